From an optimization exercise on the open Yosys and OpenROAD flow, aimed at small area; shortcuts taken in it are not production practice. Function was checked by simulation only, so behaviour that the tests miss may differ from the original. The runs stand in the order in which they began. Some may have run side by side, so a run need not build on the results above it, and the first need not be the original design. Not every run is shown, and edits may drop behaviour that the tests do not exercise.

## design/flow/design.v

```verilog
module top (
    input clk,                   
    input mode,                  
    input song,                  
    input plus,                  
    input minus,                 
    input rst,                   
    input set,                   
    input refer,                 
    input player1,               
    input player2,               
    output reg [8:0] rope,       
    output reg [1:0] sel,        
    output reg [1:0] ledr,       
    output reg [1:0] ledg,       
    output reg [1:0] ledb,       
    output reg [3:0] ledop,      
    output reg [7:0] segdata1,   
    output reg [7:0] segdata0,   
    output reg [7:0] seg,        
    output reg [7:0] sel8,       
    output reg ledplayer1,       
    output reg ledplayer2,       
    output reg buzzer,           
    output reg round_indicator_1, 
    output reg round_indicator_2 
);
wire playsong;                   
wire song_pulse;                 
wire mode_pulse;                 
wire plus_pulse;                 
wire minus_pulse;                
wire set_pulse;                  
wire refer_pulse;                
wire player1_pulse;              
wire player2_pulse;              
wire [1:0] led_slowgreen;        
wire [3:0] led_midyellow;        
wire [1:0] led_fastred;          
wire [8:0] led_rope_afk1;        
wire [1:0] led_win_afk1;         
wire [1:0] led_test_afk1;        
wire [8:0] led_rope_afk2;        
wire [1:0] led_win_afk2;         
wire [1:0] led_test_afk2;        
reg gameoverflag;                    
reg win1;                        
reg win2;                        
reg draw;                        
reg winflag_1;                   
reg winflag_2;                   
reg buzzerflag;                  
reg [1:0] modereg;               
reg [3:0] cycle;                 
reg [2:0] scan;                  
reg [3:0] score1;                
reg [3:0] score2;                
reg [3:0] win;                   
reg [3:0] now_round_reg1;        
reg [3:0] now_round_reg0;        
reg [7:0] secreg;                
reg [3:0] secreg1;               
reg [3:0] secreg0;               
reg [7:0] sec;                   
reg [3:0] sec1;                  
reg [3:0] sec0;                  
reg [4:0] now_round;             
reg [1:0] cntdownsec;            
reg [1:0] buzzer_gameover_1;     
reg [3:0] buzzer_gameover_8;     
reg [3:0] next_state;            
reg [3:0] current_state;         
reg [63:0] dispseg;              
reg [23:0] flick_cnt_1Hz;        
reg [23:0] flick_cnt_2Hz;        
reg [22:0] flick_cnt_4Hz_1;      
reg [22:0] flick_cnt_4Hz_2;      
reg [22:0] flick_cnt_4_33Hz;     
reg [23:0] buzzer_cnt_1Hz;       
reg [22:0] buzzer_cnt_4Hz;       
reg [25:0] buzzer_cnt_0_5Hz;     
reg [23:0] countdown_1Hz;        
reg [23:0] win_cnt_2Hz;          
parameter init              = 4'd0;
parameter time_set          = 4'd1;
parameter round_set         = 4'd2;
parameter finish_setting    = 4'd3;
parameter counting_down     = 4'd4;
parameter gaming            = 4'd5;
parameter check             = 4'd6;
parameter gameover          = 4'd7;
debounce mode_debounce (                               
    .clk (clk),
    .rst (rst),
    .key (mode),
    .key_pulse (mode_pulse)
);
debounce song_debounce (                               
    .clk (clk),
    .rst (rst),
    .key (song),
    .key_pulse (song_pulse)
);
debounce sec_plus_debounce (                               
    .clk (clk),
    .rst (rst),
    .key (plus),
    .key_pulse (plus_pulse)
);
debounce sec_minus_debounce (                               
    .clk (clk),
    .rst (rst),
    .key (minus),
    .key_pulse (minus_pulse)
);
debounce set_debounce (                               
    .clk (clk),
    .rst (rst),
    .key (set),
    .key_pulse (set_pulse)
);
debounce refer_debounce (                               
    .clk (clk),
    .rst (rst),
    .key (refer),
    .key_pulse (refer_pulse)
);
debounce player1_debounce (                               
    .clk (clk),
    .rst (rst),
    .key (player1),
    .key_pulse (player1_pulse)
);
debounce player2_debounce (                               
    .clk (clk),
    .rst (rst),
    .key (player2),
    .key_pulse (player2_pulse)
);
breath_led_slow greenslow (
    .clk(clk),
    .rst(rst),
    .ledslow1(led_slowgreen[0]),
    .ledslow2(led_slowgreen[1])
);
breath_led_mid yellowmid (
    .clk(clk),
    .rst(rst),
    .ledmid11(led_midyellow[0]),
    .ledmid12(led_midyellow[1]),
    .ledmid21(led_midyellow[2]),
    .ledmid22(led_midyellow[3])
);
breath_led_fast redfast (
    .clk(clk),
    .rst(rst),
    .ledfast1(led_fastred[0]),
    .ledfast2(led_fastred[1])
);
breath_led_afk1 afk1(
    .clk(clk),
    .rst(rst),
    .ledafkrope(led_rope_afk1),
    .ledafk1(led_win_afk1[0]),
    .ledafk2(led_win_afk1[1]),
    .ledafk3(led_test_afk1[0]),
    .ledafk4(led_test_afk1[1])
);
breath_led_afk2 afk2(
    .clk(clk),
    .rst(rst),
    .ledafkrope(led_rope_afk2),
    .ledafk1(led_win_afk2[0]),
    .ledafk2(led_win_afk2[1]),
    .ledafk3(led_test_afk2[0]),
    .ledafk4(led_test_afk2[1])
);
playsongs bgm(
    .clk(clk),
    .rst(gameoverflag),
    .song(song_pulse),
    .buzzer(playsong)
);
always @(posedge clk or negedge rst)
begin
    if(!rst)
    begin
        ledop[1] <= 0;
        current_state <= init;
    end
    else
    begin
        current_state <= next_state;
        ledop[1] <= 1;
    end
end
always @(posedge clk)
begin
    case(current_state)
    init:   next_state <= time_set;
    time_set:
    begin
        if(set_pulse)
        next_state <= round_set;
    end
    round_set:
    begin
        if(set_pulse)
        next_state <= finish_setting;
    end
    finish_setting:
    begin
        if(refer_pulse)
        next_state <= counting_down;
    end
    counting_down:
    begin
        if(cntdownsec == 0)
        next_state <= gaming;
    end
    gaming:
    begin
        if(secreg > 0)
        begin
            if(rope[0] || rope[8])
            next_state <= check;
        end
        else
        next_state<= check;
    end
    check:
    begin
        if((score1 == win)|| (score2 == win))
        next_state <= gameover;
        else
        begin
            if(refer_pulse)
            next_state <= counting_down;
        end
    end
    gameover:
    begin
        next_state <= gameover;
    end
    endcase
end
always @(posedge clk)
begin
    case(current_state)
    init:
    begin
        score1  <= 0;
        score2  <= 0;
        win1    <= 0;
        win2    <= 0;
        now_round<=1;
        draw    <= 0;
    end
    gaming:
    begin
        if      (rope[0])   begin win1 <= 1; win2 <= 0; end
        else if (rope[8])   begin win1 <= 0; win2 <= 1; end
        else if ((rope[0]||rope[1]||rope[2]||rope[3])&&(secreg == 0)) begin win1 <= 1; win2 <= 0; end
        else if ((rope[5]||rope[6]||rope[7]||rope[8])&&(secreg == 0)) begin win1 <= 0; win2 <= 1; end
        else if (rope[4]&&(secreg == 0)) begin draw <= 1; end
    end
    check:
    begin
        if      (win1)  begin score1 <= score1 + 1; now_round <= now_round + 1; win1 <= 0; end
        else if (win2)  begin score2 <= score2 + 1; now_round <= now_round + 1; win2 <= 0; end
        else if (draw)  begin now_round <= now_round + 1; draw <= 0; end
    end
    default:
    begin
        win1 <= 0;
        win2 <= 0;
    end
    endcase
end
always @(posedge clk)
begin
    case(current_state)
    init:
    begin
        ledr    <= 2'b00;
        ledg    <= 2'b11;
        ledb    <= 2'b11;
    end
    time_set:
    begin
    if(set_pulse)  
    begin
        ledr[1] <= 1;
        ledg[1] <= 0;
    end
    end
    round_set:
    begin
    if(set_pulse)  
    begin
        ledr[0] <= 1;
        ledg[0] <= 0;
    end  
    end
    finish_setting:
    begin
        if(refer_pulse)
        begin
            ledr <= 2'b11;
            ledg <= 2'b11;
            ledb <= 2'b11;
            flick_cnt_4Hz_1 <= 0;
        end
    end
    counting_down:
    begin
        if(flick_cnt_4Hz_1 >= 3_000)
        begin
            ledr <= ~ledr;
            ledg <= ~ledg;
            ledb <= ~ledb;
            flick_cnt_4Hz_1 <= 0;
        end
        else flick_cnt_4Hz_1 <= flick_cnt_4Hz_1 + 1;
        if(cntdownsec == 0)
        begin
            ledr <= 2'b11;
            ledg <= 2'b11;
            ledb <= 2'b11;
        end
    end
    gaming:
    begin
        if(rope[4])
        begin
            ledg[0] <= led_slowgreen[0];
            ledg[1] <= led_slowgreen[1];
            ledr[1] <= 1;
            ledr[0] <= 1;
        end
        else if(rope[2]||rope[3]||rope[5]||rope[6])
        begin
            ledg[0] <= led_midyellow[0];
            ledr[0] <= led_midyellow[1];
            ledg[1] <= led_midyellow[2];
            ledr[1] <= led_midyellow[3];
        end
        else if(rope[0]||rope[1]||rope[7]||rope[8])
        begin
            ledg[0] <= 1;
            ledg[1] <= 1;
            ledr[0] <= led_fastred[0];
            ledr[1] <= led_fastred[1];
        end
    end
    default:
    begin
        ledr    <= 2'b11;
        ledg    <= 2'b11;
        ledb    <= 2'b11;
        flick_cnt_4Hz_1 <= 0;
    end
    endcase
end
always @(posedge clk)
begin
    case(current_state)
    init:
    begin
        sec     <= 5;
        win     <= 1;
    end
    time_set:
    begin
        if(plus_pulse)  
        begin
            if (sec >= 95)
            sec <= 5;
            else
            sec <= sec + 5;
        end
        if(minus_pulse)  
        begin
            if (sec <= 5)
            sec <= 95;
            else
            sec <= sec - 5;
        end
    end
    round_set:
    begin
        if(plus_pulse)  
        begin
            if(win == 9) win <= 1;
            else win <= win + 1;
        end
        if(minus_pulse)  
        begin
            if(win == 1) win <= 9;
            else win <= win - 1;
        end
    end
    default: begin win <= win; end
    endcase
end
always @(posedge clk)
begin
    case(current_state)
    init:
    begin
        ledop[3] <= 1;
        ledop[2] <= 1;
        ledop[0] <= 1;
    end
    time_set:
    begin
        if(set) ledop[0] <= 1;
        else    ledop[0] <= 0;
        if(plus)ledop[2] <= 1;
        else    ledop[2] <= 0;
        if(minus)ledop[3] <= 1;
        else    ledop[3] <= 0;
    end
    round_set:
    begin
        if(set) ledop[0] <= 1;
        else    ledop[0] <= 0;
        if(plus)ledop[2] <= 1;
        else    ledop[2] <= 0;
        if(minus)ledop[3] <= 1;
        else    ledop[3] <= 0;
    end
    default:
    begin
        ledop[3] <= 1;
        ledop[2] <= 1;
        ledop[0] <= 1;
    end
    endcase
end
always @(posedge clk)
begin
    case(current_state)
    counting_down:
    begin
        if(flick_cnt_1Hz >= 12_000)
        begin
            cntdownsec <= cntdownsec - 1;
            flick_cnt_1Hz <= 0;
        end
        else flick_cnt_1Hz <= flick_cnt_1Hz + 1;
    end
    default:
    begin
        flick_cnt_1Hz <= 0;
        cntdownsec <= 3;
    end
    endcase
end
always @(posedge clk)
begin
    case(current_state)
    init: countdown_1Hz <= 0;
    counting_down:
    begin
        secreg <= sec;
    end
    gaming:
    begin
        if(countdown_1Hz >= 12_000)
        begin
            countdown_1Hz <= 0;
            secreg <= secreg - 1;
        end
        else countdown_1Hz <= countdown_1Hz + 1;
    end
    check:
    begin
        if(rope[0]||rope[8])    secreg <= secreg;
        if(secreg == 0)         secreg <= secreg;
    end
    endcase
end
always @(posedge clk)
begin
    if(current_state == init)
    begin
        sec1    <= 0;
        sec0    <= 0;
        secreg1 <= 0;
        secreg0 <= 0;
        now_round_reg1 <= 0;
        now_round_reg0 <= 0;
    end
    sec0 <= sec % 10;
    sec1 <= sec / 10;
    secreg0 <= secreg % 10;
    secreg1 <= secreg / 10;
    now_round_reg0 <= now_round % 10;
    now_round_reg1 <= now_round / 10;
end
always @(posedge clk)
begin
    case(current_state)
    init:
    begin
        sel <= 2'b11;
        flick_cnt_2Hz <= 0;
    end
    time_set:
    begin
        if(flick_cnt_2Hz>=6_000)
        begin
            sel <= ~sel;
            flick_cnt_2Hz <= 0;
        end
        else flick_cnt_2Hz <= flick_cnt_2Hz + 1;
    end
    round_set:
    begin
    sel[0] <= 1;
    if(flick_cnt_2Hz>=6_000)
        begin
            sel[1] <= ~sel[1];
            flick_cnt_2Hz <= 0;
        end
    else flick_cnt_2Hz <= flick_cnt_2Hz + 1;
    end
    finish_setting: sel <= 2'b00;
    counting_down: sel <= 2'b10;
    gaming: sel <= 2'b00;
    endcase
end
always @(posedge clk)
begin
    case(current_state)
    init: dispseg <= 64'h0;
    time_set:
    begin
    case(sec0)
        0: segdata0 <= 8'h3f;
        5: segdata0 <= 8'h6d;
    endcase
    case(sec1)
        0: segdata1 <= 8'h3f;
        1: segdata1 <= 8'h06;
        2: segdata1 <= 8'h5b;
        3: segdata1 <= 8'h4f;
        4: segdata1 <= 8'h66;
        5: segdata1 <= 8'h6d;
        6: segdata1 <= 8'h7d;
        7: segdata1 <= 8'h07;
        8: segdata1 <= 8'h7f;
        9: segdata1 <= 8'h6f;
    endcase
    end
    round_set:
    begin
    case(win)
        1: segdata1 <= 8'h06;
        2: segdata1 <= 8'h5b;
        3: segdata1 <= 8'h4f;
        4: segdata1 <= 8'h66;
        5: segdata1 <= 8'h6d;
        6: segdata1 <= 8'h7d;
        7: segdata1 <= 8'h07;
        8: segdata1 <= 8'h7f;
        9: segdata1 <= 8'h6f;
    endcase
    end
    finish_setting:
    begin
    case(sec0)
        0: segdata0 <= 8'h3f;
        5: segdata0 <= 8'h6d;
    endcase
    case(sec1)
        0: segdata1 <= 8'h3f;
        1: segdata1 <= 8'h06;
        2: segdata1 <= 8'h5b;
        3: segdata1 <= 8'h4f;
        4: segdata1 <= 8'h66;
        5: segdata1 <= 8'h6d;
        6: segdata1 <= 8'h7d;
        7: segdata1 <= 8'h07;
        8: segdata1 <= 8'h7f;
        9: segdata1 <= 8'h6f;
    endcase
    case(win)
    1:
    begin
        dispseg[63:56] <= 8'h06;     
        dispseg[55:48] <= 8'h40;     
        dispseg[47:40] <= 8'h3f;     
        dispseg[39:32] <= 8'h3f;     
        dispseg[31:24] <= 8'h3f;     
        dispseg[23:16] <= 8'h40;     
        dispseg[15:8]  <= 8'h40;     
        dispseg[7:0]   <= 8'h3f;     
    end
    2:
    begin
        dispseg[63:56] <= 8'h5b;     
        dispseg[55:48] <= 8'h40;     
        dispseg[47:40] <= 8'h3f;     
        dispseg[39:32] <= 8'h3f;     
        dispseg[31:24] <= 8'h3f;     
        dispseg[23:16] <= 8'h40;     
        dispseg[15:8]  <= 8'h40;     
        dispseg[7:0]   <= 8'h3f;     
    end
    3:
    begin
        dispseg[63:56] <= 8'h4f;     
        dispseg[55:48] <= 8'h40;     
        dispseg[47:40] <= 8'h3f;     
        dispseg[39:32] <= 8'h3f;     
        dispseg[31:24] <= 8'h3f;     
        dispseg[23:16] <= 8'h40;     
        dispseg[15:8]  <= 8'h40;     
        dispseg[7:0]   <= 8'h3f;     
    end
    4:
    begin
        dispseg[63:56] <= 8'h66;     
        dispseg[55:48] <= 8'h40;     
        dispseg[47:40] <= 8'h3f;     
        dispseg[39:32] <= 8'h3f;     
        dispseg[31:24] <= 8'h3f;     
        dispseg[23:16] <= 8'h40;     
        dispseg[15:8]  <= 8'h40;     
        dispseg[7:0]   <= 8'h3f;     
    end
    5:
    begin
        dispseg[63:56] <= 8'h6d;     
        dispseg[55:48] <= 8'h40;     
        dispseg[47:40] <= 8'h3f;     
        dispseg[39:32] <= 8'h3f;     
        dispseg[31:24] <= 8'h3f;     
        dispseg[23:16] <= 8'h40;     
        dispseg[15:8]  <= 8'h40;     
        dispseg[7:0]   <= 8'h3f;     
    end
    6:
    begin
        dispseg[63:56] <= 8'h7d;     
        dispseg[55:48] <= 8'h40;     
        dispseg[47:40] <= 8'h3f;     
        dispseg[39:32] <= 8'h3f;     
        dispseg[31:24] <= 8'h3f;     
        dispseg[23:16] <= 8'h40;     
        dispseg[15:8]  <= 8'h40;     
        dispseg[7:0]   <= 8'h3f;     
    end
    7:
    begin
        dispseg[63:56] <= 8'h07;     
        dispseg[55:48] <= 8'h40;     
        dispseg[47:40] <= 8'h3f;     
        dispseg[39:32] <= 8'h3f;     
        dispseg[31:24] <= 8'h3f;     
        dispseg[23:16] <= 8'h40;     
        dispseg[15:8]  <= 8'h40;     
        dispseg[7:0]   <= 8'h3f;     
    end
    8:
    begin
        dispseg[63:56] <= 8'h7f;     
        dispseg[55:48] <= 8'h40;     
        dispseg[47:40] <= 8'h3f;     
        dispseg[39:32] <= 8'h3f;     
        dispseg[31:24] <= 8'h3f;     
        dispseg[23:16] <= 8'h40;     
        dispseg[15:8]  <= 8'h40;     
        dispseg[7:0]   <= 8'h3f;     
    end
    9:
    begin
        dispseg[63:56] <= 8'h6f;     
        dispseg[55:48] <= 8'h40;     
        dispseg[47:40] <= 8'h3f;     
        dispseg[39:32] <= 8'h3f;     
        dispseg[31:24] <= 8'h3f;     
        dispseg[23:16] <= 8'h40;     
        dispseg[15:8]  <= 8'h40;     
        dispseg[7:0]   <= 8'h3f;     
    end
    endcase
    end
    counting_down:
    begin
    case(now_round_reg1)
        0: dispseg[47:40] <=8'h3f;
        1: dispseg[47:40] <=8'h06;
        2: dispseg[47:40] <=8'h5b;
        3: dispseg[47:40] <=8'h4f;
        4: dispseg[47:40] <=8'h66;
        5: dispseg[47:40] <=8'h6d;
        6: dispseg[47:40] <=8'h7d;
        7: dispseg[47:40] <=8'h07;
        8: dispseg[47:40] <=8'h7f;
        9: dispseg[47:40] <=8'h6f;
    endcase
    case(now_round_reg0)
        0: dispseg[39:32] <=8'h3f;
        1: dispseg[39:32] <=8'h06;
        2: dispseg[39:32] <=8'h5b;
        3: dispseg[39:32] <=8'h4f;
        4: dispseg[39:32] <=8'h66;
        5: dispseg[39:32] <=8'h6d;
        6: dispseg[39:32] <=8'h7d;
        7: dispseg[39:32] <=8'h07;
        8: dispseg[39:32] <=8'h7f;
        9: dispseg[39:32] <=8'h6f;
    endcase
    case(cntdownsec)   
        3: segdata0 <= 8'h4f;
        2: segdata0 <= 8'h5b;
        1: segdata0 <= 8'h06;
        0: segdata0 <= 8'h3f;
    endcase
    end
    gaming:
    begin
    case(secreg0)
        0: segdata0 <= 8'h3f;
        1: segdata0 <= 8'h06;
        2: segdata0 <= 8'h5b;
        3: segdata0 <= 8'h4f;
        4: segdata0 <= 8'h66;
        5: segdata0 <= 8'h6d;
        6: segdata0 <= 8'h7d;
        7: segdata0 <= 8'h07;
        8: segdata0 <= 8'h7f;
        9: segdata0 <= 8'h6f;
    endcase
    case(secreg1)
        0: segdata1 <= 8'h3f;
        1: segdata1 <= 8'h06;
        2: segdata1 <= 8'h5b;
        3: segdata1 <= 8'h4f;
        4: segdata1 <= 8'h66;
        5: segdata1 <= 8'h6d;
        6: segdata1 <= 8'h7d;
        7: segdata1 <= 8'h07;
        8: segdata1 <= 8'h7f;
        9: segdata1 <= 8'h6f;
    endcase
    end
    check:
    begin
    case(score1)
        0: dispseg[31:24] <= 8'h3f;
        1: dispseg[31:24] <= 8'h06;
        2: dispseg[31:24] <= 8'h5b;
        3: dispseg[31:24] <= 8'h4f;
        4: dispseg[31:24] <= 8'h66;
        5: dispseg[31:24] <= 8'h6d;
        6: dispseg[31:24] <= 8'h7d;
        7: dispseg[31:24] <= 8'h07;
        8: dispseg[31:24] <= 8'h7f;
        9: dispseg[31:24] <= 8'h6f;
    endcase
    case(score2)
        0: dispseg[7 : 0] <= 8'h3f;
        1: dispseg[7 : 0] <= 8'h06;
        2: dispseg[7 : 0] <= 8'h5b;
        3: dispseg[7 : 0] <= 8'h4f;
        4: dispseg[7 : 0] <= 8'h66;
        5: dispseg[7 : 0] <= 8'h6d;
        6: dispseg[7 : 0] <= 8'h7d;
        7: dispseg[7 : 0] <= 8'h07;
        8: dispseg[7 : 0] <= 8'h7f;
        9: dispseg[7 : 0] <= 8'h6f;
    endcase
    end
    gameover:
    begin
    if(score1 == win)
    begin
        dispseg[63:56] <= 8'h7d;
        dispseg[55:48] <= 8'h7d;
        dispseg[47:40] <= 8'h7d;
        dispseg[39:32] <= 8'h7d;
        dispseg[31:24] <= 8'h38;
        dispseg[23:16] <= 8'h3f;
        dispseg[15:8]  <= 8'h6d;
        dispseg[7:0]   <= 8'h79;
    end
    if(score2 == win)
    begin
        dispseg[63:56] <= 8'h38;
        dispseg[55:48] <= 8'h3f;
        dispseg[47:40] <= 8'h6d;
        dispseg[39:32] <= 8'h79;
        dispseg[31:24] <= 8'h7d;
        dispseg[23:16] <= 8'h7d;
        dispseg[15:8]  <= 8'h7d;
        dispseg[7:0]   <= 8'h7d;
    end
    end
    endcase
end
always @(posedge clk)
begin
    if(current_state >= finish_setting)
    begin
        scan <= scan + 1;
        case(scan)
        3'd0: begin sel8 <= 8'b1111_1110; seg <= dispseg[7:0]; end
        3'd1: begin sel8 <= 8'b1111_1101; seg <= dispseg[15:8]; end
        3'd2: begin sel8 <= 8'b1111_1011; seg <= dispseg[23:16]; end
        3'd3: begin sel8 <= 8'b1111_0111; seg <= dispseg[31:24]; end
        3'd4: begin sel8 <= 8'b1110_1111; seg <= dispseg[39:32]; end
        3'd5: begin sel8 <= 8'b1101_1111; seg <= dispseg[47:40]; end
        3'd6: begin sel8 <= 8'b1011_1111; seg <= dispseg[55:48]; end
        3'd7: begin sel8 <= 8'b0111_1111; seg <= dispseg[63:56]; end
        endcase
    end
    else sel8 <= 8'b1111_1111;
    if(current_state == init)
    begin
        scan <= 0;
        seg  <= 8'h00;
    end
end
always @(posedge clk)
begin
    case(current_state)
    init:
    begin
        flick_cnt_4_33Hz <= 0;
        cycle <= 1;
        winflag_2 <= 0;
        flick_cnt_4Hz_2 <= 0;
        rope <= 9'b0000_0_0000;
    end
    time_set:
    begin
        if      (modereg == 2'b00) rope <= led_rope_afk1;
        else if (modereg == 2'b01)
        begin
            rope[8:5] <= led_rope_afk2[8:5];
            rope[3:0] <= led_rope_afk2[3:0];
            rope[4] <= led_rope_afk2[4];
        end
        else if (modereg == 2'b10) rope <= 9'b1111_1_1111;
        else if (modereg == 2'b11) rope <= 9'b0000_0_0000;
    end
    round_set:
    begin
        if      (modereg == 2'b00) rope <= led_rope_afk1;
        else if (modereg == 2'b01)
        begin
            rope[8:5] <= led_rope_afk2[8:5];
            rope[3:0] <= led_rope_afk2[3:0];
            rope[4] <= led_rope_afk2[4];
        end
        else if (modereg == 2'b10) rope <= 9'b1111_1_1111;
        else if (modereg == 2'b11) rope <= 9'b0000_0_0000;
    end
    finish_setting: rope <= 9'b0000_0_0000;
    counting_down:
    begin
        if (flick_cnt_4_33Hz >= 2_769)
        begin
            cycle <= cycle + 1;
            flick_cnt_4_33Hz <= 0;
        end
        else flick_cnt_4_33Hz <= flick_cnt_4_33Hz + 1;
        case(cycle)
            1: rope <= 9'b1000_0_0001;
            2: rope <= 9'b0100_0_0010;
            3: rope <= 9'b0010_0_0100;
            4: rope <= 9'b0001_0_1000;
            5: rope <= 9'b0000_1_0000;
            6: rope <= 9'b0001_0_1000;
            7: rope <= 9'b0010_0_0100;
            8: rope <= 9'b0100_0_0010;
            9: rope <= 9'b1000_0_0001;
            10:rope <= 9'b0100_0_0010;
            11:rope <= 9'b0010_0_0100;
            12:rope <= 9'b0001_0_1000;
            13:rope <= 9'b0000_1_0000;
        endcase
    end
    gaming:
    begin
        if(player1_pulse) rope <= {rope[7:0],rope[8]};
        if(player2_pulse) rope <= {rope[0],rope[8:1]};
    end
    check:
    begin
        if((score1==win || score2==win )) winflag_2 <= 1;
        rope <= rope;
        flick_cnt_4_33Hz <= 0;
        cycle <= 1;
    end
    gameover:
    begin
        if((score1==win || score2==win ) && (winflag_2 == 1))
        begin
            rope <= 9'b0101_0_1010;
            winflag_2 <= 0;
        end
        if(flick_cnt_4Hz_2 >= 3_000)
        begin
            rope <= ~rope;
            flick_cnt_4Hz_2 <= 0;
        end
        else flick_cnt_4Hz_2 <= flick_cnt_4Hz_2 + 1;
    end
    default:
    begin
        flick_cnt_4_33Hz <= 0;
        cycle <= 1;
    end
    endcase
end
always @(posedge clk)
begin
    case(current_state)
    time_set:
    begin
        if(set_pulse||plus_pulse||minus_pulse||buzzerflag)
        begin
            if(buzzer_cnt_4Hz <= 1_500)
            begin
                buzzerflag <= 1;
                buzzer <= 1;
                buzzer_cnt_4Hz <= buzzer_cnt_4Hz + 1;
            end
            else
            begin
                buzzerflag <= 0;
                buzzer <= 0;
                buzzer_cnt_4Hz <= 0;
            end
        end
    end
    round_set:
    begin
        if(plus_pulse||minus_pulse||buzzerflag)
        begin
            if(buzzer_cnt_4Hz <= 1_500)
            begin
                buzzerflag <= 1;
                buzzer <= 1;
                buzzer_cnt_4Hz <= buzzer_cnt_4Hz + 1;
            end
            else
            begin
                buzzerflag <= 0;
                buzzer <= 0;
                buzzer_cnt_4Hz <= 0;
            end
        end
        if(set_pulse) buzzerflag <= 1;
    end
    finish_setting:
    begin
        if(buzzer_cnt_4Hz <= 1_500 && buzzerflag == 1)
        begin
            buzzerflag <= 1;
            buzzer <= 1;
            buzzer_cnt_4Hz <= buzzer_cnt_4Hz + 1;
        end
        else
        begin
            buzzerflag <= 0;
            buzzer <= 0;
            buzzer_cnt_4Hz <= 0;
        end
    end
    counting_down:
    begin
        if(buzzer_cnt_1Hz >= 6_000)
        begin
            buzzer <= ~buzzer;
            buzzer_cnt_1Hz <= 0;
        end
        else buzzer_cnt_1Hz <= buzzer_cnt_1Hz + 1;
    end
    check:
    begin
        if((score1==win || score2==win )) winflag_1 <= 1;
        if(buzzer_cnt_4Hz >= 1_500 && buzzer_gameover_8 < 8)
        begin
            buzzer <= ~buzzer;
            buzzer_cnt_4Hz <= 0;
            buzzer_gameover_8 <= buzzer_gameover_8 + 1;
        end
        else buzzer_cnt_4Hz <= buzzer_cnt_4Hz + 1;
    end
    gameover:
    begin
        if((score1==win || score2==win ) && (winflag_1 == 1))
        begin
            buzzer <= ~buzzer;
            winflag_1 <= 0;
        end
        if(buzzer_cnt_0_5Hz >= 24_000 && buzzer_gameover_1 < 1)
        begin
            buzzer <= ~buzzer;
            buzzer_cnt_0_5Hz <= 0;
            gameoverflag <= 1;
            buzzer_gameover_1 <= buzzer_gameover_1 + 1;
        end
        else buzzer_cnt_0_5Hz <= buzzer_cnt_0_5Hz + 1;
        if(buzzer_gameover_1 == 1)  buzzer <= playsong;
    end
    default:
    begin
        buzzer <= 0;
        buzzer_gameover_8 <= 0;
        buzzer_gameover_1 <= 0;
        buzzer_cnt_4Hz <= 0;
        buzzer_cnt_0_5Hz <= 0;
        winflag_1 <= 0;
        buzzerflag <= 0;
        gameoverflag <= 0;
    end 
    endcase
    if(current_state == init) buzzer_cnt_1Hz <= 0;
end
always @(posedge clk) 
begin
    case(current_state)
    time_set:
    begin
        if(modereg == 2'b00)
        begin
            ledplayer1 <= led_win_afk1[0];  
            ledplayer2 <= led_win_afk1[1];
        end
        else if(modereg == 2'b01)
        begin
            ledplayer1 <= led_win_afk2[0];  
            ledplayer2 <= led_win_afk2[1];
        end
        else if(modereg == 2'b10)
        begin
            ledplayer1 <= 1;  
            ledplayer2 <= 1;
        end
        else if(modereg == 2'b11)
        begin
            ledplayer1 <= 0;  
            ledplayer2 <= 0;
        end
    end
    round_set:
    begin
        if(modereg == 2'b00)
        begin
            ledplayer1 <= led_win_afk1[0];  
            ledplayer2 <= led_win_afk1[1];
        end
        else if(modereg == 2'b01)
        begin
            ledplayer1 <= led_win_afk2[0];  
            ledplayer2 <= led_win_afk2[1];
        end
        else if(modereg == 2'b10)
        begin
            ledplayer1 <= 1;  
            ledplayer2 <= 1;
        end
        else if(modereg == 2'b11)
        begin
            ledplayer1 <= 0;  
            ledplayer2 <= 0;
        end
    end
    check:
    begin
        if(win_cnt_2Hz >= 3_000)
        begin
            win_cnt_2Hz <= 0;
            if(rope[0]||rope[1]||rope[2]||rope[3])
            ledplayer1 <= ~ledplayer1;
            if(rope[5]||rope[6]||rope[7]||rope[8])
            ledplayer2 <= ~ledplayer2;
        end
        else win_cnt_2Hz <= win_cnt_2Hz + 1;
    end
    gameover:
    begin
        if(win_cnt_2Hz >= 3_000)
        begin
            win_cnt_2Hz <= 0;
            if(score1 == win)
            ledplayer1 <= ~ledplayer1;
            if(score2 == win)
            ledplayer2 <= ~ledplayer2;
        end
        else win_cnt_2Hz <= win_cnt_2Hz + 1;
    end
    default:
    begin
        ledplayer1 <= 0;
        ledplayer2 <= 0;
        win_cnt_2Hz <= 0;
    end
    endcase
end
always @(posedge clk)
begin
    case(current_state)
    time_set:
    begin
        if(modereg == 2'b00)
        begin
            round_indicator_1 <= led_test_afk1[0];
            round_indicator_2 <= led_test_afk1[1];
        end
        else if(modereg == 2'b01)
        begin
            round_indicator_1 <= led_test_afk2[0];
            round_indicator_2 <= led_test_afk2[1];
        end
        else if(modereg == 2'b10)
        begin
            round_indicator_1 <= 1;
            round_indicator_2 <= 1;
        end
        else if(modereg == 2'b11)
        begin
            round_indicator_1 <= 0;
            round_indicator_2 <= 0;
        end
    end
    round_set:
    begin
        if(modereg == 2'b00)
        begin
            round_indicator_1 <= led_test_afk1[0];
            round_indicator_2 <= led_test_afk1[1];
        end
        else if(modereg == 2'b01)
        begin
            round_indicator_1 <= led_test_afk2[0];
            round_indicator_2 <= led_test_afk2[1];
        end
        else if(modereg == 2'b10)
        begin
            round_indicator_1 <= 1;
            round_indicator_2 <= 1;
        end
        else if(modereg == 2'b11)
        begin
            round_indicator_1 <= 0;
            round_indicator_2 <= 0;
        end
    end
    default:
    begin
        round_indicator_1 <= 0;
        round_indicator_2 <= 0;
    end
    endcase
end
always @(posedge clk or negedge rst)
begin
    if(!rst) modereg <= 2'b00;
    else if(mode_pulse) modereg <= modereg + 1;
end
endmodule
module debounce (clk,rst,key,key_pulse);
parameter       N  =  1;                       
input             clk;
input             rst;
input 	[N-1:0]   key;                         
output  [N-1:0]   key_pulse;                   
reg     [N-1:0]   key_rst_pre;                 
reg     [N-1:0]   key_rst;                     
wire    [N-1:0]   key_edge;                    
always @(posedge clk or negedge rst)
begin
    if (!rst) begin
        key_rst <= {N{1'b1}};                 
        key_rst_pre <= {N{1'b1}};
    end
    else begin
        key_rst <= key;                      
        key_rst_pre <= key_rst;              
    end    
end
assign key_edge = key_rst_pre & (~key_rst); 
reg	[7:0]	  cnt;                        
always @(posedge clk or negedge rst)
begin
    if(!rst)
        cnt <= 8'h0;
    else if(key_edge)
        cnt <= 8'h0;
    else
        cnt <= cnt + 1'h1;
end  
reg     [N-1:0]   key_sec_pre;                 
reg     [N-1:0]   key_sec;                    
always @(posedge clk or negedge rst)
begin
    if (!rst) 
        key_sec <= {N{1'b1}};                
    else if (cnt==8'hff)
        key_sec <= key;  
end
always @(posedge clk or negedge rst)
begin
    if (!rst)
        key_sec_pre <= {N{1'b1}};
    else                   
        key_sec_pre <= key_sec;             
end      
assign key_pulse = key_sec_pre & (~key_sec);     
endmodule
module breath_led_slow(clk,rst,ledslow1,ledslow2);
input clk;             	 
input rst;             	 
output reg ledslow1;     
output reg ledslow2;
reg [24:0] cnt1;       	 
reg [24:0] cnt2;       	 
reg flag;              	 
parameter   CNT_NUM = 40;	 
always@(posedge clk or negedge rst) begin 
	if(!rst) begin
		cnt1<=13'd0;
		end 
	else begin
		if(cnt1>=CNT_NUM-1) 
			cnt1<=1'b0;
		else 
			cnt1<=cnt1+1'b1; 
		end
	end
always@(posedge clk or negedge rst) begin 
	if(!rst) begin
		cnt2<=13'd0;
		flag<=1'b0;
	end 
	else begin
		if(cnt1==CNT_NUM-1) begin	 
			if(!flag) begin       	 
				if(cnt2>=CNT_NUM-1)	 
					flag<=1'b1;
				else
					cnt2<=cnt2+1'b1;
			end 
			else begin           	 
				if(cnt2<=0)          
					flag<=1'b0;
				else 
					cnt2<=cnt2-1'b1;
			end
		end
	else cnt2<=cnt2;   	 
	ledslow1 <= (cnt1<cnt2)?1'b0:1'b1;
	ledslow2 <= (cnt2<cnt1)?1'b0:1'b1;
	end
end
endmodule
module breath_led_mid(clk,rst,ledmid11,ledmid12,ledmid21,ledmid22);
input clk;             	 
input rst;             	 
output reg ledmid11;     
output reg ledmid12;
output reg ledmid21;
output reg ledmid22;
reg [24:0] cnt1;       	 
reg [24:0] cnt2;       	 
reg flag;              	 
parameter   CNT_NUM = 24;	 
always@(posedge clk or negedge rst) begin 
	if(!rst) begin
		cnt1<=13'd0;
		end 
	else begin
		if(cnt1>=CNT_NUM-1) 
			cnt1<=1'b0;
		else 
			cnt1<=cnt1+1'b1; 
		end
	end
always@(posedge clk or negedge rst) begin 
	if(!rst) begin
		cnt2<=13'd0;
		flag<=1'b0;
	end 
	else begin
		if(cnt1==CNT_NUM-1) begin	 
			if(!flag) begin       	 
				if(cnt2>=CNT_NUM-1)	 
					flag<=1'b1;
				else
					cnt2<=cnt2+1'b1;
			end 
			else begin           	 
				if(cnt2<=0)          
					flag<=1'b0;
				else 
					cnt2<=cnt2-1'b1;
			end
		end
	else cnt2<=cnt2;   	 
	ledmid11 <= (cnt1<cnt2)?1'b0:1'b1;
	ledmid12 <= ledmid11;
	ledmid21 <= (cnt2<cnt1)?1'b0:1'b1;
	ledmid22 <= ledmid21;
	end
end
endmodule
module breath_led_fast(clk,rst,ledfast1,ledfast2);
input clk;             	 
input rst;             	 
output reg ledfast1;     
output reg ledfast2;
reg [24:0] cnt1;       	 
reg [24:0] cnt2;       	 
reg flag;              	 
parameter   CNT_NUM = 15;	 
always@(posedge clk or negedge rst) begin 
	if(!rst) begin
		cnt1<=13'd0;
		end 
	else begin
		if(cnt1>=CNT_NUM-1) 
			cnt1<=1'b0;
		else 
			cnt1<=cnt1+1'b1; 
		end
	end
always@(posedge clk or negedge rst) begin 
	if(!rst) begin
		cnt2<=13'd0;
		flag<=1'b0;
	end 
	else begin
		if(cnt1==CNT_NUM-1) begin	 
			if(!flag) begin       	 
				if(cnt2>=CNT_NUM-1)	 
					flag<=1'b1;
				else
					cnt2<=cnt2+1'b1;
			end 
			else begin           	 
				if(cnt2<=0)          
					flag<=1'b0;
				else 
					cnt2<=cnt2-1'b1;
			end
		end
	else cnt2<=cnt2;   	 
	ledfast1 <= (cnt1<cnt2)?1'b0:1'b1;
	ledfast2 <= (cnt2<cnt1)?1'b0:1'b1;
	end
end
endmodule
module breath_led_afk1(clk,rst,ledafkrope,ledafk1,ledafk2,ledafk3,ledafk4);
input clk;             	 
input rst;             	 
output reg [8:0] ledafkrope;     
output reg ledafk1;
output reg ledafk2;
output reg ledafk3;
output reg ledafk4;
reg [24:0] cnt1;       	 
reg [24:0] cnt2;       	 
reg flag;              	 
parameter   CNT_NUM = 40;	 
always@(posedge clk or negedge rst) begin 
	if(!rst) begin
		cnt1<=13'd0;
		end 
	else begin
		if(cnt1>=CNT_NUM-1) 
			cnt1<=1'b0;
		else 
			cnt1<=cnt1+1'b1; 
		end
	end
always@(posedge clk or negedge rst) begin 
	if(!rst) begin
		cnt2<=13'd0;
		flag<=1'b0;
	end 
	else begin
		if(cnt1==CNT_NUM-1) begin	 
			if(!flag) begin       	 
				if(cnt2>=CNT_NUM-1)	 
					flag<=1'b1;
				else
					cnt2<=cnt2+1'b1;
			end 
			else begin           	 
				if(cnt2<=0)          
					flag<=1'b0;
				else 
					cnt2<=cnt2-1'b1;
			end
		end
	else cnt2<=cnt2;   	 
	ledafkrope[8] <= (cnt1<cnt2)?1'b0:1'b1;
	ledafkrope[7] <= (cnt1<cnt2)?1'b0:1'b1;
	ledafkrope[6] <= (cnt1<cnt2)?1'b0:1'b1;
	ledafkrope[5] <= (cnt1<cnt2)?1'b0:1'b1;
	ledafkrope[4] <= (cnt1<cnt2)?1'b0:1'b1;
	ledafkrope[3] <= (cnt1<cnt2)?1'b0:1'b1;
	ledafkrope[2] <= (cnt1<cnt2)?1'b0:1'b1;
	ledafkrope[1] <= (cnt1<cnt2)?1'b0:1'b1;
	ledafkrope[0] <= (cnt1<cnt2)?1'b0:1'b1;
	ledafk1 <= (cnt1<cnt2)?1'b0:1'b1;
	ledafk2 <= (cnt1<cnt2)?1'b0:1'b1;
	ledafk3 <= (cnt1<cnt2)?1'b0:1'b1;
	ledafk4 <= (cnt1<cnt2)?1'b0:1'b1;
	end
end
endmodule
module breath_led_afk2(clk,rst,ledafkrope,ledafk1,ledafk2,ledafk3,ledafk4);
input clk;             	 
input rst;             	 
output reg [8:0] ledafkrope;     
output reg ledafk1;
output reg ledafk2;
output reg ledafk3;
output reg ledafk4;
reg [24:0] cnt1;       	 
reg [24:0] cnt2;       	 
reg flag;              	 
parameter   CNT_NUM = 40;	 
always@(posedge clk or negedge rst) begin 
	if(!rst) begin
		cnt1<=13'd0;
		end 
	else begin
		if(cnt1>=CNT_NUM-1) 
			cnt1<=1'b0;
		else 
			cnt1<=cnt1+1'b1; 
		end
	end
always@(posedge clk or negedge rst) begin 
	if(!rst) begin
		cnt2<=13'd0;
		flag<=1'b0;
	end 
	else begin
		if(cnt1==CNT_NUM-1) begin	 
			if(!flag) begin       	 
				if(cnt2>=CNT_NUM-1)	 
					flag<=1'b1;
				else
					cnt2<=cnt2+1'b1;
			end 
			else begin           	 
				if(cnt2<=0)          
					flag<=1'b0;
				else 
					cnt2<=cnt2-1'b1;
			end
		end
	else cnt2<=cnt2;   	 
	ledafkrope[8] <= (cnt1<cnt2)?1'b0:1'b1;
	ledafkrope[7] <= (cnt1<cnt2)?1'b0:1'b1;
	ledafkrope[6] <= (cnt1<cnt2)?1'b0:1'b1;
	ledafkrope[5] <= (cnt1<cnt2)?1'b0:1'b1;
	ledafkrope[4] <= (cnt1>cnt2)?1'b0:1'b1;
	ledafkrope[3] <= (cnt1<cnt2)?1'b0:1'b1;
	ledafkrope[2] <= (cnt1<cnt2)?1'b0:1'b1;
	ledafkrope[1] <= (cnt1<cnt2)?1'b0:1'b1;
	ledafkrope[0] <= (cnt1<cnt2)?1'b0:1'b1;
	ledafk1 <= (cnt1>cnt2)?1'b0:1'b1;
	ledafk2 <= (cnt1>cnt2)?1'b0:1'b1;
	ledafk3 <= (cnt1>cnt2)?1'b0:1'b1;
	ledafk4 <= (cnt1>cnt2)?1'b0:1'b1;
	end
end
endmodule
module playsongs(
    input clk,
    input rst,
    input song,
    output reg buzzer
);
parameter   N_sil= 440,  
            N_do = 458,  
            N_re = 408,  
            N_mi = 364,  
            N_fa = 343,  
            N_so = 306,  
            N_la = 272,  
            N_si = 243,  
            stoptime= 11,
            dotime  = 13,
            retime  = 14,
            mitime  = 16,
            fatime  = 17,
            sotime  = 19,
            latime  = 22,
            sitime  = 24;
reg [16:0]	cnt0;	     
reg [10:0]	cnt1;	     
reg	[6 :0]	cnt2;	     
reg	[16:0]	pre_set;	 
wire[16:0]	pre_div;	 
reg	[10:0]	cishu;	     
wire[10:0]	cishu_div;	 
reg [1: 0]  flag;	     
reg	[6 :0]	YINFU;	     
always @(posedge clk or negedge rst)
begin
    if(!rst)        flag <= 2'b00;
    else if(song)   flag <= flag + 1;
end
always @(posedge clk or negedge rst)
begin
    if(!rst)                YINFU <= 66;
    else if(flag == 2'b00)  YINFU <= 66;
    else if(flag == 2'b01)  YINFU <= 48;
    else if(flag == 2'b10)  YINFU <= 36;
    else                    YINFU <= 1;
end
always @(posedge clk or negedge rst)
begin
    if(!rst)                    cnt0 <= 0;
    else if(flag == 2'b11)      cnt0 <= 0;
    else if(song)               cnt0 <= 0;
    else
    begin
        if(cnt0 == pre_set - 1) cnt0 <= 0;
        else                    cnt0 <= cnt0 + 1;
    end
end
always @(posedge clk or negedge rst)
begin
    if(!rst)                    cnt1 <= 0;
    else if(flag == 2'b11)      cnt1 <= 0;
    else if(song)               cnt1 <= 0;
    else
    begin
        if(cnt0 == pre_set - 1)
        begin
            if(cnt1 == cishu)   cnt1 <= 0;
            else                cnt1 <= cnt1 + 1;
        end
    end
end
always @(posedge clk or negedge rst)
begin
    if(!rst)                        cnt2 <= 0;
    else if(flag == 2'b11)          cnt2 <= 0;
    else if(song)                   cnt2 <= 0;
    else
    begin
        if(cnt1 == cishu && cnt0 == pre_set - 1)
        begin
            if(cnt2 == YINFU - 1)   cnt2 <= 0;
            else                    cnt2 <= cnt2 + 1;
        end
    end
end
always @(*)
begin
    case(pre_set)
        N_sil:cishu<= stoptime;
        N_do:cishu <= dotime;
        N_re:cishu <= retime;
        N_mi:cishu <= mitime;
        N_fa:cishu <= fatime;
        N_so:cishu <= sotime;
        N_la:cishu <= latime;
        N_si:cishu <= sitime;
        default:cishu <= stoptime;
    endcase
end
always @(*)
begin
    if(flag == 2'b00)
    begin
        case(cnt2)	 
            0 : pre_set <= N_mi;
            1 : pre_set <= N_mi;
            2 : pre_set <= N_fa;
            3 : pre_set <= N_so;
            4 : pre_set <= N_so;
            5 : pre_set <= N_fa;
            6 : pre_set <= N_mi;
            7 : pre_set <= N_re;
            8 : pre_set <= N_do;
            9 : pre_set <= N_do;
            10: pre_set <= N_re;
            11: pre_set <= N_mi;            
            12: pre_set <= N_mi;
            13: pre_set <= N_re;
            14: pre_set <= N_re;
            15: pre_set <= N_sil;
            16: pre_set <= N_mi;
            17: pre_set <= N_mi;
            18: pre_set <= N_fa;
            19: pre_set <= N_so;
            20: pre_set <= N_so;
            21: pre_set <= N_fa;
            22: pre_set <= N_mi;
            23: pre_set <= N_re;
            24: pre_set <= N_do;
            25: pre_set <= N_do;
            26: pre_set <= N_re;
            27: pre_set <= N_mi;
            28: pre_set <= N_re;
            29: pre_set <= N_do;
            30: pre_set <= N_do;
            31: pre_set <= N_sil;
            32: pre_set <= N_re;
            33: pre_set <= N_re;
            34: pre_set <= N_mi;
            35: pre_set <= N_do;
            36: pre_set <= N_re;
            37: pre_set <= N_mi;
            38: pre_set <= N_fa;
            39: pre_set <= N_mi;
            40: pre_set <= N_do;
            41: pre_set <= N_re;
            42: pre_set <= N_mi;
            43: pre_set <= N_fa;
            44: pre_set <= N_mi;
            45: pre_set <= N_re;
            46: pre_set <= N_do;
            47: pre_set <= N_re;
            48: pre_set <= N_so;
            49: pre_set <= N_sil;
            50: pre_set <= N_mi;
            51: pre_set <= N_mi;
            52: pre_set <= N_fa;
            53: pre_set <= N_so;
            54: pre_set <= N_so;
            55: pre_set <= N_fa;
            56: pre_set <= N_mi;
            57: pre_set <= N_re;
            58: pre_set <= N_do;
            59: pre_set <= N_do;
            60: pre_set <= N_re;
            61: pre_set <= N_mi;
            62: pre_set <= N_re;
            63: pre_set <= N_do;
            64: pre_set <= N_do;
            65: pre_set <= N_sil;
            default: pre_set <= N_sil;
        endcase
    end
    else if (flag == 2'b01)
    begin
        case(cnt2)	 
            0 : pre_set <= N_do;
            1 : pre_set <= N_do;
            2 : pre_set <= N_so;
            3 : pre_set <= N_so;
            4 : pre_set <= N_la;
            5 : pre_set <= N_la;
            6 : pre_set <= N_so;
            7 : pre_set <= N_sil;
            8 : pre_set <= N_fa;
            9 : pre_set <= N_fa;
            10: pre_set <= N_mi;
            11: pre_set <= N_mi;
            12: pre_set <= N_re;
            13: pre_set <= N_re;
            14: pre_set <= N_do;
            15: pre_set <= N_sil;
            16: pre_set <= N_so;
            17: pre_set <= N_so;
            18: pre_set <= N_fa;
            19: pre_set <= N_fa;
            20: pre_set <= N_mi;
            21: pre_set <= N_mi;
            22: pre_set <= N_re;
            23: pre_set <= N_sil;
            24: pre_set <= N_so;
            25: pre_set <= N_so;
            26: pre_set <= N_fa;
            27: pre_set <= N_fa;
            28: pre_set <= N_mi;
            29: pre_set <= N_mi;
            30: pre_set <= N_re;
            31: pre_set <= N_sil;
            32: pre_set <= N_do;
            33: pre_set <= N_do;
            34: pre_set <= N_so;
            35: pre_set <= N_so;
            36: pre_set <= N_la;
            37: pre_set <= N_la;
            38: pre_set <= N_so;
            39: pre_set <= N_sil;
            40: pre_set <= N_fa;
            41: pre_set <= N_fa;
            42: pre_set <= N_mi;
            43: pre_set <= N_mi;
            44: pre_set <= N_re;
            45: pre_set <= N_re;
            46: pre_set <= N_do;
            47: pre_set <= N_sil;
            default: pre_set <= N_sil;
        endcase
    end
    else if (flag == 2'b10)
    begin
        case(cnt2)	 
            0 : pre_set <= N_do;
            1 : pre_set <= N_re;
            2 : pre_set <= N_mi;
            3 : pre_set <= N_do;
            4 : pre_set <= N_do;
            5 : pre_set <= N_re;
            6 : pre_set <= N_mi;
            7 : pre_set <= N_do;
            8 : pre_set <= N_mi;
            9 : pre_set <= N_fa;
            10: pre_set <= N_so;
            11: pre_set <= N_sil;
            12: pre_set <= N_mi;
            13: pre_set <= N_fa;
            14: pre_set <= N_so;
            15: pre_set <= N_sil;
            16: pre_set <= N_so;
            17: pre_set <= N_la;
            18: pre_set <= N_so;
            19: pre_set <= N_fa;
            20: pre_set <= N_mi;
            21: pre_set <= N_do;
            22: pre_set <= N_so;
            23: pre_set <= N_la;
            24: pre_set <= N_so;
            25: pre_set <= N_fa;
            26: pre_set <= N_mi;
            27: pre_set <= N_do;
            28: pre_set <= N_re;
            29: pre_set <= N_so;
            30: pre_set <= N_do;
            31: pre_set <= N_sil;
            32: pre_set <= N_re;
            33: pre_set <= N_so;
            34: pre_set <= N_do;
            35: pre_set <= N_sil;
            default: pre_set <= N_sil;
        endcase
    end
    else    pre_set <= N_sil;
end
assign pre_div = pre_set / 2;
assign cishu_div = cishu * 4 / 5;
always @(posedge clk or negedge rst)
begin
    if(!rst)                    buzzer <= 0;
    else if(pre_set != N_sil)
    begin
        if(cnt1 < cishu_div)
        begin
            if(cnt0 < pre_div)  buzzer <= 0;
            else                buzzer <= 1;
        end
        else                    buzzer <= 0;
    end
    else                        buzzer <= 0;
end
endmodule
```

## design/flow/run.sh

```bash
#!/bin/bash
# synth_recipe.tcl (not shown) runs the flow's synth.tcl, then flattens the netlist and writes it again
# the make line also repeats each setting of config.mk as NAME=value (left out here)
make -C /OpenROAD-flow-scripts/flow DESIGN_CONFIG=/design/flow/config.mk WORK_HOME=/design/flow/orfs CLKGATE_MAP_FILE= SYNTH_SCRIPT=/design/flow/synth_recipe.tcl finish
```

## design/flow/config.mk

```make
export PLATFORM = sky130hd
export DESIGN_NAME = top
export DESIGN_NICKNAME = top
export VERILOG_FILES = /design/flow/design.v
export SDC_FILE = /design/flow/constraint.sdc
export NUM_CORES = 4
export LEC_CHECK = 0
export CAP_MARGIN = 20
export CORE_MARGIN = 2
export CORE_UTILIZATION = 40
export PLACE_DENSITY = 0.6
export SLEW_MARGIN = 20
```

## design/flow/constraint.sdc

```tcl
create_clock -name core_clock -period 10.0 [get_ports {clk}]
set_input_delay 2.0000 -clock core_clock [delete_from_list [all_inputs] [get_ports {clk}]]
set_output_delay 2.0000 -clock core_clock [all_outputs]
set_load 0.01 [all_outputs]
```

==> run notes, run 1 <==
- Slew Viols, Final: 0
- Required @ worst endpoint: 10600 ps
- Row count: 127
- Initial core utilization: 40.15%
- Crit path capture type: register
- Sink Count: 824
- Clock slew at reported path FFs: 60 ps
- Gr usage total: 17.99%
- First-pass GRT wire length: 182200 um
- Setup ws final: 1598 ps
- Routed len/inst: 16.08 um
- I/O pin count: 68
- Register area share after synthesis: 45.49%
- H-tree depth: 3
- Slew margin rel.: 28.88%
- Clock buffer depth: 3
- Layout Nets: 5535
- Drc violations: 0
- Max-cap violation count: 0
- Largest net degree at the start of global routing: 91
- Final hold vios: 0
- Storage cell area: 0.02183 mm2
- Placed inst area: 0.05091 mm2
- Fin crit period: 8402 ps
- CP most frequent cell: ha_1
- Synth async-reset ratio: 48.67%
- Num CTS Buffers: 93
- Fillcell total: 11.38k
- Root Driver: clkbuf_16
- Register bit total from synthesis: 824
- Crit path max fanout: 25
- Clk_skew: 34.84 ps
- Synth top area cells: edfxtp_1 21%, dfrtp_1 19%, ha_1 9.5%
- Core ar.: 0.1195 mm2
- Synth Flop Type: dfrtp_1
- Clock insertion delay at the later pin of the skew report: 690 ps
- Vias per Instance: 5.279
- Initial DRC count: 2459
- Post-route cell area: 0.05412 mm2
- P&R area growth vs syn: 12.80%
- HPWL Detailed: 78530 um
- Via Count: 36.15k
- Die Width: 350.3 um
- Initial antenna violation count: 1
- DIE AREA: 0.1227 mm2
- Cells after synthesis: 4954
- Placer congestion estimate: 0.8995
- Footprint of the multi-input gates: 0.02505 mm2
- Fmax: 119.0 MHz
- Vias in the first global route: 34.84k
- Die height: 350.3 um
- Startpoint Class: register
- Worst hold path class: register to register
- Quantity of gates resized following cts: 0
- Total gr overflow: 0
- CTS tree: yes
- Slew @ Worst Pin: 1040 ps
- Netlist Area Pre-Place: 0.04798 mm2
- Layout cells sized above 1: 6.114%
- Yosys cell types: 102
- RSZ-0062 raised after global routing: false
- Count leader, synth: nor2_1
- Post-CTS Hold Fix Bufs: 0
- Synth warnings: 8
- Post-CTS Setup Inserts: 0
- Period utilization: 84.02%
- Final setup fails: 0
- IO Port Bufs: 64
- Slowest cell on the critical path: dfrtp_1
- Arr. time, crit path: 9000 ps
- TritonRoute pass-1 iters: 6
- Area leader, netlist: edfxtp_1
- Crit Path Category: register to register
- Number of routed nets with antenna violations: 0
- Status: no timing/DRC/antenna violations
- Mean Syn Cell Area: 9.685 um2
- Post-Route WL: 110100 um
- Largest stage delay, worst path: 970 ps
- Number of synthesized flops with an enable pin: 328
- Most common library cells after synthesis: 534 x nor2_1, 368 x dfrtp_1, 366 x ha_1
- Yosys top cell area share: 20.53%
- DP Worst Slack: 1735 ps
- Final setup TNS: 0 ps
[critical path, delay by kind of cell, from the launching register on]
| family | cells | cell delay, ps |
|---|---|---|
| AO/OA/AOI/OAI | 14 | 3110 |
| adder cells (fa/ha/maj) | 5 | 1670 |
| buffers and inverters | 3 | 650 |
| flip-flops | 1 | 970 |
| AND/OR/NAND/NOR | 8 | 1920 |
[area by class of cell]
| cell class | count | share of cell area [%] |
|---|---|---|
| Inverter | 283 | 1.963 |
| Tap cell | 1612 | 3.727 |
| Sequential cell | 824 | 40.33 |
| Clock buffer | 135 | 5.137 |
| Timing Repair Buffer | 106 | 1.782 |
| Antenna cell | 1 | 0.004624 |
| Multi-Input combinational cell | 3846 | 46.29 |
| Clock inverter | 40 | 0.7698 |
[layout by cell type (no fill, tap or decap), types with 33 or more instances in the layout]
cell type | synthesis | routed
nor2_1 | 534 | 532
dfrtp_1 | 368 | 368
ha_1 | 366 | 366
nand2_1 | 343 | 343
o21ai_0 | 331 | 329
edfxtp_1 | 328 | 328
inv_1 | 277 | 277
a21oi_1 | 253 | 253
xnor2_1 | 199 | 199
nand3_1 | 177 | 177
conb_1 | 2 | 177
xor2_1 | 156 | 156
nor4_1 | 101 | 101
nor2b_1 | 97 | 97
clkbuf_16 | 0 | 97
nor3_1 | 98 | 95
dfxtp_1 | 95 | 95
a21o_1 | 94 | 94
and3_1 | 85 | 85
nand4_1 | 83 | 83
nand2b_1 | 66 | 65
clkdlybuf4s50_1 | 0 | 63
a31oi_1 | 55 | 55
o21a_1 | 48 | 48
mux2i_1 | 41 | 41
buf_4 | 6 | 41
o211ai_1 | 36 | 36
dfstp_2 | 33 | 33
[cells by family (layout without fill, tap and decap cells)]
| group | Yosys count | after routing | synth area share [%] |
|---|---|---|---|
| adder cells (fa/ha/maj) | 375 | 375 | 9.837 |
| multiplexers | 66 | 66 | 1.497 |
| other | 2 | 178 | 0.01565 |
| AO/OA/AOI/OAI | 1105 | 1105 | 14.79 |
| XOR/XNOR | 355 | 355 | 6.480 |
| flip-flops | 824 | 824 | 45.49 |
| AND/OR/NAND/NOR | 1768 | 1768 | 18.11 |
| buffers and inverters | 459 | 564 | 3.776 |
[state kept, by name (all words and copies together), names as in the netlist, 11 cells and up]
signal and cells:
afk2.cnt1 25, afk1.cnt1 25, buzzer_cnt_4Hz 23, flick_cnt_4Hz_2 23, bgm.cnt1 11, yellowmid.cnt2 25, redfast.cnt1 25, win_cnt_2Hz 24
flick_cnt_4_33Hz 23, greenslow.cnt1 25, bgm.cnt0 17, countdown_1Hz 24, afk2.cnt2 25, flick_cnt_2Hz 24, afk1.cnt2 25, buzzer_cnt_1Hz 24
greenslow.cnt2 25, buzzer_cnt_0_5Hz 26, flick_cnt_4Hz_1 23, dispseg 40, redfast.cnt2 25, flick_cnt_1Hz 24, yellowmid.cnt1 25
[per-layer routing]
metal,wire (um),track usage (%),part of all wire (%),up-vias
met5,13,0,0.012,-
met4,2290,4.984,2.1,2
met3,5780,3.261,5.3,170
met2,49030,28.28,45,641
met1,52970,25.39,48,17210
li1,-,-,-,18124
[per-stage QoR]
stage / hold slack (ps) / std cells / utilization [%]
finish: 363.1 / 6847 / 45.29
global route: 371.4 / 6846 / 45.29
CTS: 364.9 / 6846 / 45.28
detailed placement: 355.9 / 6671 / 42.60
global placement: 355.9 / 6671 / 42.60
floorplan: 354.1 / 5129 / -
[final timing paths]
kind	startpoint	endpoint	slack, ps	cells after the start
worst max-delay path	bgm.cnt2[1]	bgm.buzzer	1600	30
worst min register to register	player2_debounce.key_sec	player2_debounce.key_sec_pre	360	0
max in group asynchronous	rst	greenslow.cnt1[10]	6800	3
worst max register to register	bgm.cnt2[1]	bgm.buzzer	1600	30
min in group asynchronous	gameoverflag	bgm.cnt1[9]	430	1
worst min-delay path	player2_debounce.key_sec	player2_debounce.key_sec_pre	360	0
Power of run 1 is not shown: the default activity estimate is doubtful for this run.
==> inputs of run 2 (changes only) <==
==> design/flow/design.v (replaced) <==
module top (
    input clk,
    input mode,
    input song,
    input plus,
    input minus,
    input rst,
    input set,
    input refer,
    input player1,
    input player2,
    output reg [8:0] rope,
    output reg [1:0] sel,
    output reg [1:0] ledr,
    output reg [1:0] ledg,
    output [1:0] ledb,
    output [3:0] ledop,
    output [7:0] segdata1,
    output [7:0] segdata0,
    output [7:0] seg,
    output [7:0] sel8,
    output reg ledplayer1,
    output reg ledplayer2,
    output reg buzzer,
    output reg round_indicator_1,
    output reg round_indicator_2
);
localparam SYM_DASH = 4'd10, SYM_L = 4'd11, SYM_E = 4'd12, SYM_BLANK = 4'd13;
wire playsong;
wire song_pulse, mode_pulse, plus_pulse, minus_pulse, set_pulse, refer_pulse;
wire player1_pulse, player2_pulse;
wire set_q, plus_q, minus_q;    
wire b40_lt, b40_gt;         
wire mid_lt, mid_gt;         
wire fast_lt, fast_gt;       
reg  mid_lt_d, mid_gt_d;
parameter init              = 3'd0;
parameter time_set          = 3'd1;
parameter round_set         = 3'd2;
parameter finish_setting    = 3'd3;
parameter counting_down     = 3'd4;
parameter gaming            = 3'd5;
parameter check             = 3'd6;
parameter gameover          = 3'd7;
reg [2:0] current_state;
reg [2:0] next_state;
reg gameoverflag;            
reg win1, win2, draw;
reg winflag_1, winflag_2, buzzerflag;
reg [1:0] modereg;
reg [3:0] cycle;
reg [2:0] scan;
reg [3:0] score1, score2;
reg [3:0] win;
reg [1:0] nr1;              
reg [3:0] nr0;              
reg [4:0] seck;              
reg [4:0] seck_d;            
reg [3:0] sr1, sr0;          
reg [3:0] sr1_d, sr0_d;      
reg [1:0] cntdownsec;
reg [3:0] buzzer_gameover_8;
reg       ledb_r;
reg       insetting_d;       
reg       act_d;             
reg [3:0] sd0, sd1;          
reg [3:0] segsym;            
reg [1:0] dmode;             
reg [1:0] d_r1;
reg [3:0] d_r0, d_s1, d_s2;
reg [14:0] p1;
reg [12:0] p2;
reg [11:0] p3;
reg [12:0] buzzer_cnt_1Hz;
reg [13:0] countdown_1Hz;
wire [14:0] p1_next = {p1[13:0], ~(p1[14] ^ p1[13])};
wire [12:0] p2_next = {p2[11:0], ~(p2[12] ^ p2[3] ^ p2[2] ^ p2[0])};
wire [11:0] p3_next = {p3[10:0], ~(p3[11] ^ p3[5] ^ p3[3] ^ p3[0])};
wire [12:0] b1_next = {buzzer_cnt_1Hz[11:0], ~(buzzer_cnt_1Hz[12] ^ buzzer_cnt_1Hz[3] ^ buzzer_cnt_1Hz[2] ^ buzzer_cnt_1Hz[0])};
wire [13:0] cd_next = {countdown_1Hz[12:0], ~(countdown_1Hz[13] ^ countdown_1Hz[4] ^ countdown_1Hz[2] ^ countdown_1Hz[0])};
wire p1_1500  = (p1 == 15'h300e);
wire p1_1501  = (p1 == 15'h601c);
wire p1_12000 = (p1 == 15'h594c);
wire p1_24000 = (p1 == 15'h187a);
wire p2_3000  = (p2 == 13'h1cd0);
wire p2_6000  = (p2 == 13'h0457);
wire p3_2769  = (p3 == 12'h50d);
wire p3_3000  = (p3 == 12'hd32);
wire b1_6000  = (buzzer_cnt_1Hz == 13'h0457);
wire cd_12000 = (countdown_1Hz == 14'h3115);
debounce mode_debounce    (.clk(clk), .rst(rst), .key(mode),    .key_pulse(mode_pulse));
debounce song_debounce    (.clk(clk), .rst(rst), .key(song),    .key_pulse(song_pulse));
debounce sec_plus_debounce(.clk(clk), .rst(rst), .key(plus),    .key_pulse(plus_pulse), .key_q(plus_q));
debounce sec_minus_debounce(.clk(clk), .rst(rst), .key(minus),  .key_pulse(minus_pulse), .key_q(minus_q));
debounce set_debounce     (.clk(clk), .rst(rst), .key(set),     .key_pulse(set_pulse), .key_q(set_q));
debounce refer_debounce   (.clk(clk), .rst(rst), .key(refer),   .key_pulse(refer_pulse));
debounce player1_debounce (.clk(clk), .rst(rst), .key(player1), .key_pulse(player1_pulse));
debounce player2_debounce (.clk(clk), .rst(rst), .key(player2), .key_pulse(player2_pulse));
breath_gen #(.N(40), .W(6)) b40  (.clk(clk), .rst(rst), .lt(b40_lt),  .gt(b40_gt));
breath_gen #(.N(24), .W(5)) bmid (.clk(clk), .rst(rst), .lt(mid_lt),  .gt(mid_gt));
breath_gen #(.N(15), .W(4)) bfast(.clk(clk), .rst(rst), .lt(fast_lt), .gt(fast_gt));
always @(posedge clk) begin
    mid_lt_d <= mid_lt;
    mid_gt_d <= mid_gt;
end
playsongs bgm(.clk(clk), .rst(gameoverflag), .song(song_pulse), .buzzer(playsong));
wire st_init  = (current_state == init);
wire st_ts    = (current_state == time_set);
wire st_rs    = (current_state == round_set);
wire st_fin   = (current_state == finish_setting);
wire st_cd    = (current_state == counting_down);
wire st_game  = (current_state == gaming);
wire st_check = (current_state == check);
wire st_over  = (current_state == gameover);
wire secreg_zero = (sr1 == 4'd0) && (sr0 == 4'd0);
wire p1won = (score1 == win);
wire p2won = (score2 == win);
wire rope_left  = rope[0] | rope[1] | rope[2] | rope[3];
wire rope_right = rope[5] | rope[6] | rope[7] | rope[8];
always @(posedge clk or negedge rst)
begin
    if (!rst) current_state <= init;
    else      current_state <= next_state;
end
always @(posedge clk)
begin
    case (current_state)
    init:           next_state <= time_set;
    time_set:       if (set_pulse) next_state <= round_set;
    round_set:      if (set_pulse) next_state <= finish_setting;
    finish_setting: if (refer_pulse) next_state <= counting_down;
    counting_down:  if (cntdownsec == 0) next_state <= gaming;
    gaming: begin
        if (!secreg_zero) begin
            if (rope[0] || rope[8]) next_state <= check;
        end
        else next_state <= check;
    end
    check: begin
        if (p1won || p2won) next_state <= gameover;
        else if (refer_pulse) next_state <= counting_down;
    end
    default:        next_state <= gameover;
    endcase
end
always @(posedge clk)
begin
    case (current_state)
    init: begin
        score1 <= 0; score2 <= 0; win1 <= 0; win2 <= 0; nr1 <= 2'd0; nr0 <= 4'd1; draw <= 0;
    end
    gaming: begin
        if      (rope[0]) begin win1 <= 1; win2 <= 0; end
        else if (rope[8]) begin win1 <= 0; win2 <= 1; end
        else if (rope_left && secreg_zero)  begin win1 <= 1; win2 <= 0; end
        else if (rope_right && secreg_zero) begin win1 <= 0; win2 <= 1; end
        else if (rope[4] && secreg_zero) draw <= 1;
    end
    check: begin
        if      (win1) begin score1 <= score1 + 1'b1; win1 <= 0; end
        else if (win2) begin score2 <= score2 + 1'b1; win2 <= 0; end
        else if (draw) draw <= 0;
        if (win1 || win2 || draw) begin
            if (nr1 == 2'd3 && nr0 == 4'd1) begin nr1 <= 2'd0; nr0 <= 4'd0; end
            else if (nr0 == 4'd9) begin nr1 <= nr1 + 1'b1; nr0 <= 4'd0; end
            else nr0 <= nr0 + 1'b1;
        end
    end
    default: begin win1 <= 0; win2 <= 0; end
    endcase
end
always @(posedge clk)
begin
    case (current_state)
    init: begin
        ledr <= 2'b00; ledg <= 2'b11; ledb_r <= 1'b1;
    end
    time_set:  if (set_pulse) begin ledr[1] <= 1; ledg[1] <= 0; end
    round_set: if (set_pulse) begin ledr[0] <= 1; ledg[0] <= 0; end
    finish_setting: if (refer_pulse) begin
        ledr <= 2'b11; ledg <= 2'b11; ledb_r <= 1'b1;
    end
    counting_down: begin
        if (p2_3000) begin
            ledr <= ~ledr; ledg <= ~ledg; ledb_r <= ~ledb_r;
        end
        if (cntdownsec == 0) begin
            ledr <= 2'b11; ledg <= 2'b11; ledb_r <= 1'b1;
        end
    end
    gaming: begin
        if (rope[4]) begin
            ledg[0] <= b40_lt; ledg[1] <= b40_gt; ledr <= 2'b11;
        end
        else if (rope[2] || rope[3] || rope[5] || rope[6]) begin
            ledg[0] <= mid_lt; ledr[0] <= mid_lt_d; ledg[1] <= mid_gt; ledr[1] <= mid_gt_d;
        end
        else if (rope[0] || rope[1] || rope[7] || rope[8]) begin
            ledg <= 2'b11; ledr[0] <= fast_lt; ledr[1] <= fast_gt;
        end
    end
    default: begin
        ledr <= 2'b11; ledg <= 2'b11; ledb_r <= 1'b1;
    end
    endcase
end
assign ledb = {2{ledb_r}};
always @(posedge clk)
begin
    case (current_state)
    init: begin seck <= 5'd1; win <= 4'd1; end
    time_set: begin
        if (minus_pulse) seck <= (seck == 5'd1)  ? 5'd19 : seck - 1'b1;
        else if (plus_pulse) seck <= (seck == 5'd19) ? 5'd1 : seck + 1'b1;
    end
    round_set: begin
        if (minus_pulse) win <= (win == 4'd1) ? 4'd9 : win - 1'b1;
        else if (plus_pulse) win <= (win == 4'd9) ? 4'd1 : win + 1'b1;
    end
    default: ;
    endcase
end
always @(posedge clk) insetting_d <= st_ts | st_rs;
assign ledop[0] = ~insetting_d | set_q;
assign ledop[1] = 1'b1;
assign ledop[2] = ~insetting_d | plus_q;
assign ledop[3] = ~insetting_d | minus_q;
always @(posedge clk)
begin
    if (st_cd) begin
        if (p1_12000) cntdownsec <= cntdownsec - 1'b1;
    end
    else cntdownsec <= 2'd3;
end
always @(posedge clk)
begin
    case (current_state)
    init: countdown_1Hz <= 14'd0;
    counting_down: begin
        sr1 <= {1'b0, seck[4:1]};
        sr0 <= seck[0] ? 4'd5 : 4'd0;
    end
    gaming: begin
        if (cd_12000) begin
            countdown_1Hz <= 14'd0;
            if (sr0 == 4'd0) begin sr0 <= 4'd9; sr1 <= sr1 - 1'b1; end
            else sr0 <= sr0 - 1'b1;
        end
        else countdown_1Hz <= cd_next;
    end
    default: ;
    endcase
end
always @(posedge clk)
begin
    seck_d <= seck;
    sr1_d  <= sr1;
    sr0_d  <= sr0;
end
always @(posedge clk)
begin
    case (current_state)
    init: sel <= 2'b11;
    time_set: if (p2_6000) sel <= ~sel;
    round_set: begin
        sel[0] <= 1'b1;
        if (p2_6000) sel[1] <= ~sel[1];
    end
    finish_setting: sel <= 2'b00;
    counting_down:  sel <= 2'b10;
    gaming:         sel <= 2'b00;
    default: ;
    endcase
end
always @(posedge clk)
begin
    case (current_state)
    init: dmode <= 2'd0;
    time_set: begin
        sd0 <= seck_d[0] ? 4'd5 : 4'd0;
        sd1 <= seck_d[4:1];
    end
    round_set: sd1 <= win;
    finish_setting: begin
        sd0 <= seck_d[0] ? 4'd5 : 4'd0;
        sd1 <= seck_d[4:1];
        dmode <= 2'd1;
        d_r1 <= 2'd0; d_r0 <= 4'd0; d_s1 <= 4'd0; d_s2 <= 4'd0;
    end
    counting_down: begin
        d_r1 <= nr1;
        d_r0 <= nr0;
        sd0 <= {2'b00, cntdownsec};
    end
    gaming: begin
        sd0 <= sr0_d;
        sd1 <= sr1_d;
    end
    check: begin
        d_s1 <= score1;
        d_s2 <= score2;
    end
    default: begin
        if (p2won)      dmode <= 2'd3;
        else if (p1won) dmode <= 2'd2;
    end
    endcase
end
assign segdata0[7] = 1'b0;
seg7 seg7_sd0 (.d(sd0), .s(segdata0[6:0]));
assign segdata1[7] = 1'b0;
seg7 seg7_sd1 (.d(sd1), .s(segdata1[6:0]));
reg [3:0] scan_sym;
always @(*) begin
    case (dmode)
    2'd1: case (scan)
        3'd0: scan_sym = d_s2;
        3'd1: scan_sym = SYM_DASH;
        3'd2: scan_sym = SYM_DASH;
        3'd3: scan_sym = d_s1;
        3'd4: scan_sym = d_r0;
        3'd5: scan_sym = {2'b00, d_r1};
        3'd6: scan_sym = SYM_DASH;
        default: scan_sym = win;
        endcase
    2'd2: case (scan)
        3'd0: scan_sym = SYM_E;
        3'd1: scan_sym = 4'd5;
        3'd2: scan_sym = 4'd0;
        3'd3: scan_sym = SYM_L;
        default: scan_sym = 4'd6;
        endcase
    2'd3: case (scan)
        3'd4: scan_sym = SYM_E;
        3'd5: scan_sym = 4'd5;
        3'd6: scan_sym = 4'd0;
        3'd7: scan_sym = SYM_L;
        default: scan_sym = 4'd6;
        endcase
    default: scan_sym = SYM_BLANK;
    endcase
end
always @(posedge clk)
begin
    act_d <= (current_state >= finish_setting);
    if (st_init) begin
        scan <= 3'd0;
        segsym <= SYM_BLANK;
    end
    else if (current_state >= finish_setting) begin
        scan <= scan + 1'b1;
        segsym <= scan_sym;
    end
end
assign seg[7] = 1'b0;
seg7 seg7_seg (.d(segsym), .s(seg[6:0]));
assign sel8 = act_d ? ~(8'd1 << (scan - 1'b1)) : 8'hff;
always @(posedge clk)
begin
    case (current_state)
    init: begin
        cycle <= 4'd1;
        winflag_2 <= 0;
        rope <= 9'b0;
    end
    time_set, round_set: begin
        case (modereg)
        2'b00: rope <= {9{b40_lt}};
        2'b01: rope <= {{4{b40_lt}}, b40_gt, {4{b40_lt}}};
        2'b10: rope <= 9'b1111_1_1111;
        default: rope <= 9'b0;
        endcase
    end
    finish_setting: rope <= 9'b0;
    counting_down: begin
        if (p3_2769) cycle <= cycle + 1'b1;
        case (cycle)
            4'd1:  rope <= 9'b1000_0_0001;
            4'd2:  rope <= 9'b0100_0_0010;
            4'd3:  rope <= 9'b0010_0_0100;
            4'd4:  rope <= 9'b0001_0_1000;
            4'd5:  rope <= 9'b0000_1_0000;
            4'd6:  rope <= 9'b0001_0_1000;
            4'd7:  rope <= 9'b0010_0_0100;
            4'd8:  rope <= 9'b0100_0_0010;
            4'd9:  rope <= 9'b1000_0_0001;
            4'd10: rope <= 9'b0100_0_0010;
            4'd11: rope <= 9'b0010_0_0100;
            4'd12: rope <= 9'b0001_0_1000;
            4'd13: rope <= 9'b0000_1_0000;
            default: ;
        endcase
    end
    gaming: begin
        if (player2_pulse)      rope <= {rope[0], rope[8:1]};
        else if (player1_pulse) rope <= {rope[7:0], rope[8]};
    end
    check: begin
        if (p1won || p2won) winflag_2 <= 1'b1;
        cycle <= 4'd1;
    end
    default: begin
        if (p2_3000) rope <= ~rope;
        else if ((p1won || p2won) && winflag_2) rope <= 9'b0101_0_1010;
        if ((p1won || p2won) && winflag_2) winflag_2 <= 1'b0;
    end
    endcase
end
wire beep_go = ~p1_1501;     
always @(posedge clk)
begin
    case (current_state)
    time_set: begin
        if (set_pulse || plus_pulse || minus_pulse || buzzerflag) begin
            buzzerflag <= beep_go; buzzer <= beep_go;
        end
    end
    round_set: begin
        if (plus_pulse || minus_pulse || buzzerflag) begin
            buzzerflag <= beep_go; buzzer <= beep_go;
        end
        if (set_pulse) buzzerflag <= 1'b1;
    end
    finish_setting: begin
        buzzerflag <= beep_go & buzzerflag;
        buzzer     <= beep_go & buzzerflag;
    end
    counting_down: if (b1_6000) buzzer <= ~buzzer;
    check: begin
        if (p1won || p2won) winflag_1 <= 1'b1;
        if (p1_1500 && buzzer_gameover_8 < 4'd8) begin
            buzzer <= ~buzzer;
            buzzer_gameover_8 <= buzzer_gameover_8 + 1'b1;
        end
    end
    gameover: begin
        if ((p1won || p2won) && winflag_1) begin
            buzzer <= ~buzzer;
            winflag_1 <= 1'b0;
        end
        if (p1_24000 && !gameoverflag) begin
            buzzer <= ~buzzer;
            gameoverflag <= 1'b1;
        end
        if (gameoverflag) buzzer <= playsong;
    end
    default: begin
        buzzer <= 1'b0;
        buzzer_gameover_8 <= 0;
        winflag_1 <= 1'b0;
        buzzerflag <= 1'b0;
        gameoverflag <= 1'b0;
    end
    endcase
end
always @(posedge clk)
begin
    if (st_init) buzzer_cnt_1Hz <= 13'd0;
    else if (st_cd) buzzer_cnt_1Hz <= b1_6000 ? 13'd0 : b1_next;
end
wire ns_over = (next_state == gameover);
always @(posedge clk)
begin
    case (current_state)
    time_set: begin
        if (set_pulse || plus_pulse || minus_pulse || buzzerflag)
            p1 <= beep_go ? p1_next : 15'd0;
    end
    round_set: begin
        if (plus_pulse || minus_pulse || buzzerflag)
            p1 <= beep_go ? p1_next : 15'd0;
    end
    finish_setting:
        p1 <= (beep_go && buzzerflag && next_state != counting_down) ? p1_next : 15'd0;
    counting_down:
        p1 <= (p1_12000 || ns_over) ? 15'd0 : p1_next;
    check:
        p1 <= (next_state != check || (p1_1500 && buzzer_gameover_8 < 4'd8)) ? 15'd0 : p1_next;
    gameover:
        p1 <= (p1_24000 && !gameoverflag) ? 15'd0 : p1_next;
    default: p1 <= 15'd0;
    endcase
end
always @(posedge clk)
begin
    case (current_state)
    time_set, round_set: p2 <= p2_6000 ? 13'd0 : p2_next;
    counting_down:       p2 <= (p2_3000 || ns_over) ? 13'd0 : p2_next;
    gameover:            p2 <= p2_3000 ? 13'd0 : p2_next;
    default:             p2 <= 13'd0;
    endcase
end
always @(posedge clk)
begin
    case (current_state)
    counting_down: p3 <= (p3_2769 || ns_over) ? 12'd0 : p3_next;
    check:         p3 <= (p3_3000 || next_state == counting_down) ? 12'd0 : p3_next;
    gameover:      p3 <= p3_3000 ? 12'd0 : p3_next;
    default:       p3 <= 12'd0;
    endcase
end
always @(posedge clk)
begin
    case (current_state)
    time_set, round_set: begin
        case (modereg)
        2'b00: begin ledplayer1 <= b40_lt; ledplayer2 <= b40_lt; end
        2'b01: begin ledplayer1 <= b40_gt; ledplayer2 <= b40_gt; end
        2'b10: begin ledplayer1 <= 1'b1;   ledplayer2 <= 1'b1;   end
        default: begin ledplayer1 <= 1'b0; ledplayer2 <= 1'b0;   end
        endcase
    end
    check: begin
        if (p3_3000) begin
            if (rope_left)  ledplayer1 <= ~ledplayer1;
            if (rope_right) ledplayer2 <= ~ledplayer2;
        end
    end
    gameover: begin
        if (p3_3000) begin
            if (p1won) ledplayer1 <= ~ledplayer1;
            if (p2won) ledplayer2 <= ~ledplayer2;
        end
    end
    default: begin
        ledplayer1 <= 1'b0;
        ledplayer2 <= 1'b0;
    end
    endcase
end
always @(posedge clk)
begin
    case (current_state)
    time_set, round_set: begin
        case (modereg)
        2'b00: begin round_indicator_1 <= b40_lt; round_indicator_2 <= b40_lt; end
        2'b01: begin round_indicator_1 <= b40_gt; round_indicator_2 <= b40_gt; end
        2'b10: begin round_indicator_1 <= 1'b1;   round_indicator_2 <= 1'b1;   end
        default: begin round_indicator_1 <= 1'b0; round_indicator_2 <= 1'b0;   end
        endcase
    end
    default: begin
        round_indicator_1 <= 1'b0;
        round_indicator_2 <= 1'b0;
    end
    endcase
end
always @(posedge clk or negedge rst)
begin
    if (!rst) modereg <= 2'b00;
    else if (mode_pulse) modereg <= modereg + 1'b1;
end
endmodule
module seg7 (
    input      [3:0] d,
    output reg [6:0] s
);
always @(*) begin
    case (d)
        4'd0:  s = 7'h3f;
        4'd1:  s = 7'h06;
        4'd2:  s = 7'h5b;
        4'd3:  s = 7'h4f;
        4'd4:  s = 7'h66;
        4'd5:  s = 7'h6d;
        4'd6:  s = 7'h7d;
        4'd7:  s = 7'h07;
        4'd8:  s = 7'h7f;
        4'd9:  s = 7'h6f;
        4'd10: s = 7'h40;
        4'd11: s = 7'h38;
        4'd12: s = 7'h79;
        default: s = 7'h00;
    endcase
end
endmodule
module debounce (clk,rst,key,key_pulse,key_q);
input  clk;
input  rst;
input  key;
output key_pulse;
output key_q;
reg       key_rst_pre_n;
reg       key_rst_n;
reg [7:0] cnt;
reg       key_sec_n;
reg       key_sec_pre_n;
wire key_edge = ~key_rst_pre_n & key_rst_n;
always @(posedge clk or negedge rst)
begin
    if (!rst) begin
        key_rst_n     <= 1'b0;
        key_rst_pre_n <= 1'b0;
        cnt           <= 8'h0;
        key_sec_n     <= 1'b0;
        key_sec_pre_n <= 1'b0;
    end
    else begin
        key_rst_n     <= ~key;
        key_rst_pre_n <= key_rst_n;
        if (key_edge) cnt <= 8'h0;
        else          cnt <= cnt + 1'b1;
        if (cnt == 8'hff) key_sec_n <= ~key;
        key_sec_pre_n <= key_sec_n;
    end
end
assign key_pulse = ~key_sec_pre_n & key_sec_n;
assign key_q = ~key_rst_n;
endmodule
module breath_gen #(parameter N = 40, parameter W = 6) (
    input  clk,
    input  rst,
    output reg lt,
    output reg gt
);
reg [W-1:0] cnt1;
reg [W-1:0] cnt2;
reg         flag;
always @(posedge clk or negedge rst) begin
    if (!rst) begin
        cnt1 <= 0;
        cnt2 <= 0;
        flag <= 1'b0;
    end
    else begin
        if (cnt1 == N-1) cnt1 <= 0;
        else             cnt1 <= cnt1 + 1'b1;
        if (cnt1 == N-1) begin
            if (!flag) begin
                if (cnt2 == N-1) flag <= 1'b1;
                else             cnt2 <= cnt2 + 1'b1;
            end
            else begin
                if (cnt2 == 0) flag <= 1'b0;
                else           cnt2 <= cnt2 - 1'b1;
            end
        end
    end
end
always @(posedge clk) begin
    lt <= !(cnt1 < cnt2);
    gt <= !(cnt2 < cnt1);
end
endmodule
module playsongs(
    input clk,
    input rst,
    input song,
    output reg buzzer
);
reg [8:0] cnt0;      
reg [4:0] cnt1;      
reg [6:0] cnt2;      
reg [1:0] flag;      
reg [2:0] note;      
reg [8:0] per_m1;    
reg [7:0] half;      
reg [4:0] cishu;
reg [4:0] cishu_div;
reg [6:0] last;      
always @(*) begin
    case (flag)
        2'd0: case (cnt2)
            7'd0: note = 3'd3;
            7'd1: note = 3'd3;
            7'd2: note = 3'd4;
            7'd3: note = 3'd5;
            7'd4: note = 3'd5;
            7'd5: note = 3'd4;
            7'd6: note = 3'd3;
            7'd7: note = 3'd2;
            7'd8: note = 3'd1;
            7'd9: note = 3'd1;
            7'd10: note = 3'd2;
            7'd11: note = 3'd3;
            7'd12: note = 3'd3;
            7'd13: note = 3'd2;
            7'd14: note = 3'd2;
            7'd16: note = 3'd3;
            7'd17: note = 3'd3;
            7'd18: note = 3'd4;
            7'd19: note = 3'd5;
            7'd20: note = 3'd5;
            7'd21: note = 3'd4;
            7'd22: note = 3'd3;
            7'd23: note = 3'd2;
            7'd24: note = 3'd1;
            7'd25: note = 3'd1;
            7'd26: note = 3'd2;
            7'd27: note = 3'd3;
            7'd28: note = 3'd2;
            7'd29: note = 3'd1;
            7'd30: note = 3'd1;
            7'd32: note = 3'd2;
            7'd33: note = 3'd2;
            7'd34: note = 3'd3;
            7'd35: note = 3'd1;
            7'd36: note = 3'd2;
            7'd37: note = 3'd3;
            7'd38: note = 3'd4;
            7'd39: note = 3'd3;
            7'd40: note = 3'd1;
            7'd41: note = 3'd2;
            7'd42: note = 3'd3;
            7'd43: note = 3'd4;
            7'd44: note = 3'd3;
            7'd45: note = 3'd2;
            7'd46: note = 3'd1;
            7'd47: note = 3'd2;
            7'd48: note = 3'd5;
            7'd50: note = 3'd3;
            7'd51: note = 3'd3;
            7'd52: note = 3'd4;
            7'd53: note = 3'd5;
            7'd54: note = 3'd5;
            7'd55: note = 3'd4;
            7'd56: note = 3'd3;
            7'd57: note = 3'd2;
            7'd58: note = 3'd1;
            7'd59: note = 3'd1;
            7'd60: note = 3'd2;
            7'd61: note = 3'd3;
            7'd62: note = 3'd2;
            7'd63: note = 3'd1;
            7'd64: note = 3'd1;
            default: note = 3'd0;
        endcase
        2'd1: case (cnt2)
            7'd0: note = 3'd1;
            7'd1: note = 3'd1;
            7'd2: note = 3'd5;
            7'd3: note = 3'd5;
            7'd4: note = 3'd6;
            7'd5: note = 3'd6;
            7'd6: note = 3'd5;
            7'd8: note = 3'd4;
            7'd9: note = 3'd4;
            7'd10: note = 3'd3;
            7'd11: note = 3'd3;
            7'd12: note = 3'd2;
            7'd13: note = 3'd2;
            7'd14: note = 3'd1;
            7'd16: note = 3'd5;
            7'd17: note = 3'd5;
            7'd18: note = 3'd4;
            7'd19: note = 3'd4;
            7'd20: note = 3'd3;
            7'd21: note = 3'd3;
            7'd22: note = 3'd2;
            7'd24: note = 3'd5;
            7'd25: note = 3'd5;
            7'd26: note = 3'd4;
            7'd27: note = 3'd4;
            7'd28: note = 3'd3;
            7'd29: note = 3'd3;
            7'd30: note = 3'd2;
            7'd32: note = 3'd1;
            7'd33: note = 3'd1;
            7'd34: note = 3'd5;
            7'd35: note = 3'd5;
            7'd36: note = 3'd6;
            7'd37: note = 3'd6;
            7'd38: note = 3'd5;
            7'd40: note = 3'd4;
            7'd41: note = 3'd4;
            7'd42: note = 3'd3;
            7'd43: note = 3'd3;
            7'd44: note = 3'd2;
            7'd45: note = 3'd2;
            7'd46: note = 3'd1;
            default: note = 3'd0;
        endcase
        2'd2: case (cnt2)
            7'd0: note = 3'd1;
            7'd1: note = 3'd2;
            7'd2: note = 3'd3;
            7'd3: note = 3'd1;
            7'd4: note = 3'd1;
            7'd5: note = 3'd2;
            7'd6: note = 3'd3;
            7'd7: note = 3'd1;
            7'd8: note = 3'd3;
            7'd9: note = 3'd4;
            7'd10: note = 3'd5;
            7'd12: note = 3'd3;
            7'd13: note = 3'd4;
            7'd14: note = 3'd5;
            7'd16: note = 3'd5;
            7'd17: note = 3'd6;
            7'd18: note = 3'd5;
            7'd19: note = 3'd4;
            7'd20: note = 3'd3;
            7'd21: note = 3'd1;
            7'd22: note = 3'd5;
            7'd23: note = 3'd6;
            7'd24: note = 3'd5;
            7'd25: note = 3'd4;
            7'd26: note = 3'd3;
            7'd27: note = 3'd1;
            7'd28: note = 3'd2;
            7'd29: note = 3'd5;
            7'd30: note = 3'd1;
            7'd32: note = 3'd2;
            7'd33: note = 3'd5;
            7'd34: note = 3'd1;
            default: note = 3'd0;
        endcase        default: note = 3'd0;
    endcase
end
always @(*) begin
    case (note)
        3'd0: begin per_m1 = 9'd439; half = 8'd220; cishu = 5'd11; cishu_div = 5'd8;  end
        3'd1: begin per_m1 = 9'd457; half = 8'd229; cishu = 5'd13; cishu_div = 5'd10; end
        3'd2: begin per_m1 = 9'd407; half = 8'd204; cishu = 5'd14; cishu_div = 5'd11; end
        3'd3: begin per_m1 = 9'd363; half = 8'd182; cishu = 5'd16; cishu_div = 5'd12; end
        3'd4: begin per_m1 = 9'd342; half = 8'd171; cishu = 5'd17; cishu_div = 5'd13; end
        3'd5: begin per_m1 = 9'd305; half = 8'd153; cishu = 5'd19; cishu_div = 5'd15; end
        3'd6: begin per_m1 = 9'd271; half = 8'd136; cishu = 5'd22; cishu_div = 5'd17; end
        default: begin per_m1 = 9'd242; half = 8'd121; cishu = 5'd24; cishu_div = 5'd19; end
    endcase
    case (flag)
        2'd0: last = 7'd65;
        2'd1: last = 7'd47;
        2'd2: last = 7'd35;
        default: last = 7'd0;
    endcase
end
wire end0 = (cnt0 == per_m1);
wire end1 = (cnt1 == cishu);
always @(posedge clk or negedge rst)
begin
    if (!rst) begin
        flag   <= 2'b00;
        cnt0   <= 0;
        cnt1   <= 0;
        cnt2   <= 0;
        buzzer <= 1'b0;
    end
    else begin
        if (song) flag <= flag + 1'b1;
        if (flag == 2'b11 || song) begin
            cnt0 <= 0;
            cnt1 <= 0;
            cnt2 <= 0;
        end
        else begin
            if (end0) cnt0 <= 0;
            else      cnt0 <= cnt0 + 1'b1;
            if (end0) begin
                if (end1) cnt1 <= 0;
                else      cnt1 <= cnt1 + 1'b1;
            end
            if (end0 && end1) begin
                if (cnt2 == last) cnt2 <= 0;
                else              cnt2 <= cnt2 + 1'b1;
            end
        end
        buzzer <= (note != 3'd0) && (cnt1 < cishu_div) && !(cnt0 < half);
    end
end
endmodule
==> run 2 against run 1 <==
  * Still clean
  * Design area down 59%
  * First-iteration DRC count fell by 64%
  * Cell count fell by 60%
  * Via count is 60% lower
  * Core utilization grew 0.32 points
  * Die area is 58% lower
  * Sequential cell count is 453 lower
  * Clock skew shrank 8.7 ps
  * Wire length down 60%
  * Worst setup slack better by 3800 ps
  * Hold slack worse by 73 ps
  * Critical endpoint is now bgm.cnt2[6]
  * Largest cell class unchanged
==> run notes, run 2 <==
- First-pass GRT wire length: 74400 um
- Ant. Diodes: 0
- H-tree depth: 2
- Clock insertion delay at the later pin of the skew report: 570 ps
- Root Driver: clkbuf_16
- Worst R2R Path Depth: 12
- IO Port Bufs: 63
- Post-CTS Hold Fix Bufs: 0
- Period utilization: 46.07%
- Die Width: 226.2 um
- R2R Path Start: bgm.cnt2[1]
- Synth Flop Type: dfrtp_1
- Cells after synthesis: 1997
- Fmax: 217.1 MHz
- Register bit total from synthesis: 371
- Arr. time, crit path: 5060 ps
- Crit Path Category: register to register
- Register area share after synthesis: 47.68%
- Clk_skew: 26.16 ps
- Synth warnings: 7
- Yosys cell types: 107
- Regs by FF count: p1: 15 flops, countdown_1Hz: 14 flops
- Routed len/inst: 16.21 um
- Initial core utilization: 40.44%
- Layout cells sized above 1: 6.596%
- Number of synthesized flops with an enable pin: 120
- Final setup fails: 0
- Vias in the first global route: 14.43k
- Core ar.: 0.04885 mm2
- Clock buffer depth: 3
- Layout Utilization: 45.61%
- Slew margin rel.: 29.25%
- Initial antenna violation count: 0
- Post-Route WL: 44200 um
- Total gr overflow: 0
- Die height: 226.2 um
- Crit path max fanout: 16
- Worst hold path class: register to asynchronous set/reset pin
- I/O pin count: 68
- Fin crit period: 4607 ps
- Synth async-reset ratio: 42.59%
- Quantity of gates resized following cts: 0
- Slew @ Worst Pin: 1056 ps
- Clock slew at reported path FFs: 60 ps
- Initial DRC count: 887
- Synth top area cells: dfrtp_1 20%, edfxtp_1 18%, dfxtp_1 9.4%
- Final setup TNS: 0 ps
- Vias per Instance: 5.347
- TritonRoute pass-1 iters: 5
- DIE AREA: 0.05118 mm2
- Count leader, synth: nor2_1
- Number of routed nets with antenna violations: 0
- Fillcell total: 4671
- Fin Hold WS: 290.4 ps
- CTS tree: yes
- Max reg flops: 15
- Placer congestion estimate: 0.8917
- Drc violations: 0
- Layout Nets: 2160
- Most common cell after layout, fill and taps aside: nor2_1
- Netlist Area Pre-Place: 0.01976 mm2
- Reg2Reg Setup Slack: 5390 ps
- Crit path capture type: register
- Num CTS Buffers: 43
- Mean Syn Cell Area: 9.892 um2
- Gr usage total: 17.85%
- DP Worst Slack: 5433 ps
- RSZ-0062 raised after global routing: false
- Slew Viols, Final: 0
- Setup ws final: 5393 ps
- P&R area growth vs syn: 12.78%
- Max-cap violation count: 0
- Most common library cells after synthesis: 196 x nor2_1, 158 x dfrtp_1, 147 x nand2_1
- Sink Count: 371
- Startpoint Class: register
- Row count: 81
- Largest net degree at the start of global routing: 79
- HPWL Detailed: 31080 um
- Yosys top cell area share: 20.01%
- Post-CTS Setup Inserts: 0
- Commonest non-fill, non-tap cells in the layout: 196 x nor2_1, 158 x dfrtp_1, 147 x nand2_1, 120 x edfxtp_1, 119 x ha_1
- Final hold vios: 0
- Largest register by flop count: p1
- Status: no timing/DRC/antenna violations
- Reg-to-Reg End: bgm.cnt2[6]
- Required @ worst endpoint: 10460 ps
- Area leader, netlist: dfrtp_1
- Via Count: 14.58k
run 2: cell types whose count changed in the layout (fill, tap and decap cells not counted), sizes merged, moves of 185 or more:
cell	previous run	this run
dfrtp	368	158
edfxtp	328	120
ha	366	119
inv	283	98
nand2	345	149
nor2	535	198
o21ai	335	110
run 2: cell type report:
class / count / area, um2 / area share [%]
well taps: 664 / 830.8 / 3.729
clock inverters: 11 / 67.56 / 0.3033
clock buffers: 68 / 1316 / 5.908
repair buffers: 78 / 744.5 / 3.341
inverters: 96 / 360.3 / 1.617
flip-flops and latches: 371 / 9419 / 42.28
multi-input cells: 1438 / 9542 / 42.83
run 2: worst max path at each step:
stage / start / end / slack [ps] / cells past startpoint
detailed placement: bgm.cnt2[1] / bgm.cnt2[6] / 5430 / 12
global route: bgm.cnt2[1] / bgm.buzzer / 4920 / 20
global placement: bgm.cnt2[1] / bgm.cnt2[4] / 5550 / 12
floorplan: bgm.cnt2[1] / bgm.cnt1[0] / 6330 / 14
finish: bgm.cnt2[1] / bgm.cnt2[6] / 5390 / 12
CTS: bgm.cnt2[1] / bgm.cnt2[4] / 5430 / 12
run 2: worst max-delay path, cell delays in order, from the launching register on:
cell and delay (ps):
dfrtp_1 650, inv_1 290, ha_1 540, nor2b_1 120
o41ai_1 420, o221ai_2 190, nand4_2 240, nand3_2 330
or4_1 490, o211a_2 170, nor4_4 510, nand3_4 210
o41ai_2 320
run 2: stage by stage:
| step | instance area [um2] | std cells |
|---|---|---|
| finish | 22280 | 2726 |
| detailed placement | 20890 | 2647 |
| floorplan | 19760 | 1999 |
| global placement | 20890 | 2647 |
| CTS | 22280 | 2726 |
| global route | 22280 | 2726 |
run 2: per-layer routing:
metal / track usage, % / part of all wire, % / wire [um]
met1: 23.23 / 45 / 19800
met4: 6.154 / 2.9 / 1292
met5: 0 / 0 / 0
met2: 30.05 / 48 / 21100
met3: 2.966 / 4.6 / 2013
run 2: logic make-up after synthesis:
logic type / after synthesis / synth area share (%)
AO/OA/AOI/OAI: 405 / 13.65
XOR/XNOR: 113 / 5.010
adder cells (fa/ha/maj): 122 / 7.841
buffers and inverters: 190 / 4.104
flip-flops: 371 / 47.68
multiplexers: 35 / 1.938
other: 2 / 0.03802
AND/OR/NAND/NOR: 759 / 19.74
Power of run 2 is not shown: the default activity estimate is doubtful for this run.
==> inputs of run 3 (changes only) <==
--- a/design/flow/config.mk
+++ b/design/flow/config.mk
@@ -8,5 +8,6 @@
 export CAP_MARGIN = 20
 export CORE_MARGIN = 2
 export CORE_UTILIZATION = 40
+export CTS_BUF_LIST = sky130_fd_sc_hd__clkbuf_4
 export PLACE_DENSITY = 0.6
 export SLEW_MARGIN = 20
==> run 3 against run 2 <==
  * Hold slack worse by 13 ps
  * Register-to-register slack about the same
  * Still clean on timing, DRC and antenna
  * Core utilization up 0.064 points
  * Area after synthesis unchanged
  * Critical endpoint is now bgm.cnt2[4]
  * Cell count up 4.3%
  * Largest cell class unchanged
  * Highest routed layer unchanged
  * Global-route usage up 0.26 points
==> run notes, run 3 <==
- Layout Nets: 2218
- Slew margin rel.: 30.37%
- Clock buffer depth: 3
- RSZ-0062 raised after global routing: false
- Cells after synthesis: 1997
- I/O pin count: 68
- Row count: 81
- P&R area growth vs syn: 12.94%
- Drc violations: 0
- Synth warnings: 7
- Number of routed nets with antenna violations: 0
- Compound-gate portion of the synthesized area: 13.65%
- Routed len/inst: 15.81 um
- Placed inst area: 0.02089 mm2
- Mean Syn Cell Area: 9.892 um2
- TritonRoute pass-1 iters: 7
- Placer congestion estimate: 0.8917
- Post-Route WL: 44950 um
- Gr usage total: 18.12%
- Arr. time, crit path: 5330 ps
- Die height: 226.2 um
- Vias in the first global route: 15.01k
- Largest net degree at the start of global routing: 79
- Period utilization: 46.10%
- Initial core utilization: 40.44%
- Max reg flops: 15
- Synth async-reset ratio: 42.59%
- Status: no timing/DRC/antenna violations
- Slew Viols, Final: 0
- CP Cell Sequence: inv_1 > ha_1 > nor2b_1 > o41ai_1 > o221ai_2 > nand4_2 > nand3_2 > or4_1 > o211a_2 > nor4_4 > nand3_4 > o41ai_2
- Regs by FF count: p1: 15 flops, countdown_1Hz: 14 flops
- Root Driver: clkbuf_4
- IO Port Bufs: 63
- Crit path max fanout: 16
- H-tree depth: 3
- Crit path capture type: register
- Register bit total from synthesis: 371
- R2R Path Start: bgm.cnt2[1]
- Fillcell total: 4752
- Adder-Cell Fraction of Synth Area: 7.841%
- Synth Flop Type: dfrtp_1
- Simple-Gate Fraction of Synth Area: 19.74%
- Slew @ Worst Pin: 1040 ps
- Fin crit period: 4610 ps
- Final setup fails: 0
- Yosys top cell area share: 20.01%
- Count leader, synth: nor2_1
- CTS tree: yes
- Mux share of post-synthesis cell area: 1.938%
- Worst hold path class: register to asynchronous set/reset pin
- Sink Count: 371
- HPWL Detailed: 31080 um
- Most common library cells after synthesis: 196 x nor2_1, 158 x dfrtp_1, 147 x nand2_1
- First-pass GRT wire length: 75530 um
- Initial antenna violation count: 2
- Register area share after synthesis: 47.68%
- Initial DRC count: 856
- Crit Path Category: register to register
- Number of synthesized flops with an enable pin: 120
- Quantity of gates resized following cts: 0
- Slowest cell on the critical path: dfrtp_1
- Clk_skew: 45.31 ps
- Vias per Instance: 5.279
- Post-route cell area: 0.02231 mm2
- Largest stage delay, worst path: 650 ps
- Required @ worst endpoint: 10720 ps
- Area leader, netlist: dfrtp_1
- Via Count: 15.01k
- Largest register by flop count: p1
- Layout Utilization: 45.67%
- Max-cap violation count: 0
- Clock slew at reported path FFs: 80 ps
- Main combinational cell family by area after synthesis: simple AND/OR/NAND/NOR gates
- CP startpoint: bgm.cnt2[1]
- Post-CTS Hold Fix Bufs: 0
- Synth top area cells: dfrtp_1 20%, edfxtp_1 18%, dfxtp_1 9.4%
- Final setup TNS: 0 ps
- Most common cell after layout, fill and taps aside: nor2_1
- Num CTS Buffers: 101
- DIE AREA: 0.05118 mm2
- Total gr overflow: 0
- Yosys cell types: 107
- Layout cells sized above 1: 11.22%
- Startpoint Class: register
- Clock insertion delay at the later pin of the skew report: 830 ps
- Fmax: 216.9 MHz
- Commonest non-fill, non-tap cells in the layout: 196 x nor2_1, 166 x clkbuf_4, 158 x dfrtp_1, 147 x nand2_1, 120 x edfxtp_1
- Netlist Area Pre-Place: 0.01976 mm2
- Post-CTS Setup Inserts: 0
- Die Width: 226.2 um
- Final hold vios: 0
- Synth Area in XOR/XNOR: 5.010%
- Core ar.: 0.04885 mm2
==> run 3: logic make-up after synthesis <==
logic type | count (synthesis)
other | 2
XOR/XNOR | 113
AND/OR/NAND/NOR | 759
buffers and inverters | 190
adder cells (fa/ha/maj) | 122
multiplexers | 35
flip-flops | 371
AO/OA/AOI/OAI | 405
==> run 3: path summary, 6_finish.rpt <==
check,end,slack (ps),cells after the start
worst min register to register,bgm.cnt2[3],280,1
worst max-delay path,bgm.cnt2[4],5390,12
worst max register to register,bgm.cnt2[4],5390,12
min in group core_clock,refer_debounce.key_rst_pre_n,370,0
max in group asynchronous,set_debounce.cnt[3],7560,2
worst min-delay path,bgm.cnt2[3],280,1
==> run 3: layer usage <==
metal	vias up	global-route usage (%)	share of wire [%]
met4	0	7.428	2.8
li1	7348	-	-
met5	-	0	0
met1	7191	22.89	44
met3	111	3.513	4.6
met2	357	30.38	48
==> run 3: final cells by class <==
class | count | area (um2) | area share [%]
clock buffer | 166 | 1246 | 5.585
clock inverter | 25 | 156.4 | 0.7010
timing repair buffer | 78 | 744.5 | 3.337
tap | 664 | 830.8 | 3.724
antenna | 5 | 12.51 | 0.05608
sequential | 371 | 9419 | 42.22
multi-input combinational | 1438 | 9542 | 42.77
inverter | 96 | 360.3 | 1.615
==> run 3: through the flow <==
stage,std cells,setup WS [ps],hold WS [ps]
after floorplan,1999,6331,331.4
after global placement,2647,5547,261.9
after detailed placement,2647,5433,279.9
after CTS,2838,5304,273.7
after global routing,2843,4877,310.8
final,2843,5390,277.7
==> run 3: critical path, delay by kind of cell (launching register included) <==
family          cells  cell delay (ps)
fa+ha+maj           1              540
buf+inv             1              290
flops               1              650
compound gates      4             1090
simple gates        6             1900
Power of run 3 is not shown: the default activity estimate is doubtful for this run.
==> inputs of run 4 (changes only) <==
--- a/design/flow/design.v
+++ b/design/flow/design.v
@@ -67,7 +67,8 @@
 reg [3:0] segsym;            
 reg [1:0] dmode;             
 reg [1:0] d_r1;
-reg [3:0] d_r0, d_s1, d_s2;
+reg [3:0] d_r0;
+reg       lag1, lag2;        
 reg [14:0] p1;
 reg [12:0] p2;
 reg [11:0] p3;
@@ -285,7 +286,7 @@
         sd0 <= seck_d[0] ? 4'd5 : 4'd0;
         sd1 <= seck_d[4:1];
         dmode <= 2'd1;
-        d_r1 <= 2'd0; d_r0 <= 4'd0; d_s1 <= 4'd0; d_s2 <= 4'd0;
+        d_r1 <= 2'd0; d_r0 <= 4'd0;
     end
     counting_down: begin
         d_r1 <= nr1;
@@ -296,10 +297,7 @@
         sd0 <= sr0_d;
         sd1 <= sr1_d;
     end
-    check: begin
-        d_s1 <= score1;
-        d_s2 <= score2;
-    end
+    check: ;
     default: begin
         if (p2won)      dmode <= 2'd3;
         else if (p1won) dmode <= 2'd2;
@@ -310,6 +308,12 @@
 seg7 seg7_sd0 (.d(sd0), .s(segdata0[6:0]));
 assign segdata1[7] = 1'b0;
 seg7 seg7_sd1 (.d(sd1), .s(segdata1[6:0]));
+always @(posedge clk) begin
+    lag1 <= st_check & win1;
+    lag2 <= st_check & win2 & ~win1;
+end
+wire [3:0] d_s1 = lag1 ? score1 - 1'b1 : score1;
+wire [3:0] d_s2 = lag2 ? score2 - 1'b1 : score2;
 reg [3:0] scan_sym;
 always @(*) begin
     case (dmode)
@@ -648,13 +652,14 @@
     input song,
     output reg buzzer
 );
-reg [8:0] cnt0;      
+reg [7:0] hcnt;      
+reg       ph;        
 reg [4:0] cnt1;      
 reg [6:0] cnt2;      
 reg [1:0] flag;      
 reg [2:0] note;      
-reg [8:0] per_m1;    
-reg [7:0] half;      
+reg [7:0] hlast;     
+reg [7:0] hlast2;    
 reg [4:0] cishu;
 reg [4:0] cishu_div;
 reg [6:0] last;      
@@ -809,14 +814,14 @@
 end
 always @(*) begin
     case (note)
-        3'd0: begin per_m1 = 9'd439; half = 8'd220; cishu = 5'd11; cishu_div = 5'd8;  end
-        3'd1: begin per_m1 = 9'd457; half = 8'd229; cishu = 5'd13; cishu_div = 5'd10; end
-        3'd2: begin per_m1 = 9'd407; half = 8'd204; cishu = 5'd14; cishu_div = 5'd11; end
-        3'd3: begin per_m1 = 9'd363; half = 8'd182; cishu = 5'd16; cishu_div = 5'd12; end
-        3'd4: begin per_m1 = 9'd342; half = 8'd171; cishu = 5'd17; cishu_div = 5'd13; end
-        3'd5: begin per_m1 = 9'd305; half = 8'd153; cishu = 5'd19; cishu_div = 5'd15; end
-        3'd6: begin per_m1 = 9'd271; half = 8'd136; cishu = 5'd22; cishu_div = 5'd17; end
-        default: begin per_m1 = 9'd242; half = 8'd121; cishu = 5'd24; cishu_div = 5'd19; end
+        3'd0: begin hlast = 8'd219; hlast2 = 8'd219; cishu = 5'd11; cishu_div = 5'd8; end
+        3'd1: begin hlast = 8'd228; hlast2 = 8'd228; cishu = 5'd13; cishu_div = 5'd10; end
+        3'd2: begin hlast = 8'd203; hlast2 = 8'd203; cishu = 5'd14; cishu_div = 5'd11; end
+        3'd3: begin hlast = 8'd181; hlast2 = 8'd181; cishu = 5'd16; cishu_div = 5'd12; end
+        3'd4: begin hlast = 8'd170; hlast2 = 8'd171; cishu = 5'd17; cishu_div = 5'd13; end
+        3'd5: begin hlast = 8'd152; hlast2 = 8'd152; cishu = 5'd19; cishu_div = 5'd15; end
+        3'd6: begin hlast = 8'd135; hlast2 = 8'd135; cishu = 5'd22; cishu_div = 5'd17; end
+        default: begin hlast = 8'd120; hlast2 = 8'd121; cishu = 5'd24; cishu_div = 5'd19; end
     endcase
     case (flag)
         2'd0: last = 7'd65;
@@ -825,13 +830,15 @@
         default: last = 7'd0;
     endcase
 end
-wire end0 = (cnt0 == per_m1);
+wire hend = (hcnt == (ph ? hlast2 : hlast));    
+wire end0 = ph & hend;                           
 wire end1 = (cnt1 == cishu);
 always @(posedge clk or negedge rst)
 begin
     if (!rst) begin
         flag   <= 2'b00;
-        cnt0   <= 0;
+        hcnt   <= 0;
+        ph     <= 1'b0;
         cnt1   <= 0;
         cnt2   <= 0;
         buzzer <= 1'b0;
@@ -839,13 +846,15 @@
     else begin
         if (song) flag <= flag + 1'b1;
         if (flag == 2'b11 || song) begin
-            cnt0 <= 0;
+            hcnt <= 0;
+            ph   <= 1'b0;
             cnt1 <= 0;
             cnt2 <= 0;
         end
         else begin
-            if (end0) cnt0 <= 0;
-            else      cnt0 <= cnt0 + 1'b1;
+            if (hend) hcnt <= 0;
+            else              hcnt <= hcnt + 1'b1;
+            if (hend) ph <= ~ph;
             if (end0) begin
                 if (end1) cnt1 <= 0;
                 else      cnt1 <= cnt1 + 1'b1;
@@ -855,7 +864,7 @@
                 else              cnt2 <= cnt2 + 1'b1;
             end
         end
-        buzzer <= (note != 3'd0) && (cnt1 < cishu_div) && !(cnt0 < half);
+        buzzer <= (note != 3'd0) && (cnt1 < cishu_div) && ph;
     end
 end
 endmodule
--- a/design/flow/config.mk
+++ b/design/flow/config.mk
@@ -8,6 +8,5 @@
 export CAP_MARGIN = 20
 export CORE_MARGIN = 2
 export CORE_UTILIZATION = 40
-export CTS_BUF_LIST = sky130_fd_sc_hd__clkbuf_4
 export PLACE_DENSITY = 0.6
 export SLEW_MARGIN = 20
==> run 4 against run 3 <==
  * Maximum frequency decreased by 6.4%
  * Area after synthesis decreased by 2.9%
  * Sequential share of layout area increased by 0.45 points
  * Highest routed layer unchanged
  * Critical path depth increased by 2
  * Cell count decreased by 6.9%
  * Hold slack about the same
  * Die area decreased by 2.9%
  * Largest cell class is now registers
  * Global-route usage decreased by 0.57 points
  * Via count decreased by 4.4%
  * Wire length decreased by 4.6%
  * Synthesized cell count decreased by 1.7%
  * Register-to-register slack got worse by 310 ps
==> run notes, run 4 <==
- Compound-gate portion of the synthesized area: 12.92%
- Gr usage total: 17.55%
- Crit path max fanout: 21
- Status: no timing/DRC/antenna violations
- Clock insertion delay at the later pin of the skew report: 560 ps
- Drc violations: 0
- Met3 Wirelength: 2688 um
- Required @ worst endpoint: 10470 ps
- Worst R2R Path Depth: 14
- Die height: 223.0 um
- Largest stage delay, worst path: 630 ps
- Synth async-reset ratio: 43.29%
- CP Cell Sequence: inv_1 > ha_1 > nor2b_1 > o21ai_0 > a22oi_1 > o311ai_1 > a21oi_1 > buf_4 > nand2b_1 > or4b_4 > a311oi_4 > nand4_2 > or4_1 > a21oi_1
- CTS tree: yes
- Yosys cell types: 90
- RSZ-0062 raised after global routing: false
- Total gr overflow: 0
- Fin crit period: 4924 ps
- IO Port Bufs: 63
- HPWL Detailed: 30550 um
- Slew @ Worst Pin: 1134 ps
- H-tree depth: 2
- Max reg flops: 15
- Largest register by flop count: p1
- DIE AREA: 0.04971 mm2
- Period utilization: 49.24%
- Largest net degree at the start of global routing: 83
- Synth Flop Type: dfrtp_1
- Netlist Area Pre-Place: 0.01918 mm2
- Vias in the first global route: 14.03k
- Layout Nets: 2125
- Met2 Routed Length: 19300 um
- Crit path capture type: register
- I/O pin count: 68
- Mux share of post-synthesis cell area: 1.481%
- DR top layer: met4
- Final setup TNS: 0 ps
- Worst hold path class: register to asynchronous set/reset pin
- Fillcell total: 4481
- Buf/Inv on CP: 2
- Final hold vios: 0
- Post-CTS Setup Inserts: 0
- Final setup fails: 0
- Area leader, netlist: dfrtp_1
- Routed len/inst: 16.20 um
- Die Width: 223.0 um
- Startpoint Class: register
- Crit Path Category: register to register
- Core ar.: 0.04755 mm2
- TritonRoute pass-1 iters: 5
- Most common cell after layout, fill and taps aside: nor2_1
- Initial antenna violation count: 0
- Slew Viols, Final: 0
- Vias per Instance: 5.421
- Sink Count: 365
- Placer congestion estimate: 0.8421
- Initial core utilization: 40.33%
- WL met1: 19690 um
- Fin Hold WS: 277.7 ps
- Synth warnings: 7
- Synth top area cells: dfrtp_1 21%, edfxtp_1 18%, dfxtp_1 9.9%
- Quantity of gates resized following cts: 0
- Main combinational cell family by area after synthesis: simple AND/OR/NAND/NOR gates
- Num CTS Buffers: 41
- Count leader, synth: nor2_1
- Number of routed nets with antenna violations: 0
- Regs by FF count: p1: 15 flops, countdown_1Hz: 14 flops
- Root Driver: clkbuf_16
- Placed insts: 2570
- Clk_skew: 17.92 ps
- Commonest non-fill, non-tap cells in the layout: 182 x nor2_1, 158 x nand2_1, 158 x dfrtp_1, 114 x ha_1, 112 x edfxtp_1
- First-pass GRT wire length: 71780 um
- Clock slew at reported path FFs: 60 ps
- Post-CTS Hold Fix Bufs: 0
- Max-cap violation count: 0
- Mean Syn Cell Area: 9.764 um2
- Via Count: 14.35k
- Arr. time, crit path: 5390 ps
- Clock buffer depth: 3
- Register bit total from synthesis: 365
- P&R area growth vs syn: 12.66%
- Yosys top cell area share: 20.62%
- Number of synthesized flops with an enable pin: 112
- Post-Route WL: 42880 um
- Cells after synthesis: 1964
- Initial DRC count: 1263
- Adder-Cell Fraction of Synth Area: 7.803%
- Row count: 80
- Ant. Diodes: 0
- Fmax: 203.1 MHz
- Slowest cell on the critical path: dfrtp_1
- Synth Area in XOR/XNOR: 5.526%
- Top delay family on crit path: simple AND/OR/NAND/NOR gates
- Register area share after synthesis: 48.07%
- Slew margin rel.: 23.31%
- Layout cells sized above 1: 5.515%
- CP most frequent cell: a21oi_1
- Simple-Gate Fraction of Synth Area: 20.06%
- Stages on worst setup path: 14
- Non-Filler Instances: 2646
- Most common library cells after synthesis: 182 x nor2_1, 158 x dfrtp_1, 158 x nand2_1
run 4: changes by cell type after synthesis, sizes merged, moves of 6 or more:
cell,delta
nor3,-11
o22ai,+7
xnor2,+11
a32oi,-6
a221oi,-6
edfxtp,-8
nand2,+10
and3,+9
nor2,-16
run 4: kinds of logic (layout without fill, tap and decap cells):
kind of cell,count (synthesis),after routing
multiplexers,26,26
buffers and inverters,187,252
flip-flops,365,365
other,2,4
adder cells (fa/ha/maj),118,118
XOR/XNOR,121,121
AO/OA/AOI/OAI,391,391
AND/OR/NAND/NOR,754,754
run 4: per-stage QoR:
stage	worst slack, ps	instance area [um2]	util [%]
3_5_place_dp	5110	20280	42.65
6_report	5076	21610	45.44
3_3_place_gp	5224	20270	42.63
4_1_cts	5083	21600	45.42
2_1_floorplan	6175	19180	-
5_1_grt	4671	21610	45.44
run 4: layout make-up:
| class | count | area [um2] | area share, % |
|---|---|---|---|
| clock inverters | 11 | 88.84 | 0.4112 |
| inverters | 99 | 371.6 | 1.720 |
| flip-flops and latches | 365 | 9219 | 42.67 |
| repair buffers | 77 | 737.0 | 3.411 |
| multi-input cells | 1414 | 9190 | 42.54 |
| clock buffers | 65 | 1230 | 5.693 |
| well taps | 615 | 769.5 | 3.562 |
run 4: final timing paths:
| path | slack [ps] | startpoint | to |
|---|---|---|---|
| max | 5080 | bgm.cnt2[1] | bgm.cnt2[3] |
| min | 280 | gameoverflag | bgm.hcnt[5] |
| max reg2reg | 5080 | bgm.cnt2[1] | bgm.cnt2[3] |
| min reg2reg | 280 | gameoverflag | bgm.hcnt[5] |
| max in group asynchronous | 7310 | rst | bfast.cnt2[0] |
| min in group core_clock | 360 | refer_debounce.key_rst_n | refer_debounce.key_rst_pre_n |
run 4: routing by layer:
layer  up-vias  track usage (%)
met2       339            27.89
met5         -                0
met3        72            4.188
met4         0            5.954
met1      6929            23.51
li1       7005                -
Power of run 4 is not shown: the default activity estimate is doubtful for this run.
==> inputs of run 5 (changes only) <==
--- a/design/flow/config.mk
+++ b/design/flow/config.mk
@@ -8,5 +8,7 @@
 export CAP_MARGIN = 20
 export CORE_MARGIN = 2
 export CORE_UTILIZATION = 40
+export CTS_CLUSTER_DIAMETER = 100
+export CTS_CLUSTER_SIZE = 30
 export PLACE_DENSITY = 0.6
 export SLEW_MARGIN = 20
==> run 5 against run 4 <==
  * Still clean on timing, DRC and antenna
  * Design area down 3.7%
  * Maximum frequency down 0.67%
  * Cell count down 1.8%
  * First-iteration DRC count up 1.0%
  * Core utilization down 1.7 points
  * Critical path type unchanged
  * Highest routed layer unchanged
==> run notes, run 5 <==
- DIE AREA: 0.04971 mm2
- Clock insertion delay at the later pin of the skew report: 540 ps
- Clock slew at reported path FFs: 120 ps
- Final setup TNS: 0 ps
- Status: no timing/DRC/antenna violations
- Gr usage total: 17.00%
- R2R Path Start: bgm.cnt2[1]
- Vias per Instance: 5.493
- Row count: 80
- RSZ-0062 raised after global routing: false
- Crit Path Category: register to register
- Crit path capture type: register
- Fmax: 201.7 MHz
- H-tree depth: 1
- Area leader, netlist: dfrtp_1
- Number of routed nets with antenna violations: 0
- Max-cap violation count: 0
- CP Cell Sequence: inv_1 > ha_1 > nor2b_1 > o21ai_0 > a22oi_1 > o311ai_1 > a21oi_1 > buf_4 > nand2b_1 > or4b_4 > a311oi_4 > nand4_2 > or4_1 > a21oi_1
- Commonest non-fill, non-tap cells in the layout: 182 x nor2_1, 158 x nand2_1, 158 x dfrtp_1, 114 x ha_1, 112 x edfxtp_1
- Placer congestion estimate: 0.8421
- Slew @ Worst Pin: 1137 ps
- Layout cells sized above 1: 3.831%
- Die height: 223.0 um
- TritonRoute pass-1 iters: 5
- P&R area growth vs syn: 8.534%
- Largest register by flop count: p1
- Most common cell after layout, fill and taps aside: nor2_1
- Worst hold path class: register to asynchronous set/reset pin
- Netlist Area Pre-Place: 0.01918 mm2
- Quantity of gates resized following cts: 0
- Count leader, synth: nor2_1
- Drc violations: 0
- Register bit total from synthesis: 365
- First-pass GRT wire length: 70410 um
- Final hold vios: 0
- Via Count: 14.28k
- Fillcell total: 4543
- Sink Count: 365
- Number of synthesized flops with an enable pin: 112
- Arr. time, crit path: 5420 ps
- CP most frequent cell: a21oi_1
- I/O pin count: 68
- Ant. Diodes: 0
- Slew margin rel.: 23.16%
- Final setup fails: 0
- Routed len/inst: 16.24 um
- Layout Nets: 2101
- Die Width: 223.0 um
- Required @ worst endpoint: 10470 ps
- Post-Route WL: 42220 um
- Most common library cells after synthesis: 182 x nor2_1, 158 x dfrtp_1, 158 x nand2_1
- Synth top area cells: dfrtp_1 21%, edfxtp_1 18%, dfxtp_1 9.9%
- Storage cell area: 0.009219 mm2
- Largest net degree at the start of global routing: 83
- CTS tree: yes
- IO Port Bufs: 63
- Period utilization: 49.57%
- Reg2Reg Setup Slack: 5040 ps
- Post-CTS Setup Inserts: 0
- Mean Syn Cell Area: 9.764 um2
- Initial DRC count: 1276
- Startpoint Class: register
- Total gr overflow: 0
- Initial core utilization: 40.33%
- Largest stage delay, worst path: 650 ps
- Yosys top cell area share: 20.62%
- Clock buffer depth: 3
- Fin crit period: 4957 ps
- Vias in the first global route: 13.73k
- Footprint of the multi-input gates: 0.009190 mm2
- Post-CTS Hold Fix Bufs: 0
- Core ar.: 0.04755 mm2
- Register area share after synthesis: 48.07%
- Synth warnings: 7
- Initial antenna violation count: 0
- Max reg flops: 15
- Synth async-reset ratio: 43.29%
- Num CTS Buffers: 17
- HPWL Detailed: 30550 um
- Crit path max fanout: 21
- Slowest cell on the critical path: dfrtp_1
- Synth Flop Type: dfrtp_1
- Regs by FF count: p1: 15 flops, countdown_1Hz: 14 flops
- Clk_skew: 31.07 ps
- Slew Viols, Final: 0
- Yosys cell types: 90
- Reg-to-Reg End: bgm.cnt2[4]
- Worst R2R Path Depth: 14
- Root Driver: clkbuf_16
- Cells after synthesis: 1964
run 5: cell families after synthesis:
| kind of cell | share of synthesized area [%] |
|---|---|
| AO/OA/AOI/OAI | 12.93 |
| flip-flops | 48.07 |
| adder cells (fa/ha/maj) | 7.803 |
| other | 0.03916 |
| XOR/XNOR | 5.526 |
| AND/OR/NAND/NOR | 20.06 |
| buffers and inverters | 4.091 |
| multiplexers | 1.481 |
run 5: worst max path at each step:
stage                     cells after the start           to         from  slack [ps]
after floorplan                              13  bgm.cnt2[3]  bgm.cnt2[1]        6170
after global placement                       14  bgm.cnt2[4]  bgm.cnt2[1]        5220
after detailed placement                     14  bgm.cnt2[4]  bgm.cnt2[1]        5110
after CTS                                    14  bgm.cnt2[4]  bgm.cnt2[1]        5060
after global routing                         14  bgm.cnt2[4]  bgm.cnt2[1]        4650
final                                        14  bgm.cnt2[4]  bgm.cnt2[1]        5040
run 5: final cells by class:
cell class | count | share of cell area [%]
inverter | 99 | 1.785
clock inverter | 5 | 0.3126
timing repair buffer | 77 | 3.541
tap | 615 | 3.697
multi-input combinational | 1414 | 44.15
clock buffer | 24 | 2.218
sequential | 365 | 44.29
run 5: metal layers:
layer / vias to the layer above / wire length [um] / GRT usage (%)
met5: - / 0 / 0
met4: 0 / 961 / 4.438
met3: 57 / 2287 / 2.713
met2: 356 / 19240 / 27.60
met1: 6943 / 19730 / 23.69
li1: 6921 / - / -
run 5: stage by stage:
stage,instance area [um2],util (%),hold slack (ps),setup WS [ps],instances
2_1_floorplan,19180,-,331.4,6175,1966
3_3_place_gp,20270,42.63,273.2,5224,2569
3_5_place_dp,20280,42.65,284.3,5110,2570
4_1_cts,20810,43.76,298.3,5056,2599
5_1_grt,20810,43.78,323.2,4650,2599
6_report,20810,43.78,285.5,5043,2599
run 5: critical path: cells and delay by family, from the launching register on:
family	cells	cell delay, ps
AND/OR/NAND/NOR	5	1810
AO/OA/AOI/OAI	6	1400
adder cells (fa/ha/maj)	1	510
flip-flops	1	650
buffers and inverters	2	490
Power of run 5 is not shown: the default activity estimate is doubtful for this run.
==> inputs of run 6 (changes only) <==
--- a/design/flow/config.mk
+++ b/design/flow/config.mk
@@ -8,7 +8,7 @@
 export CAP_MARGIN = 20
 export CORE_MARGIN = 2
 export CORE_UTILIZATION = 40
-export CTS_CLUSTER_DIAMETER = 100
+export CTS_CLUSTER_DIAMETER = 70
 export CTS_CLUSTER_SIZE = 30
 export PLACE_DENSITY = 0.6
 export SLEW_MARGIN = 20
==> run 6 against run 5 <==
  * First-iteration DRC count decreased by 2.7%
  * Maximum frequency increased by 0.55%
  * Core utilization increased by 1.0 points
  * Wire length increased by 0.70%
  * Critical endpoint unchanged
==> run notes, run 6 <==
- Status: no timing/DRC/antenna violations
- Footprint of the multi-input gates: 0.009190 mm2
- Total gr overflow: 0
- Row count: 80
- Fmax: 202.8 MHz
- Num CTS Buffers: 27
- Regs by FF count: p1: 15 flops, countdown_1Hz: 14 flops
- Clk_skew: 29.01 ps
- Number of synthesized flops with an enable pin: 112
- Largest net degree at the start of global routing: 83
- Met2 Routed Length: 19180 um
- Most common library cells after synthesis: 182 x nor2_1, 158 x dfrtp_1, 158 x nand2_1
- Placed inst area: 0.02028 mm2
- Placer congestion estimate: 0.8421
- Layout Nets: 2111
- Reg2Reg Setup Slack: 5070 ps
- Ant. Diodes: 0
- Storage cell area: 0.009219 mm2
- I/O pin count: 68
- Yosys cell types: 90
- RSZ-0062 raised after global routing: false
- Post-Route WL: 42510 um
- Final hold vios: 0
- H-tree depth: 1
- DR top layer: met4
- Slew Viols, Final: 0
- Die Width: 223.0 um
- Slew @ Worst Pin: 1139 ps
- Clock slew at reported path FFs: 110 ps
- Crit path capture type: register
- Count leader, synth: nor2_1
- Register bit total from synthesis: 365
- Fillcell total: 4496
- Post-CTS Hold Fix Bufs: 0
- Synth top area cells: dfrtp_1 21%, edfxtp_1 18%, dfxtp_1 9.9%
- Most common cell after layout, fill and taps aside: nor2_1
- IO Port Bufs: 63
- Synth Flop Type: dfrtp_1
- Arr. time, crit path: 5460 ps
- Netlist Area Pre-Place: 0.01918 mm2
- CTS tree: yes
- Final setup TNS: 0 ps
- Setup ws final: 5070 ps
- R2R Path Start: bgm.cnt2[1]
- Required @ worst endpoint: 10530 ps
- Die height: 223.0 um
- Max-cap violation count: 0
- Initial core utilization: 40.33%
- Met3 Wirelength: 2342 um
- Drc violations: 0
- Mean Syn Cell Area: 9.764 um2
- Commonest non-fill, non-tap cells in the layout: 182 x nor2_1, 158 x nand2_1, 158 x dfrtp_1, 114 x ha_1, 112 x edfxtp_1
- Reg-to-Reg End: bgm.cnt2[4]
- Slew margin rel.: 23.35%
- Final setup fails: 0
- DP Worst Slack: 5110 ps
- Startpoint Class: register
- Cells after synthesis: 1964
- Layout cells sized above 1: 5.137%
- Area leader, netlist: dfrtp_1
- Crit Path Category: register to register
- Synth warnings: 7
- P&R area growth vs syn: 11.10%
- First-pass GRT wire length: 70950 um
- Core ar.: 0.04755 mm2
- Post-route cell area: 0.02131 mm2
- Worst hold path class: register to asynchronous set/reset pin
- Sink Count: 365
- Initial antenna violation count: 0
- Synth async-reset ratio: 43.29%
- Routed len/inst: 16.23 um
- Fin crit period: 4930 ps
- Root Driver: clkbuf_16
- Vias in the first global route: 13.87k
- Crit path max fanout: 21
- Clock buffer depth: 3
- Largest register by flop count: p1
- Post-CTS Setup Inserts: 0
- Max reg flops: 15
- Vias per Instance: 5.452
- Clock insertion delay at the later pin of the skew report: 610 ps
- Number of routed nets with antenna violations: 0
- Register area share after synthesis: 48.07%
- Yosys top cell area share: 20.62%
- Period utilization: 49.30%
- WL met1: 19850 um
- Initial DRC count: 1241
- Worst R2R Path Depth: 14
- Gr usage total: 17.19%
- Quantity of gates resized following cts: 0
- Via Count: 14.28k
- HPWL Detailed: 30550 um
- DIE AREA: 0.04971 mm2
- TritonRoute pass-1 iters: 8
run 6: changes by cell type in the layout (fill, tap and decap cells not counted), sizes merged:
cell / delta
clkinv: +2
clkbuf: +3
inv: +16
run 6: stage by stage:
step / std cells / utilization (%) / hold WS, ps
floorplan: 1966 / - / 331.4
global placement: 2569 / 42.63 / 273.2
detailed placement: 2570 / 42.65 / 284.3
CTS: 2620 / 44.79 / 278.2
global route: 2620 / 44.81 / 303.6
finish: 2620 / 44.81 / 261.1
run 6: how the worst max path moves through the flow:
stage	slack (ps)	endpoint	from
after floorplan	6170	bgm.cnt2[3]	bgm.cnt2[1]
after global placement	5220	bgm.cnt2[4]	bgm.cnt2[1]
after detailed placement	5110	bgm.cnt2[4]	bgm.cnt2[1]
after CTS	5080	bgm.cnt2[4]	bgm.cnt2[1]
after global routing	4670	bgm.cnt2[4]	bgm.cnt2[1]
final	5070	bgm.cnt2[4]	bgm.cnt2[1]
run 6: logic make-up (layout without fill, tap and decap cells):
family          after synthesis  count (layout)  share of synthesized area [%]
buf+inv                     187             226                          4.091
mux                          26              26                          1.481
xor+xnor                    121             121                          5.526
fa+ha+maj                   118             118                          7.803
simple gates                754             754                          20.06
other cells                   2               4                        0.03916
flops                       365             365                          48.07
compound gates              391             391                          12.93
run 6: per-layer routing:
layer / track usage, % / up-vias
li1: - / 6965
met1: 23.61 / 6907
met2: 27.63 / 339
met3: 2.976 / 72
met4: 5.542 / 0
met5: 0 / -
run 6: worst max-delay path, stage by stage, from the launching register on:
cell and delay (ps):
dfrtp_1 640, inv_1 270, ha_1 500, nor2b_1 110, o21ai_0 170, a22oi_1 120, o311ai_1 430, a21oi_1 120
buf_4 220, nand2b_1 190, or4b_4 550, a311oi_4 400, nand4_2 370, or4_1 600, a21oi_1 160
run 6: layout make-up:
type	instances	share of cell area, %
sequential	365	43.27
multi-input combinational	1414	43.13
tap	615	3.611
timing repair buffer	77	3.459
clock buffer	27	3.171
inverter	99	1.744
clock inverter	23	1.615
Power of run 6 is not shown: the default activity estimate is doubtful for this run.
==> inputs of run 7 (changes only) <==
--- a/design/flow/config.mk
+++ b/design/flow/config.mk
@@ -8,7 +8,7 @@
 export CAP_MARGIN = 20
 export CORE_MARGIN = 2
 export CORE_UTILIZATION = 40
-export CTS_CLUSTER_DIAMETER = 70
-export CTS_CLUSTER_SIZE = 30
+export CTS_CLUSTER_DIAMETER = 100
+export CTS_CLUSTER_SIZE = 25
 export PLACE_DENSITY = 0.6
 export SLEW_MARGIN = 20
==> run 7 against run 6 <==
  * First-iteration DRC count down 3.1%
  * Non-clock buffer count unchanged
  * Count of clock-buffer cells in the layout unchanged
  * Wire length down 0.71%
  * Synthesized cell count unchanged
  * Cell count down 0.61%
  * Maximum frequency down 0.34%
  * Register-to-register slack worse by 20 ps
  * Sequential share of layout area up 0.94 points
==> run notes, run 7 <==
- DP Worst Slack: 5110 ps
- Mean Syn Cell Area: 9.764 um2
- Max reg flops: 15
- Num CTS Buffers: 19
- DIE AREA: 0.04971 mm2
- Slew margin rel.: 22.68%
- Max-cap violation count: 0
- CP most frequent cell: a21oi_1
- Netlist Area Pre-Place: 0.01918 mm2
- Status: no timing/DRC/antenna violations
- Initial antenna violation count: 0
- Sink Count: 365
- Yosys top cell area share: 20.62%
- Setup ws final: 5053 ps
- Largest register by flop count: p1
- Crit path max fanout: 21
- Layout cells sized above 1: 4.022%
- Startpoint Class: register
- Post-CTS Setup Inserts: 0
- Arr. time, crit path: 5430 ps
- Storage cell area: 0.009219 mm2
- Die Width: 223.0 um
- Clock insertion delay at the later pin of the skew report: 560 ps
- Period utilization: 49.47%
- Yosys cell types: 90
- Layout Nets: 2103
- Gr usage total: 17.03%
- Number of synthesized flops with an enable pin: 112
- Commonest non-fill, non-tap cells in the layout: 182 x nor2_1, 158 x nand2_1, 158 x dfrtp_1, 114 x ha_1, 112 x edfxtp_1
- Routed len/inst: 16.21 um
- Buf/Inv on CP: 2
- Row count: 80
- Clk_skew: 28.23 ps
- Most common library cells after synthesis: 182 x nor2_1, 158 x dfrtp_1, 158 x nand2_1
- Initial core utilization: 40.33%
- Fillcell total: 4528
- Root Driver: clkbuf_16
- Initial DRC count: 1202
- Crit Path Category: register to register
- Synth Flop Type: dfrtp_1
- Count leader, synth: nor2_1
- Fmax: 202.2 MHz
- Required @ worst endpoint: 10480 ps
- Clock slew at reported path FFs: 100 ps
- Slew Viols, Final: 0
- Slowest cell on the critical path: dfrtp_1
- P&R area growth vs syn: 8.749%
- Fin crit period: 4947 ps
- RSZ-0062 raised after global routing: false
- HPWL Detailed: 30550 um
- Register area share after synthesis: 48.07%
- CTS tree: yes
- Vias in the first global route: 13.75k
- Regs by FF count: p1: 15 flops, countdown_1Hz: 14 flops
- Ant. Diodes: 0
- Top delay family on crit path: simple AND/OR/NAND/NOR gates
- Largest stage delay, worst path: 650 ps
- Synth top area cells: dfrtp_1 21%, edfxtp_1 18%, dfxtp_1 9.9%
- Clock buffer depth: 3
- Largest net degree at the start of global routing: 83
- Drc violations: 0
- First-pass GRT wire length: 70420 um
- CP Cell Sequence: inv_1 > ha_1 > nor2b_1 > o21ai_0 > a22oi_1 > o311ai_1 > a21oi_1 > buf_4 > nand2b_1 > or4b_4 > a311oi_4 > nand4_2 > or4_1 > a21oi_1
- Cells after synthesis: 1964
- Final setup fails: 0
- Register bit total from synthesis: 365
- IO Port Bufs: 63
- Slew @ Worst Pin: 1144 ps
- Quantity of gates resized following cts: 0
- Final setup TNS: 0 ps
- Layout Utilization: 43.86%
- Post-Route WL: 42210 um
- Via Count: 14.29k
- Crit path capture type: register
- Area leader, netlist: dfrtp_1
- Total gr overflow: 0
- TritonRoute pass-1 iters: 5
- Synth async-reset ratio: 43.29%
- I/O pin count: 68
- Placer congestion estimate: 0.8421
- Post-CTS Hold Fix Bufs: 0
- Vias per Instance: 5.488
- Core ar.: 0.04755 mm2
- Final hold vios: 0
- Footprint of the multi-input gates: 0.009190 mm2
- Die height: 223.0 um
- Number of routed nets with antenna violations: 0
- Worst hold path class: register to asynchronous set/reset pin
- Synth warnings: 7
- H-tree depth: 1
- Most common cell after layout, fill and taps aside: nor2_1
-- run 7: kinds of logic (layout without fill, tap and decap cells) --
| family | Yosys count | after routing | synth area share [%] |
|---|---|---|---|
| DFF | 365 | 365 | 48.07 |
| adders and majority gates | 118 | 118 | 7.803 |
| xor gates and xnor gates | 121 | 121 | 5.526 |
| muxes | 26 | 26 | 1.481 |
| and+or+nand+nor | 754 | 754 | 20.06 |
| buffers and inverters | 187 | 210 | 4.091 |
| AOI/OAI and AO/OA | 391 | 391 | 12.93 |
| other | 2 | 4 | 0.03916 |
-- run 7: worst reg2reg max path, stage by stage (launching register included) --
cell	delay, ps
dfrtp_1	650
inv_1	270
ha_1	510
nor2b_1	110
o21ai_0	170
a22oi_1	120
o311ai_1	430
a21oi_1	120
buf_4	220
nand2b_1	190
or4b_4	550
a311oi_4	400
nand4_2	370
or4_1	600
a21oi_1	160
-- run 7: final timing paths --
path | slack, ps | start | cells past startpoint | to
max reg2reg | 5050 | bgm.cnt2[1] | 14 | bgm.cnt2[4]
max | 5050 | bgm.cnt2[1] | 14 | bgm.cnt2[4]
min in group core_clock | 360 | bmid.gt | 0 | mid_gt_d
min reg2reg | 260 | gameoverflag | 1 | bgm.cnt2[3]
max in group asynchronous | 7330 | rst | 2 | song_debounce.cnt[0]
min | 260 | gameoverflag | 1 | bgm.cnt2[3]
-- run 7: metrics by stage --
step / hold WS (ps) / cells / cell area, um2
after floorplan: 331.4 / 1966 / 19180
after global placement: 273.2 / 2569 / 20270
after detailed placement: 284.3 / 2570 / 20280
after CTS: 266.3 / 2604 / 20850
after global routing: 299.5 / 2604 / 20860
final: 263.2 / 2604 / 20860
-- run 7: routing by layer --
layer  share of wire (%)  wire, um  global-route usage, %  up-vias
li1                    -         -                      -     6936
met1                  47     19740                  23.62     6944
met2                  46     19230                  27.61      348
met3                 5.2      2212                  2.858       63
met4                 2.5      1035                  4.568        0
met5                   0         0                      0        -
-- run 7: final cells by class --
type	instances	area share, %
Inverter	99	1.782
Clock inverter	7	0.2520
Timing Repair Buffer	77	3.534
Tap cell	615	3.690
Multi-Input combinational cell	1414	44.07
Clock buffer	27	2.472
Sequential cell	365	44.20
Power of run 7 is not shown: the default activity estimate is doubtful for this run.
==> inputs of run 8 (changes only) <==
--- a/design/flow/design.v
+++ b/design/flow/design.v
@@ -305,9 +305,9 @@
     endcase
 end
 assign segdata0[7] = 1'b0;
-seg7 seg7_sd0 (.d(sd0), .s(segdata0[6:0]));
+seg7d seg7_sd0 (.d(sd0), .s(segdata0[6:0]));
 assign segdata1[7] = 1'b0;
-seg7 seg7_sd1 (.d(sd1), .s(segdata1[6:0]));
+seg7d seg7_sd1 (.d(sd1), .s(segdata1[6:0]));
 always @(posedge clk) begin
     lag1 <= st_check & win1;
     lag2 <= st_check & win2 & ~win1;
@@ -574,7 +574,28 @@
         4'd10: s = 7'h40;
         4'd11: s = 7'h38;
         4'd12: s = 7'h79;
-        default: s = 7'h00;
+        4'd13: s = 7'h00;
+        default: s = 7'bx;
+    endcase
+end
+endmodule
+module seg7d (
+    input      [3:0] d,
+    output reg [6:0] s
+);
+always @(*) begin
+    case (d)
+        4'd0:  s = 7'h3f;
+        4'd1:  s = 7'h06;
+        4'd2:  s = 7'h5b;
+        4'd3:  s = 7'h4f;
+        4'd4:  s = 7'h66;
+        4'd5:  s = 7'h6d;
+        4'd6:  s = 7'h7d;
+        4'd7:  s = 7'h07;
+        4'd8:  s = 7'h7f;
+        4'd9:  s = 7'h6f;
+        default: s = 7'bx;
     endcase
 end
 endmodule
@@ -641,9 +662,11 @@
         end
     end
 end
+wire eq = (cnt1 == cnt2);
+wire ge = eq | ((cnt1 != 0) & lt);
 always @(posedge clk) begin
-    lt <= !(cnt1 < cnt2);
-    gt <= !(cnt2 < cnt1);
+    lt <= ge;
+    gt <= ~ge | eq;
 end
 endmodule
 module playsongs(
@@ -814,14 +837,14 @@
 end
 always @(*) begin
     case (note)
-        3'd0: begin hlast = 8'd219; hlast2 = 8'd219; cishu = 5'd11; cishu_div = 5'd8; end
-        3'd1: begin hlast = 8'd228; hlast2 = 8'd228; cishu = 5'd13; cishu_div = 5'd10; end
-        3'd2: begin hlast = 8'd203; hlast2 = 8'd203; cishu = 5'd14; cishu_div = 5'd11; end
-        3'd3: begin hlast = 8'd181; hlast2 = 8'd181; cishu = 5'd16; cishu_div = 5'd12; end
-        3'd4: begin hlast = 8'd170; hlast2 = 8'd171; cishu = 5'd17; cishu_div = 5'd13; end
-        3'd5: begin hlast = 8'd152; hlast2 = 8'd152; cishu = 5'd19; cishu_div = 5'd15; end
-        3'd6: begin hlast = 8'd135; hlast2 = 8'd135; cishu = 5'd22; cishu_div = 5'd17; end
-        default: begin hlast = 8'd120; hlast2 = 8'd121; cishu = 5'd24; cishu_div = 5'd19; end
+        3'd0: begin hlast = 8'hcf; hlast2 = 8'hcf; cishu = 5'd11; cishu_div = 5'd8; end
+        3'd1: begin hlast = 8'h15; hlast2 = 8'h15; cishu = 5'd13; cishu_div = 5'd10; end
+        3'd2: begin hlast = 8'h59; hlast2 = 8'h59; cishu = 5'd14; cishu_div = 5'd11; end
+        3'd3: begin hlast = 8'h11; hlast2 = 8'h11; cishu = 5'd16; cishu_div = 5'd12; end
+        3'd4: begin hlast = 8'hb5; hlast2 = 8'h6a; cishu = 5'd17; cishu_div = 5'd13; end
+        3'd5: begin hlast = 8'h3a; hlast2 = 8'h3a; cishu = 5'd19; cishu_div = 5'd15; end
+        3'd6: begin hlast = 8'h9c; hlast2 = 8'h9c; cishu = 5'd22; cishu_div = 5'd17; end
+        default: begin hlast = 8'h17; hlast2 = 8'h2e; cishu = 5'd24; cishu_div = 5'd19; end
     endcase
     case (flag)
         2'd0: last = 7'd65;
@@ -853,7 +876,7 @@
         end
         else begin
             if (hend) hcnt <= 0;
-            else              hcnt <= hcnt + 1'b1;
+            else              hcnt <= {hcnt[6:0], ~(hcnt[7] ^ hcnt[5] ^ hcnt[4] ^ hcnt[3])};
             if (hend) ph <= ~ph;
             if (end0) begin
                 if (end1) cnt1 <= 0;
--- a/design/flow/config.mk
+++ b/design/flow/config.mk
@@ -5,6 +5,8 @@
 export SDC_FILE = /design/flow/constraint.sdc
 export NUM_CORES = 4
 export LEC_CHECK = 0
+export ABC_AREA = 1
+export ABC_CLOCK_PERIOD_IN_PS = 1000000
 export CAP_MARGIN = 20
 export CORE_MARGIN = 2
 export CORE_UTILIZATION = 40
==> run 8 against run 7 <==
  * Highest routed layer unchanged
  * Hold slack gained 80 ps
  * Design area shrank 1.0%
  * Via count increased by 2.3%
  * Sequential cell count did not move
  * Cell count up 11%
  * Worst setup slack improved by 460 ps
  * Largest cell class unchanged
  * Sequential share of layout area up 0.45 points
  * Maximum frequency grew 10%
==> run notes, run 8 <==
- Most common library cells after synthesis: 341 x nand2_1, 329 x inv_1, 285 x nor2_1
- Largest register by flop count: p1
- Worst hold path class: register to asynchronous set/reset pin
- CTS tree: yes
- Fillcell total: 4511
- Via Count: 14.62k
- Fin crit period: 4488 ps
- Num CTS Buffers: 19
- Initial DRC count: 1051
- Placer congestion estimate: 0.8905
- P&R area growth vs syn: 9.635%
- DP Worst Slack: 6052 ps
- Required @ worst endpoint: 8000 ps
- Slew Viols, Final: 0
- Post-CTS Hold Fix Bufs: 0
- Worst R2R Path Depth: 21
- Area leader, netlist: dfrtp_1
- Regs by FF count: p1: 15 flops, countdown_1Hz: 14 flops
- Largest net degree at the start of global routing: 74
- Synth warnings: 8
- Slew @ Worst Pin: 1041 ps
- Startpoint Class: register
- Arr. time, crit path: 2490 ps
- Fmax: 222.8 MHz
- Commonest non-fill, non-tap cells in the layout: 341 x nand2_1, 329 x inv_1, 284 x nor2_1, 158 x dfrtp_1, 151 x nand3_1
- IO Port Bufs: 63
- R2R Path Start: bgm.cnt2[1]
- Row count: 79
- TritonRoute pass-1 iters: 5
- Layout cells sized above 1: 3.988%
- Worst setup path endpoint: sel8[4]
- I/O pin count: 68
- Root Driver: clkbuf_16
- Quantity of gates resized following cts: 0
- RSZ-0062 raised after global routing: false
- Post-Route WL: 40490 um
- Clock buffer depth: 3
- Register bit total from synthesis: 365
- Drc violations: 0
- Crit path capture type: output pin
- Crit path max fanout: 8
- CP startpoint: scan[0]
- Initial antenna violation count: 0
- Setup ws final: 5512 ps
- Slew margin rel.: 30.44%
- Die height: 221.0 um
- Layout Nets: 2381
- Sink Count: 365
- Total gr overflow: 0
- Layout Utilization: 44.34%
- Cells after synthesis: 2216
- Register area share after synthesis: 48.96%
- Final hold vios: 0
- Number of routed nets with antenna violations: 0
- Number of synthesized flops with an enable pin: 112
- Clock insertion delay at the later pin of the skew report: 540 ps
- Yosys cell types: 66
- Routed len/inst: 14.02 um
- Die Width: 221.0 um
- Post-CTS Setup Inserts: 0
- Synth top area cells: dfrtp_1 21%, edfxtp_1 18%, dfxtp_1 10%
- Max-cap violation count: 0
- Crit Path Category: register to output pin
- First-pass GRT wire length: 68310 um
- Vias per Instance: 5.060
- Period utilization: 44.88%
- Core ar.: 0.04656 mm2
- H-tree depth: 1
- Most common cell after layout, fill and taps aside: nand2_1
- Synth async-reset ratio: 43.29%
- Synth Flop Type: dfrtp_1
- Ant. Diodes: 0
- HPWL Detailed: 29940 um
- Initial core utilization: 40.44%
- DIE AREA: 0.04883 mm2
- Final setup fails: 0
- Mean Syn Cell Area: 8.497 um2
- Netlist Area Pre-Place: 0.01883 mm2
- Clk_skew: 25.32 ps
- Final setup TNS: 0 ps
- Gr usage total: 16.46%
- Clock slew at reported path FFs: 110 ps
- Count leader, synth: nand2_1
- Yosys top cell area share: 21.00%
- Max reg flops: 15
- Reg2Reg Setup Slack: 6430 ps
- Reg-to-Reg End: bgm.cnt2[2]
- Vias in the first global route: 14.02k
- Status: no timing/DRC/antenna violations
## run 8: critical path, stage by stage (launching register included)
cell	delay (ps)
dfxtp_1	470
inv_1	160
ha_1	230
or2_2	270
nand2_1	130
inv_1	90
nand3_1	70
clkdlybuf4s50_1	540
## run 8: layer usage
metal / vias up / GRT usage [%] / share of wire, %
met5: - / 0 / 0
met3: 57 / 2.138 / 3.5
met1: 6908 / 21.96 / 47
li1: 7417 / - / -
met4: 0 / 3.962 / 2.4
met2: 236 / 28.35 / 47
## run 8: metrics by stage
step / std cells / hold slack, ps / area (um2)
3_3_place_gp: 2857 / 346.3 / 20080
4_1_cts: 2889 / 351.7 / 20640
3_5_place_dp: 2857 / 326.0 / 20090
6_report: 2889 / 343.3 / 20640
2_1_floorplan: 2218 / 330.8 / 18840
5_1_grt: 2889 / 384.7 / 20640
## run 8: cell type report
cell class / instances / area (um2) / share of cell area (%)
Clock buffer: 28 / 509.2 / 2.467
Sequential cell: 365 / 9219 / 44.66
Tap cell: 607 / 759.5 / 3.679
Inverter: 344 / 1294 / 6.267
Timing Repair Buffer: 73 / 706.9 / 3.424
Multi-Input combinational cell: 1468 / 8109 / 39.28
Clock inverter: 4 / 46.29 / 0.2243
## run 8: cells by family (layout without fill, tap and decap cells)
group           Yosys count  in the layout  synth area share (%)
simple gates            970            970                 23.13
buf+inv                 385            449                 8.067
flops                   365            365                 48.96
compound gates          331            331                 10.11
fa+ha+maj               100            100                 6.765
xor+xnor                 63             63                 2.930
other cells               2              4               0.03988
## run 8: worst min-delay path by stage
| stage | slack (ps) | cells after the start | endpoint | start |
|---|---|---|---|---|
| 5_1_grt | 380 | 0 | song_debounce.key_rst_pre_n | song_debounce.key_rst_n |
| 6_report | 340 | 1 | bgm.buzzer | gameoverflag |
| 3_3_place_gp | 350 | 1 | bgm.cnt1[2] | gameoverflag |
| 4_1_cts | 350 | 1 | bgm.buzzer | gameoverflag |
| 3_5_place_dp | 330 | 1 | bgm.buzzer | gameoverflag |
| 2_1_floorplan | 330 | 0 | mid_gt_d | bmid.gt |
Power of run 8 is not shown: the default activity estimate is doubtful for this run.
==> inputs of run 9 (changes only) <==
--- a/design/flow/config.mk
+++ b/design/flow/config.mk
@@ -9,8 +9,8 @@
 export ABC_CLOCK_PERIOD_IN_PS = 1000000
 export CAP_MARGIN = 20
 export CORE_MARGIN = 2
-export CORE_UTILIZATION = 40
+export CORE_UTILIZATION = 60
 export CTS_CLUSTER_DIAMETER = 100
 export CTS_CLUSTER_SIZE = 25
-export PLACE_DENSITY = 0.6
+export PLACE_DENSITY = 0.75
 export SLEW_MARGIN = 20
==> run 9 against run 8 <==
  * Sequential share of layout area increased by 0.65 points
  * Via count is 1.2% higher
  * Global-route usage up 7.6 points
  * Design area shrank 1.4%
  * Critical path depth is the same
  * Worst setup slack worse by 48 ps
  * Cell count shrank 7.4%
==> run notes, run 9 <==
- Startpoint Class: register
- Fin Hold WS: 286.8 ps
- Post-route cell area: 0.02035 mm2
- Initial antenna violation count: 0
- CP most frequent cell: inv_1
- Crit Path Category: register to output pin
- TritonRoute pass-1 iters: 5
- Final setup TNS: 0 ps
- Num CTS Buffers: 18
- Register bit total from synthesis: 365
- DIE AREA: 0.03282 mm2
- Status: no timing/DRC/antenna violations
- Mean Syn Cell Area: 8.497 um2
- Adder-Cell Fraction of Synth Area: 6.765%
- Cells after synthesis: 2216
- Largest net degree at the start of global routing: 75
- Main combinational cell family by area after synthesis: simple AND/OR/NAND/NOR gates
- Slew @ Worst Pin: 1021 ps
- CP Cell Sequence: inv_1 > ha_1 > or2_2 > nand2_1 > inv_1 > nand3_1 > clkdlybuf4s50_1
- Root Driver: clkbuf_16
- Regs by FF count: p1: 15 flops, countdown_1Hz: 14 flops
- Slowest cell on the critical path: clkdlybuf4s50_1
- H-tree depth: 1
- Count leader, synth: nand2_1
- Initial core utilization: 61.23%
- Max reg flops: 15
- Drc violations: 0
- CTS tree: yes
- Synth top area cells: dfrtp_1 21%, edfxtp_1 18%, dfxtp_1 10%
- P&R area growth vs syn: 8.067%
- RSZ-0062 raised after global routing: false
- Final setup fails: 0
- Post-CTS Setup Inserts: 0
- Largest stage delay, worst path: 540 ps
- Total gr overflow: 0
- Gr usage total: 24.03%
- Reg2Reg Setup Slack: 6350 ps
- IO Port Bufs: 63
- Most common library cells after synthesis: 341 x nand2_1, 329 x inv_1, 285 x nor2_1
- Ant. Diodes: 0
- HPWL Detailed: 29020 um
- Max-cap violation count: 0
- Die Width: 181.2 um
- Arr. time, crit path: 2540 ps
- Simple-Gate Fraction of Synth Area: 23.13%
- Layout Nets: 2378
- Final hold vios: 0
- I/O pin count: 68
- Required @ worst endpoint: 8000 ps
- Post-CTS Hold Fix Bufs: 0
- Fmax: 220.5 MHz
- Layout cells sized above 1: 3.816%
- Synth warnings: 8
- Period utilization: 45.36%
- Compound-gate portion of the synthesized area: 10.11%
- Crit path max fanout: 8
- Row count: 64
- Clock insertion delay at the later pin of the skew report: 530 ps
- Clock slew at reported path FFs: 110 ps
- Initial DRC count: 1008
- Mux share of post-synthesis cell area: 0%
- Fin crit period: 4536 ps
- Worst hold path class: register to asynchronous set/reset pin
- Register area share after synthesis: 48.96%
- Synth Area in XOR/XNOR: 2.930%
- Sink Count: 365
- Synth Flop Type: dfrtp_1
- Crit path capture type: output pin
- Clock buffer depth: 3
- Vias per Instance: 5.527
- Placed inst area: 0.01981 mm2
- Yosys cell types: 66
- Commonest non-fill, non-tap cells in the layout: 341 x nand2_1, 329 x inv_1, 284 x nor2_1, 158 x dfrtp_1, 151 x nand3_1
- Number of routed nets with antenna violations: 0
- Post-Route WL: 39200 um
- Core ar.: 0.03075 mm2
- Via Count: 14.79k
- Most common cell after layout, fill and taps aside: nand2_1
- Yosys top cell area share: 21.00%
- Die height: 181.2 um
- Slew Viols, Final: 0
- Largest register by flop count: p1
- Area leader, netlist: dfrtp_1
- Number of synthesized flops with an enable pin: 112
- Placer congestion estimate: 0.9121
- Synth async-reset ratio: 43.29%
- Slew margin rel.: 31.78%
- Vias in the first global route: 14.06k
- Clk_skew: 22.25 ps
- Routed len/inst: 14.65 um
- Netlist Area Pre-Place: 0.01883 mm2
- First-pass GRT wire length: 66320 um
- Quantity of gates resized following cts: 0
[run 9: final timing paths]
path,end,depth (start not counted),start
min reg2reg,bgm.hcnt[0],1,gameoverflag
max in group asynchronous,sec_plus_debounce.cnt[4],2,rst
min,bgm.hcnt[0],1,gameoverflag
min in group core_clock,mid_gt_d,0,bmid.gt
max reg2reg,bgm.hcnt[3],21,bgm.cnt2[1]
max,sel8[5],7,scan[0]
[run 9: through the flow]
| step | cells | util (%) | setup WS, ps |
|---|---|---|---|
| 3_3_place_gp | 2644 | 64.40 | 6108 |
| 2_1_floorplan | 2218 | - | 6668 |
| 3_5_place_dp | 2644 | 64.42 | 6012 |
| 5_1_grt | 2676 | 66.17 | 5317 |
| 4_1_cts | 2676 | 66.17 | 5445 |
| 6_report | 2676 | 66.17 | 5464 |
[run 9: per-layer routing]
metal / part of all wire, % / GRT usage (%) / vias up
li1: - / - / 7405
met1: 45 / 32.50 / 6908
met2: 47 / 40.86 / 401
met3: 4.5 / 2.096 / 77
met4: 3.2 / 8.325 / 0
met5: 0 / 0 / -
[run 9: critical path, delay by kind of cell, from the launching register on]
| family | cells | cell delay [ps] |
|---|---|---|
| flip-flops | 1 | 490 |
| adder cells (fa/ha/maj) | 1 | 230 |
| AND/OR/NAND/NOR | 3 | 490 |
| buffers and inverters | 3 | 810 |
[run 9: cell type report]
type | instances | area (um2)
Inverter | 344 | 1294
Tap cell | 396 | 495.5
Clock inverter | 1 | 8.758
Timing Repair Buffer | 71 | 691.9
Fill cell | 2549 | 10400
Sequential cell | 365 | 9219
Multi-Input combinational cell | 1468 | 8109
Clock buffer | 31 | 530.5
[run 9: cells by family (layout without fill, tap and decap cells)]
family | Yosys count | after routing
XOR/XNOR | 63 | 63
AND/OR/NAND/NOR | 970 | 970
other | 2 | 4
buffers and inverters | 385 | 447
flip-flops | 365 | 365
AO/OA/AOI/OAI | 331 | 331
adder cells (fa/ha/maj) | 100 | 100
Power of run 9 is not shown: the default activity estimate is doubtful for this run.
==> inputs of run 10 (changes only) <==
--- a/design/flow/design.v
+++ b/design/flow/design.v
@@ -97,9 +97,9 @@
 debounce refer_debounce   (.clk(clk), .rst(rst), .key(refer),   .key_pulse(refer_pulse));
 debounce player1_debounce (.clk(clk), .rst(rst), .key(player1), .key_pulse(player1_pulse));
 debounce player2_debounce (.clk(clk), .rst(rst), .key(player2), .key_pulse(player2_pulse));
-breath_gen #(.N(40), .W(6)) b40  (.clk(clk), .rst(rst), .lt(b40_lt),  .gt(b40_gt));
-breath_gen #(.N(24), .W(5)) bmid (.clk(clk), .rst(rst), .lt(mid_lt),  .gt(mid_gt));
-breath_gen #(.N(15), .W(4)) bfast(.clk(clk), .rst(rst), .lt(fast_lt), .gt(fast_gt));
+breath_gen #(.N(40), .W(6), .T2(5), .LAST(6'h2d)) b40  (.clk(clk), .rst(rst), .lt(b40_lt),  .gt(b40_gt));
+breath_gen #(.N(24), .W(5), .T2(3), .LAST(5'h1a)) bmid (.clk(clk), .rst(rst), .lt(mid_lt),  .gt(mid_gt));
+breath_gen #(.N(15), .W(4), .T2(3), .LAST(4'h8)) bfast(.clk(clk), .rst(rst), .lt(fast_lt), .gt(fast_gt));
 always @(posedge clk) begin
     mid_lt_d <= mid_lt;
     mid_gt_d <= mid_gt;
@@ -632,7 +632,7 @@
 assign key_pulse = ~key_sec_pre_n & key_sec_n;
 assign key_q = ~key_rst_n;
 endmodule
-module breath_gen #(parameter N = 40, parameter W = 6) (
+module breath_gen #(parameter N = 40, parameter W = 6, parameter T2 = 5, parameter [W-1:0] LAST = 6'h2d) (
     input  clk,
     input  rst,
     output reg lt,
@@ -641,6 +641,10 @@
 reg [W-1:0] cnt1;
 reg [W-1:0] cnt2;
 reg         flag;
+wire [W-1:0] c1_up   = {cnt1[W-2:0], ~(cnt1[W-1] ^ cnt1[T2-1])};
+wire [W-1:0] c2_up   = {cnt2[W-2:0], ~(cnt2[W-1] ^ cnt2[T2-1])};
+wire [W-1:0] c2_down = {~(cnt2[0] ^ cnt2[T2]), cnt2[W-1:1]};
+wire c1_last = (cnt1 == LAST);
 always @(posedge clk or negedge rst) begin
     if (!rst) begin
         cnt1 <= 0;
@@ -648,16 +652,15 @@
         flag <= 1'b0;
     end
     else begin
-        if (cnt1 == N-1) cnt1 <= 0;
-        else             cnt1 <= cnt1 + 1'b1;
-        if (cnt1 == N-1) begin
+        cnt1 <= c1_last ? {W{1'b0}} : c1_up;
+        if (c1_last) begin
             if (!flag) begin
-                if (cnt2 == N-1) flag <= 1'b1;
-                else             cnt2 <= cnt2 + 1'b1;
+                if (cnt2 == LAST) flag <= 1'b1;
+                else              cnt2 <= c2_up;
             end
             else begin
                 if (cnt2 == 0) flag <= 1'b0;
-                else           cnt2 <= cnt2 - 1'b1;
+                else           cnt2 <= c2_down;
             end
         end
     end
--- a/design/flow/config.mk
+++ b/design/flow/config.mk
@@ -9,8 +9,8 @@
 export ABC_CLOCK_PERIOD_IN_PS = 1000000
 export CAP_MARGIN = 20
 export CORE_MARGIN = 2
-export CORE_UTILIZATION = 60
+export CORE_UTILIZATION = 40
 export CTS_CLUSTER_DIAMETER = 100
 export CTS_CLUSTER_SIZE = 25
-export PLACE_DENSITY = 0.75
+export PLACE_DENSITY = 0.6
 export SLEW_MARGIN = 20
==> run 10 against run 9 <==
  * Clock skew up 0.78 ps
  * First-iteration DRC count increased by 21%
  * Cell count up 8.3%
  * Synthesized cell count grew 0.86%
  * Register-to-register slack gained 60 ps
  * Hold slack gained 28 ps
  * Still clean on timing, DRC and antenna
  * Sequential cell count unchanged
  * Die area rose by 48%
  * Maximum frequency is 0.45% higher
  * Critical endpoint is now sel8[4]
  * Global-route usage fell by 7.1 points
==> run notes, run 10 <==
- Crit path max fanout: 7
- Worst hold path class: register to asynchronous set/reset pin
- Clock slew at reported path FFs: 100 ps
- Synth Flop Type: dfrtp_1
- CP startpoint: scan[0]
- Storage cell area: 0.009219 mm2
- Register area share after synthesis: 49.26%
- Largest stage delay, worst path: 530 ps
- Post-Route WL: 40990 um
- Placer congestion estimate: 0.8685
- Gr usage total: 16.90%
- Layout cells sized above 1: 3.623%
- Final hold vios: 0
- Fillcell total: 4523
- Footprint of the multi-input gates: 0.007919 mm2
- Ant. Diodes: 0
- Netlist Area Pre-Place: 0.01872 mm2
- Synth warnings: 8
- Commonest non-fill, non-tap cells in the layout: 396 x nand2_1, 332 x inv_1, 283 x nor2_1, 158 x dfrtp_1, 138 x nand3_1
- TritonRoute pass-1 iters: 5
- Number of routed nets with antenna violations: 0
- HPWL Detailed: 30080 um
- Count leader, synth: nand2_1
- CTS tree: yes
- Crit Path Category: register to output pin
- R2R Path Start: bgm.cnt2[1]
- Sink Count: 365
- P&R area growth vs syn: 9.273%
- DIE AREA: 0.04853 mm2
- Worst setup path endpoint: sel8[4]
- Via Count: 14.55k
- Max reg flops: 15
- Slew Viols, Final: 0
- I/O pin count: 68
- Max-cap violation count: 0
- Area leader, netlist: dfrtp_1
- Largest net degree at the start of global routing: 81
- CP Cell Sequence: inv_1 > ha_1 > or2_2 > nand2_1 > inv_1 > nand3_1 > clkdlybuf4s50_1
- Register bit total from synthesis: 365
- Period utilization: 45.15%
- Worst R2R Path Depth: 22
- Clock buffer depth: 3
- Routed len/inst: 14.14 um
- Die Width: 220.3 um
- Initial DRC count: 1218
- Vias in the first global route: 13.79k
- Regs by FF count: p1: 15 flops, countdown_1Hz: 14 flops
- Drc violations: 0
- Final setup TNS: 0 ps
- Slowest cell on the critical path: clkdlybuf4s50_1
- Startpoint Class: register
- RSZ-0062 raised after global routing: false
- Row count: 79
- Fin crit period: 4515 ps
- Post-CTS Hold Fix Bufs: 0
- Most common cell after layout, fill and taps aside: nand2_1
- Largest register by flop count: p1
- Yosys cell types: 60
- Number of synthesized flops with an enable pin: 112
- Yosys top cell area share: 21.13%
- Vias per Instance: 5.022
- Clk_skew: 23.03 ps
- Post-CTS Setup Inserts: 0
- Slew @ Worst Pin: 997.3 ps
- IO Port Bufs: 63
- Root Driver: clkbuf_16
- Fmax: 221.5 MHz
- Reg-to-Reg End: bgm.cnt1[1]
- Crit path capture type: output pin
- Cells after synthesis: 2235
- Required @ worst endpoint: 8000 ps
- Slew margin rel.: 33.27%
- Core ar.: 0.04636 mm2
- Initial core utilization: 40.37%
- First-pass GRT wire length: 68080 um
- Initial antenna violation count: 0
- H-tree depth: 1
- Quantity of gates resized following cts: 0
- Total gr overflow: 0
- Synth top area cells: dfrtp_1 21%, edfxtp_1 18%, dfxtp_1 10%
- Clock insertion delay at the later pin of the skew report: 540 ps
- Reg2Reg Setup Slack: 6410 ps
- Die height: 220.3 um
- Synth async-reset ratio: 43.29%
- Layout Nets: 2381
- Status: no timing/DRC/antenna violations
- Arr. time, crit path: 2520 ps
- Most common library cells after synthesis: 396 x nand2_1, 332 x inv_1, 283 x nor2_1
- Final setup fails: 0
- Num CTS Buffers: 18
- Mean Syn Cell Area: 8.374 um2
- CP most frequent cell: inv_1
-- run 10: how the worst min path moves through the flow --
stage | startpoint | end | slack, ps | depth (start not counted)
4_1_cts | gameoverflag | bgm.cnt1[0] | 330 | 1
3_5_place_dp | gameoverflag | bgm.cnt1[0] | 330 | 1
6_report | gameoverflag | bgm.cnt1[4] | 310 | 1
2_1_floorplan | bmid.gt | mid_gt_d | 330 | 0
5_1_grt | gameoverflag | bgm.cnt2[3] | 360 | 1
3_3_place_gp | gameoverflag | bgm.cnt1[0] | 330 | 1
-- run 10: cells by family after synthesis --
logic type,share of synthesized area (%)
AOI/OAI and AO/OA,9.426
xor gates and xnor gates,2.574
adders and majority gates,6.151
buffers and inverters,8.470
DFF,49.26
other,0.04013
and+or+nand+nor,24.08
-- run 10: area by class of cell --
class | instances | area share [%]
flip-flops and latches | 365 | 45.08
multi-input cells | 1475 | 38.72
inverters | 346 | 6.375
well taps | 607 | 3.714
repair buffers | 73 | 3.475
clock buffers | 31 | 2.594
clock inverters | 1 | 0.04283
-- run 10: worst max-delay path, delay by kind of cell (launching register included) --
family | cells | cell delay (ps)
and+or+nand+nor | 3 | 470
buffers and inverters | 3 | 800
adders and majority gates | 1 | 240
DFF | 1 | 470
-- run 10: metrics by stage --
| step | instances | hold slack, ps | instance area (um2) | util (%) | worst slack (ps) |
|---|---|---|---|---|---|
| final | 2898 | 314.6 | 20450 | 44.11 | 5485 |
| after global routing | 2898 | 363.7 | 20450 | 44.11 | 5304 |
| after CTS | 2898 | 332.8 | 20450 | 44.11 | 5442 |
| after detailed placement | 2866 | 327.2 | 19910 | 42.94 | 6040 |
| after global placement | 2866 | 328.0 | 19910 | 42.94 | 6134 |
| after floorplan | 2237 | 330.8 | 18720 | - | 6699 |
-- run 10: per-layer routing --
metal | GRT usage, % | share of wire [%] | wire (um)
met2 | 28.23 | 46 | 19030
met3 | 2.089 | 4.5 | 1826
met5 | 0 | 0 | 0
met4 | 3.445 | 1.6 | 675
met1 | 23.63 | 47 | 19450
Power of run 10 is not shown: the default activity estimate is doubtful for this run.
==> inputs of run 11 (changes only) <==
==> design/flow/flow/run.sh (new file) <==
#!/bin/bash
# The standard layout (standard.sh, unchanged synthesis) with two CTS
# and placement options: the port buffers are sky130_fd_sc_hd__buf_1 cells,
# and clock tree synthesis inserts no dummy loads. Each tool's output is kept
# in a log file here.
set -euo pipefail
export BUFFER_PORTS_ARGS="-buffer_cell sky130_fd_sc_hd__buf_1"
export CTS_ARGS="-sink_clustering_enable -repair_clock_nets -sink_clustering_size 25 -sink_clustering_max_diameter 100 -dont_use_dummy_load"
bash ./standard.sh > standard.log 2>&1
==> design/flow/standard.sh (new file) <==
#!/bin/bash
# synth_recipe.tcl (not shown) runs the flow's synth.tcl, then flattens the netlist and writes it again
# the make line also repeats each setting of config.mk as NAME=value (left out here)
make -C /OpenROAD-flow-scripts/flow DESIGN_CONFIG=/design/flow/config.mk WORK_HOME=/design/flow/orfs CLKGATE_MAP_FILE= SYNTH_SCRIPT=/design/flow/synth_recipe.tcl "${@:-finish}"
removed: design/flow/run.sh
==> run 11 against run 10 <==
  * Clock skew grew 42 ps
  * Critical endpoint is now sel8[5]
  * Sequential share of layout area increased by 1.0 points
  * Area after synthesis did not move
  * Highest routed layer unchanged
  * Design area decreased by 2.2%
  * Wire length decreased by 0.56%
  * Critical path type unchanged
  * Sequential cell count unchanged
  * Largest cell class unchanged
  * Core utilization decreased by 0.99 points
  * Die area stayed put
  * Register-to-register slack improved by 110 ps
==> run notes, run 11 <==
- Area leader, netlist: dfrtp_1
- Fillcell total: 4526
- Post-CTS Setup Inserts: 0
- HPWL Detailed: 30280 um
- Via Count: 14.69k
- Sink Count: 365
- Main combinational cell family by area after synthesis: simple AND/OR/NAND/NOR gates
- Yosys cell types: 60
- Final setup fails: 0
- Setup ws final: 5872 ps
- Drc violations: 0
- First-pass GRT wire length: 68610 um
- Vias per Instance: 5.093
- Vias in the first global route: 14.12k
- Post-Route WL: 40760 um
- Cells after synthesis: 2235
- Die height: 220.3 um
- Core ar.: 0.04636 mm2
- Layout Nets: 2382
- Post-CTS Hold Fix Bufs: 0
- Largest net degree at the start of global routing: 72
- CTS tree: yes
- Netlist Area Pre-Place: 0.01872 mm2
- Ant. Diodes: 0
- Placed inst area: 0.01952 mm2
- Most common cell after layout, fill and taps aside: nand2_1
- Register area share after synthesis: 49.26%
- TritonRoute pass-1 iters: 5
- Number of synthesized flops with an enable pin: 112
- Crit path max fanout: 7
- CP Cell Sequence: inv_1 > ha_1 > or2_2 > nand2_1 > inv_1 > nand3_1 > buf_1
- Final hold vios: 0
- H-tree depth: 1
- Total gr overflow: 0
- Mean Syn Cell Area: 8.374 um2
- Initial antenna violation count: 0
- Worst hold path class: register to asynchronous set/reset pin
- DP Worst Slack: 6267 ps
- Synth top area cells: dfrtp_1 21%, edfxtp_1 18%, dfxtp_1 10%
- Largest stage delay, worst path: 480 ps
- Slew margin rel.: 36.41%
- Placer congestion estimate: 0.9046
- Number of routed nets with antenna violations: 0
- Clock insertion delay at the later pin of the skew report: 550 ps
- Crit Path Category: register to output pin
- Regs by FF count: p1: 15 flops, countdown_1Hz: 14 flops
- Period utilization: 41.28%
- Arr. time, crit path: 2130 ps
- DIE AREA: 0.04853 mm2
- Max-cap violation count: 0
- Routed len/inst: 14.13 um
- Clock slew at reported path FFs: 100 ps
- Commonest non-fill, non-tap cells in the layout: 396 x nand2_1, 332 x inv_1, 283 x nor2_1, 158 x dfrtp_1, 138 x nand3_1
- Fmax: 242.3 MHz
- Most common library cells after synthesis: 396 x nand2_1, 332 x inv_1, 283 x nor2_1
- Root Driver: clkbuf_16
- Mux share of post-synthesis cell area: 0%
- I/O pin count: 68
- Post-route cell area: 0.01999 mm2
- Largest register by flop count: p1
- Required @ worst endpoint: 8000 ps
- Startpoint Class: register
- CP most frequent cell: inv_1
- Initial core utilization: 40.37%
- Register bit total from synthesis: 365
- Slew @ Worst Pin: 948.0 ps
- Max reg flops: 15
- Gr usage total: 17.06%
- Crit path capture type: output pin
- P&R area growth vs syn: 6.819%
- Initial DRC count: 1157
- Num CTS Buffers: 19
- Status: no timing/DRC/antenna violations
- RSZ-0062 raised after global routing: false
- Synth warnings: 8
- Die Width: 220.3 um
- Compound-gate portion of the synthesized area: 9.426%
- Slowest cell on the critical path: dfxtp_1
- Synth Area in XOR/XNOR: 2.574%
- Row count: 79
- Slew Viols, Final: 0
- Clk_skew: 64.65 ps
- Clock buffer depth: 3
- IO Port Bufs: 63
- Fin crit period: 4128 ps
- Synth async-reset ratio: 43.29%
- Layout cells sized above 1: 3.556%
- Final setup TNS: 0 ps
- Count leader, synth: nand2_1
- Adder-Cell Fraction of Synth Area: 6.151%
- Synth Flop Type: dfrtp_1
- Quantity of gates resized following cts: 0
- Yosys top cell area share: 21.13%
- Simple-Gate Fraction of Synth Area: 24.08%
[run 11: cell count changes in the layout (fill, tap and decap cells not counted), sizes merged]
cell	previous run	this run
clkdlybuf4s50	62	0
inv	344	343
buf	11	73
clkbuf	31	19
[run 11: cell type report]
| type | instances | area (um2) | area share [%] |
|---|---|---|---|
| Timing Repair Buffer | 73 | 315.3 | 1.577 |
| Multi-Input combinational cell | 1475 | 7919 | 39.61 |
| Clock buffer | 19 | 475.5 | 2.378 |
| Tap cell | 607 | 759.5 | 3.799 |
| Inverter | 346 | 1304 | 6.521 |
| Sequential cell | 365 | 9219 | 46.11 |
[run 11: worst paths after layout]
check                                                 from                             end  slack (ps)  cells past startpoint
worst max-delay path                               scan[0]                         sel8[5]        5870                      7
worst min-delay path                          gameoverflag                     bgm.cnt1[0]         330                      1
worst max register to register            current_state[0]                      ledplayer1        6520                     10
worst min register to register                gameoverflag                     bgm.cnt1[0]         330                      1
max in group asynchronous                              rst         song_debounce.key_sec_n        7010                      2
min in group core_clock         player2_debounce.key_rst_n  player2_debounce.key_rst_pre_n         330                      0
[run 11: per-stage QoR]
step	util, %	cells	hold slack, ps
2_1_floorplan	-	2237	330.8
3_3_place_gp	42.10	2866	325.5
3_5_place_dp	42.10	2866	346.2
4_1_cts	43.12	2885	320.3
5_1_grt	43.12	2885	325.5
6_report	43.12	2885	326.9
[run 11: kinds of logic after synthesis]
family / after synthesis
xor gates and xnor gates: 55
adders and majority gates: 92
DFF: 365
and+or+nand+nor: 1016
AOI/OAI and AO/OA: 308
buffers and inverters: 397
other: 2
[run 11: critical path: cells and delay by family, from the launching register on]
| family | cells | cell delay, ps |
|---|---|---|
| DFF | 1 | 480 |
| adders and majority gates | 1 | 240 |
| and+or+nand+nor | 3 | 480 |
| buffers and inverters | 3 | 430 |
[run 11: metal layers]
| metal | track usage [%] | part of all wire, % |
|---|---|---|
| met5 | 0 | 0 |
| met4 | 4.564 | 1.9 |
| met3 | 2.199 | 4.9 |
| met2 | 28.93 | 47 |
| met1 | 22.98 | 47 |
Power of run 11 is not shown: the default activity estimate is doubtful for this run.
==> inputs of run 12 (changes only) <==
--- a/design/flow/design.v
+++ b/design/flow/design.v
@@ -611,6 +611,8 @@
 reg       key_sec_n;
 reg       key_sec_pre_n;
 wire key_edge = ~key_rst_pre_n & key_rst_n;
+wire [7:0] carry = {&cnt[6:0], &cnt[5:0], &cnt[4:0], &cnt[3:0], &cnt[2:0], &cnt[1:0], cnt[0], 1'b1};
+wire [7:0] cnt_next = (cnt ^ carry) & {8{~key_edge}};
 always @(posedge clk or negedge rst)
 begin
     if (!rst) begin
@@ -623,9 +625,8 @@
     else begin
         key_rst_n     <= ~key;
         key_rst_pre_n <= key_rst_n;
-        if (key_edge) cnt <= 8'h0;
-        else          cnt <= cnt + 1'b1;
-        if (cnt == 8'hff) key_sec_n <= ~key;
+        cnt <= cnt_next;
+        if (carry[7] & cnt[7]) key_sec_n <= ~key;
         key_sec_pre_n <= key_sec_n;
     end
 end
==> run 12 against run 11 <==
  * Wire length shrank 1.1%
  * First-iteration DRC count grew 3.0%
  * Non-clock buffer count shrank 1
  * Hold slack gained 35 ps
  * Core utilization grew 0.45 points
  * Critical path depth grew 5
  * Die area shrank 0.92%
  * Via count shrank 4.0%
  * Count of clock-buffer cells in the layout is the same
  * Critical path type is now register to register
  * Critical endpoint is now seg7_sd0.s[6]
==> run notes, run 12 <==
- Synth async-reset ratio: 43.29%
- Max reg flops: 15
- Register area share after synthesis: 49.73%
- Most common cell after layout, fill and taps aside: inv_1
- Num CTS Buffers: 19
- Crit Path Category: register to register
- I/O pin count: 68
- First-pass GRT wire length: 66630 um
- Clock buffer depth: 3
- Reg2Reg Setup Slack: 5860 ps
- Largest net degree at the start of global routing: 83
- Placed inst area: 0.01937 mm2
- Crit path capture type: register
- Vias in the first global route: 13.37k
- Slowest cell on the critical path: nor2_1
- CP most frequent cell: inv_1
- Min-Delay Path Depth: 0
- Row count: 78
- IO Port Bufs: 63
- Post-CTS Hold Fix Bufs: 0
- Die Width: 219.3 um
- Largest register by flop count: p1
- Slew Viols, Final: 0
- Number of routed nets with antenna violations: 0
- Sink Count: 365
- Count leader, synth: inv_1
- Die height: 219.3 um
- CP Cell Sequence: nor2_1 > inv_1 > nor2_1 > inv_1 > buf_4 > nand3_1 > nand3_1 > o21ai_0 > inv_1 > ha_1 > or2_2 > o211ai_1
- Status: no timing/DRC/antenna violations
- Slew @ Worst Pin: 934.7 ps
- Area leader, netlist: dfrtp_1
- Total gr overflow: 0
- Regs by FF count: p1: 15 flops, countdown_1Hz: 14 flops
- Fin crit period: 4142 ps
- Clock slew at reported path FFs: 100 ps
- Top delay family on crit path: simple AND/OR/NAND/NOR gates
- Layout Nets: 2357
- Slew margin rel.: 37.46%
- Gr usage total: 16.95%
- Worst R2R Path Depth: 12
- Quantity of gates resized following cts: 0
- Register bit total from synthesis: 365
- Period utilization: 41.42%
- Commonest non-fill, non-tap cells in the layout: 349 x inv_1, 347 x nand2_1, 308 x nor2_1, 158 x dfrtp_1, 155 x nand3_1
- Fmax: 241.4 MHz
- Post-Route WL: 40330 um
- Cells after synthesis: 2187
- Ant. Diodes: 0
- Core ar.: 0.04558 mm2
- Post-route cell area: 0.01986 mm2
- Fin Hold WS: 361.9 ps
- DIE AREA: 0.04809 mm2
- Final hold vios: 0
- Placer congestion estimate: 0.8634
- Synth warnings: 8
- Required @ worst endpoint: 10440 ps
- Synth top area cells: dfrtp_1 21%, edfxtp_1 18%, dfxtp_1 10%
- Hold Path Sink: mid_gt_d
- Post-CTS Setup Inserts: 0
- Worst hold path class: register to register
- Largest stage delay, worst path: 670 ps
- Initial DRC count: 1192
- RSZ-0062 raised after global routing: false
- Arr. time, crit path: 4590 ps
- Clock insertion delay at the later pin of the skew report: 560 ps
- Yosys top cell area share: 21.33%
- Startpoint Class: register
- Number of synthesized flops with an enable pin: 112
- Netlist Area Pre-Place: 0.01854 mm2
- R2R Path Start: current_state[1]
- Max-cap violation count: 0
- P&R area growth vs syn: 7.133%
- Hold_sp: bmid.gt
- Mean Syn Cell Area: 8.477 um2
- Yosys cell types: 60
- Reg-to-Reg End: seg7_sd0.s[6]
- H-tree depth: 1
- Buf/Inv on CP: 4
- Initial core utilization: 40.68%
- Crit path max fanout: 21
- HPWL Detailed: 30090 um
- Most common library cells after synthesis: 349 x inv_1, 347 x nand2_1, 308 x nor2_1
- Final setup TNS: 0 ps
- Synth Flop Type: dfrtp_1
- Vias per Instance: 4.988
- Final setup fails: 0
- CTS tree: yes
- Clk_skew: 53.99 ps
- Via Count: 14.11k
- Drc violations: 0
- TritonRoute pass-1 iters: 5
- Layout cells sized above 1: 3.410%
- Root Driver: clkbuf_16
- Routed len/inst: 14.26 um
- Initial antenna violation count: 1
[run 12: cell types whose count changed after synthesis, sizes merged, moves of 11 or more]
cell | previous run | this run
nand2 | 405 | 357
nor3 | 55 | 25
ha | 92 | 116
nor2 | 294 | 315
nor3b | 27 | 9
nand3 | 140 | 157
inv | 343 | 359
o21ai | 115 | 130
a21oi | 109 | 95
and3 | 17 | 4
nand4 | 37 | 26
[run 12: worst reg2reg max path, stage by stage, from the launching register on]
cell and delay (ps):
dfrtp_1 470, nor2_1 570, inv_1 200, nor2_1 670, inv_1 530, buf_4 350, nand3_1 150, nand3_1 90
o21ai_0 280, inv_1 140, ha_1 200, or2_2 300, o211ai_1 80
[run 12: logic make-up (layout without fill, tap and decap cells)]
| group | Yosys count | after routing | synth area share, % |
|---|---|---|---|
| xor gates and xnor gates | 60 | 60 | 2.835 |
| buffers and inverters | 416 | 456 | 8.706 |
| DFF | 365 | 365 | 49.73 |
| other | 2 | 4 | 0.04051 |
| adders and majority gates | 116 | 116 | 7.829 |
| and+or+nand+nor | 925 | 925 | 21.43 |
| AOI/OAI and AO/OA | 303 | 303 | 9.428 |
[run 12: worst max path at each step]
stage                           startpoint  slack, ps  depth (start not counted)             to
after detailed placement  current_state[1]       5970                         12  seg7_sd0.s[6]
after global routing      current_state[0]       5510                         12  seg7_sd0.s[6]
after floorplan                     win[0]       6700                         10        rope[0]
final                     current_state[1]       5860                         12  seg7_sd0.s[6]
after global placement    current_state[1]       6150                         12  seg7_sd0.s[0]
after CTS                          scan[0]       5860                          7        sel8[7]
[run 12: routing by layer]
metal | track usage [%] | share of wire, % | vias to the layer above
met3 | 3.049 | 5.2 | 51
met5 | 0 | 0.027 | -
met2 | 27.23 | 45 | 290
met4 | 3.964 | 2.2 | 2
li1 | - | - | 7142
met1 | 23.73 | 48 | 6626
[run 12: area by class of cell]
type                            instances  area (um2)
Inverter                              365        1373
Sequential cell                       365        9219
Clock buffer                           19       475.5
Multi-Input combinational cell       1408        7732
Fill cell                            4521       25710
Tap cell                              600       750.7
Timing Repair Buffer                   72       311.5
[run 12: through the flow]
| step | setup WS, ps | instances | util [%] |
|---|---|---|---|
| final | 5858 | 2829 | 43.58 |
| after global routing | 5509 | 2829 | 43.58 |
| after CTS | 5857 | 2828 | 43.55 |
| after detailed placement | 5971 | 2809 | 42.51 |
| after global placement | 6149 | 2809 | 42.48 |
| after floorplan | 6700 | 2189 | - |
Power of run 12 is not shown: the default activity estimate is doubtful for this run.
==> inputs of run 13 (changes only) <==
--- a/design/flow/design.v
+++ b/design/flow/design.v
@@ -556,48 +556,36 @@
 end
 endmodule
 module seg7 (
-    input      [3:0] d,
-    output reg [6:0] s
+    input  [3:0] d,
+    output [6:0] s
 );
-always @(*) begin
-    case (d)
-        4'd0:  s = 7'h3f;
-        4'd1:  s = 7'h06;
-        4'd2:  s = 7'h5b;
-        4'd3:  s = 7'h4f;
-        4'd4:  s = 7'h66;
-        4'd5:  s = 7'h6d;
-        4'd6:  s = 7'h7d;
-        4'd7:  s = 7'h07;
-        4'd8:  s = 7'h7f;
-        4'd9:  s = 7'h6f;
-        4'd10: s = 7'h40;
-        4'd11: s = 7'h38;
-        4'd12: s = 7'h79;
-        4'd13: s = 7'h00;
-        default: s = 7'bx;
-    endcase
-end
+assign s = (d == 4'd0)  ? 7'h3f :
+           (d == 4'd1)  ? 7'h06 :
+           (d == 4'd2)  ? 7'h5b :
+           (d == 4'd3)  ? 7'h4f :
+           (d == 4'd4)  ? 7'h66 :
+           (d == 4'd5)  ? 7'h6d :
+           (d == 4'd6)  ? 7'h7d :
+           (d == 4'd7)  ? 7'h07 :
+           (d == 4'd8)  ? 7'h7f :
+           (d == 4'd9)  ? 7'h6f :
+           (d == 4'd10) ? 7'h40 :
+           (d == 4'd11) ? 7'h38 :
+           (d == 4'd12) ? 7'h79 : 7'h00;
 endmodule
 module seg7d (
-    input      [3:0] d,
-    output reg [6:0] s
+    input  [3:0] d,
+    output [6:0] s
 );
-always @(*) begin
-    case (d)
-        4'd0:  s = 7'h3f;
-        4'd1:  s = 7'h06;
-        4'd2:  s = 7'h5b;
-        4'd3:  s = 7'h4f;
-        4'd4:  s = 7'h66;
-        4'd5:  s = 7'h6d;
-        4'd6:  s = 7'h7d;
-        4'd7:  s = 7'h07;
-        4'd8:  s = 7'h7f;
-        4'd9:  s = 7'h6f;
-        default: s = 7'bx;
-    endcase
-end
+assign s = (d == 4'd0)  ? 7'h3f :
+           (d == 4'd1)  ? 7'h06 :
+           (d == 4'd2)  ? 7'h5b :
+           (d == 4'd3)  ? 7'h4f :
+           (d == 4'd4)  ? 7'h66 :
+           (d == 4'd5)  ? 7'h6d :
+           (d == 4'd6)  ? 7'h7d :
+           (d == 4'd7)  ? 7'h07 :
+           (d == 4'd8)  ? 7'h7f : 7'h6f;
 endmodule
 module debounce (clk,rst,key,key_pulse,key_q);
 input  clk;
==> run 13 against run 12 <==
  * Cell count shrank 2.2%
  * Sequential cell count is 21 lower
  * Count of clock-buffer cells in the layout decreased by 2
  * Critical path depth shrank 5
  * First-iteration DRC count shrank 35%
  * Global-route usage is 0.39 points lower
  * Via count shrank 2.2%
  * Synthesized cell count decreased by 2.1%
  * Worst setup slack better by 63 ps
  * Area after synthesis is 2.9% lower
  * Critical endpoint is now sel8[5]
==> run notes, run 13 <==
- Initial core utilization: 40.64%
- Startpoint Class: register
- Synth top area cells: dfrtp_1 22%, edfxtp_1 19%, dfxtp_1 8.2%
- Required @ worst endpoint: 8000 ps
- Initial DRC count: 776
- I/O pin count: 68
- Die height: 216.2 um
- Arr. time, crit path: 2080 ps
- Slew @ Worst Pin: 1028 ps
- Area leader, netlist: dfrtp_1
- Reg-to-Reg End: bgm.cnt2[5]
- Crit path max fanout: 7
- Yosys top cell area share: 21.96%
- Final hold vios: 0
- Max reg flops: 15
- Layout cells sized above 1: 3.632%
- Slew Viols, Final: 0
- Mean Syn Cell Area: 8.411 um2
- Total gr overflow: 0
- Row count: 77
- Ant. Diodes: 0
- Count leader, synth: nand2_1
- IO Port Bufs: 63
- Worst hold path class: register to asynchronous set/reset pin
- Drc violations: 0
- Slew margin rel.: 31.21%
- Layout Nets: 2287
- Largest register by flop count: p1
- CP startpoint: scan[0]
- Crit Path Category: register to output pin
- Gr usage total: 16.56%
- Register area share after synthesis: 48.86%
- RSZ-0062 raised after global routing: false
- Initial antenna violation count: 0
- Number of routed nets with antenna violations: 0
- DIE AREA: 0.04673 mm2
- Number of synthesized flops with an enable pin: 112
- Vias in the first global route: 13.28k
- Quantity of gates resized following cts: 0
- Final setup fails: 0
- Final setup TNS: 0 ps
- Most common library cells after synthesis: 344 x nand2_1, 337 x inv_1, 308 x nor2_1
- Cells after synthesis: 2141
- Worst setup path endpoint: sel8[5]
- Placed inst area: 0.01878 mm2
- Most common cell after layout, fill and taps aside: nand2_1
- Post-route cell area: 0.01921 mm2
- Crit path capture type: output pin
- Regs by FF count: p1: 15 flops, countdown_1Hz: 14 flops
- Post-Route WL: 38920 um
- First-pass GRT wire length: 65230 um
- Commonest non-fill, non-tap cells in the layout: 344 x nand2_1, 337 x inv_1, 307 x nor2_1, 158 x dfrtp_1, 150 x nand3_1
- Setup ws final: 5921 ps
- Layout Utilization: 43.34%
- Clk_skew: 22.02 ps
- HPWL Detailed: 28890 um
- Placer congestion estimate: 0.8813
- Fmax: 245.2 MHz
- Synth Flop Type: dfrtp_1
- Status: no timing/DRC/antenna violations
- Post-CTS Hold Fix Bufs: 0
- Via Count: 13.80k
- Clock buffer depth: 3
- Max-cap violation count: 0
- Synth async-reset ratio: 45.93%
- Clock insertion delay at the later pin of the skew report: 520 ps
- DP Worst Slack: 6277 ps
- Clock slew at reported path FFs: 100 ps
- Register bit total from synthesis: 344
- P&R area growth vs syn: 6.649%
- Routed len/inst: 14.07 um
- Reg2Reg Setup Slack: 6460 ps
- Synth warnings: 6
- Netlist Area Pre-Place: 0.01801 mm2
- CTS tree: yes
- Post-CTS Setup Inserts: 0
- TritonRoute pass-1 iters: 5
- Die Width: 216.2 um
- Largest net degree at the start of global routing: 71
- Sink Count: 344
- Yosys cell types: 60
- Root Driver: clkbuf_16
- H-tree depth: 1
- Worst R2R Path Depth: 21
- Num CTS Buffers: 17
- Core ar.: 0.04432 mm2
- Period utilization: 40.79%
- Vias per Instance: 4.987
- R2R Path Start: bgm.cnt2[1]
- Fin crit period: 4079 ps
[run 13: changes by cell type after synthesis, moves of 7 or more]
cell / delta
dfxtp_1: -21
nor3_1: +7
o21ai_0: -13
xor2_1: +8
inv_1: -12
ha_1: -16
[run 13: layout make-up]
class,instances,area (um2)
timing repair buffer,71,300.3
tap,592,740.7
inverter,352,1326
sequential,344,8798
multi-input combinational,1391,7615
fill,4477,25110
clock buffer,17,425.4
[run 13: worst min path at each step]
stage            startpoint          end  slack, ps  cells after the start
2_1_floorplan       bmid.gt     mid_gt_d        330                      0
3_3_place_gp   gameoverflag  bgm.cnt1[2]        270                      1
3_5_place_dp   gameoverflag  bgm.cnt1[2]        280                      1
4_1_cts        gameoverflag  bgm.cnt1[2]        280                      1
5_1_grt        gameoverflag  bgm.cnt1[2]        320                      1
6_report       gameoverflag  bgm.cnt1[3]        270                      1
[run 13: stage by stage]
step	hold slack, ps	instances
2_1_floorplan	331.9	2143
6_report	269.9	2767
3_5_place_dp	275.2	2750
5_1_grt	315.3	2767
3_3_place_gp	265.0	2750
4_1_cts	278.6	2767
[run 13: kinds of logic after synthesis]
logic type | after synthesis | share of synthesized area, %
flip-flops | 344 | 48.86
adder cells (fa/ha/maj) | 100 | 6.948
multiplexers | 1 | 0.05558
buffers and inverters | 408 | 8.949
AND/OR/NAND/NOR | 934 | 22.73
AO/OA/AOI/OAI | 283 | 9.067
other | 2 | 0.04170
XOR/XNOR | 69 | 3.356
[run 13: metal layers]
metal	GRT usage (%)	share of wire (%)	wire, um
met5	0	0	0
met4	4.406	2.2	850
met3	1.418	3.6	1414
met2	28.93	49	19080
met1	22.08	45	17570
[run 13: critical path, cell delays in order, from the launching register on]
cell and delay (ps):
dfxtp_1 460, inv_1 140, ha_1 220, or2_2 270, nand2_1 130, inv_1 100
nand3_1 80, buf_1 150
Power of run 13 is not shown: the default activity estimate is doubtful for this run.
==> inputs of run 14 (changes only) <==
--- a/design/flow/design.v
+++ b/design/flow/design.v
@@ -466,14 +466,10 @@
 always @(posedge clk)
 begin
     case (current_state)
-    time_set: begin
-        if (set_pulse || plus_pulse || minus_pulse || buzzerflag)
-            p1 <= beep_go ? p1_next : 15'd0;
-    end
-    round_set: begin
-        if (plus_pulse || minus_pulse || buzzerflag)
-            p1 <= beep_go ? p1_next : 15'd0;
-    end
+    time_set:
+        p1 <= ((set_pulse || plus_pulse || minus_pulse || buzzerflag) && beep_go) ? p1_next : 15'd0;
+    round_set:
+        p1 <= ((plus_pulse || minus_pulse || buzzerflag) && beep_go) ? p1_next : 15'd0;
     finish_setting:
         p1 <= (beep_go && buzzerflag && next_state != counting_down) ? p1_next : 15'd0;
     counting_down:
==> run 14 against run 13 <==
  * First-iteration DRC count increased by 45%
  * Cell count decreased by 0.72%
  * Register-to-register slack got worse by 70 ps
  * Wire length decreased by 0.17%
  * Count of clock-buffer cells in the layout increased by 1
  * Design area decreased by 1.5%
  * Worst setup slack got worse by 46 ps
  * Synthesized cell count decreased by 0.98%
  * Sequential cell count unchanged
  * Critical path depth unchanged
  * Highest routed layer unchanged
  * Global-route usage increased by 0.29 points
  * Still clean
==> run notes, run 14 <==
- Status: no timing/DRC/antenna violations
- Largest register by flop count: p1
- Netlist Area Pre-Place: 0.01765 mm2
- Layout cells sized above 1: 2.821%
- Gr usage total: 16.85%
- I/O pin count: 68
- Fmax: 242.5 MHz
- Number of routed nets with antenna violations: 0
- Vias per Instance: 5.012
- Placer congestion estimate: 0.9088
- Final hold vios: 0
- Register bit total from synthesis: 344
- Mean Syn Cell Area: 8.326 um2
- Synth async-reset ratio: 45.93%
- Period utilization: 41.24%
- Buf/Inv on CP: 3
- H-tree depth: 1
- Sink Count: 344
- CTS tree: yes
- CP most frequent cell: inv_1
- Non-Filler Instances: 2747
- Post-CTS Setup Inserts: 0
- Core ar.: 0.04336 mm2
- Root Driver: clkbuf_16
- Synth Flop Type: dfrtp_1
- Most common cell after layout, fill and taps aside: nand2_1
- First-pass GRT wire length: 65290 um
- Routed len/inst: 14.14 um
- Largest stage delay, worst path: 490 ps
- Post-Route WL: 38850 um
- Commonest non-fill, non-tap cells in the layout: 365 x nand2_1, 331 x inv_1, 299 x nor2_1, 158 x dfrtp_1, 147 x nand3_1
- Fin crit period: 4124 ps
- Slew @ Worst Pin: 950.5 ps
- Regs by FF count: p1: 15 flops, countdown_1Hz: 14 flops
- IO Port Bufs: 63
- Drc violations: 0
- Row count: 76
- Die height: 214.1 um
- Number of synthesized flops with an enable pin: 97
- Crit Path Category: register to output pin
- Max reg flops: 15
- Yosys top cell area share: 22.40%
- Die Width: 214.1 um
- Clock buffer depth: 3
- Ant. Diodes: 0
- Synth warnings: 6
- TritonRoute pass-1 iters: 5
- Slew Viols, Final: 0
- Via Count: 13.77k
- P&R area growth vs syn: 7.187%
- HPWL Detailed: 29000 um
- Register area share after synthesis: 48.99%
- Largest net degree at the start of global routing: 78
- Crit path capture type: output pin
- Num CTS Buffers: 18
- Area leader, netlist: dfrtp_1
- Yosys cell types: 55
- Final setup fails: 0
- Top delay family on crit path: flip-flops
- Crit path max fanout: 7
- Initial DRC count: 1122
- Clock insertion delay at the later pin of the skew report: 510 ps
- Total gr overflow: 0
- Layout Nets: 2275
- CP Cell Sequence: inv_1 > ha_1 > or2_2 > nand2_1 > inv_1 > nand3_1 > buf_1
- Worst hold path class: register to asynchronous set/reset pin
- Vias in the first global route: 13.04k
- Startpoint Class: register
- Layout Utilization: 43.63%
- Clock slew at reported path FFs: 110 ps
- Count leader, synth: nand2_1
- Required @ worst endpoint: 8000 ps
- Initial antenna violation count: 1
- DIE AREA: 0.04583 mm2
- Clk_skew: 40.87 ps
- Synth top area cells: dfrtp_1 22%, edfxtp_1 17%, dfxtp_1 10%
- Arr. time, crit path: 2120 ps
- Post-CTS Hold Fix Bufs: 0
- Most common library cells after synthesis: 365 x nand2_1, 331 x inv_1, 300 x nor2_1
- Placed insts: 2728
- Initial core utilization: 40.71%
- Cells after synthesis: 2120
- Quantity of gates resized following cts: 0
- Max-cap violation count: 0
- Slowest cell on the critical path: dfxtp_1
- Slew margin rel.: 36.64%
- Final setup TNS: 0 ps
- RSZ-0062 raised after global routing: false
## run 14: cell type report
| class | count | area [um2] |
|---|---|---|
| flip-flops and latches | 344 | 8648 |
| multi-input cells | 1381 | 7462 |
| inverters | 345 | 1297 |
| repair buffers | 74 | 330.3 |
| fillers | 4370 | 24440 |
| clock buffers | 18 | 450.4 |
| well taps | 585 | 732.0 |
## run 14: logic make-up (layout without fill, tap and decap cells)
logic type | after synthesis | count (layout) | share of synthesized area, %
flip-flops | 344 | 344 | 48.99
XOR/XNOR | 68 | 68 | 3.374
other | 2 | 4 | 0.04254
adder cells (fa/ha/maj) | 101 | 101 | 7.159
AND/OR/NAND/NOR | 927 | 927 | 22.36
AO/OA/AOI/OAI | 281 | 281 | 9.264
buffers and inverters | 397 | 437 | 8.811
## run 14: metal layers
| layer | share of wire, % | track usage, % | wire (um) |
|---|---|---|---|
| met1 | 47 | 23.38 | 18180 |
| met2 | 46 | 28.02 | 18020 |
| met3 | 5.0 | 2.482 | 1938 |
| met4 | 1.8 | 3.588 | 710 |
| met5 | 0 | 0 | 0 |
## run 14: stage by stage
step	hold WS [ps]	cell area, um2	worst slack (ps)
after floorplan	329.8	17660	6711
after global placement	347.7	18450	6307
after detailed placement	358.0	18450	6256
after CTS	375.0	18900	5847
after global routing	301.0	18920	5689
final	232.9	18920	5876
## run 14: worst paths after layout
check,from,endpoint,slack (ps),depth (start not counted)
worst max-delay path,scan[0],sel8[5],5880,7
max in group asynchronous,rst,refer_debounce.cnt[0],6930,2
min in group core_clock,bmid.gt,mid_gt_d,370,0
worst max register to register,bgm.cnt2[2],bgm.cnt2[2],6390,21
worst min-delay path,gameoverflag,bgm.hcnt[7],230,0
worst min register to register,gameoverflag,bgm.hcnt[7],230,0
Power of run 14 is not shown: the default activity estimate is doubtful for this run.
==> inputs of run 15 (changes only) <==
--- a/design/flow/design.v
+++ b/design/flow/design.v
@@ -89,22 +89,6 @@
 wire p3_3000  = (p3 == 12'hd32);
 wire b1_6000  = (buzzer_cnt_1Hz == 13'h0457);
 wire cd_12000 = (countdown_1Hz == 14'h3115);
-debounce mode_debounce    (.clk(clk), .rst(rst), .key(mode),    .key_pulse(mode_pulse));
-debounce song_debounce    (.clk(clk), .rst(rst), .key(song),    .key_pulse(song_pulse));
-debounce sec_plus_debounce(.clk(clk), .rst(rst), .key(plus),    .key_pulse(plus_pulse), .key_q(plus_q));
-debounce sec_minus_debounce(.clk(clk), .rst(rst), .key(minus),  .key_pulse(minus_pulse), .key_q(minus_q));
-debounce set_debounce     (.clk(clk), .rst(rst), .key(set),     .key_pulse(set_pulse), .key_q(set_q));
-debounce refer_debounce   (.clk(clk), .rst(rst), .key(refer),   .key_pulse(refer_pulse));
-debounce player1_debounce (.clk(clk), .rst(rst), .key(player1), .key_pulse(player1_pulse));
-debounce player2_debounce (.clk(clk), .rst(rst), .key(player2), .key_pulse(player2_pulse));
-breath_gen #(.N(40), .W(6), .T2(5), .LAST(6'h2d)) b40  (.clk(clk), .rst(rst), .lt(b40_lt),  .gt(b40_gt));
-breath_gen #(.N(24), .W(5), .T2(3), .LAST(5'h1a)) bmid (.clk(clk), .rst(rst), .lt(mid_lt),  .gt(mid_gt));
-breath_gen #(.N(15), .W(4), .T2(3), .LAST(4'h8)) bfast(.clk(clk), .rst(rst), .lt(fast_lt), .gt(fast_gt));
-always @(posedge clk) begin
-    mid_lt_d <= mid_lt;
-    mid_gt_d <= mid_gt;
-end
-playsongs bgm(.clk(clk), .rst(gameoverflag), .song(song_pulse), .buzzer(playsong));
 wire st_init  = (current_state == init);
 wire st_ts    = (current_state == time_set);
 wire st_rs    = (current_state == round_set);
@@ -113,6 +97,22 @@
 wire st_game  = (current_state == gaming);
 wire st_check = (current_state == check);
 wire st_over  = (current_state == gameover);
+debounce mode_debounce (.clk(clk), .init(st_init), .key(mode),    .key_pulse(mode_pulse));
+debounce song_debounce (.clk(clk), .init(st_init), .key(song),    .key_pulse(song_pulse));
+debounce sec_plus_debounce (.clk(clk), .init(st_init), .key(plus),    .key_pulse(plus_pulse), .key_q(plus_q));
+debounce sec_minus_debounce (.clk(clk), .init(st_init), .key(minus),  .key_pulse(minus_pulse), .key_q(minus_q));
+debounce set_debounce (.clk(clk), .init(st_init), .key(set),     .key_pulse(set_pulse), .key_q(set_q));
+debounce refer_debounce (.clk(clk), .init(st_init), .key(refer),   .key_pulse(refer_pulse));
+debounce player1_debounce (.clk(clk), .init(st_init), .key(player1), .key_pulse(player1_pulse));
+debounce player2_debounce (.clk(clk), .init(st_init), .key(player2), .key_pulse(player2_pulse));
+breath_gen #(.N(40), .W(6), .T2(5), .LAST(6'h2d)) b40  (.clk(clk), .init(st_init), .lt(b40_lt),  .gt(b40_gt));
+breath_gen #(.N(24), .W(5), .T2(3), .LAST(5'h1a)) bmid (.clk(clk), .init(st_init), .lt(mid_lt),  .gt(mid_gt));
+breath_gen #(.N(15), .W(4), .T2(3), .LAST(4'h8)) bfast(.clk(clk), .init(st_init), .lt(fast_lt), .gt(fast_gt));
+always @(posedge clk) begin
+    mid_lt_d <= mid_lt;
+    mid_gt_d <= mid_gt;
+end
+playsongs bgm(.clk(clk), .rst(gameoverflag), .song(song_pulse), .buzzer(playsong));
 wire secreg_zero = (sr1 == 4'd0) && (sr0 == 4'd0);
 wire p1won = (score1 == win);
 wire p2won = (score2 == win);
@@ -583,9 +583,9 @@
            (d == 4'd7)  ? 7'h07 :
            (d == 4'd8)  ? 7'h7f : 7'h6f;
 endmodule
-module debounce (clk,rst,key,key_pulse,key_q);
+module debounce (clk,init,key,key_pulse,key_q);
 input  clk;
-input  rst;
+input  init;
 input  key;
 output key_pulse;
 output key_q;
@@ -597,17 +597,16 @@
 wire key_edge = ~key_rst_pre_n & key_rst_n;
 wire [7:0] carry = {&cnt[6:0], &cnt[5:0], &cnt[4:0], &cnt[3:0], &cnt[2:0], &cnt[1:0], cnt[0], 1'b1};
 wire [7:0] cnt_next = (cnt ^ carry) & {8{~key_edge}};
-always @(posedge clk or negedge rst)
+always @(posedge clk)
 begin
-    if (!rst) begin
-        key_rst_n     <= 1'b0;
+    key_rst_n <= ~key;
+    if (init) begin
         key_rst_pre_n <= 1'b0;
-        cnt           <= 8'h0;
+        cnt           <= 8'h1;
         key_sec_n     <= 1'b0;
         key_sec_pre_n <= 1'b0;
     end
     else begin
-        key_rst_n     <= ~key;
         key_rst_pre_n <= key_rst_n;
         cnt <= cnt_next;
         if (carry[7] & cnt[7]) key_sec_n <= ~key;
@@ -619,7 +618,7 @@
 endmodule
 module breath_gen #(parameter N = 40, parameter W = 6, parameter T2 = 5, parameter [W-1:0] LAST = 6'h2d) (
     input  clk,
-    input  rst,
+    input  init,
     output reg lt,
     output reg gt
 );
@@ -630,9 +629,10 @@
 wire [W-1:0] c2_up   = {cnt2[W-2:0], ~(cnt2[W-1] ^ cnt2[T2-1])};
 wire [W-1:0] c2_down = {~(cnt2[0] ^ cnt2[T2]), cnt2[W-1:1]};
 wire c1_last = (cnt1 == LAST);
-always @(posedge clk or negedge rst) begin
-    if (!rst) begin
-        cnt1 <= 0;
+wire [W-1:0] c1_one = {{(W-1){1'b0}}, 1'b1};
+always @(posedge clk) begin
+    if (init) begin
+        cnt1 <= c1_one;
         cnt2 <= 0;
         flag <= 1'b0;
     end
@@ -653,8 +653,8 @@
 wire eq = (cnt1 == cnt2);
 wire ge = eq | ((cnt1 != 0) & lt);
 always @(posedge clk) begin
-    lt <= ge;
-    gt <= ~ge | eq;
+    lt <= ge | init;
+    gt <= ~ge | eq | init;
 end
 endmodule
 module playsongs(
==> run 15 against run 14 <==
  * Count of clock-buffer cells in the layout unchanged
  * Via count rose by 0.94%
  * Global-route usage decreased by 0.056 points
  * Critical path type unchanged
  * Core utilization shrank 0.38 points
  * Clock skew is 0.74 ps lower
  * Register-to-register slack better by 120 ps
  * Hold slack improved by 88 ps
  * Synthesized cell count up 3.3%
==> run notes, run 15 <==
- Num CTS Buffers: 18
- Yosys top cell area share: 25.08%
- Post-CTS Hold Fix Bufs: 0
- Slowest cell on the critical path: dfxtp_1
- Post-CTS Setup Inserts: 0
- Period utilization: 41.02%
- Layout cells sized above 1: 3.375%
- Crit path capture type: output pin
- Largest register by flop count: p1
- Initial antenna violation count: 0
- Clock slew at reported path FFs: 100 ps
- RSZ-0062 raised after global routing: false
- Register area share after synthesis: 45.99%
- GR Layer Usage met1: 22.70%
- Area leader, netlist: dfxtp_1
- Vias per Instance: 4.952
- Initial core utilization: 40.48%
- Vias in the first global route: 12.89k
- Commonest non-fill, non-tap cells in the layout: 349 x inv_1, 347 x nand2_1, 308 x nor2_1, 218 x dfxtp_1, 143 x nand3_1
- Final setup fails: 0
- Yosys cell types: 62
- Die Width: 212.6 um
- Status: no timing/DRC/antenna violations
- Via Count: 13.90k
- Crit Path Category: register to output pin
- Quantity of gates resized following cts: 0
- Met3 GRT Util: 1.891%
- Drc violations: 0
- Count leader, synth: inv_1
- Placed inst area: 0.01814 mm2
- Initial DRC count: 1017
- Largest net degree at the start of global routing: 56
- Top delay family on crit path: simple AND/OR/NAND/NOR gates
- Most common library cells after synthesis: 350 x inv_1, 347 x nand2_1, 310 x nor2_1
- Slew Viols, Final: 0
- Placer congestion estimate: 0.8866
- Buf/Inv on CP: 3
- DIE AREA: 0.04519 mm2
- Synth Flop Type: dfxtp_1
- Final hold vios: 0
- TritonRoute pass-1 iters: 5
- Number of routed nets with antenna violations: 0
- Clock insertion delay at the later pin of the skew report: 520 ps
- DP Worst Slack: 6472 ps
- CTS tree: yes
- Total gr overflow: 0
- Setup ws final: 5898 ps
- Slew margin rel.: 36.21%
- Final setup TNS: 0 ps
- Gr usage total: 16.79%
- Most common cell after layout, fill and taps aside: inv_1
- Slew @ Worst Pin: 946.9 ps
- Layout Utilization: 43.26%
- Required @ worst endpoint: 8000 ps
- Layout Nets: 2335
- GR peak layer: met2
- Worst hold path class: register to asynchronous set/reset pin
- Sink Count: 344
- Cells after synthesis: 2190
- Synth async-reset ratio: 8.430%
- Die height: 212.6 um
- Ant. Diodes: 0
- Crit path max fanout: 7
- Max-cap violation count: 0
- IO Port Bufs: 63
- CP Cell Sequence: inv_1 > ha_1 > or2_2 > nand2_1 > inv_1 > nand3_1 > buf_1
- HPWL Detailed: 28330 um
- Number of synthesized flops with an enable pin: 97
- Clock buffer depth: 3
- Largest stage delay, worst path: 460 ps
- Core ar.: 0.04298 mm2
- Root Driver: clkbuf_16
- Mean Syn Cell Area: 7.945 um2
- I/O pin count: 68
- Netlist Area Pre-Place: 0.01740 mm2
- Register bit total from synthesis: 344
- Clk_skew: 40.13 ps
- Max reg flops: 15
- First-pass GRT wire length: 62980 um
- Post-Route WL: 38170 um
- Synth top area cells: dfxtp_1 25%, edfxtp_1 17%, inv_1 7.6%
- Row count: 76
- P&R area growth vs syn: 6.846%
- Fmax: 243.8 MHz
- Startpoint Class: register
- Arr. time, crit path: 2100 ps
- GR Util met2: 28.87%
- CP most frequent cell: inv_1
- Fin crit period: 4102 ps
- Synth warnings: 6
- Routed len/inst: 13.60 um
- Regs by FF count: p1: 15 flops, countdown_1Hz: 14 flops
- H-tree depth: 1
- Post-route cell area: 0.01859 mm2
-- run 15: path summary, 6_finish.rpt --
check	cells past startpoint	endpoint	slack, ps	from
setup / recovery	7	sel8[4]	5900	scan[0]
hold / removal	1	bgm.buzzer	320	gameoverflag
setup reg to reg	9	buzzer_gameover_8[3]	6510	current_state[2]
hold reg to reg	1	bgm.buzzer	320	gameoverflag
max in group asynchronous	1	modereg[0]	8340	rst
min in group core_clock	0	sr0_d[1]	380	sr0[1]
-- run 15: final cells by class --
type,count,area [um2]
fill,4389,24390
sequential,344,8003
multi-input combinational,1426,7744
inverter,364,1374
tap,585,732.0
clock buffer,18,450.4
timing repair buffer,70,289.0
-- run 15: per-stage QoR --
step | hold WS, ps | std cells
after global placement | 330.4 | 2789
final | 320.6 | 2807
after global routing | 377.6 | 2807
after detailed placement | 329.2 | 2789
after floorplan | 331.9 | 2192
after CTS | 340.5 | 2807
-- run 15: cells by family after synthesis --
logic type	count (synthesis)	synth area share (%)
other	2	0.04316
and+or+nand+nor	929	23.13
AOI/OAI and AO/OA	327	10.68
buffers and inverters	422	9.628
xor gates and xnor gates	65	3.272
adders and majority gates	101	7.263
DFF	344	45.99
-- run 15: per-layer routing --
layer	part of all wire [%]	routed length, um
met3	4.9	1874
met2	47	17920
met1	47	17750
met4	1.6	621
met5	0	0
Power of run 15 is not shown: the default activity estimate is doubtful for this run.
==> inputs of run 16 (changes only) <==
--- a/design/flow/flow/run.sh
+++ b/design/flow/flow/run.sh
@@ -5,5 +5,5 @@
 # in a log file here.
 set -euo pipefail
 export BUFFER_PORTS_ARGS="-buffer_cell sky130_fd_sc_hd__buf_1"
-export CTS_ARGS="-sink_clustering_enable -repair_clock_nets -sink_clustering_size 25 -sink_clustering_max_diameter 100 -dont_use_dummy_load"
+export CTS_ARGS="-sink_clustering_enable -repair_clock_nets -sink_clustering_size 30 -sink_clustering_max_diameter 100 -dont_use_dummy_load"
 bash ./standard.sh > standard.log 2>&1
--- a/design/flow/config.mk
+++ b/design/flow/config.mk
@@ -11,6 +11,6 @@
 export CORE_MARGIN = 2
 export CORE_UTILIZATION = 40
 export CTS_CLUSTER_DIAMETER = 100
-export CTS_CLUSTER_SIZE = 25
+export CTS_CLUSTER_SIZE = 30
 export PLACE_DENSITY = 0.6
 export SLEW_MARGIN = 20
==> run 16 against run 15 <==
  * Synthesized cell count did not move
  * Critical path depth did not move
  * First-iteration DRC count fell by 2.5%
  * Hold slack improved by 6.9 ps
==> run notes, run 16 <==
- Largest net degree at the start of global routing: 56
- Period utilization: 40.93%
- Ant. Diodes: 0
- Post-CTS Setup Inserts: 0
- Clock insertion delay at the later pin of the skew report: 540 ps
- Post-CTS Hold Fix Bufs: 0
- Vias per Instance: 4.960
- R2R Path Start: current_state[2]
- CTS tree: yes
- Slew margin rel.: 37.09%
- Initial antenna violation count: 0
- Gr usage total: 16.76%
- H-tree depth: 1
- Fmax: 244.3 MHz
- Root Driver: clkbuf_16
- Slew @ Worst Pin: 933.8 ps
- Status: no timing/DRC/antenna violations
- Synth async-reset ratio: 8.430%
- Clock buffer depth: 3
- Number of routed nets with antenna violations: 0
- Count leader, synth: inv_1
- Top delay family on crit path: simple AND/OR/NAND/NOR gates
- Clk_skew: 70.05 ps
- Worst R2R Path Depth: 9
- Row count: 76
- Sink Count: 344
- Met3 GRT Util: 1.832%
- Footprint of the multi-input gates: 0.007744 mm2
- Reg2Reg Setup Slack: 6480 ps
- Die height: 212.6 um
- Vias in the first global route: 12.88k
- HPWL Detailed: 28330 um
- GR Layer Usage met1: 22.59%
- Most common cell after layout, fill and taps aside: inv_1
- Largest stage delay, worst path: 460 ps
- Yosys cell types: 62
- Core ar.: 0.04298 mm2
- Storage cell area: 0.008003 mm2
- Post-Route WL: 37970 um
- Layout cells sized above 1: 3.288%
- GR peak layer: met2
- Yosys top cell area share: 25.08%
- Clock slew at reported path FFs: 110 ps
- Commonest non-fill, non-tap cells in the layout: 349 x inv_1, 347 x nand2_1, 308 x nor2_1, 218 x dfxtp_1, 143 x nand3_1
- Synth Flop Type: dfxtp_1
- CP startpoint: scan[0]
- Largest register by flop count: p1
- Num CTS Buffers: 16
- Register area share after synthesis: 45.99%
- Final setup TNS: 0 ps
- Crit Path Category: register to output pin
- Via Count: 13.91k
- Regs by FF count: p1: 15 flops, countdown_1Hz: 14 flops
- Placer congestion estimate: 0.8866
- Layout Nets: 2333
- Crit path max fanout: 7
- Initial DRC count: 992
- RSZ-0062 raised after global routing: false
- Max-cap violation count: 0
- Drc violations: 0
- GR Util met2: 28.70%
- Area leader, netlist: dfxtp_1
- Required @ worst endpoint: 8000 ps
- Layout Utilization: 43.14%
- Synth top area cells: dfxtp_1 25%, edfxtp_1 17%, inv_1 7.6%
- Netlist Area Pre-Place: 0.01740 mm2
- Fin crit period: 4093 ps
- Reg-to-Reg End: buzzer_gameover_8[3]
- Worst hold path class: register to asynchronous set/reset pin
- Routed len/inst: 13.53 um
- Crit path capture type: output pin
- Register bit total from synthesis: 344
- Max reg flops: 15
- Startpoint Class: register
- Quantity of gates resized following cts: 0
- Cells after synthesis: 2190
- I/O pin count: 68
- Initial core utilization: 40.48%
- Mean Syn Cell Area: 7.945 um2
- IO Port Bufs: 63
- TritonRoute pass-1 iters: 6
- Slowest cell on the critical path: dfxtp_1
- Die Width: 212.6 um
- Final setup fails: 0
- Arr. time, crit path: 2090 ps
- Number of synthesized flops with an enable pin: 97
- Synth warnings: 6
- Final hold vios: 0
- First-pass GRT wire length: 62650 um
- Buf/Inv on CP: 3
- Fillcell total: 4392
- Stages on worst setup path: 7
- Slew Viols, Final: 0
- Most common library cells after synthesis: 350 x inv_1, 347 x nand2_1, 310 x nor2_1
- CP most frequent cell: inv_1
- CP Cell Sequence: inv_1 > ha_1 > or2_2 > nand2_1 > inv_1 > nand3_1 > buf_1
- P&R area growth vs syn: 6.558%
- DIE AREA: 0.04519 mm2
- Total gr overflow: 0
==> run 16: cell counts after synthesis <==
No cell type changed its count.
==> run 16: kinds of logic after synthesis <==
group                      Yosys count  share of synthesized area (%)
buffers and inverters              422                          9.628
adders and majority gates          101                          7.263
DFF                                344                          45.99
other                                2                        0.04316
and+or+nand+nor                    929                          23.13
AOI/OAI and AO/OA                  327                          10.68
xor gates and xnor gates            65                          3.272
==> run 16: metrics by stage <==
step                      worst slack [ps]  instances  hold slack, ps  cell area, um2
after global placement                6534       2789           330.4           18140
final                                 5907       2805           327.6           18540
after global routing                  5790       2805           383.4           18540
after CTS                             5894       2805           348.2           18540
after floorplan                       6711       2192           331.9           17410
after detailed placement              6472       2789           329.2           18140
==> run 16: routing by layer <==
metal	routed length, um	up-vias
met5	0	-
met4	640	0
met3	1789	43
met2	17810	300
met1	17720	6455
li1	-	7116
==> run 16: worst register-to-register path: cells and delay by family, from the launching register on <==
kind | cells | cell delay (ps)
buf+inv | 4 | 1070
flops | 1 | 500
simple gates | 5 | 1600
==> run 16: worst max-delay path by stage <==
stage / endpoint / slack [ps]
3_3_place_gp: buzzer_gameover_8[2] / 6530
3_5_place_dp: sel8[7] / 6470
6_report: sel8[4] / 5910
4_1_cts: sel8[7] / 5890
5_1_grt: sel8[6] / 5790
2_1_floorplan: sel8[4] / 6710
==> run 16: cell type report <==
cell class | instances | share of cell area (%)
repair buffers | 70 | 1.559
inverters | 364 | 7.409
clock buffers | 16 | 2.159
multi-input cells | 1426 | 41.76
flip-flops and latches | 344 | 43.16
well taps | 585 | 3.948
Power of run 16 is not shown: the default activity estimate is doubtful for this run.
==> inputs of run 17 (changes only) <==
--- a/design/flow/flow/run.sh
+++ b/design/flow/flow/run.sh
@@ -5,5 +5,5 @@
 # in a log file here.
 set -euo pipefail
 export BUFFER_PORTS_ARGS="-buffer_cell sky130_fd_sc_hd__buf_1"
-export CTS_ARGS="-sink_clustering_enable -repair_clock_nets -sink_clustering_size 30 -sink_clustering_max_diameter 100 -dont_use_dummy_load"
+export CTS_ARGS="-sink_clustering_enable -repair_clock_nets -sink_clustering_size 35 -sink_clustering_max_diameter 90 -dont_use_dummy_load"
 bash ./standard.sh > standard.log 2>&1
--- a/design/flow/config.mk
+++ b/design/flow/config.mk
@@ -10,7 +10,7 @@
 export CAP_MARGIN = 20
 export CORE_MARGIN = 2
 export CORE_UTILIZATION = 40
-export CTS_CLUSTER_DIAMETER = 100
-export CTS_CLUSTER_SIZE = 30
+export CTS_CLUSTER_DIAMETER = 90
+export CTS_CLUSTER_SIZE = 35
 export PLACE_DENSITY = 0.6
 export SLEW_MARGIN = 20
==> run 17 against run 16 <==
  * Cell count is essentially flat
  * Core utilization grew 0.058 points
  * Hold slack gained 31 ps
  * Sequential cell count is the same
  * Via count shrank 0.22%
  * Synthesized cell count is the same
  * Wire length grew 0.16%
  * Highest routed layer unchanged
==> run notes, run 17 <==
- Register bit total from synthesis: 344
- Final hold vios: 0
- Status: no timing/DRC/antenna violations
- Largest net degree at the start of global routing: 56
- Row count: 76
- Placer congestion estimate: 0.8866
- Yosys top cell area share: 25.08%
- Layout cells sized above 1: 3.332%
- Required @ worst endpoint: 8000 ps
- Final setup TNS: 0 ps
- Period utilization: 41.06%
- Cells after synthesis: 2190
- Num CTS Buffers: 17
- Startpoint Class: register
- Slew margin rel.: 37.37%
- IO Port Bufs: 63
- Via Count: 13.88k
- RSZ-0062 raised after global routing: false
- Core ar.: 0.04298 mm2
- Mean Syn Cell Area: 7.945 um2
- Synth Flop Type: dfxtp_1
- Number of routed nets with antenna violations: 0
- Fin crit period: 4106 ps
- Final setup fails: 0
- Synth async-reset ratio: 8.430%
- Worst hold path class: register to asynchronous set/reset pin
- Register area share after synthesis: 45.99%
- Area leader, netlist: dfxtp_1
- Gr usage total: 16.81%
- DIE AREA: 0.04519 mm2
- Die Width: 212.6 um
- Top delay family on crit path: simple AND/OR/NAND/NOR gates
- Synth warnings: 6
- Largest register by flop count: p1
- Vias in the first global route: 12.92k
- CP most frequent cell: inv_1
- Netlist Area Pre-Place: 0.01740 mm2
- Root Driver: clkbuf_16
- Vias per Instance: 4.948
- TritonRoute pass-1 iters: 5
- Crit path max fanout: 7
- Sink Count: 344
- Count leader, synth: inv_1
- Clock insertion delay at the later pin of the skew report: 550 ps
- Slowest cell on the critical path: dfxtp_1
- HPWL Detailed: 28330 um
- Ant. Diodes: 0
- P&R area growth vs syn: 6.702%
- Crit path capture type: output pin
- H-tree depth: 1
- First-pass GRT wire length: 62870 um
- Die height: 212.6 um
- Slew Viols, Final: 0
- Fmax: 243.5 MHz
- I/O pin count: 68
- Clock slew at reported path FFs: 110 ps
- Total gr overflow: 0
- Post-Route WL: 38020 um
- Initial DRC count: 965
- CP Cell Sequence: inv_1 > ha_1 > or2_2 > nand2_1 > inv_1 > nand3_1 > buf_1
- Post-CTS Hold Fix Bufs: 0
- CTS tree: yes
- Commonest non-fill, non-tap cells in the layout: 349 x inv_1, 347 x nand2_1, 308 x nor2_1, 218 x dfxtp_1, 143 x nand3_1
- Most common library cells after synthesis: 350 x inv_1, 347 x nand2_1, 310 x nor2_1
- Arr. time, crit path: 2110 ps
- Post-CTS Setup Inserts: 0
- Crit Path Category: register to output pin
- Initial core utilization: 40.48%
- Yosys cell types: 62
- Slew @ Worst Pin: 929.7 ps
- Clock buffer depth: 3
- Clk_skew: 89.72 ps
- Largest stage delay, worst path: 460 ps
- Initial antenna violation count: 0
- Max reg flops: 15
- Synth top area cells: dfxtp_1 25%, edfxtp_1 17%, inv_1 7.6%
- Max-cap violation count: 0
- Buf/Inv on CP: 3
- Layout Nets: 2334
- Regs by FF count: p1: 15 flops, countdown_1Hz: 14 flops
- Most common cell after layout, fill and taps aside: inv_1
- Routed len/inst: 13.55 um
- Number of synthesized flops with an enable pin: 97
- Quantity of gates resized following cts: 0
- Layout Utilization: 43.20%
- Drc violations: 0
==> run 17: layout make-up <==
type	count	area, um2
sequential	344	8003
tap	585	732.0
timing repair buffer	70	289.0
multi-input combinational	1426	7744
clock buffer	17	425.4
fill	4398	24410
inverter	364	1374
==> run 17: path summary, 6_finish.rpt <==
| path | slack [ps] | depth (start not counted) | endpoint | start |
|---|---|---|---|---|
| setup / recovery | 5890 | 7 | sel8[4] | scan[0] |
| hold / removal | 360 | 1 | bgm.cnt1[3] | gameoverflag |
| setup reg to reg | 6430 | 9 | buzzer_gameover_8[3] | current_state[2] |
| hold reg to reg | 360 | 1 | bgm.cnt1[3] | gameoverflag |
| max in group asynchronous | 8330 | 1 | modereg[0] | rst |
| min in group core_clock | 380 | 0 | sr0_d[1] | sr0[1] |
==> run 17: per-stage QoR <==
stage	instances	hold WS, ps	area, um2	worst slack (ps)
6_report	2806	358.5	18570	5894
5_1_grt	2806	405.6	18570	5781
4_1_cts	2806	372.9	18560	5884
3_5_place_dp	2789	329.2	18140	6472
3_3_place_gp	2789	330.4	18140	6534
2_1_floorplan	2192	331.9	17410	6711
==> run 17: layer usage <==
metal,share of wire [%],track usage (%),vias up
met5,0,0,-
met4,1.7,4.148,0
met3,4.7,1.846,37
met2,47,28.85,285
met1,46,22.63,6428
li1,-,-,7133
==> run 17: kinds of logic after synthesis <==
logic type | count (synthesis) | share of synthesized area [%]
other | 2 | 0.04316
xor gates and xnor gates | 65 | 3.272
buffers and inverters | 422 | 9.628
AOI/OAI and AO/OA | 327 | 10.68
DFF | 344 | 45.99
and+or+nand+nor | 929 | 23.13
adders and majority gates | 101 | 7.263
Power of run 17 is not shown: the default activity estimate is doubtful for this run.
==> inputs of run 18 (changes only) <==
==> design/flow/flow/run.sh (replaced) <==
#!/bin/bash
# The standard layout (standard.sh, unchanged synthesis) with three
# changes: after synthesis every combinational cell gets the smallest drive
# strength of its function (flow/downsize.tcl; placement's repair step sizes
# up again where needed), the port buffers are sky130_fd_sc_hd__buf_1 cells,
# and clock tree synthesis inserts no dummy loads. Each tool's output is kept
# in a log file here.
set -euo pipefail
export BUFFER_PORTS_ARGS="-buffer_cell sky130_fd_sc_hd__buf_1"
export CTS_ARGS="-sink_clustering_enable -repair_clock_nets -sink_clustering_size 25 -sink_clustering_max_diameter 100 -dont_use_dummy_load"
bash ./standard.sh synth > standard_synth.log 2>&1
DOWNSIZE_DIR="$(pwd)/orfs/results/sky130hd/top/base" openroad -no_init -exit flow/downsize.tcl > downsize.log 2>&1
bash ./standard.sh > standard.log 2>&1
==> design/flow/flow/downsize.tcl (new file) <==
# Give every combinational cell of the synthesized netlist the smallest drive
# strength of its function (drive _1, else _0). Flip-flops, clock cells and
# the platform's low-power cells are left alone. Placement's repair step
# upsizes or buffers again wherever slew or capacitance needs it.
set results $::env(DOWNSIZE_DIR)
read_db $results/1_synth.odb
set db [ord::get_db]
set block [ord::get_db_block]
set swapped 0
foreach inst [$block getInsts] {
  set m [[$inst getMaster] getName]
  if {![regexp {^sky130_fd_sc_hd__(.+)_([0-9]+)$} $m -> f d]} { continue }
  if {$d <= 1} { continue }
  if {[regexp {^(df|edf|sdf|sedf|dl|clk|conb|tap|fill|decap|diode|lpflow|probe|ebuf|einv)} $f]} { continue }
  foreach s {1 0} {
    set nm [$db findMaster sky130_fd_sc_hd__${f}_$s]
    if {$nm ne "NULL" && $nm ne ""} {
      $inst swapMaster $nm
      incr swapped
      break
    }
  }
}
puts "downsize: swapped $swapped instances"
write_db $results/1_synth.odb
--- a/design/flow/config.mk
+++ b/design/flow/config.mk
@@ -10,7 +10,7 @@
 export CAP_MARGIN = 20
 export CORE_MARGIN = 2
 export CORE_UTILIZATION = 40
-export CTS_CLUSTER_DIAMETER = 90
-export CTS_CLUSTER_SIZE = 35
+export CTS_CLUSTER_DIAMETER = 100
+export CTS_CLUSTER_SIZE = 25
 export PLACE_DENSITY = 0.6
 export SLEW_MARGIN = 20
==> run 18 against run 17 <==
  * Count of clock-buffer cells in the layout is 1 higher
  * Still clean on timing, DRC and antenna
  * Sequential cell count unchanged
  * First-iteration DRC count is 8.2% lower
  * Hold slack worse by 73 ps
  * Core utilization rose by 0.46 points
  * Critical path depth rose by 13
  * Non-clock buffer count unchanged
  * Critical path type is now register to register
  * Clock skew is 23 ps lower
  * Cell count shrank 1.6%
  * Sequential share of layout area rose by 0.40 points
  * Global-route usage increased by 0.31 points
  * Register-to-register slack got worse by 540 ps
==> run notes, run 18 <==
- Initial antenna violation count: 1
- Required @ worst endpoint: 10400 ps
- Reg-to-Reg End: bgm.cnt2[1]
- Initial DRC count: 886
- Fin crit period: 4108 ps
- Crit path max fanout: 11
- Crit Path Category: register to register
- Gr usage total: 17.12%
- Vias in the first global route: 12.92k
- Die Width: 211.2 um
- CP startpoint: bgm.cnt2[1]
- Cells after synthesis: 2190
- Footprint of the multi-input gates: 0.007612 mm2
- Drc violations: 0
- Largest register by flop count: p1
- Period utilization: 41.08%
- Quantity of gates resized following cts: 0
- CTS tree: yes
- Post-CTS Setup Inserts: 0
- Reg2Reg Setup Slack: 5890 ps
- I/O pin count: 68
- Row count: 75
- Die height: 211.2 um
- GR peak layer: met2
- Fmax: 243.4 MHz
- Layout cells sized above 1: 1.305%
- Max-cap violation count: 0
- First-pass GRT wire length: 63450 um
- Worst R2R Path Depth: 20
- TritonRoute pass-1 iters: 5
- Fillcell total: 4205
- Slew margin rel.: 39.99%
- RSZ-0062 raised after global routing: false
- Largest net degree at the start of global routing: 56
- Worst hold path class: register to asynchronous set/reset pin
- Layout Utilization: 43.66%
- Routed len/inst: 13.98 um
- Startpoint Class: register
- Clock slew at reported path FFs: 100 ps
- Via Count: 14.00k
- GR Util met2: 28.94%
- Root Driver: clkbuf_16
- Met3 GRT Util: 1.695%
- Final setup TNS: 0 ps
- P&R area growth vs syn: 7.087%
- Crit path capture type: register
- Layout Nets: 2335
- Post-CTS Hold Fix Bufs: 0
- Regs by FF count: p1: 15 flops, countdown_1Hz: 14 flops
- Sink Count: 344
- DIE AREA: 0.04462 mm2
- Arr. time, crit path: 4500 ps
- Mean Syn Cell Area: 7.844 um2
- Total gr overflow: 0
- Num CTS Buffers: 18
- R2R Path Start: bgm.cnt2[1]
- Clk_skew: 66.46 ps
- GR Layer Usage met1: 23.48%
- Vias per Instance: 5.071
- Final setup fails: 0
- Placer congestion estimate: 0.8852
- Post-Route WL: 38590 um
- Status: no timing/DRC/antenna violations
- H-tree depth: 1
- Initial core utilization: 40.77%
- Slew Viols, Final: 0
- Netlist Area Pre-Place: 0.01718 mm2
- Max reg flops: 15
- Slew @ Worst Pin: 894.6 ps
- IO Port Bufs: 63
- Number of routed nets with antenna violations: 0
- HPWL Detailed: 28250 um
- Storage cell area: 0.008003 mm2
- Ant. Diodes: 0
- Commonest non-fill, non-tap cells in the layout: 359 x nand2_1, 359 x inv_1, 314 x nor2_1, 218 x dfxtp_1, 146 x nand3_1
- Clock insertion delay at the later pin of the skew report: 530 ps
- Synth warnings: 6
- Clock buffer depth: 3
- Final hold vios: 0
- Core ar.: 0.04213 mm2
run 18: per-stage QoR:
step	setup WS [ps]	area (um2)	std cells	hold WS (ps)
after floorplan	6779	17190	2192	331.9
after detailed placement	5963	17940	2743	289.7
after CTS	5945	18390	2761	303.2
after global routing	5344	18400	2761	336.2
after global placement	6059	17940	2743	300.5
final	5892	18400	2761	285.3
run 18: how the worst max path moves through the flow:
stage	endpoint	slack, ps	cells past startpoint
after floorplan	sel8[4]	6780	6
after global placement	bgm.cnt2[4]	6060	23
after detailed placement	bgm.cnt2[4]	5960	18
after CTS	bgm.cnt2[1]	5940	18
after global routing	bgm.cnt2[4]	5340	23
final	bgm.cnt2[1]	5890	20
run 18: critical path, stage by stage (launching register included):
cell and delay [ps]:
dfrtp_1 560, inv_1 260, ha_1 420, inv_1 140, nand2_1 60, nand3_1 110, nand3_1 80, nand2_1 90
nand4_1 110, nand2_1 90, nand2_1 200, inv_1 280, nand2_1 230, nand2_1 160, nand2_1 60, nand2_1 50
nand4_1 120, o21ai_1 510, nand2_1 280, nand2_1 120, nand2_1 50
run 18: final cells by class:
cell class	instances	area share, %
Sequential cell	344	43.50
Clock buffer	18	2.449
Multi-Input combinational cell	1426	41.38
Tap cell	539	3.666
Timing Repair Buffer	70	1.571
Inverter	364	7.428
run 18: routing by layer:
metal,vias to the layer above,part of all wire (%)
li1,7131,-
met4,2,2.1
met1,6546,48
met2,265,46
met3,57,3.6
met5,-,0.034
Power of run 18 is not shown: the default activity estimate is doubtful for this run.
==> inputs of run 19 (changes only) <==
--- a/design/flow/flow/run.sh
+++ b/design/flow/flow/run.sh
@@ -7,7 +7,7 @@
 # in a log file here.
 set -euo pipefail
 export BUFFER_PORTS_ARGS="-buffer_cell sky130_fd_sc_hd__buf_1"
-export CTS_ARGS="-sink_clustering_enable -repair_clock_nets -sink_clustering_size 25 -sink_clustering_max_diameter 100 -dont_use_dummy_load"
+export CTS_ARGS="-sink_clustering_enable -repair_clock_nets -sink_clustering_size 16 -sink_clustering_max_diameter 80 -dont_use_dummy_load -sink_clustering_buffer sky130_fd_sc_hd__clkbuf_8"
 bash ./standard.sh synth > standard_synth.log 2>&1
 DOWNSIZE_DIR="$(pwd)/orfs/results/sky130hd/top/base" openroad -no_init -exit flow/downsize.tcl > downsize.log 2>&1
 bash ./standard.sh > standard.log 2>&1
==> run 19 against run 18 <==
  * Maximum frequency up 0.21%
  * Non-clock buffer count unchanged
  * Sequential share of layout area up 0.17 points
  * Core utilization down 0.17 points
  * Register-to-register slack about the same
  * Critical endpoint unchanged
==> run notes, run 19 <==
- Status: no timing/DRC/antenna violations
- Reg-to-Reg End: bgm.cnt2[1]
- Slew @ Worst Pin: 897.4 ps
- Initial DRC count: 821
- Clock buffer depth: 3
- Routed len/inst: 13.98 um
- TritonRoute pass-1 iters: 6
- Largest net degree at the start of global routing: 56
- Max-cap violation count: 0
- Die height: 211.2 um
- Synth warnings: 6
- Layout cells sized above 1: 1.615%
- Placer congestion estimate: 0.8852
- Ant. Diodes: 0
- Startpoint Class: register
- Mean Syn Cell Area: 7.844 um2
- Storage cell area: 0.008003 mm2
- Fmax: 243.9 MHz
- Arr. time, crit path: 4500 ps
- Max reg flops: 15
- Crit path max fanout: 19
- Die Width: 211.2 um
- Regs by FF count: p1: 15 flops, countdown_1Hz: 14 flops
- Buf/Inv on CP: 2
- Post-CTS Hold Fix Bufs: 0
- Root Driver: clkbuf_16
- Cells after synthesis: 2190
- Layout Nets: 2342
- Via Count: 14.09k
- CP Cell Sequence: inv_1 > ha_1 > a21oi_1 > nand3_1 > nand2_1 > nand2_1 > nand3_1 > nand2_1 > inv_1 > nand2_1 > nand2_1 > nand2_1 > nand2_1 > nand4_1 > o21ai_1 > nand2_1 > nand2_1 > nand2_1
- Top delay family on crit path: simple AND/OR/NAND/NOR gates
- Core ar.: 0.04213 mm2
- Clock insertion delay at the later pin of the skew report: 520 ps
- Reg2Reg Setup Slack: 5900 ps
- Largest stage delay, worst path: 730 ps
- Quantity of gates resized following cts: 0
- Clock slew at reported path FFs: 100 ps
- Sink Count: 344
- Gr usage total: 17.21%
- DIE AREA: 0.04462 mm2
- Fin crit period: 4099 ps
- Vias in the first global route: 13.01k
- Num CTS Buffers: 25
- Commonest non-fill, non-tap cells in the layout: 359 x nand2_1, 359 x inv_1, 314 x nor2_1, 218 x dfxtp_1, 146 x nand3_1
- Slowest cell on the critical path: dfrtp_1
- Final setup TNS: 0 ps
- RSZ-0062 raised after global routing: false
- R2R Path Start: bgm.cnt2[2]
- CP most frequent cell: nand2_1
- HPWL Detailed: 28250 um
- Clk_skew: 24.73 ps
- Footprint of the multi-input gates: 0.007612 mm2
- Required @ worst endpoint: 10400 ps
- Crit Path Category: register to register
- Fillcell total: 4220
- Initial antenna violation count: 1
- First-pass GRT wire length: 63770 um
- Fin Hold WS: 283.6 ps
- CTS tree: yes
- P&R area growth vs syn: 6.665%
- Worst hold path class: register to asynchronous set/reset pin
- Post-Route WL: 38690 um
- Number of routed nets with antenna violations: 0
- Netlist Area Pre-Place: 0.01718 mm2
- Slew margin rel.: 39.81%
- Largest register by flop count: p1
- Post-CTS Setup Inserts: 0
- Row count: 75
- Drc violations: 0
- Initial core utilization: 40.77%
- Final setup fails: 0
- H-tree depth: 1
- Crit path capture type: register
- Final hold vios: 0
- IO Port Bufs: 63
- Period utilization: 40.99%
- Vias per Instance: 5.089
- Slew Viols, Final: 0
- Total gr overflow: 0
- Worst R2R Path Depth: 18
- I/O pin count: 68
-- run 19: changes by cell type in the layout (fill, tap and decap cells not counted) --
cell,before,now
clkbuf_8,0,22
clkbuf_16,18,3
-- run 19: metrics by stage --
step	cell area (um2)	cells	util (%)	setup WS, ps
detailed placement	17940	2743	42.58	5963
CTS	18320	2768	43.48	5945
finish	18320	2768	43.49	5901
floorplan	17190	2192	-	6779
global placement	17940	2743	42.58	6059
global route	18320	2768	43.49	5346
-- run 19: how the worst max path moves through the flow --
stage	start	to	slack (ps)	cells past startpoint
finish	bgm.cnt2[2]	bgm.cnt2[1]	5900	18
global route	bgm.cnt2[2]	bgm.cnt2[2]	5350	23
CTS	bgm.cnt2[2]	bgm.cnt2[1]	5940	18
detailed placement	bgm.cnt2[2]	bgm.cnt2[4]	5960	18
global placement	bgm.cnt2[2]	bgm.cnt2[4]	6060	23
floorplan	scan[0]	sel8[4]	6780	6
-- run 19: worst register-to-register path, stage by stage, from the launching register on --
cell	delay, ps
dfrtp_1	730
inv_1	370
ha_1	400
a21oi_1	230
nand3_1	110
nand2_1	70
nand2_1	50
nand3_1	120
nand2_1	180
inv_1	180
nand2_1	200
nand2_1	160
nand2_1	60
nand2_1	50
nand4_1	120
o21ai_1	500
nand2_1	280
nand2_1	120
nand2_1	60
-- run 19: metal layers --
layer / share of wire, % / track usage, % / wire (um) / up-vias
met5: 0.034 / 0 / 13 / -
met4: 2.5 / 4.857 / 984 / 2
met3: 3.8 / 1.814 / 1480 / 66
met2: 46 / 28.74 / 17740 / 289
met1: 48 / 23.66 / 18470 / 6594
li1: - / - / - / 7136
-- run 19: area by class of cell --
class | instances | share of cell area [%]
tap | 539 | 3.681
clock buffer | 25 | 2.062
sequential | 344 | 43.68
multi-input combinational | 1426 | 41.55
inverter | 364 | 7.457
timing repair buffer | 70 | 1.577
Power of run 19 is not shown: the default activity estimate is doubtful for this run.
==> inputs of run 20 (changes only) <==
--- a/design/flow/flow/run.sh
+++ b/design/flow/flow/run.sh
@@ -7,7 +7,7 @@
 # in a log file here.
 set -euo pipefail
 export BUFFER_PORTS_ARGS="-buffer_cell sky130_fd_sc_hd__buf_1"
-export CTS_ARGS="-sink_clustering_enable -repair_clock_nets -sink_clustering_size 16 -sink_clustering_max_diameter 80 -dont_use_dummy_load -sink_clustering_buffer sky130_fd_sc_hd__clkbuf_8"
+export CTS_ARGS="-sink_clustering_enable -repair_clock_nets -sink_clustering_size 20 -sink_clustering_max_diameter 70 -dont_use_dummy_load -sink_clustering_buffer sky130_fd_sc_hd__clkbuf_8"
 bash ./standard.sh synth > standard_synth.log 2>&1
 DOWNSIZE_DIR="$(pwd)/orfs/results/sky130hd/top/base" openroad -no_init -exit flow/downsize.tcl > downsize.log 2>&1
 bash ./standard.sh > standard.log 2>&1
==> run 20 against run 19 <==
  * Wire length hardly changed
  * Register-to-register slack about the same
  * Sequential share of layout area barely moved
  * Hold slack better by 24 ps
==> run notes, run 20 <==
- Status: no timing/DRC/antenna violations
- Total gr overflow: 0
- Layout Nets: 2343
- Routed len/inst: 13.97 um
- Post-CTS Hold Fix Bufs: 0
- Drc violations: 0
- Period utilization: 40.94%
- Initial core utilization: 40.77%
- Startpoint Class: register
- Met2 Routed Length: 17780 um
- DR top layer: met5
- Crit path capture type: register
- IO Port Bufs: 63
- Netlist Area Pre-Place: 0.01718 mm2
- Quantity of gates resized following cts: 0
- Worst hold path class: register to asynchronous set/reset pin
- Number of routed nets with antenna violations: 0
- Synth warnings: 6
- Slew margin rel.: 37.26%
- Layout cells sized above 1: 1.659%
- DIE AREA: 0.04462 mm2
- WL met1: 18260 um
- Sink Count: 344
- Fin crit period: 4094 ps
- Initial DRC count: 874
- Required @ worst endpoint: 10360 ps
- Final setup fails: 0
- Clock buffer depth: 3
- Ant. Diodes: 0
- Root Driver: clkbuf_16
- Commonest non-fill, non-tap cells in the layout: 359 x nand2_1, 359 x inv_1, 314 x nor2_1, 218 x dfxtp_1, 146 x nand3_1
- Core ar.: 0.04213 mm2
- CP startpoint: bgm.cnt2[1]
- Final setup TNS: 0 ps
- Post-CTS Setup Inserts: 0
- I/O pin count: 68
- Cells after synthesis: 2190
- Via Count: 14.08k
- Met3 Wirelength: 1742 um
- TritonRoute pass-1 iters: 5
- Vias in the first global route: 13.01k
- Mean Syn Cell Area: 7.844 um2
- Largest register by flop count: p1
- H-tree depth: 1
- Largest net degree at the start of global routing: 56
- Placer congestion estimate: 0.8852
- Crit Path Category: register to register
- CTS tree: yes
- Arr. time, crit path: 4450 ps
- Clock insertion delay at the later pin of the skew report: 550 ps
- RSZ-0062 raised after global routing: false
- Max reg flops: 15
- Regs by FF count: p1: 15 flops, countdown_1Hz: 14 flops
- Final hold vios: 0
- Max-cap violation count: 0
- Slew @ Worst Pin: 935.3 ps
- Fmax: 244.3 MHz
- Gr usage total: 17.24%
- R2R Path Start: bgm.cnt2[1]
- Clk_skew: 86.57 ps
- Initial antenna violation count: 1
- P&R area growth vs syn: 6.745%
- Vias per Instance: 5.083
- Die Width: 211.2 um
- Row count: 75
- Num CTS Buffers: 26
- First-pass GRT wire length: 63650 um
- Slew Viols, Final: 0
- Post-Route WL: 38680 um
- Die height: 211.2 um
- HPWL Detailed: 28250 um
- Crit path max fanout: 11
- Clock slew at reported path FFs: 110 ps
## run 20: final timing paths
kind | slack (ps) | cells past startpoint | end
hold / removal | 310 | 1 | bgm.cnt1[2]
hold reg to reg | 310 | 1 | bgm.cnt1[2]
setup reg to reg | 5910 | 20 | bgm.cnt2[1]
min in group core_clock | 390 | 0 | mid_gt_d
setup / recovery | 5910 | 20 | bgm.cnt2[1]
max in group asynchronous | 8350 | 1 | current_state[2]
## run 20: worst max-delay path, cell delays in order, from the launching register on
cell     delay [ps]
dfrtp_1         540
inv_1           260
ha_1            420
inv_1           140
nand2_1          60
nand3_1         100
nand3_1          80
nand2_1          90
nand4_1         110
nand2_1          90
nand2_1         210
inv_1           280
nand2_1         240
nand2_1         170
nand2_1          60
nand2_1          50
nand4_1         120
o21ai_1         500
nand2_1         270
nand2_1         120
nand2_1          50
## run 20: metal layers
layer  global-route usage [%]  vias up
li1                         -     7134
met1                    23.44     6597
met2                    28.81      284
met3                    2.290       59
met4                    4.735        2
met5                        0        -
## run 20: metrics by stage
stage,utilization [%],worst slack (ps),area [um2],hold WS [ps],std cells
after floorplan,-,6779,17190,331.9,2192
after global placement,42.58,6059,17940,300.5,2743
after global routing,43.52,5353,18340,366.2,2769
after detailed placement,42.58,5963,17940,289.7,2743
final,43.52,5906,18340,307.2,2769
after CTS,43.51,5951,18330,333.2,2769
## run 20: final cells by class
class | instances | area, um2
inverter | 364 | 1366
multi-input combinational | 1426 | 7612
tap | 539 | 674.4
timing repair buffer | 70 | 289.0
sequential | 344 | 8003
clock buffer | 26 | 391.6
fill | 4208 | 23800
Power of run 20 is not shown: the default activity estimate is doubtful for this run.
==> inputs of run 21 (changes only) <==
--- a/design/flow/design.v
+++ b/design/flow/design.v
@@ -52,10 +52,10 @@
 reg [2:0] scan;
 reg [3:0] score1, score2;
 reg [3:0] win;
-reg [1:0] nr1;              
-reg [3:0] nr0;              
-reg [4:0] seck;              
+reg [1:0] rnd_pend;         
+reg       rnd_inc_d;        
 reg [4:0] seck_d;            
+reg       sec_up_d, sec_dn_d;    
 reg [3:0] sr1, sr0;          
 reg [3:0] sr1_d, sr0_d;      
 reg [1:0] cntdownsec;
@@ -148,7 +148,7 @@
 begin
     case (current_state)
     init: begin
-        score1 <= 0; score2 <= 0; win1 <= 0; win2 <= 0; nr1 <= 2'd0; nr0 <= 4'd1; draw <= 0;
+        score1 <= 0; score2 <= 0; win1 <= 0; win2 <= 0; draw <= 0;
     end
     gaming: begin
         if      (rope[0]) begin win1 <= 1; win2 <= 0; end
@@ -161,11 +161,6 @@
         if      (win1) begin score1 <= score1 + 1'b1; win1 <= 0; end
         else if (win2) begin score2 <= score2 + 1'b1; win2 <= 0; end
         else if (draw) draw <= 0;
-        if (win1 || win2 || draw) begin
-            if (nr1 == 2'd3 && nr0 == 4'd1) begin nr1 <= 2'd0; nr0 <= 4'd0; end
-            else if (nr0 == 4'd9) begin nr1 <= nr1 + 1'b1; nr0 <= 4'd0; end
-            else nr0 <= nr0 + 1'b1;
-        end
     end
     default: begin win1 <= 0; win2 <= 0; end
     endcase
@@ -209,11 +204,7 @@
 always @(posedge clk)
 begin
     case (current_state)
-    init: begin seck <= 5'd1; win <= 4'd1; end
-    time_set: begin
-        if (minus_pulse) seck <= (seck == 5'd1)  ? 5'd19 : seck - 1'b1;
-        else if (plus_pulse) seck <= (seck == 5'd19) ? 5'd1 : seck + 1'b1;
-    end
+    init: win <= 4'd1;
     round_set: begin
         if (minus_pulse) win <= (win == 4'd1) ? 4'd9 : win - 1'b1;
         else if (plus_pulse) win <= (win == 4'd9) ? 4'd1 : win + 1'b1;
@@ -221,6 +212,14 @@
     default: ;
     endcase
 end
+always @(posedge clk)
+begin
+    sec_up_d <= st_ts & plus_pulse & ~minus_pulse;
+    sec_dn_d <= st_ts & minus_pulse;
+    if (st_init) seck_d <= 5'd1;
+    else if (sec_dn_d) seck_d <= (seck_d == 5'd1)  ? 5'd19 : seck_d - 1'b1;
+    else if (sec_up_d) seck_d <= (seck_d == 5'd19) ? 5'd1 : seck_d + 1'b1;
+end
 always @(posedge clk) insetting_d <= st_ts | st_rs;
 assign ledop[0] = ~insetting_d | set_q;
 assign ledop[1] = 1'b1;
@@ -238,8 +237,8 @@
     case (current_state)
     init: countdown_1Hz <= 14'd0;
     counting_down: begin
-        sr1 <= {1'b0, seck[4:1]};
-        sr0 <= seck[0] ? 4'd5 : 4'd0;
+        sr1 <= {1'b0, seck_d[4:1]};
+        sr0 <= seck_d[0] ? 4'd5 : 4'd0;
     end
     gaming: begin
         if (cd_12000) begin
@@ -254,7 +253,6 @@
 end
 always @(posedge clk)
 begin
-    seck_d <= seck;
     sr1_d  <= sr1;
     sr0_d  <= sr0;
 end
@@ -275,6 +273,20 @@
 end
 always @(posedge clk)
 begin
+    rnd_inc_d <= st_check & (win1 | win2 | draw);
+    case (current_state)
+    init:          rnd_pend <= 2'd1;
+    counting_down: rnd_pend <= {1'b0, rnd_inc_d};
+    default:       rnd_pend <= rnd_pend + rnd_inc_d;
+    endcase
+end
+wire [3:0] d_r_sum0 = d_r0 + {2'b00, rnd_pend};
+wire       d_r_wrap = (d_r1 == 2'd3) && (d_r_sum0 >= 4'd2);    
+wire       d_r_carry = (d_r_sum0 >= 4'd10);
+wire [1:0] d_r_next1 = d_r_wrap ? 2'd0 : d_r_carry ? d_r1 + 1'b1 : d_r1;
+wire [3:0] d_r_next0 = d_r_wrap ? d_r_sum0 - 4'd2 : d_r_carry ? d_r_sum0 - 4'd10 : d_r_sum0;
+always @(posedge clk)
+begin
     case (current_state)
     init: dmode <= 2'd0;
     time_set: begin
@@ -289,8 +301,8 @@
         d_r1 <= 2'd0; d_r0 <= 4'd0;
     end
     counting_down: begin
-        d_r1 <= nr1;
-        d_r0 <= nr0;
+        d_r1 <= d_r_next1;
+        d_r0 <= d_r_next0;
         sd0 <= {2'b00, cntdownsec};
     end
     gaming: begin
@@ -545,9 +557,9 @@
     end
     endcase
 end
-always @(posedge clk or negedge rst)
+always @(posedge clk)
 begin
-    if (!rst) modereg <= 2'b00;
+    if (st_init) modereg <= 2'b00;
     else if (mode_pulse) modereg <= modereg + 1'b1;
 end
 endmodule
--- a/design/flow/flow/run.sh
+++ b/design/flow/flow/run.sh
@@ -7,7 +7,7 @@
 # in a log file here.
 set -euo pipefail
 export BUFFER_PORTS_ARGS="-buffer_cell sky130_fd_sc_hd__buf_1"
-export CTS_ARGS="-sink_clustering_enable -repair_clock_nets -sink_clustering_size 20 -sink_clustering_max_diameter 70 -dont_use_dummy_load -sink_clustering_buffer sky130_fd_sc_hd__clkbuf_8"
+export CTS_ARGS="-sink_clustering_enable -repair_clock_nets -sink_clustering_size 25 -sink_clustering_max_diameter 100 -dont_use_dummy_load"
 bash ./standard.sh synth > standard_synth.log 2>&1
 DOWNSIZE_DIR="$(pwd)/orfs/results/sky130hd/top/base" openroad -no_init -exit flow/downsize.tcl > downsize.log 2>&1
 bash ./standard.sh > standard.log 2>&1
==> run 21 against run 20 <==
  * Still clean
  * Maximum frequency is 1.8% lower
  * Core utilization up 0.14 points
  * Wire length about the same
  * First-iteration DRC count grew 24%
  * Non-clock buffer count rose by 2
  * Cell count grew 0.79%
  * Sequential share of layout area fell by 1.4 points
  * Sequential cell count is 6 lower
  * Register-to-register slack got worse by 80 ps
  * Clock skew decreased by 41 ps
  * Hold slack lost 34 ps
  * Critical endpoint is now bgm.cnt1[1]
==> run notes, run 21 <==
- Count leader, synth: inv_1
- Initial core utilization: 40.76%
- GR Layer Usage met1: 23.41%
- IO Port Bufs: 63
- Placer congestion estimate: 0.9232
- Register area share after synthesis: 44.93%
- Clock buffer depth: 3
- CP Cell Sequence: inv_1 > ha_1 > inv_1 > o21ai_1 > and2_1 > nand2_1 > nand2_1 > nor2_1 > nor2_1 > nand2_1 > nand2_1 > nand3_1 > nand3_1 > nand3_1 > nor2_1 > nand3_1 > nand2_1 > inv_1 > nand2_1 > nand2_1
- Drc violations: 0
- Layout cells sized above 1: 1.377%
- DIE AREA: 0.04461 mm2
- Initial antenna violation count: 0
- Status: no timing/DRC/antenna violations
- Final setup TNS: 0 ps
- Die Width: 211.2 um
- Fmax: 239.8 MHz
- Vias per Instance: 5.089
- Total gr overflow: 0
- Area leader, netlist: dfxtp_1
- Largest stage delay, worst path: 860 ps
- Commonest non-fill, non-tap cells in the layout: 361 x inv_1, 340 x nor2_1, 329 x nand2_1, 225 x dfxtp_1, 155 x nand3_1
- Most common library cells after synthesis: 356 x inv_1, 336 x nor2_1, 328 x nand2_1
- Cells after synthesis: 2217
- Startpoint Class: register
- Simple-Gate Fraction of Synth Area: 22.86%
- Root Driver: clkbuf_16
- Main combinational cell family by area after synthesis: simple AND/OR/NAND/NOR gates
- Mux share of post-synthesis cell area: 0.05794%
- Gr usage total: 17.46%
- Synth warnings: 6
- Post-CTS Setup Inserts: 0
- Regs by FF count: p1: 15 flops, countdown_1Hz: 14 flops
- Slew Viols, Final: 0
- Compound-gate portion of the synthesized area: 11.62%
- Required @ worst endpoint: 10390 ps
- Storage cell area: 0.007762 mm2
- Num CTS Buffers: 17
- Netlist Area Pre-Place: 0.01717 mm2
- Fin Hold WS: 273.1 ps
- TritonRoute pass-1 iters: 5
- Crit path capture type: register
- Synth async-reset ratio: 7.988%
- Sink Count: 338
- Final setup fails: 0
- Met3 GRT Util: 2.379%
- Footprint of the multi-input gates: 0.007863 mm2
- Max reg flops: 15
- Clock insertion delay at the later pin of the skew report: 530 ps
- I/O pin count: 68
- Layout Nets: 2368
- GR peak layer: met2
- P&R area growth vs syn: 7.118%
- Arr. time, crit path: 4560 ps
- Clock slew at reported path FFs: 100 ps
- H-tree depth: 1
- CTS tree: yes
- Crit Path Category: register to register
- Crit path max fanout: 23
- Die height: 211.2 um
- Vias in the first global route: 13.63k
- Period utilization: 41.70%
- Post-Route WL: 38700 um
- CP most frequent cell: nand2_1
- Slowest cell on the critical path: dfrtp_1
- Slew @ Worst Pin: 926.0 ps
- Reg2Reg Setup Slack: 5830 ps
- Reg-to-Reg End: bgm.cnt1[1]
- Register bit total from synthesis: 338
- Mean Syn Cell Area: 7.746 um2
- Slew margin rel.: 37.89%
- First-pass GRT wire length: 64910 um
- Synth Flop Type: dfxtp_1
- Post-CTS Hold Fix Bufs: 0
- R2R Path Start: bgm.cnt2[2]
- Ant. Diodes: 0
- HPWL Detailed: 28700 um
- Worst R2R Path Depth: 20
- Quantity of gates resized following cts: 0
- Number of synthesized flops with an enable pin: 86
- Synth top area cells: dfxtp_1 26%, edfxtp_1 15%, inv_1 7.7%
- Core ar.: 0.04213 mm2
- Initial DRC count: 1085
- Fin crit period: 4170 ps
- Clk_skew: 46.03 ps
- Max-cap violation count: 0
- Worst hold path class: register to asynchronous set/reset pin
- Most common cell after layout, fill and taps aside: inv_1
- RSZ-0062 raised after global routing: false
- Fillcell total: 4196
- Synth Area in XOR/XNOR: 3.498%
- Number of routed nets with antenna violations: 0
- Routed len/inst: 13.86 um
- Yosys cell types: 57
- Synthesis area per yosys: 0.01728 mm2
- Final hold vios: 0
- Row count: 75
- Largest register by flop count: p1
- Yosys top cell area share: 26.07%
- GR Util met2: 29.40%
- Adder-Cell Fraction of Synth Area: 7.575%
- Largest net degree at the start of global routing: 56
- Via Count: 14.20k
## run 21: final cells by class
class	instances	area share (%)
timing repair buffer	72	1.653
sequential	338	42.20
inverter	364	7.428
tap	539	3.666
multi-input combinational	1461	42.74
clock buffer	17	2.313
## run 21: worst max-delay path by stage
stage / to / slack [ps] / start
final: bgm.cnt1[1] / 5830 / bgm.cnt2[2]
after CTS: bgm.cnt1[0] / 5850 / bgm.cnt2[2]
after detailed placement: bgm.cnt1[0] / 5880 / bgm.cnt2[2]
after global placement: bgm.cnt1[4] / 5940 / bgm.cnt2[2]
after global routing: bgm.cnt1[0] / 5330 / bgm.cnt2[3]
after floorplan: sel8[4] / 6800 / scan[0]
## run 21: metal layers
layer	routed length [um]	part of all wire, %
met3	1993	5.2
met4	887	2.3
met1	18070	47
met2	17740	46
met5	0	0
## run 21: cell families (layout without fill, tap and decap cells)
logic type | Yosys count | after routing
XOR/XNOR | 69 | 69
flip-flops | 338 | 338
adder cells (fa/ha/maj) | 104 | 104
multiplexers | 1 | 1
buffers and inverters | 420 | 453
other | 2 | 4
AND/OR/NAND/NOR | 932 | 932
AO/OA/AOI/OAI | 351 | 351
## run 21: worst max-delay path: cells and delay by family (launching register included)
kind                       cells  cell delay, ps
buffers and inverters          3             600
adders and majority gates      1             400
AOI/OAI and AO/OA              1             130
and+or+nand+nor               15            2080
DFF                            1             860
## run 21: stage by stage
| stage | std cells | worst slack, ps | instance area [um2] | util, % |
|---|---|---|---|---|
| 2_1_floorplan | 2219 | 6799 | 17180 | - |
| 3_3_place_gp | 2774 | 5942 | 17970 | 42.65 |
| 3_5_place_dp | 2774 | 5881 | 17970 | 42.65 |
| 4_1_cts | 2791 | 5852 | 18400 | 43.66 |
| 5_1_grt | 2791 | 5331 | 18400 | 43.66 |
| 6_report | 2791 | 5830 | 18400 | 43.66 |
Power of run 21 is not shown: the default activity estimate is doubtful for this run.
==> inputs of run 22 (changes only) <==
--- a/design/flow/design.v
+++ b/design/flow/design.v
@@ -56,8 +56,9 @@
 reg       rnd_inc_d;        
 reg [4:0] seck_d;            
 reg       sec_up_d, sec_dn_d;    
-reg [3:0] sr1, sr0;          
 reg [3:0] sr1_d, sr0_d;      
+reg       sr_load_d;         
+reg       sr_tick_d;         
 reg [1:0] cntdownsec;
 reg [3:0] buzzer_gameover_8;
 reg       ledb_r;
@@ -113,6 +114,10 @@
     mid_gt_d <= mid_gt;
 end
 playsongs bgm(.clk(clk), .rst(gameoverflag), .song(song_pulse), .buzzer(playsong));
+wire [3:0] sr1 = sr_load_d ? {1'b0, seck_d[4:1]} :
+                 (sr_tick_d && sr0_d == 4'd0) ? sr1_d - 1'b1 : sr1_d;
+wire [3:0] sr0 = sr_load_d ? (seck_d[0] ? 4'd5 : 4'd0) :
+                 !sr_tick_d ? sr0_d : (sr0_d == 4'd0) ? 4'd9 : sr0_d - 1'b1;
 wire secreg_zero = (sr1 == 4'd0) && (sr0 == 4'd0);
 wire p1won = (score1 == win);
 wire p2won = (score2 == win);
@@ -234,18 +239,12 @@
 end
 always @(posedge clk)
 begin
+    sr_load_d <= st_cd;
+    sr_tick_d <= st_game & cd_12000;
     case (current_state)
     init: countdown_1Hz <= 14'd0;
-    counting_down: begin
-        sr1 <= {1'b0, seck_d[4:1]};
-        sr0 <= seck_d[0] ? 4'd5 : 4'd0;
-    end
     gaming: begin
-        if (cd_12000) begin
-            countdown_1Hz <= 14'd0;
-            if (sr0 == 4'd0) begin sr0 <= 4'd9; sr1 <= sr1 - 1'b1; end
-            else sr0 <= sr0 - 1'b1;
-        end
+        if (cd_12000) countdown_1Hz <= 14'd0;
         else countdown_1Hz <= cd_next;
     end
     default: ;
==> run 22 against run 21 <==
  * Critical path depth is the same
  * Critical endpoint is now bgm.cnt2[6]
  * Core utilization shrank 0.34 points
  * Design area shrank 1.4%
  * Sequential share of layout area shrank 0.48 points
  * Clock skew shrank 19 ps
  * Register-to-register slack lost 99 ps
  * Global-route usage grew 0.11 points
  * Wire length grew 0.12%
  * Non-clock buffer count shrank 1
  * Via count shrank 0.99%
  * Die area shrank 1.5%
  * Critical path type unchanged
==> run notes, run 22 <==
- Fmax: 234.3 MHz
- H-tree depth: 1
- Vias in the first global route: 13.42k
- Clock buffer depth: 3
- Initial DRC count: 1083
- Via Count: 14.06k
- Min-Delay Path Depth: 0
- IO Port Bufs: 63
- Total gr overflow: 0
- Crit path max fanout: 18
- Row count: 75
- Slew @ Worst Pin: 987.3 ps
- Layout Nets: 2358
- Number of routed nets with antenna violations: 0
- P&R area growth vs syn: 7.191%
- Fillcell total: 4275
- Die height: 209.6 um
- Period utilization: 42.69%
- Fin crit period: 4269 ps
- Largest net degree at the start of global routing: 45
- Max-cap violation count: 0
- Sink Count: 332
- Reg-to-Reg End: bgm.cnt2[6]
- Synth warnings: 6
- Post-CTS Hold Fix Bufs: 0
- Netlist Area Pre-Place: 0.01691 mm2
- Commonest non-fill, non-tap cells in the layout: 377 x nand2_1, 366 x inv_1, 327 x nor2_1, 227 x dfxtp_1, 138 x o21ai_0
- First-pass GRT wire length: 64310 um
- I/O pin count: 68
- CP Cell Sequence: inv_1 > ha_1 > inv_1 > o21ai_0 > nand2_1 > o21bai_1 > nand3_1 > nand2_1 > nor2_1 > inv_1 > nand2_1 > nand2_1 > nand2_1 > nand3_1 > nor2_1 > nand3_1 > nand2_1 > nand2_1 > nand2_1 > nand2_1
- Worst hold path class: register to register
- Core ar.: 0.04185 mm2
- Slew margin rel.: 33.78%
- R2R Path Start: bgm.cnt2[2]
- Vias per Instance: 5.055
- Mean Syn Cell Area: 7.670 um2
- Max reg flops: 15
- Quantity of gates resized following cts: 0
- Arr. time, crit path: 4670 ps
- Crit Path Category: register to register
- TritonRoute pass-1 iters: 6
- Clock slew at reported path FFs: 100 ps
- Root Driver: clkbuf_16
- Num CTS Buffers: 17
- Drc violations: 0
- Largest stage delay, worst path: 730 ps
- Final setup fails: 0
- Gr usage total: 17.56%
- HPWL Detailed: 28950 um
- Largest register by flop count: p1
- Slowest cell on the critical path: dfrtp_1
- Ant. Diodes: 0
- Crit path capture type: register
- Hold_sp: bmid.gt
- Hold Path Sink: mid_gt_d
- Startpoint Class: register
- Post-CTS Setup Inserts: 0
- Worst R2R Path Depth: 20
- CTS tree: yes
- Post-Route WL: 38740 um
- Routed len/inst: 13.93 um
- Status: no timing/DRC/antenna violations
- Reg2Reg Setup Slack: 5730 ps
- Clk_skew: 27.18 ps
- Final hold vios: 0
- Final setup TNS: 0 ps
- Cells after synthesis: 2205
- DIE AREA: 0.04394 mm2
- Initial antenna violation count: 0
- Placer congestion estimate: 0.8906
- Layout cells sized above 1: 1.204%
- Slew Viols, Final: 0
- Most common cell after layout, fill and taps aside: nand2_1
- Initial core utilization: 40.41%
- Regs by FF count: p1: 15 flops, countdown_1Hz: 14 flops
- Clock insertion delay at the later pin of the skew report: 520 ps
- Die Width: 209.6 um
- Required @ worst endpoint: 10400 ps
- CP most frequent cell: nand2_1
- RSZ-0062 raised after global routing: false
[run 22: how the worst max path moves through the flow]
stage | startpoint | end | depth (start not counted)
final | bgm.cnt2[2] | bgm.cnt2[6] | 20
after global placement | bgm.cnt2[2] | bgm.cnt2[2] | 20
after detailed placement | bgm.cnt2[2] | bgm.cnt2[4] | 20
after CTS | bgm.cnt2[2] | bgm.cnt2[2] | 20
after global routing | bgm.cnt2[3] | bgm.cnt2[6] | 19
after floorplan | bgm.cnt2[2] | bgm.cnt2[2] | 24
[run 22: stage by stage]
| step | instances | worst slack [ps] | instance area (um2) | hold slack [ps] | util, % |
|---|---|---|---|---|---|
| 2_1_floorplan | 2207 | 6704 | 16920 | 330.8 | - |
| 3_3_place_gp | 2765 | 5810 | 17700 | 345.7 | 42.30 |
| 3_5_place_dp | 2765 | 5759 | 17700 | 346.8 | 42.30 |
| 4_1_cts | 2782 | 5722 | 18130 | 368.8 | 43.32 |
| 5_1_grt | 2782 | 5156 | 18130 | 388.7 | 43.32 |
| 6_report | 2782 | 5731 | 18130 | 361.2 | 43.32 |
[run 22: final cells by class]
type                    count  area, um2  area share (%)
well taps                 539      674.4           3.720
clock buffers              17      425.4           2.347
repair buffers             71      296.5           1.636
multi-input cells        1453       7781           42.92
flip-flops and latches    332       7562           41.71
inverters                 370       1389           7.661
[run 22: metal layers]
layer | share of wire, % | track usage, % | vias to the layer above | wire length, um
met5 | 0 | 0 | - | 0
met2 | 46 | 30.31 | 328 | 17900
met3 | 5.1 | 2.424 | 64 | 1987
li1 | - | - | 7193 | -
met4 | 2.5 | 4.329 | 0 | 963
met1 | 46 | 23.25 | 6479 | 17890
[run 22: critical path: cells and delay by family (launching register included)]
| kind | cells | cell delay, ps |
|---|---|---|
| AOI/OAI and AO/OA | 2 | 360 |
| adders and majority gates | 1 | 380 |
| buffers and inverters | 3 | 540 |
| DFF | 1 | 730 |
| and+or+nand+nor | 14 | 2150 |
Power of run 22 is not shown: the default activity estimate is doubtful for this run.
==> inputs of run 23 (changes only) <==
--- a/design/flow/design.v
+++ b/design/flow/design.v
@@ -676,6 +676,7 @@
 );
 reg [7:0] hcnt;      
 reg       ph;        
+reg       on;        
 reg [4:0] cnt1;      
 reg [6:0] cnt2;      
 reg [1:0] flag;      
@@ -861,6 +862,7 @@
         flag   <= 2'b00;
         hcnt   <= 0;
         ph     <= 1'b0;
+        on     <= 1'b1;
         cnt1   <= 0;
         cnt2   <= 0;
         buzzer <= 1'b0;
@@ -870,6 +872,7 @@
         if (flag == 2'b11 || song) begin
             hcnt <= 0;
             ph   <= 1'b0;
+            on   <= 1'b1;
             cnt1 <= 0;
             cnt2 <= 0;
         end
@@ -880,13 +883,15 @@
             if (end0) begin
                 if (end1) cnt1 <= 0;
                 else      cnt1 <= cnt1 + 1'b1;
+                if (end1) on <= 1'b1;
+                else if (cnt1 == cishu_div - 1'b1) on <= 1'b0;
             end
             if (end0 && end1) begin
                 if (cnt2 == last) cnt2 <= 0;
                 else              cnt2 <= cnt2 + 1'b1;
             end
         end
-        buzzer <= (note != 3'd0) && (cnt1 < cishu_div) && ph;
+        buzzer <= (note != 3'd0) && on && ph;
     end
 end
 endmodule
==> run 23 against run 22 <==
  * Register-to-register slack worse by 140 ps
  * Area after synthesis is 0.42% higher
  * Design area is 0.47% higher
  * Maximum frequency is 3.1% lower
  * First-iteration DRC count is 4.6% higher
  * Non-clock buffer count is 2 higher
  * Cell count hardly changed
  * Worst setup slack worse by 140 ps
  * Global-route usage is 0.12 points lower
  * Core utilization is 0.11 points higher
  * Synthesized cell count stayed put
  * Die area is 0.41% higher
==> run notes, run 23 <==
- Startpoint Class: register
- Quantity of gates resized following cts: 0
- P&R area growth vs syn: 7.242%
- Yosys top cell area share: 26.56%
- Final setup TNS: 0 ps
- Num CTS Buffers: 17
- TritonRoute pass-1 iters: 5
- Synth Flop Type: dfxtp_1
- Post-Route WL: 38690 um
- Layout Nets: 2357
- Number of routed nets with antenna violations: 0
- Worst R2R Path Depth: 23
- Final hold vios: 0
- Storage cell area: 0.007589 mm2
- Number of synthesized flops with an enable pin: 78
- Via Count: 14.09k
- Die height: 210.1 um
- Area leader, netlist: dfxtp_1
- Post-CTS Hold Fix Bufs: 0
- Synthesis area per yosys: 0.01711 mm2
- DIE AREA: 0.04412 mm2
- Register bit total from synthesis: 333
- Max reg flops: 15
- Synth warnings: 6
- Core ar.: 0.04195 mm2
- Most common cell after layout, fill and taps aside: inv_1
- Largest register by flop count: p1
- I/O pin count: 68
- Register area share after synthesis: 44.34%
- Most common library cells after synthesis: 359 x inv_1, 343 x nand2_1, 309 x nor2_1
- Slew Viols, Final: 0
- HPWL Detailed: 28620 um
- Row count: 75
- Initial antenna violation count: 1
- Crit path capture type: register
- Yosys cell types: 59
- Worst hold path class: register to asynchronous set/reset pin
- Commonest non-fill, non-tap cells in the layout: 365 x inv_1, 354 x nand2_1, 312 x nor2_1, 227 x dfxtp_1, 153 x nand3_1
- Mean Syn Cell Area: 7.702 um2
- Placed insts: 2766
- IO Port Bufs: 63
- Crit path max fanout: 26
- Regs by FF count: p1: 15 flops, countdown_1Hz: 14 flops
- Vias in the first global route: 13.22k
- Clock slew at reported path FFs: 90 ps
- RSZ-0062 raised after global routing: false
- Fin crit period: 4407 ps
- Clk_skew: 31.03 ps
- Netlist Area Pre-Place: 0.01698 mm2
- Reg-to-Reg End: bgm.cnt2[3]
- Required @ worst endpoint: 10390 ps
- Synth top area cells: dfxtp_1 27%, edfxtp_1 14%, inv_1 7.9%
- H-tree depth: 1
- Sink Count: 333
- Die Width: 210.1 um
- Non-Filler Instances: 2783
- Post-CTS Setup Inserts: 0
- Synth async-reset ratio: 8.408%
- Total gr overflow: 0
- Max-cap violation count: 0
- Layout cells sized above 1: 1.381%
- Crit Path Category: register to register
- Fillcell total: 4225
- Largest net degree at the start of global routing: 56
- Placer congestion estimate: 0.8847
- Slew margin rel.: 37.89%
- Vias per Instance: 5.063
- R2R Path Start: bgm.cnt2[2]
- Clock buffer depth: 3
- Final setup fails: 0
- Arr. time, crit path: 4790 ps
- Reg2Reg Setup Slack: 5590 ps
- Initial core utilization: 40.49%
- Routed len/inst: 13.90 um
- Cells after synthesis: 2205
- Footprint of the multi-input gates: 0.007833 mm2
- Count leader, synth: inv_1
- Ant. Diodes: 0
- Drc violations: 0
- Slew @ Worst Pin: 908.1 ps
- Fmax: 226.9 MHz
- First-pass GRT wire length: 64450 um
- Gr usage total: 17.44%
- Initial DRC count: 1133
- CTS tree: yes
- Root Driver: clkbuf_16
- Status: no timing/DRC/antenna violations
- Clock insertion delay at the later pin of the skew report: 510 ps
- Period utilization: 44.07%
==> run 23: critical path, cell delays in order, from the launching register on <==
cell and delay [ps]:
dfrtp_1 870, inv_1 380, ha_1 410, a21oi_1 90, nor2_1 130, nand2_1 60
nand2_1 50, inv_1 30, nand2_1 80, nand2_1 130, inv_1 250, nand2_1 160
nand2_1 120, nand3_1 90, nand2_1 70, nand2_1 50, nand2_1 50, nand2_1 40
nor2_1 170, nand3_1 120, nand2_1 410, nand2_1 320, nand2_1 120, nand2_1 50
==> run 23: worst max path at each step <==
stage | end | start | slack, ps | cells after the start
after floorplan | sel8[4] | scan[0] | 6770 | 6
after global placement | bgm.cnt2[2] | bgm.cnt2[2] | 5740 | 23
after detailed placement | bgm.cnt2[6] | bgm.cnt2[2] | 5670 | 23
after CTS | bgm.cnt2[3] | bgm.cnt2[2] | 5640 | 23
after global routing | bgm.cnt2[4] | bgm.cnt2[2] | 5050 | 23
final | bgm.cnt2[3] | bgm.cnt2[2] | 5590 | 23
==> run 23: kinds of logic (layout without fill, tap and decap cells) <==
kind of cell               Yosys count  after routing  synth area share [%]
xor gates and xnor gates            70             70                 3.583
muxes                                1              1               0.05849
other                                2              4               0.04389
and+or+nand+nor                    923            923                 23.11
buffers and inverters              421            458                 9.556
DFF                                333            333                 44.34
AOI/OAI and AO/OA                  354            354                 11.87
adders and majority gates          101            101                 7.429
==> run 23: per-stage QoR <==
stage	setup WS (ps)	area, um2	util [%]	hold WS, ps
global route	5050	18210	43.42	370.1
CTS	5641	18210	43.42	330.7
finish	5593	18210	43.42	314.6
detailed placement	5673	17790	42.41	323.5
global placement	5737	17780	42.39	325.7
floorplan	6767	16990	-	331.9
==> run 23: cell type report <==
class | instances | share of cell area [%]
Inverter | 368 | 7.584
Tap cell | 539 | 3.703
Sequential cell | 333 | 41.66
Multi-Input combinational cell | 1453 | 43.00
Clock buffer | 17 | 2.336
Timing Repair Buffer | 73 | 1.711
==> run 23: metal layers <==
metal,GRT usage [%],share of wire (%),vias to the layer above
li1,-,-,7216
met1,24.60,48,6485
met2,28.65,45,333
met3,1.847,5.1,57
met4,4.451,2.3,0
met5,0,0,-
Power of run 23 is not shown: the default activity estimate is doubtful for this run.
==> inputs of run 24 (changes only) <==
--- a/design/flow/design.v
+++ b/design/flow/design.v
@@ -676,7 +676,6 @@
 );
 reg [7:0] hcnt;      
 reg       ph;        
-reg       on;        
 reg [4:0] cnt1;      
 reg [6:0] cnt2;      
 reg [1:0] flag;      
@@ -751,6 +750,65 @@
             7'd62: note = 3'd2;
             7'd63: note = 3'd1;
             7'd64: note = 3'd1;
+            7'd66: note = 3'd4;
+            7'd67: note = 3'd5;
+            7'd68: note = 3'd5;
+            7'd69: note = 3'd4;
+            7'd70: note = 3'd3;
+            7'd71: note = 3'd2;
+            7'd72: note = 3'd1;
+            7'd73: note = 3'd1;
+            7'd74: note = 3'd2;
+            7'd75: note = 3'd3;
+            7'd76: note = 3'd3;
+            7'd77: note = 3'd2;
+            7'd78: note = 3'd2;
+            7'd80: note = 3'd3;
+            7'd81: note = 3'd3;
+            7'd82: note = 3'd4;
+            7'd83: note = 3'd5;
+            7'd84: note = 3'd5;
+            7'd85: note = 3'd4;
+            7'd86: note = 3'd3;
+            7'd87: note = 3'd2;
+            7'd88: note = 3'd1;
+            7'd89: note = 3'd1;
+            7'd90: note = 3'd2;
+            7'd91: note = 3'd3;
+            7'd92: note = 3'd2;
+            7'd93: note = 3'd1;
+            7'd94: note = 3'd1;
+            7'd96: note = 3'd2;
+            7'd97: note = 3'd2;
+            7'd98: note = 3'd3;
+            7'd99: note = 3'd1;
+            7'd100: note = 3'd2;
+            7'd101: note = 3'd3;
+            7'd102: note = 3'd4;
+            7'd103: note = 3'd3;
+            7'd104: note = 3'd1;
+            7'd105: note = 3'd2;
+            7'd106: note = 3'd3;
+            7'd107: note = 3'd4;
+            7'd108: note = 3'd3;
+            7'd109: note = 3'd2;
+            7'd110: note = 3'd1;
+            7'd111: note = 3'd2;
+            7'd112: note = 3'd5;
+            7'd114: note = 3'd3;
+            7'd115: note = 3'd3;
+            7'd116: note = 3'd4;
+            7'd117: note = 3'd5;
+            7'd118: note = 3'd5;
+            7'd119: note = 3'd4;
+            7'd120: note = 3'd3;
+            7'd121: note = 3'd2;
+            7'd122: note = 3'd1;
+            7'd123: note = 3'd1;
+            7'd124: note = 3'd2;
+            7'd125: note = 3'd3;
+            7'd126: note = 3'd2;
+            7'd127: note = 3'd1;
             default: note = 3'd0;
         endcase
         2'd1: case (cnt2)
@@ -796,6 +854,76 @@
             7'd44: note = 3'd2;
             7'd45: note = 3'd2;
             7'd46: note = 3'd1;
+            7'd48: note = 3'd5;
+            7'd49: note = 3'd5;
+            7'd50: note = 3'd4;
+            7'd51: note = 3'd4;
+            7'd52: note = 3'd3;
+            7'd53: note = 3'd3;
+            7'd54: note = 3'd2;
+            7'd56: note = 3'd5;
+            7'd57: note = 3'd5;
+            7'd58: note = 3'd4;
+            7'd59: note = 3'd4;
+            7'd60: note = 3'd3;
+            7'd61: note = 3'd3;
+            7'd62: note = 3'd2;
+            7'd64: note = 3'd1;
+            7'd65: note = 3'd1;
+            7'd66: note = 3'd5;
+            7'd67: note = 3'd5;
+            7'd68: note = 3'd6;
+            7'd69: note = 3'd6;
+            7'd70: note = 3'd5;
+            7'd72: note = 3'd4;
+            7'd73: note = 3'd4;
+            7'd74: note = 3'd3;
+            7'd75: note = 3'd3;
+            7'd76: note = 3'd2;
+            7'd77: note = 3'd2;
+            7'd78: note = 3'd1;
+            7'd80: note = 3'd5;
+            7'd81: note = 3'd5;
+            7'd82: note = 3'd4;
+            7'd83: note = 3'd4;
+            7'd84: note = 3'd3;
+            7'd85: note = 3'd3;
+            7'd86: note = 3'd2;
+            7'd88: note = 3'd5;
+            7'd89: note = 3'd5;
+            7'd90: note = 3'd4;
+            7'd91: note = 3'd4;
+            7'd92: note = 3'd3;
+            7'd93: note = 3'd3;
+            7'd94: note = 3'd2;
+            7'd96: note = 3'd1;
+            7'd97: note = 3'd1;
+            7'd98: note = 3'd5;
+            7'd99: note = 3'd5;
+            7'd100: note = 3'd6;
+            7'd101: note = 3'd6;
+            7'd102: note = 3'd5;
+            7'd104: note = 3'd4;
+            7'd105: note = 3'd4;
+            7'd106: note = 3'd3;
+            7'd107: note = 3'd3;
+            7'd108: note = 3'd2;
+            7'd109: note = 3'd2;
+            7'd110: note = 3'd1;
+            7'd112: note = 3'd5;
+            7'd113: note = 3'd5;
+            7'd114: note = 3'd4;
+            7'd115: note = 3'd4;
+            7'd116: note = 3'd3;
+            7'd117: note = 3'd3;
+            7'd118: note = 3'd2;
+            7'd120: note = 3'd5;
+            7'd121: note = 3'd5;
+            7'd122: note = 3'd4;
+            7'd123: note = 3'd4;
+            7'd124: note = 3'd3;
+            7'd125: note = 3'd3;
+            7'd126: note = 3'd2;
             default: note = 3'd0;
         endcase
         2'd2: case (cnt2)
@@ -831,8 +959,91 @@
             7'd32: note = 3'd2;
             7'd33: note = 3'd5;
             7'd34: note = 3'd1;
+            7'd36: note = 3'd1;
+            7'd37: note = 3'd2;
+            7'd38: note = 3'd3;
+            7'd39: note = 3'd1;
+            7'd40: note = 3'd3;
+            7'd41: note = 3'd4;
+            7'd42: note = 3'd5;
+            7'd44: note = 3'd3;
+            7'd45: note = 3'd4;
+            7'd46: note = 3'd5;
+            7'd48: note = 3'd5;
+            7'd49: note = 3'd6;
+            7'd50: note = 3'd5;
+            7'd51: note = 3'd4;
+            7'd52: note = 3'd3;
+            7'd53: note = 3'd1;
+            7'd54: note = 3'd5;
+            7'd55: note = 3'd6;
+            7'd56: note = 3'd5;
+            7'd57: note = 3'd4;
+            7'd58: note = 3'd3;
+            7'd59: note = 3'd1;
+            7'd60: note = 3'd2;
+            7'd61: note = 3'd5;
+            7'd62: note = 3'd1;
+            7'd64: note = 3'd1;
+            7'd65: note = 3'd2;
+            7'd66: note = 3'd3;
+            7'd67: note = 3'd1;
+            7'd68: note = 3'd1;
+            7'd69: note = 3'd2;
+            7'd70: note = 3'd3;
+            7'd71: note = 3'd1;
+            7'd72: note = 3'd3;
+            7'd73: note = 3'd4;
+            7'd74: note = 3'd5;
+            7'd76: note = 3'd3;
+            7'd77: note = 3'd4;
+            7'd78: note = 3'd5;
+            7'd80: note = 3'd5;
+            7'd81: note = 3'd6;
+            7'd82: note = 3'd5;
+            7'd83: note = 3'd4;
+            7'd84: note = 3'd3;
+            7'd85: note = 3'd1;
+            7'd86: note = 3'd5;
+            7'd87: note = 3'd6;
+            7'd88: note = 3'd5;
+            7'd89: note = 3'd4;
+            7'd90: note = 3'd3;
+            7'd91: note = 3'd1;
+            7'd92: note = 3'd2;
+            7'd93: note = 3'd5;
+            7'd94: note = 3'd1;
+            7'd96: note = 3'd2;
+            7'd97: note = 3'd5;
+            7'd98: note = 3'd1;
+            7'd100: note = 3'd1;
+            7'd101: note = 3'd2;
+            7'd102: note = 3'd3;
+            7'd103: note = 3'd1;
+            7'd104: note = 3'd3;
+            7'd105: note = 3'd4;
+            7'd106: note = 3'd5;
+            7'd108: note = 3'd3;
+            7'd109: note = 3'd4;
+            7'd110: note = 3'd5;
+            7'd112: note = 3'd5;
+            7'd113: note = 3'd6;
+            7'd114: note = 3'd5;
+            7'd115: note = 3'd4;
+            7'd116: note = 3'd3;
+            7'd117: note = 3'd1;
+            7'd118: note = 3'd5;
+            7'd119: note = 3'd6;
+            7'd120: note = 3'd5;
+            7'd121: note = 3'd4;
+            7'd122: note = 3'd3;
+            7'd123: note = 3'd1;
+            7'd124: note = 3'd2;
+            7'd125: note = 3'd5;
+            7'd126: note = 3'd1;
             default: note = 3'd0;
-        endcase        default: note = 3'd0;
+        endcase
+        default: note = 3'd0;
     endcase
 end
 always @(*) begin
@@ -862,7 +1073,6 @@
         flag   <= 2'b00;
         hcnt   <= 0;
         ph     <= 1'b0;
-        on     <= 1'b1;
         cnt1   <= 0;
         cnt2   <= 0;
         buzzer <= 1'b0;
@@ -872,7 +1082,6 @@
         if (flag == 2'b11 || song) begin
             hcnt <= 0;
             ph   <= 1'b0;
-            on   <= 1'b1;
             cnt1 <= 0;
             cnt2 <= 0;
         end
@@ -883,15 +1092,13 @@
             if (end0) begin
                 if (end1) cnt1 <= 0;
                 else      cnt1 <= cnt1 + 1'b1;
-                if (end1) on <= 1'b1;
-                else if (cnt1 == cishu_div - 1'b1) on <= 1'b0;
             end
             if (end0 && end1) begin
                 if (cnt2 == last) cnt2 <= 0;
                 else              cnt2 <= cnt2 + 1'b1;
             end
         end
-        buzzer <= (note != 3'd0) && on && ph;
+        buzzer <= (note != 3'd0) && (cnt1 < cishu_div) && ph;
     end
 end
 endmodule
==> run 24 against run 23 <==
  * Worst setup slack better by 290 ps
  * Critical path depth shrank 16
  * Count of clock-buffer cells in the layout is the same
  * Non-clock buffer count down 2
  * Wire length down 2.4%
  * Cell count down 1.3%
  * Core utilization fell by 0.19 points
  * Hold slack better by 14 ps
  * Critical path type is now register to output pin
  * Critical endpoint is now sel8[5]
==> run notes, run 24 <==
- Layout Nets: 2322
- Status: no timing/DRC/antenna violations
- Storage cell area: 0.007562 mm2
- Met2 Routed Length: 16640 um
- Non-Filler Instances: 2747
- Vias in the first global route: 12.98k
- CTS tree: yes
- DR top layer: met4
- Met3 Wirelength: 1489 um
- Root Driver: clkbuf_16
- Max-cap violation count: 0
- Post-CTS Hold Fix Bufs: 0
- IO Port Bufs: 63
- Crit Path Category: register to output pin
- Initial DRC count: 1025
- Arr. time, crit path: 2120 ps
- Period utilization: 41.16%
- Commonest non-fill, non-tap cells in the layout: 348 x inv_1, 333 x nor2_1, 328 x nand2_1, 227 x dfxtp_1, 149 x nand3_1
- Mean Syn Cell Area: 7.740 um2
- Largest register by flop count: p1
- Sink Count: 332
- Via Count: 13.85k
- Netlist Area Pre-Place: 0.01684 mm2
- Footprint of the multi-input gates: 0.007764 mm2
- Gr usage total: 17.32%
- H-tree depth: 1
- Ant. Diodes: 0
- Max reg flops: 15
- Clk_skew: 40.51 ps
- P&R area growth vs syn: 7.184%
- Slew @ Worst Pin: 900.8 ps
- Total gr overflow: 0
- Number of routed nets with antenna violations: 0
- Startpoint Class: register
- Synth warnings: 6
- I/O pin count: 68
- TritonRoute pass-1 iters: 5
- Placed insts: 2729
- Row count: 75
- Layout cells sized above 1: 1.313%
- First-pass GRT wire length: 63900 um
- Clock insertion delay at the later pin of the skew report: 520 ps
- Initial antenna violation count: 0
- Slew margin rel.: 39.72%
- Num CTS Buffers: 17
- Drc violations: 0
- Clock slew at reported path FFs: 110 ps
- Die Width: 209.2 um
- DIE AREA: 0.04376 mm2
- Crit path max fanout: 7
- Vias per Instance: 5.041
- Placer congestion estimate: 0.8767
- Fin crit period: 4116 ps
- Regs by FF count: p1: 15 flops, countdown_1Hz: 14 flops
- Post-Route WL: 37770 um
- Most common cell after layout, fill and taps aside: inv_1
- RSZ-0062 raised after global routing: false
- Cells after synthesis: 2176
- Core ar.: 0.04176 mm2
- Final setup TNS: 0 ps
- Largest net degree at the start of global routing: 60
- Initial core utilization: 40.33%
- Required @ worst endpoint: 8000 ps
- Slew Viols, Final: 0
- HPWL Detailed: 27940 um
- Routed len/inst: 13.75 um
- Fmax: 242.9 MHz
- WL met1: 18680 um
- Die height: 209.2 um
- Clock buffer depth: 3
- Final setup fails: 0
- Quantity of gates resized following cts: 0
- Post-CTS Setup Inserts: 0
- Final hold vios: 0
- Worst hold path class: register to asynchronous set/reset pin
- Fillcell total: 4164
- Crit path capture type: output pin
[run 24: worst max-delay path, stage by stage, from the launching register on]
cell	delay, ps
dfxtp_1	480
inv_1	190
ha_1	250
or2_1	200
nand2_1	150
inv_1	110
nand3_1	80
buf_1	150
[run 24: final timing paths]
| path | cells past startpoint | slack (ps) | end | start |
|---|---|---|---|---|
| worst max-delay path | 7 | 5880 | sel8[5] | scan[0] |
| worst min-delay path | 0 | 330 | bgm.cnt1[1] | gameoverflag |
| worst max register to register | 20 | 5890 | bgm.cnt1[0] | bgm.cnt2[2] |
| worst min register to register | 0 | 330 | bgm.cnt1[1] | gameoverflag |
| max in group asynchronous | 1 | 8600 | current_state[0] | rst |
| min in group core_clock | 0 | 380 | mid_gt_d | bmid.gt |
[run 24: cell type report]
type,instances,area share (%)
Inverter,352,7.320
Timing Repair Buffer,71,1.684
Multi-Input combinational cell,1436,43.01
Sequential cell,332,41.89
Clock buffer,17,2.357
Tap cell,539,3.736
[run 24: metal layers]
layer | up-vias | track usage (%)
met5 | - | 0
met4 | 0 | 4.704
met3 | 67 | 1.683
met2 | 304 | 27.90
met1 | 6384 | 24.84
li1 | 7093 | -
[run 24: through the flow]
stage	hold slack (ps)	area, um2	setup slack, ps	utilization (%)
detailed placement	368.8	17610	6017	42.16
finish	328.3	18050	5884	43.23
CTS	372.3	18030	5876	43.18
global placement	368.2	17600	6095	42.15
global route	381.6	18050	5464	43.23
floorplan	331.9	16850	6645	-
Power of run 24 is not shown: the default activity estimate is doubtful for this run.
==> inputs of run 25 (changes only) <==
--- a/design/flow/design.v
+++ b/design/flow/design.v
@@ -606,8 +606,8 @@
 reg       key_sec_n;
 reg       key_sec_pre_n;
 wire key_edge = ~key_rst_pre_n & key_rst_n;
-wire [7:0] carry = {&cnt[6:0], &cnt[5:0], &cnt[4:0], &cnt[3:0], &cnt[2:0], &cnt[1:0], cnt[0], 1'b1};
-wire [7:0] cnt_next = (cnt ^ carry) & {8{~key_edge}};
+wire fb = ~(cnt[7] ^ cnt[5] ^ cnt[4] ^ cnt[3]) ^ (cnt[6:0] == 7'h7f);
+wire [7:0] cnt_next = key_edge ? 8'h0 : {cnt[6:0], fb};
 always @(posedge clk)
 begin
     key_rst_n <= ~key;
@@ -620,7 +620,7 @@
     else begin
         key_rst_pre_n <= key_rst_n;
         cnt <= cnt_next;
-        if (carry[7] & cnt[7]) key_sec_n <= ~key;
+        if (cnt == 8'h80) key_sec_n <= ~key;
         key_sec_pre_n <= key_sec_n;
     end
 end
==> run 25 against run 24 <==
  * Count of clock-buffer cells in the layout unchanged
  * Sequential share of layout area rose by 0.59 points
  * Area after synthesis decreased by 1.5%
  * Global-route usage is 0.32 points higher
  * Cell count fell by 1.1%
  * Clock skew up 4.9 ps
  * Non-clock buffer count up 2
  * Hold slack got worse by 81 ps
  * Maximum frequency shrank 2.0%
==> run notes, run 25 <==
- Status: no timing/DRC/antenna violations
- I/O pin count: 68
- TritonRoute pass-1 iters: 5
- CP most frequent cell: nand2_1
- Row count: 74
- Slew Viols, Final: 0
- DIE AREA: 0.04311 mm2
- Netlist Area Pre-Place: 0.01659 mm2
- Layout Nets: 2267
- Cells after synthesis: 2149
- Crit Path Category: register to register
- Clock slew at reported path FFs: 100 ps
- Total gr overflow: 0
- Slew margin rel.: 39.41%
- Final setup fails: 0
- CTS tree: yes
- Gr usage total: 17.64%
- Slew @ Worst Pin: 885.9 ps
- Regs by FF count: p1: 15 flops, countdown_1Hz: 14 flops
- Post-CTS Hold Fix Bufs: 0
- Commonest non-fill, non-tap cells in the layout: 361 x inv_1, 332 x nand2_1, 323 x nor2_1, 227 x dfxtp_1, 116 x nand3_1
- Required @ worst endpoint: 10360 ps
- Num CTS Buffers: 17
- First-pass GRT wire length: 63580 um
- IO Port Bufs: 63
- Clk_skew: 45.44 ps
- Synth warnings: 6
- Placer congestion estimate: 0.8683
- Clock buffer depth: 3
- Die height: 207.6 um
- Startpoint Class: register
- Via Count: 13.92k
- Worst hold path class: register to asynchronous set/reset pin
- Clock insertion delay at the later pin of the skew report: 510 ps
- Fmax: 238.1 MHz
- Quantity of gates resized following cts: 0
- RSZ-0062 raised after global routing: false
- Max reg flops: 15
- CP Cell Sequence: inv_1 > ha_1 > inv_1 > nor2_1 > nor2_1 > nor2_1 > nand2_1 > nand3_1 > nand2_1 > inv_1 > nand2_1 > inv_1 > nand2_1 > nand3_1 > a21oi_1 > nand3_1 > nor2_1 > nand4_1 > nand3_1 > nand2_1
- HPWL Detailed: 29440 um
- Fin crit period: 4200 ps
- Initial core utilization: 40.53%
- Core ar.: 0.04092 mm2
- Crit path capture type: register
- Slowest cell on the critical path: dfrtp_1
- P&R area growth vs syn: 7.317%
- Final setup TNS: 0 ps
- Vias in the first global route: 12.92k
- Largest register by flop count: p1
- Largest net degree at the start of global routing: 47
- Arr. time, crit path: 4560 ps
- H-tree depth: 1
- Final hold vios: 0
- Max-cap violation count: 0
- Initial antenna violation count: 0
- Initial DRC count: 822
- Crit path max fanout: 21
- Ant. Diodes: 0
- Layout cells sized above 1: 1.327%
- Post-CTS Setup Inserts: 0
- Root Driver: clkbuf_16
- Fillcell total: 4177
- Routed len/inst: 14.36 um
- Vias per Instance: 5.123
- Post-Route WL: 39030 um
- Sink Count: 332
- Mean Syn Cell Area: 7.719 um2
- Most common cell after layout, fill and taps aside: inv_1
- Die Width: 207.6 um
- Drc violations: 0
- Number of routed nets with antenna violations: 0
- Period utilization: 42.00%
- Largest stage delay, worst path: 780 ps
## run 25: routing by layer
metal	vias to the layer above	global-route usage, %	share of wire [%]
met2	338	29.54	46
met3	61	3.434	6.0
met1	6461	23.13	46
met5	-	0	0
li1	7060	-	-
met4	0	5.185	2.6
## run 25: final cells by class
cell class	count	area, um2	area share, %
Clock buffer	17	425.4	2.390
Tap cell	532	665.6	3.739
Sequential cell	332	7562	42.48
Inverter	367	1378	7.739
Timing Repair Buffer	73	311.5	1.750
Multi-Input combinational cell	1396	7458	41.90
## run 25: final timing paths
| kind | startpoint | endpoint | slack [ps] | cells after the start |
|---|---|---|---|---|
| worst max-delay path | bgm.cnt2[2] | bgm.cnt2[0] | 5800 | 20 |
| worst min-delay path | gameoverflag | bgm.hcnt[7] | 250 | 1 |
| worst max register to register | bgm.cnt2[2] | bgm.cnt2[0] | 5800 | 20 |
| worst min register to register | gameoverflag | bgm.hcnt[7] | 250 | 1 |
| max in group asynchronous | rst | current_state[0] | 8470 | 1 |
| min in group core_clock | bmid.gt | mid_gt_d | 370 | 0 |
## run 25: worst max-delay path: cells and delay by family (launching register included)
kind	cells	cell delay, ps
buffers and inverters	4	680
AOI/OAI and AO/OA	1	140
DFF	1	780
adders and majority gates	1	370
and+or+nand+nor	14	2050
## run 25: metrics by stage
| step | hold slack [ps] | worst slack [ps] | cell area, um2 | util [%] | std cells |
|---|---|---|---|---|---|
| global placement | 259.4 | 5982 | 17380 | 42.46 | 2700 |
| floorplan | 329.8 | 6654 | 16590 | - | 2151 |
| CTS | 255.1 | 5839 | 17800 | 43.50 | 2717 |
| detailed placement | 264.2 | 5905 | 17380 | 42.46 | 2700 |
| global route | 294.9 | 5313 | 17800 | 43.50 | 2717 |
| finish | 247.8 | 5800 | 17800 | 43.50 | 2717 |
Power of run 25 is not shown: the default activity estimate is doubtful for this run.

-- static timing again, ports no longer ideal --
Ports are ideal in the flow. The routed layouts listed here were re-timed in OpenROAD.
Step 1 (the two cells are an assumption about what drives the block):
set clk [get_ports {clk}]
set_driving_cell -lib_cell sky130_fd_sc_hd__clkbuf_16 $clk
set_driving_cell -lib_cell sky130_fd_sc_hd__buf_2 [delete_from_list [all_inputs] $clk]
Step 2 adds t to the input delays and takes it off the output delays; t is the mean of the earliest and latest rising clock arrival at the registers after step 1. Input paths then give back, and output paths get back, about the clock's delay inside the block.
Slacks: no drivers / after step 1 / after step 2; pairs: no drivers / after step 1.
run | t, ns | setup WS [ns] | worst setup path after step 2
run 1 | 0.742 | 1.598 / 1.598 / 1.598 | register to register
run 2 | 0.615 | 5.393 / 5.393 / 5.393 | register to register
run 3 | 0.855 | 5.390 / 5.350 / 5.390 | register to register
run 4 | 0.605 | 5.076 / 5.076 / 5.076 | register to register
run 5 | 0.583 | 5.043 / 5.043 / 5.043 | register to register
run 6 | 0.645 | 5.070 / 5.070 / 5.070 | register to register
run 7 | 0.597 | 5.053 / 5.053 / 5.053 | register to register
run 8 | 0.581 | 5.512 / 5.462 / 6.043 | register to output
run 9 | 0.578 | 5.464 / 5.410 / 5.988 | register to output
run 10 | 0.581 | 5.485 / 5.432 / 6.012 | register to output
run 11 | 0.570 | 5.872 / 5.820 / 6.390 | register to output
run 12 | 0.583 | 5.858 / 5.852 / 5.858 | register to register
run 13 | 0.563 | 5.921 / 5.865 / 6.428 | register to output
run 14 | 0.548 | 5.876 / 5.825 / 6.373 | register to output
run 15 | 0.559 | 5.898 / 5.846 / 6.405 | register to output
run 16 | 0.557 | 5.907 / 5.857 / 6.414 | register to output
run 17 | 0.560 | 5.894 / 5.843 / 6.404 | register to output
run 18 | 0.551 | 5.892 / 5.892 / 5.892 | register to register
run 19 | 0.558 | 5.901 / 5.901 / 5.901 | register to register
run 20 | 0.558 | 5.906 / 5.906 / 5.906 | register to register
run 21 | 0.547 | 5.830 / 5.830 / 5.830 | register to register
run 22 | 0.564 | 5.731 / 5.731 / 5.731 | register to register
run 23 | 0.546 | 5.593 / 5.593 / 5.593 | register to register
run 24 | 0.553 | 5.884 / 5.830 / 5.895 | register to register
run 25 | 0.551 | 5.800 / 5.800 / 5.800 | register to register
After both steps every run listed still meets setup and hold.
